What follows belongs to an exercise in optimizing a design on an open flow for small area; a production flow would make more cautious choices.
RTL that was checked went through simulation tests only; none was proved equivalent to the original.
The runs stand in the order in which they began. Some may have run side by side, so a run need not build on the results above it, and the first need not be the original design.
The series may have gaps, and a smaller design here may also do less where the tests do not look.
For runs 2 to 7, only the layout was checked, not whether the RTL still works.
The flow treats the clock pin as an ideal source, which a real chip does not have.
No activity file was given, so power comes from the tool's default toggle rates.

<file path="design/flow/constraint.sdc">
create_clock -name core_clock -period 10.0 [get_ports {clk}]
set_input_delay 2.0000 -clock core_clock [delete_from_list [all_inputs] [get_ports {clk}]]
set_output_delay 2.0000 -clock core_clock [all_outputs]
set_load 0.01 [all_outputs]
</file>
<file path="design/flow/config.mk">
export PLATFORM = sky130hd
export DESIGN_NAME = alu_datamem_top
export DESIGN_NICKNAME = alu_datamem_top
export VERILOG_FILES = /design/flow/design.v
export SDC_FILE = /design/flow/constraint.sdc
export NUM_CORES = 4
export LEC_CHECK = 0
export CAP_MARGIN = 20
export CORE_MARGIN = 2
export CORE_UTILIZATION = 40
export SLEW_MARGIN = 20
</file>
<file path="design/flow/run.sh">
#!/bin/bash
# synth_recipe.tcl (not shown) runs the flow's synth.tcl, then flattens the netlist and writes it again
# the make line also repeats each setting of config.mk as NAME=value (left out here)
make -C /OpenROAD-flow-scripts/flow DESIGN_CONFIG=/design/flow/config.mk WORK_HOME=/design/flow/orfs CLKGATE_MAP_FILE= SYNTH_SCRIPT=/design/flow/synth_recipe.tcl finish
</file>
<file path="design/flow/design.v">
`timescale 1ns / 1ps
module TwoToOneMux(
input logic [15:0] a, b,
input logic sel_mux,
output logic [15:0] out
    );
    always_comb
        if (sel_mux)
            out = b;
        else
            out = a;
endmodule
`timescale 1ns / 1ps
module alu(
input logic signed [15:0] a,
input logic [15:0] b,
input logic [3:0] s,
output logic ovf, take_branch,
output logic [15:0] f
    );
    always_comb
        case(s)
            0 : begin
                   f = a + b;
                   take_branch = 0;
                   if ((a[15] & b[15] & ~f[15]) | (~a[15] & ~b[15] & f[15]))
                        ovf = 1;
                   else
                        ovf = 0;
                end
            1 : begin
                    f = ~b;
                    take_branch = 0;
                    ovf = 0;
                end
            2 : begin
                    f = a & b;
                    take_branch = 0;
                    ovf = 0;
                end
            3 : begin
                    f = a | b;
                    take_branch = 0;
                    ovf = 0;
                end
            4 : begin
                    f = a >>> b;
                    take_branch = 0;
                    ovf = 0;
                end
            5 : begin
                    f = a << b;
                    take_branch = 0;
                    ovf = 0;
                end
            6 : begin
                    f = 0;
                    if (a == 0)
                        take_branch = 1;
                    else
                        take_branch = 0;
                    ovf = 0;
                end
            7 : begin
                    f = 0;
                    if (a != 0)
                        take_branch = 1;
                    else
                        take_branch = 0;
                    ovf = 0;
                end
            default : begin
                        f = a ^ b;
                        take_branch = 0;
                        ovf = 0;
                    end
            endcase
endmodule
`timescale 1ns / 1ps
module regfile(
input logic rst, clk, wr_en,
input logic [2:0] rd0_addr, rd1_addr, wr_addr,
input logic [15:0] wr_data,
output logic [15:0] rd0_data, rd1_data);
    (* mem2reg *) reg [15:0] mem [0:7];
    always @ (posedge clk)
    begin
        if (rst)
            for (int i = 0; i < 8; i = i + 1)
                begin
                    mem[i] <= 0;
                end
       else if (wr_en)
        mem[wr_addr] <= wr_data;
    end
        assign rd0_data = mem[rd0_addr];
        assign rd1_data = mem[rd1_addr];
endmodule
`timescale 1ns / 1ps
module alu_datamem_top(input clk,	 
        input logic reset,
        input logic RegWrite,
        input logic [15:0] alu_input2_instr_src,
        input logic ALUSrc1, ALUSrc2,
        input logic [3:0] ALUOp,
        input logic MemToReg,
        input logic [2:0] regfile_ReadAddress1,	 
        input logic [2:0] regfile_ReadAddress2,	 
        input logic [2:0] regfile_WriteAddress,	 
        input logic [15:0] DataMemOut,
		output logic ovf_ctrl,
		output logic take_branch,
        output logic [15:0] alu_output,          
        output logic [15:0] regfile_WriteData,
        output logic [15:0] regfile_ReadData1,
        output logic [15:0] regfile_ReadData2,   
        output logic [15:0] alu_input1,
        output logic [15:0] alu_input2
    );
    logic alu_ovf_flag, alu_take_branch;
    logic [15:0] zero_register;
    assign zero_register = 16'd0;
	assign ovf_ctrl = alu_ovf_flag;
	assign take_branch = alu_take_branch;
    regfile reg1(.rst(reset),.clk(clk),.wr_en(RegWrite),.rd0_addr(regfile_ReadAddress1),
    .rd1_addr(regfile_ReadAddress2),.wr_addr(regfile_WriteAddress),
    .wr_data(regfile_WriteData),.rd0_data(regfile_ReadData1),.rd1_data(regfile_ReadData2)
    );
    TwoToOneMux mux1(.a(regfile_ReadData1),.b(zero_register),.sel_mux(ALUSrc1),.out(alu_input1));
    TwoToOneMux mux2(.a(regfile_ReadData2),.b(alu_input2_instr_src),.sel_mux(ALUSrc2),.out(alu_input2));
    alu sixteenbit_alu(
        .s(ALUOp),
        .a(alu_input1),
        .b(alu_input2),
        .f(alu_output),
        .ovf(alu_ovf_flag),
        .take_branch(alu_take_branch)
        );
    TwoToOneMux mux3(.a(alu_output),.b(DataMemOut),.sel_mux(MemToReg),.out(regfile_WriteData));
endmodule
</file>
==> results of run 1 <==
metal layers:
layer | vias up | global-route usage [%]
li1 | 5944 | -
met1 | 6406 | 46.3
met2 | 822 | 58.3
met3 | 157 | 5.36
met4 | 0 | 20.2
met5 | - | 0
worst max path at each step:
stage / from / to / slack [ns] / cells past startpoint
detailed placement: regfile_ReadAddress1[2] / regfile_WriteData[8] / 0.65 / 21
finish: regfile_ReadAddress1[2] / regfile_WriteData[6] / 0.45 / 21
global placement: regfile_ReadAddress1[2] / regfile_WriteData[0] / 0.61 / 15
CTS: regfile_ReadAddress1[2] / regfile_WriteData[8] / 0.64 / 21
global route: regfile_ReadAddress1[2] / regfile_WriteData[9] / 0.23 / 16
floorplan: regfile_ReadAddress2[2] / regfile_WriteData[14] / 1.94 / 20
cell usage after synthesis, types with 12 or more instances:
master	instances	share of area [%]
nand2_1	81	2.6
nor2_1	250	8.1
nand3b_1	24	1.6
inv_1	74	2.4
buf_4	14	0.91
a2111oi_0	26	2.0
mux2i_1	67	5.8
nand2b_1	23	1.2
o211ai_1	13	0.84
a221oi_1	27	2.0
o21ai_0	40	1.7
a31oi_1	17	0.92
o221ai_1	21	1.6
nor3b_1	14	0.91
mux2_2	18	1.8
a211oi_1	92	6.0
nor3_1	37	1.6
dfxtp_1	128	22
buf_2	32	1.4
ha_1	32	3.5
clkbuf_1	65	2.1
or3_1	12	0.65
nor2b_1	22	1.2
o2bb2ai_1	12	0.91
a21oi_1	72	3.1
o21a_1	12	0.78
nand3_1	25	1.1
o22ai_1	17	0.92
metrics by stage:
| stage | total power (uW) | setup slack, ns | area, um^2 |
|---|---|---|---|
| global route | 1810 | 0.227 | 14200 |
| CTS | 1740 | 0.636 | 14100 |
| finish | 1750 | 0.451 | 14200 |
| detailed placement | 1100 | 0.653 | 13500 |
| global placement | 1100 | 0.611 | 13500 |
| floorplan | 863 | 1.94 | 11600 |
final cells by class:
cell class / count / area (um^2) / area share (%)
timing repair buffer: 234 / 2130 / 15.1
inverter: 79 / 297 / 2.09
tap: 384 / 480 / 3.39
multi-input combinational: 1178 / 8080 / 57.0
sequential: 128 / 2560 / 18.1
clock buffer: 20 / 457 / 3.22
clock inverter: 12 / 158 / 1.11
power by group through the flow:
stage	combinational [uW]	sequential, uW	clock, uW
after global placement	546	553	0
final	562	543	650
after CTS	548	542	652
after detailed placement	546	553	0
after global routing	592	544	673
after floorplan	316	547	0
cell families (layout without fill, tap and decap cells):
family,after synthesis,in the layout,share of synthesized area (%)
AO/OA/AOI/OAI,495,495,33.2
adder cells (fa/ha/maj),33,33,3.64
multiplexers,94,94,9.25
flip-flops,128,128,22.2
AND/OR/NAND/NOR,545,545,22.7
XOR/XNOR,11,11,0.834
buffers and inverters,205,345,8.18
worst max-delay path, cell delays in order:
cell	delay (ns)
clkdlybuf4s50_1	0.94
or3_1	0.23
buf_4	0.19
nor2_1	0.08
a21oi_1	0.35
and2_1	0.49
ha_1	0.29
inv_1	0.06
fa_1	0.39
nor2b_1	0.12
o21a_1	0.13
o21ai_0	0.12
buf_4	0.17
nand2b_1	0.06
a21oi_1	0.08
xnor2_1	0.14
a21oi_1	0.43
o221ai_1	0.27
o21a_1	0.24
mux2_2	0.26
clkdlybuf4s50_1	0.49
==> flow_metrics.env, run 1 <==
export IMPL_status="no timing/DRC/antenna violations"
export IMPL_clock_sinks=128
export IMPL_pwr_share_comb_pct=32.0
export IMPL_m1WireLength_um=22000
export IMPL_rr_worst_depth=18
export IMPL_endpoint_kind="output port"
export IMPL_final_util_pct=49.6
export IMPL_final_cell_mix="nor2_1 (244), clkdlybuf4s50_1 (142), dfxtp_1 (128), a211oi_1 (92), buf_4 (85)"
export IMPL_ys_ff_latch=128
export IMPL_fmax_mhz=105
export IMPL_critPathRequiredTime_ns=8.00
export IMPL_hold_violations=0
export IMPL_holdPathStages=2
export IMPL_setup_viol=0
export IMPL_cp_max_fo=14
export IMPL_antenna_found_initial=0
export IMPL_place_hpwl_um=42300
export IMPL_top_layer_used="met4"
export IMPL_drt_iter0_drc=1459
export IMPL_mostFrequentLayoutCell="nor2_1"
export IMPL_clk_pin_slew_ns=0.06
export IMPL_hp_class="reg -> reg"
export IMPL_ff2ff_setup_slack_ns=5.19
export IMPL_r2r_start="reg1.mem[3][0]"
export IMPL_vias=13329
export IMPL_syn_to_final_growth_pct=22.6
export IMPL_grt_pass1_wl_um=82600
export IMPL_cts_root_buf="clkbuf_16"
export IMPL_antennaDiodeCount=0
export IMPL_hold_buffers=0
export IMPL_ys_types=95
export IMPL_first_global_vias=12587
export IMPL_fin_skew_ns=0.00979
export IMPL_holdPathEnd="reg1.mem[4][14]"
export IMPL_wl_per_cell_um=27.5
export IMPL_start_kind="input port"
export IMPL_gp_congestion=1.03
export IMPL_slew_viol_final=0
export IMPL_pwr_share_seq_pct=30.9
export IMPL_p_clk_share_pct=37.0
export IMPL_grt_usage_pct=36.2
export IMPL_cp_arrival_ns=7.55
export IMPL_power_switching_uw=609
export IMPL_ys_seq_area_share_pct=22.2
export IMPL_fp_row_count=62
export IMPL_routed_wl_um=56000
export IMPL_drtAntennaViolNets=0
export IMPL_wl_met2_um=25800
export IMPL_sw_frac_of_total_pct=34.7
export IMPL_power_internal_uw=1150
export IMPL_dp_cells=2002
export IMPL_fillers=2916
export IMPL_fin_crit_sh_pct=95.5
export IMPL_grt_setup_unrepaired="no"
export IMPL_p_leak_uw=0.00513
export IMPL_portBuffers=148
export IMPL_cts_buffers=17
export IMPL_cts_tree="done"
export IMPL_viasPerCell=6.55
export IMPL_drt_first_pass_iters=6
export IMPL_cts_setup_buffers=0
export IMPL_grt_overflow_total=0
export IMPL_nNetsFinal=1722
export IMPL_top_regs="reg1.mem x128"
export IMPL_yosysWarnings=3
export IMPL_layout_drive_gt1_share_pct=12.8
export IMPL_avgSynthCellArea_um2=7.64
export IMPL_min_from="reg1.mem[4][14]"
export IMPL_largest_register="reg1.mem"
export IMPL_die_x_um=174
export IMPL_die_y_um=174
export IMPL_worst_pin_slew_ns=1.05
export IMPL_pwr_density_cell_mw_per_mm2=124
export IMPL_syn_nets=1595
export IMPL_synthArstFlopShare_pct=0
export IMPL_netlist_instances=1511
export IMPL_insertion_delay_ns=0.43
export IMPL_layout_min_cycle_time_ns=9.55
export IMPL_regToRegEndpoint="reg1.mem[4][12]"
export IMPL_ir_worst_vdd_mv=0.119
export IMPL_timing_hold_ws_ns=0.504
export IMPL_worstSetupPathType="in -> out"
export IMPL_start_util_pct=40.5
export IMPL_grt_max_degree=105
export IMPL_wl_met3_um=4850
export IMPL_synth_edff_count=0
export IMPL_slew_headroom_pct=29.3
export IMPL_synth_flop_cell="dfxtp_1"
export IMPL_cts_max_level=4
export IMPL_tns_ns=0
export IMPL_drc_errors=0
export IMPL_io_pins=149
export IMPL_syn_area_mm2=0.0116
export IMPL_final_cells=2035
export IMPL_cts_resized=0
export IMPL_coreArea_mm2=0.0285
export IMPL_clockBufferDepth=2
export IMPL_largest_reg_flops=128
export IMPL_die_area_mm2=0.0303
export IMPL_maxCapViolCount=0
==> run 2, diff against run 1 <==
==> design/flow/design.v (replaced) <==
`timescale 1ns / 1ps
module TwoToOneMux(
input logic [15:0] a, b,
input logic sel_mux,
output logic [15:0] out
    );
    always_comb
        if (sel_mux)
            out = b;
        else
            out = a;
endmodule
module wb_bit(
input logic f, dmem, sel, rst,
output logic wd, wdz
    );
    assign wd  = sel ? dmem : f;
    assign wdz = wd & ~rst;
endmodule
module muxi(
input logic a, b, s,
output logic y
    );
    assign y = ~(s ? b : a);
endmodule
`timescale 1ns / 1ps
module alu_ctl(
input logic [3:0] s,
input logic big,                  
output logic add, sel_x, sel_g, sel_nb, sra, sll, op6, op7
    );
    assign add    = (s == 4'd0);
    assign sel_nb = (s == 4'd1);
    assign sel_g  = (s == 4'd2) | (s == 4'd3);
    assign sel_x  = (s == 4'd0) | (s == 4'd3) | s[3];
    assign sra    = (s == 4'd4);
    assign sll    = (s == 4'd5) & ~big;
    assign op6    = (s == 4'd6);
    assign op7    = (s == 4'd7);
endmodule
module sh_amt(
input logic [15:0] b,
output logic [3:0] amt,
output logic big
    );
    assign big = |b[15:4];
    assign amt = b[3:0] | {4{big}};
endmodule
module slice_p(
input logic a, b, cin, add, sel_x, sel_g, sel_nb, yrn, yln, sra, sll,
output logic f, coutn
    );
    logic p, g, x;
    assign p = a ^ b;
    assign g = a & b;
    assign coutn = ~((add & g) | (p & cin));
    assign x = p ^ cin;
    assign f = (x & sel_x) | (g & sel_g) | (~b & sel_nb) | (~yrn & sra) | (~yln & sll);
endmodule
module slice_n(
input logic a, b, cinn, add, sel_x, sel_g, sel_nb, yrn, yln, sra, sll,
output logic f, cout
    );
    logic p, g, x;
    assign p = a ^ b;
    assign g = a & b;
    assign cout = (add & g) | (p & ~cinn);
    assign x = p ^ ~cinn;
    assign f = (x & sel_x) | (g & sel_g) | (~b & sel_nb) | (~yrn & sra) | (~yln & sll);
endmodule
module slice_0(
input logic a, b, add, sel_x, sel_g, sel_nb, yrn, yln, sra, sll,
output logic f, coutn
    );
    logic p, g;
    assign p = a ^ b;
    assign g = a & b;
    assign coutn = ~(add & g);
    assign f = (p & sel_x) | (g & sel_g) | (~b & sel_nb) | (~yrn & sra) | (~yln & sll);
endmodule
module br_flag(
input logic [15:0] a,
input logic op6, op7,
output logic take_branch
    );
    logic z;
    assign z = ~|a;
    assign take_branch = (op6 & z) | (op7 & ~z);
endmodule
module ovf_flag(
input logic c15n, c16,
output logic ovf
    );
    assign ovf = ~c15n ^ c16;
endmodule
module rshift(
input logic [15:0] rn,
input logic [3:0] amt,
input logic fill,
output logic [15:0] yn
    );
    logic fill_n;
    assign fill_n = ~fill;
    logic [15:0] l0, l1, l2;
    genvar i;
    for (i = 0; i < 16; i = i + 1) begin : g
        muxi m0(.a(rn[i]), .b(i + 1 < 16 ? rn[i + 1] : fill_n), .s(amt[0]), .y(l0[i]));
        muxi m1(.a(l0[i]), .b(i + 2 < 16 ? l0[i + 2] : fill),   .s(amt[1]), .y(l1[i]));
        muxi m2(.a(l1[i]), .b(i + 4 < 16 ? l1[i + 4] : fill_n), .s(amt[2]), .y(l2[i]));
        muxi m3(.a(l2[i]), .b(i + 8 < 16 ? l2[i + 8] : fill),   .s(amt[3]), .y(yn[i]));
    end
endmodule
module alu(
input logic signed [15:0] a,
input logic [15:0] b,
input logic [3:0] s,
output logic ovf, take_branch,
output logic [15:0] f
    );
    logic add, sel_x, sel_g, sel_nb, sra, sll, op6, op7, big;
    logic [3:0] amt;
    logic [15:0] rn, yn;
    logic [16:0] c;    
    sh_amt  u_amt(.b(b), .amt(amt), .big(big));
    alu_ctl u_ctl(.s(s), .big(big), .add(add), .sel_x(sel_x), .sel_g(sel_g), .sel_nb(sel_nb),
                  .sra(sra), .sll(sll), .op6(op6), .op7(op7));
    genvar i;
    for (i = 0; i < 16; i = i + 1) begin : grev
        muxi r(.a(a[i]), .b(a[15 - i]), .s(s[0]), .y(rn[i]));
    end
    rshift u_sh(.rn(rn), .amt(amt), .fill(a[15] & sra), .yn(yn));
    assign c[0] = 1'b0;    
    slice_0 s0(.a(a[0]), .b(b[0]), .add(add), .sel_x(sel_x), .sel_g(sel_g), .sel_nb(sel_nb),
               .yrn(yn[0]), .yln(yn[15]), .sra(sra), .sll(sll), .f(f[0]), .coutn(c[1]));
    for (i = 1; i < 16; i = i + 1) begin : gs
        if (i % 2 == 1) begin : o
            slice_n sl(.a(a[i]), .b(b[i]), .cinn(c[i]), .add(add), .sel_x(sel_x), .sel_g(sel_g),
                       .sel_nb(sel_nb), .yrn(yn[i]), .yln(yn[15 - i]), .sra(sra), .sll(sll),
                       .f(f[i]), .cout(c[i + 1]));
        end else begin : e
            slice_p sl(.a(a[i]), .b(b[i]), .cin(c[i]), .add(add), .sel_x(sel_x), .sel_g(sel_g),
                       .sel_nb(sel_nb), .yrn(yn[i]), .yln(yn[15 - i]), .sra(sra), .sll(sll),
                       .f(f[i]), .coutn(c[i + 1]));
        end
    end
    ovf_flag u_ovf(.c15n(c[15]), .c16(c[16]), .ovf(ovf));
    br_flag  u_br(.a(a), .op6(op6), .op7(op7), .take_branch(take_branch));
endmodule
`timescale 1ns / 1ps
module rdec(
input logic [2:0] a,
output logic [7:0] s
    );
    always_comb
        for (int i = 0; i < 8; i = i + 1)
            s[i] = (a == i);
endmodule
module wdec(
input logic [2:0] a,
input logic en, rst,
output logic [7:0] s
    );
    always_comb
        for (int i = 0; i < 8; i = i + 1)
            s[i] = rst | (en & (a == i));
endmodule
module rmux8(
input logic [7:0] d,
input logic [7:0] s,
output logic y
    );
    assign y = |(d & s);
endmodule
module rport(
input logic [127:0] q,
input logic [2:0] addr,
output logic [15:0] data
    );
    logic [7:0] s;
    rdec dec(.a(addr), .s(s));
    genvar b;
    for (b = 0; b < 16; b = b + 1) begin : g
        rmux8 m(.d({q[112+b], q[96+b], q[80+b], q[64+b], q[48+b], q[32+b], q[16+b], q[b]}),
                .s(s), .y(data[b]));
    end
endmodule
`timescale 1ns / 1ps
module alu_datamem_top(input clk,	 
        input logic reset,
        input logic RegWrite,
        input logic [15:0] alu_input2_instr_src,
        input logic ALUSrc1, ALUSrc2,
        input logic [3:0] ALUOp,
        input logic MemToReg,
        input logic [2:0] regfile_ReadAddress1,	 
        input logic [2:0] regfile_ReadAddress2,	 
        input logic [2:0] regfile_WriteAddress,	 
        input logic [15:0] DataMemOut,
		output logic ovf_ctrl,
		output logic take_branch,
        output logic [15:0] alu_output,          
        output logic [15:0] regfile_WriteData,
        output logic [15:0] regfile_ReadData1,
        output logic [15:0] regfile_ReadData2,   
        output logic [15:0] alu_input1,
        output logic [15:0] alu_input2
    );
    (* mem2reg *) reg [15:0] mem [0:7];
    logic [7:0] we;
    logic [15:0] wdz;
    logic [127:0] q;
    wdec wdecode(.a(regfile_WriteAddress), .en(RegWrite), .rst(reset), .s(we));
    always @(posedge clk)
        for (int i = 0; i < 8; i = i + 1)
            if (we[i])
                mem[i] <= wdz;
    always_comb
        for (int i = 0; i < 8; i = i + 1)
            q[16 * i +: 16] = mem[i];
    rport rp1(.q(q), .addr(regfile_ReadAddress1), .data(regfile_ReadData1));
    rport rp2(.q(q), .addr(regfile_ReadAddress2), .data(regfile_ReadData2));
    assign alu_input1 = regfile_ReadData1 & {16{~ALUSrc1}};
    TwoToOneMux mux2(.a(regfile_ReadData2),.b(alu_input2_instr_src),.sel_mux(ALUSrc2),.out(alu_input2));
    alu sixteenbit_alu(
        .s(ALUOp),
        .a(alu_input1),
        .b(alu_input2),
        .f(alu_output),
        .ovf(ovf_ctrl),
        .take_branch(take_branch)
        );
    genvar i;
    for (i = 0; i < 16; i = i + 1) begin : gwb
        wb_bit w(.f(alu_output[i]), .dmem(DataMemOut[i]), .sel(MemToReg), .rst(reset),
                 .wd(regfile_WriteData[i]), .wdz(wdz[i]));
    end
endmodule
--- a/design/flow/config.mk
+++ b/design/flow/config.mk
@@ -10,2 +10,4 @@
 export CORE_UTILIZATION = 40
 export SLEW_MARGIN = 20
+export SYNTH_HIERARCHICAL = 1
+export SYNTH_MINIMUM_KEEP_SIZE = 0
==> run 2 against run 1 <==
Effect of this change: now fails the layout checks on setup timing; worst hold slack improved by 1.1 ns; power rose by 3.7%; die area down 29%; clock power shrank 5.4%; core utilization is 8.5 points higher; final cell count shrank 41%; first-iteration DRC count is 53% lower; register-to-register slack worse by 2.7 ns; combinational power down 7.5%; critical path depth increased by 26; wire length is 47% lower; final area fell by 17%; largest power group is now registers; highest routed layer unchanged.
==> flow_metrics.env, run 2 <==
export IMPL_mostFrequentLayoutCell="a22oi_1"
export IMPL_timing_hold_ws_ns=1.61
export IMPL_synth_edff_count=128
export IMPL_setup_viol=8
export IMPL_cp_max_fo=6
export IMPL_holdPathStages=8
export IMPL_avgSynthCellArea_um2=12.7
export IMPL_finalPower_uw=1820
export IMPL_synthArstFlopShare_pct=0
export IMPL_final_util_pct=58.1
export IMPL_pwr_density_cell_mw_per_mm2=155
export IMPL_wl_per_cell_um=24.6
export IMPL_drt_first_pass_iters=5
export IMPL_cp_common_cell="ha_2"
export IMPL_vias=7239
export IMPL_drt_iter0_drc=679
export IMPL_yosysTopAreaCellShare_pct=47.0
export IMPL_clockBufferDepth=2
export IMPL_die_x_um=147
export IMPL_netlist_instances=643
export IMPL_first_global_vias=7347
export IMPL_clock_sinks=128
export IMPL_violations="setup timing"
export IMPL_regToRegEndpoint="mem[2][15]"
export IMPL_routed_wl_um=29800
export IMPL_yosys_top_cells_count="a22oi_1 (144), edfxtp_1 (128), mux2i_1 (80)"
export IMPL_syn_to_final_growth_pct=43.2
export IMPL_ys_seq_area_share_pct=47.0
export IMPL_layout_min_cycle_time_ns=10.93
export IMPL_hp_class="reg -> reg"
export IMPL_largest_reg_flops=128
export IMPL_worst_pin_slew_ns=1.15
export IMPL_drc_errors=0
export IMPL_ys_ff_latch=128
export IMPL_die_area_mm2=0.0216
export IMPL_start_util_pct=40.6
export IMPL_cts_buffers=17
export IMPL_fmax_mhz=91.5
export IMPL_grt_setup_unrepaired="yes"
export IMPL_worstSetupPathType="in -> out"
export IMPL_status="complete, but fails checks"
export IMPL_yosysWarnings=10
export IMPL_synth_flop_cell="edfxtp_1"
export IMPL_syn_area_mm2=0.00819
export IMPL_hold_violations=0
export IMPL_place_hpwl_um=22400
export IMPL_grt_max_degree=25
export IMPL_portBuffers=148
export IMPL_gp_congestion=0.955
export IMPL_synth_area_leaders="edfxtp_1 (47%), a22oi_1 (13%), mux2i_1 (9.8%)"
export IMPL_critPathSlowestCell="mux2_4"
export IMPL_antenna_found_initial=0
export IMPL_cp_arrival_ns=8.93
export IMPL_yosysTopAreaCell="edfxtp_1"
export IMPL_cp_slowest_stage_delay_ns=0.32
export IMPL_grt_usage_pct=27.1
export IMPL_start_kind="input port"
export IMPL_p_leak_uw=0.00537
export IMPL_finalWorstSetupSlack_ns=-0.927
export IMPL_yosysMostFrequentCell="a22oi_1"
export IMPL_r2r_start="mem[2][1]"
export IMPL_ff2ff_setup_slack_ns=2.51
export IMPL_slew_headroom_pct=23.2
export IMPL_fin_skew_ns=0.0104
export IMPL_grt_pass1_wl_um=44300
export IMPL_ir_worst_vdd_mv=0.153
export IMPL_coreArea_mm2=0.0202
export IMPL_clk_pin_slew_ns=0.06
export IMPL_holdPathEnd="mem[4][1]"
export IMPL_rr_worst_depth=45
export IMPL_slew_viol_final=0
export IMPL_endpoint_kind="output port"
export IMPL_cts_max_level=4
export IMPL_antennaDiodeCount=0
export IMPL_largest_register="mem"
export IMPL_grt_overflow_total=0
export IMPL_maxCapViolCount=0
export IMPL_cts_root_buf="clkbuf_16"
export IMPL_final_cell_mix="a22oi_1 (140), clkdlybuf4s50_1 (129), edfxtp_1 (128), buf_4 (116), mux2i_1 (80)"
export IMPL_insertion_delay_ns=0.42
export IMPL_nNetsFinal=1008
export IMPL_startpoint="regfile_ReadAddress1[2]"
export IMPL_min_from="mem[7][1]"
export IMPL_fin_crit_sh_pct=109
export IMPL_critPathRequiredTime_ns=8.00
export IMPL_ys_types=39
export IMPL_die_y_um=147
export IMPL_layout_drive_gt1_share_pct=30.9
export IMPL_io_pins=149
export IMPL_cts_tree="done"
export IMPL_drtAntennaViolNets=0
export IMPL_top_regs="mem x128"
export IMPL_fp_row_count=52
export IMPL_syn_nets=725
export IMPL_viasPerCell=5.99
==> run 2: cell types whose count changed after synthesis, moves of 65 or more <==
cell / delta
a21oi_1: -65
a211oi_1: -92
dfxtp_1: -128
a22oi_1: +136
edfxtp_1: +128
nor2_1: -248
==> run 2: per-module statistics from Yosys (local to each module, per instance), a selection <==
module	cell area (um^2)	times used	cells inside
alu_datamem_top	3990	1	145
TwoToOneMux	249	1	18
alu_ctl	108	1	11
wdec	106	1	13
sh_amt	77.6	1	8
slice_n	68.8	8	10
rdec	65.1	2	8
slice_p	62.6	7	9
br_flag	48.8	1	6
slice_0	48.8	1	8
rmux8	36.3	32	5
wb_bit	28.8	16	2
muxi	10.0	80	1
ovf_flag	8.76	1	1
alu	6.26	1	1
rshift	3.75	1	1
==> run 2: worst max-delay path, delay by kind of cell <==
family / cells / cell delay [ns]
buffers and inverters: 10 / 0.74
and+or+nand+nor: 4 / 0.76
muxes: 1 / 0.32
AOI/OAI and AO/OA: 16 / 2.33
adders and majority gates: 16 / 2.73
==> run 2: area by class of cell <==
| cell class | count | area, um^2 |
|---|---|---|
| multi-input cells | 451 | 4320 |
| clock buffers | 17 | 425 |
| fillers | 1653 | 8450 |
| inverters | 59 | 221 |
| clock inverters | 14 | 168 |
| well taps | 270 | 338 |
| flip-flops and latches | 128 | 3840 |
| repair buffers | 269 | 2410 |
==> run 2: what timing repair did <==
item / 4_1_cts / 5_1_grt
buffers inserted: 11 / 5
cloned: 0 / 0
pin swaps: 19 / 17
hold buffers: 0 / 0
gates resized for setup: 90 / 14
setup endpoints to repair: 13 / 12
hold endpoints to repair: 0 / 0
==> run 2: metal layers <==
metal / part of all wire (%) / vias to the layer above / routed length (um) / GRT usage, %
li1: - / 3234 / - / -
met1: 42 / 3603 / 12400 / 35.2
met2: 49 / 350 / 14700 / 46.8
met3: 6.1 / 52 / 1810 / 3.76
met4: 2.8 / 0 / 840 / 8.80
met5: 0 / - / 0 / 0
==> run 2: cells by family (layout without fill, tap and decap cells) <==
kind of cell             Yosys count  after routing  synth area share [%]
multiplexers                     113            113                  15.5
buffers and inverters             64            359                  3.41
adder cells (fa/ha/maj)           31             31                  4.74
flip-flops                       128            128                  47.0
XOR/XNOR                           2              2                 0.214
AND/OR/NAND/NOR                  121            121                  11.8
AO/OA/AOI/OAI                    184            184                  17.4
==> run 2: worst max-delay path by stage <==
| stage | endpoint | slack, ns | cells past startpoint |
|---|---|---|---|
| floorplan | regfile_WriteData[15] | -0.58 | 46 |
| global placement | regfile_WriteData[15] | -1.93 | 48 |
| detailed placement | regfile_WriteData[15] | -1.95 | 49 |
| CTS | regfile_WriteData[15] | -0.91 | 48 |
| global route | regfile_WriteData[15] | -1.25 | 48 |
| finish | regfile_WriteData[15] | -0.93 | 47 |
==> run 2: metrics by stage <==
step | setup TNS [ns] | area [um^2] | worst slack, ns | cells
finish | -4.41 | 11700 | -0.927 | 1208
global route | -6.89 | 11700 | -1.25 | 1208
CTS | -4.11 | 11600 | -0.910 | 1204
detailed placement | -14.26 | 10900 | -1.95 | 1162
global placement | -13.43 | 10900 | -1.93 | 1162
floorplan | -1.14 | 8340 | -0.585 | 643
==> run 2: where the power goes <==
group          total [uW]  switching [uW]  internal [uW]
clock network         615             226            389
logic                 520             256            264
registers             684            28.4            655
==> run 3, diff against run 2 <==
--- a/design/flow/design.v
+++ b/design/flow/design.v
@@ -18,8 +18,42 @@
     assign wdz = wd & ~rst;
 endmodule
-module muxi(
-input logic a, b, s,
-output logic y
-    );
+module g_and2(input logic a, b, output logic y);
+    assign y = a & b;
+endmodule
+module g_nand2(input logic a, b, output logic y);
+    assign y = ~(a & b);
+endmodule
+module g_nand3(input logic a, b, c, output logic y);
+    assign y = ~(a & b & c);
+endmodule
+module g_xor2(input logic a, b, output logic y);
+    assign y = a ^ b;
+endmodule
+module g_xnor2(input logic a, b, output logic y);
+    assign y = ~(a ^ b);
+endmodule
+module g_ha(input logic a, b, output logic s, c);
+    assign s = a ^ b;
+    assign c = a & b;
+endmodule
+module g_a21oi(input logic a1, a2, b1, output logic y);
+    assign y = ~((a1 & a2) | b1);
+endmodule
+module g_o21ai(input logic a1, a2, b1, output logic y);
+    assign y = ~((a1 | a2) & b1);
+endmodule
+module g_a22oi(input logic a1, a2, b1, b2, output logic y);
+    assign y = ~((a1 & a2) | (b1 & b2));
+endmodule
+module g_a2bb2oi(input logic a1n, a2n, b1, b2, output logic y);
+    assign y = ~((~a1n & ~a2n) | (b1 & b2));
+endmodule
+module g_a222oi(input logic a1, a2, b1, b2, c1, c2, output logic y);
+    assign y = ~((a1 & a2) | (b1 & b2) | (c1 & c2));
+endmodule
+module g_mux2(input logic a, b, s, output logic y);
+    assign y = s ? b : a;
+endmodule
+module g_mux2i(input logic a, b, s, output logic y);
     assign y = ~(s ? b : a);
 endmodule
@@ -28,14 +62,14 @@
 input logic [3:0] s,
 input logic big,                  
-output logic add, sel_x, sel_g, sel_nb, sra, sll, op6, op7
-    );
-    assign add    = (s == 4'd0);
-    assign sel_nb = (s == 4'd1);
-    assign sel_g  = (s == 4'd2) | (s == 4'd3);
-    assign sel_x  = (s == 4'd0) | (s == 4'd3) | s[3];
-    assign sra    = (s == 4'd4);
-    assign sll    = (s == 4'd5) & ~big;
-    assign op6    = (s == 4'd6);
-    assign op7    = (s == 4'd7);
+output logic add, sel_x, sel_g, sel_nbn, sra, sll, op6, op7
+    );
+    assign add     = (s == 4'd0);
+    assign sel_nbn = (s != 4'd1);
+    assign sel_g   = (s == 4'd2) | (s == 4'd3);
+    assign sel_x   = (s == 4'd0) | (s == 4'd3) | s[3];
+    assign sra     = (s == 4'd4);
+    assign sll     = (s == 4'd5) & ~big;
+    assign op6     = (s == 4'd6);
+    assign op7     = (s == 4'd7);
 endmodule
 module sh_amt(
@@ -47,35 +81,47 @@
     assign amt = b[3:0] | {4{big}};
 endmodule
-module slice_p(
-input logic a, b, cin, add, sel_x, sel_g, sel_nb, yrn, yln, sra, sll,
+module out_sel(
+input logic x, sel_x, g, sel_g, yl, sll, b, sel_nbn, yr, sra,
+output logic f
+    );
+    logic n0, n1;
+    g_a222oi u0(.a1(x), .a2(sel_x), .b1(g), .b2(sel_g), .c1(yl), .c2(sll), .y(n0));
+    g_a2bb2oi u1(.a1n(b), .a2n(sel_nbn), .b1(yr), .b2(sra), .y(n1));
+    g_nand2 u2(.a(n0), .b(n1), .y(f));
+endmodule
+module slice_0(
+input logic a, b, add, sel_x, sel_g, sel_nbn, yr, yl, sra, sll,
 output logic f, coutn
     );
-    logic p, g, x;
-    assign p = a ^ b;
-    assign g = a & b;
-    assign coutn = ~((add & g) | (p & cin));
-    assign x = p ^ cin;
-    assign f = (x & sel_x) | (g & sel_g) | (~b & sel_nb) | (~yrn & sra) | (~yln & sll);
-endmodule
-module slice_n(
-input logic a, b, cinn, add, sel_x, sel_g, sel_nb, yrn, yln, sra, sll,
+    logic p, g;
+    g_ha    u_pg(.a(a), .b(b), .s(p), .c(g));
+    g_nand2 u_c(.a(g), .b(add), .y(coutn));
+    out_sel u_o(.x(p), .sel_x(sel_x), .g(g), .sel_g(sel_g), .yl(yl), .sll(sll),
+                .b(b), .sel_nbn(sel_nbn), .yr(yr), .sra(sra), .f(f));
+endmodule
+module slice_e(
+input logic a, b, cin, add, sel_x, sel_g, sel_nbn, yr, yl, sra, sll,
+output logic f, coutn
+    );
+    logic p, g, gk, x;
+    g_ha    u_pg(.a(a), .b(b), .s(p), .c(g));
+    g_and2  u_gk(.a(g), .b(add), .y(gk));
+    g_a21oi u_c(.a1(p), .a2(cin), .b1(gk), .y(coutn));
+    g_xor2  u_x(.a(p), .b(cin), .y(x));
+    out_sel u_o(.x(x), .sel_x(sel_x), .g(g), .sel_g(sel_g), .yl(yl), .sll(sll),
+                .b(b), .sel_nbn(sel_nbn), .yr(yr), .sra(sra), .f(f));
+endmodule
+module slice_o(
+input logic a, b, cinn, add, sel_x, sel_g, sel_nbn, yr, yl, sra, sll,
 output logic f, cout
     );
-    logic p, g, x;
-    assign p = a ^ b;
-    assign g = a & b;
-    assign cout = (add & g) | (p & ~cinn);
-    assign x = p ^ ~cinn;
-    assign f = (x & sel_x) | (g & sel_g) | (~b & sel_nb) | (~yrn & sra) | (~yln & sll);
-endmodule
-module slice_0(
-input logic a, b, add, sel_x, sel_g, sel_nb, yrn, yln, sra, sll,
-output logic f, coutn
-    );
-    logic p, g;
-    assign p = a ^ b;
-    assign g = a & b;
-    assign coutn = ~(add & g);
-    assign f = (p & sel_x) | (g & sel_g) | (~b & sel_nb) | (~yrn & sra) | (~yln & sll);
+    logic pn, g, gkn, x;
+    g_xnor2 u_p(.a(a), .b(b), .y(pn));
+    g_and2  u_g(.a(a), .b(b), .y(g));
+    g_nand2 u_gk(.a(g), .b(add), .y(gkn));
+    g_o21ai u_c(.a1(pn), .a2(cinn), .b1(gkn), .y(cout));
+    g_xor2  u_x(.a(pn), .b(cinn), .y(x));
+    out_sel u_o(.x(x), .sel_x(sel_x), .g(g), .sel_g(sel_g), .yl(yl), .sll(sll),
+                .b(b), .sel_nbn(sel_nbn), .yr(yr), .sra(sra), .f(f));
 endmodule
 module br_flag(
@@ -88,15 +134,9 @@
     assign take_branch = (op6 & z) | (op7 & ~z);
 endmodule
-module ovf_flag(
-input logic c15n, c16,
-output logic ovf
-    );
-    assign ovf = ~c15n ^ c16;
-endmodule
 module rshift(
-input logic [15:0] rn,
+input logic [15:0] r,
 input logic [3:0] amt,
 input logic fill,
-output logic [15:0] yn
+output logic [15:0] y
     );
     logic fill_n;
@@ -105,8 +145,8 @@
     genvar i;
     for (i = 0; i < 16; i = i + 1) begin : g
-        muxi m0(.a(rn[i]), .b(i + 1 < 16 ? rn[i + 1] : fill_n), .s(amt[0]), .y(l0[i]));
-        muxi m1(.a(l0[i]), .b(i + 2 < 16 ? l0[i + 2] : fill),   .s(amt[1]), .y(l1[i]));
-        muxi m2(.a(l1[i]), .b(i + 4 < 16 ? l1[i + 4] : fill_n), .s(amt[2]), .y(l2[i]));
-        muxi m3(.a(l2[i]), .b(i + 8 < 16 ? l2[i + 8] : fill),   .s(amt[3]), .y(yn[i]));
+        g_mux2i m0(.a(r[i]),  .b(i + 1 < 16 ? r[i + 1] : fill),    .s(amt[0]), .y(l0[i]));
+        g_mux2i m1(.a(l0[i]), .b(i + 2 < 16 ? l0[i + 2] : fill_n), .s(amt[1]), .y(l1[i]));
+        g_mux2i m2(.a(l1[i]), .b(i + 4 < 16 ? l1[i + 4] : fill),   .s(amt[2]), .y(l2[i]));
+        g_mux2i m3(.a(l2[i]), .b(i + 8 < 16 ? l2[i + 8] : fill_n), .s(amt[3]), .y(y[i]));
     end
 endmodule
@@ -118,32 +158,31 @@
 output logic [15:0] f
     );
-    logic add, sel_x, sel_g, sel_nb, sra, sll, op6, op7, big;
+    logic add, sel_x, sel_g, sel_nbn, sra, sll, op6, op7, big;
     logic [3:0] amt;
-    logic [15:0] rn, yn;
-    logic [16:0] c;    
+    logic [15:0] r, y;
+    logic [16:1] c;    
     sh_amt  u_amt(.b(b), .amt(amt), .big(big));
-    alu_ctl u_ctl(.s(s), .big(big), .add(add), .sel_x(sel_x), .sel_g(sel_g), .sel_nb(sel_nb),
+    alu_ctl u_ctl(.s(s), .big(big), .add(add), .sel_x(sel_x), .sel_g(sel_g), .sel_nbn(sel_nbn),
                   .sra(sra), .sll(sll), .op6(op6), .op7(op7));
     genvar i;
     for (i = 0; i < 16; i = i + 1) begin : grev
-        muxi r(.a(a[i]), .b(a[15 - i]), .s(s[0]), .y(rn[i]));
-    end
-    rshift u_sh(.rn(rn), .amt(amt), .fill(a[15] & sra), .yn(yn));
-    assign c[0] = 1'b0;    
-    slice_0 s0(.a(a[0]), .b(b[0]), .add(add), .sel_x(sel_x), .sel_g(sel_g), .sel_nb(sel_nb),
-               .yrn(yn[0]), .yln(yn[15]), .sra(sra), .sll(sll), .f(f[0]), .coutn(c[1]));
+        g_mux2 rv(.a(a[i]), .b(a[15 - i]), .s(s[0]), .y(r[i]));
+    end
+    rshift u_sh(.r(r), .amt(amt), .fill(a[15] & ~s[0]), .y(y));
+    slice_0 s0(.a(a[0]), .b(b[0]), .add(add), .sel_x(sel_x), .sel_g(sel_g), .sel_nbn(sel_nbn),
+               .yr(y[0]), .yl(y[15]), .sra(sra), .sll(sll), .f(f[0]), .coutn(c[1]));
     for (i = 1; i < 16; i = i + 1) begin : gs
         if (i % 2 == 1) begin : o
-            slice_n sl(.a(a[i]), .b(b[i]), .cinn(c[i]), .add(add), .sel_x(sel_x), .sel_g(sel_g),
-                       .sel_nb(sel_nb), .yrn(yn[i]), .yln(yn[15 - i]), .sra(sra), .sll(sll),
+            slice_o sl(.a(a[i]), .b(b[i]), .cinn(c[i]), .add(add), .sel_x(sel_x), .sel_g(sel_g),
+                       .sel_nbn(sel_nbn), .yr(y[i]), .yl(y[15 - i]), .sra(sra), .sll(sll),
                        .f(f[i]), .cout(c[i + 1]));
         end else begin : e
-            slice_p sl(.a(a[i]), .b(b[i]), .cin(c[i]), .add(add), .sel_x(sel_x), .sel_g(sel_g),
-                       .sel_nb(sel_nb), .yrn(yn[i]), .yln(yn[15 - i]), .sra(sra), .sll(sll),
+            slice_e sl(.a(a[i]), .b(b[i]), .cin(c[i]), .add(add), .sel_x(sel_x), .sel_g(sel_g),
+                       .sel_nbn(sel_nbn), .yr(y[i]), .yl(y[15 - i]), .sra(sra), .sll(sll),
                        .f(f[i]), .coutn(c[i + 1]));
         end
     end
-    ovf_flag u_ovf(.c15n(c[15]), .c16(c[16]), .ovf(ovf));
-    br_flag  u_br(.a(a), .op6(op6), .op7(op7), .take_branch(take_branch));
+    g_xnor2 u_ovf(.a(c[15]), .b(c[16]), .y(ovf));
+    br_flag u_br(.a(a), .op6(op6), .op7(op7), .take_branch(take_branch));
 endmodule
 `timescale 1ns / 1ps
@@ -170,5 +209,9 @@
 output logic y
     );
-    assign y = |(d & s);
+    logic n0, n1, n2;
+    g_a222oi u0(.a1(d[0]), .a2(s[0]), .b1(d[1]), .b2(s[1]), .c1(d[2]), .c2(s[2]), .y(n0));
+    g_a222oi u1(.a1(d[3]), .a2(s[3]), .b1(d[4]), .b2(s[4]), .c1(d[5]), .c2(s[5]), .y(n1));
+    g_a22oi  u2(.a1(d[6]), .a2(s[6]), .b1(d[7]), .b2(s[7]), .y(n2));
+    g_nand3  u3(.a(n0), .b(n1), .c(n2), .y(y));
 endmodule
 module rport(
==> design/flow/flow/run.sh (new file) <==
#!/bin/bash
# Standard ORFS flow, with two changes to how the layout is made:
#  - before floorplan, combinational cells are set to their smallest drive strength
#    (downsize.tcl); the flow's repair steps size up what timing and loads need;
#  - port buffers are the smallest buffer cell.
set -uo pipefail
F=$PWD/flow
bash standard.sh PRE_FLOORPLAN_TCL=$F/downsize.tcl \
  "BUFFER_PORTS_ARGS=-buffer_cell sky130_fd_sc_hd__buf_1" finish > make_finish.log 2>&1
==> design/flow/flow/downsize.tcl (new file) <==
# Before floorplan: put every combinational cell at the smallest drive strength of its
# function (the repair steps later size up whatever timing, slew or load needs).
set n 0
foreach inst [get_cells *] {
  set ref [get_property $inst ref_name]
  if { ![regexp {^(sky130_fd_sc_hd__[a-z0-9]+)_([0-9]+)$} $ref -> base drive] } { continue }
  set lc [get_lib_cells $ref]
  if { [get_property $lc is_sequential] } { continue }
  set best $ref
  set best_area [get_property $lc area]
  set best_drive $drive
  foreach cand [get_lib_cells ${base}_*] {
    set cname [get_property $cand name]
    if { ![regexp {^sky130_fd_sc_hd__[a-z0-9]+_([0-9]+)$} $cname -> cdrive] } { continue }
    if { [get_property $cand dont_use] } { continue }
    set a [get_property $cand area]
    if { $a < $best_area - 1e-6 || ($a < $best_area + 1e-6 && $cdrive > $best_drive && $a <= [get_property $lc area]) } {
      set best $cname
      set best_area $a
      set best_drive $cdrive
    }
  }
  if { $best ne $ref } {
    replace_cell $inst $best
    incr n
  }
}
puts "downsize: replaced $n cells"
==> design/flow/standard.sh (new file) <==
#!/bin/bash
# synth_recipe.tcl (not shown) runs the flow's synth.tcl, then flattens the netlist and writes it again
# the make line also repeats each setting of config.mk as NAME=value (left out here)
make -C /OpenROAD-flow-scripts/flow DESIGN_CONFIG=/design/flow/config.mk WORK_HOME=/design/flow/orfs CLKGATE_MAP_FILE= SYNTH_SCRIPT=/design/flow/synth_recipe.tcl "${@:-finish}"
--- a/design/flow/config.mk
+++ b/design/flow/config.mk
@@ -9,4 +9,5 @@
 export CORE_MARGIN = 2
 export CORE_UTILIZATION = 40
+export CTS_BUF_LIST = sky130_fd_sc_hd__clkbuf_4
 export SLEW_MARGIN = 20
 export SYNTH_HIERARCHICAL = 1
removed: design/flow/run.sh
==> run 3 against run 2 <==
Effect of this change: the flow now stops in 2_1_floorplan.
==> flow_metrics.env, run 3 <==
export IMPL_yosysWarnings=10
export IMPL_status="stopped before the end"
export IMPL_stop_error="Error: floorplan.tcl, 5 liberty_cell objects do not have a is_sequential property."
export IMPL_lastStage="2_1_floorplan"
==> run 4, diff against run 3 <==
==> design/flow/run.sh (new file) <==
#!/bin/bash
# synth_recipe.tcl (not shown) runs the flow's synth.tcl, then flattens the netlist and writes it again
# the make line also repeats each setting of config.mk as NAME=value (left out here)
make -C /OpenROAD-flow-scripts/flow DESIGN_CONFIG=/design/flow/config.mk WORK_HOME=/design/flow/orfs CLKGATE_MAP_FILE= SYNTH_SCRIPT=/design/flow/synth_recipe.tcl finish
removed: design/flow/flow/run.sh
removed: design/flow/flow/downsize.tcl
removed: design/flow/standard.sh
==> run 4 against run 3 <==
Effect of this change: the run now finishes clean.
==> flow_metrics.env, run 4 <==
export IMPL_status="no timing/DRC/antenna violations"
export IMPL_yosysTopAreaCell="edfxtp_1"
export IMPL_portBuffers=148
export IMPL_holdPathStages=8
export IMPL_ys_seq_area_share_pct=46.7
export IMPL_min_from="mem[4][2]"
export IMPL_synth_flop_cell="edfxtp_1"
export IMPL_grt_max_degree=24
export IMPL_drtAntennaViolNets=0
export IMPL_synth_area_leaders="edfxtp_1 (47%), a222oi_1 (9.7%), mux2i_1 (7.8%)"
export IMPL_start_kind="input port"
export IMPL_tns_ns=0
export IMPL_startpoint="regfile_ReadAddress2[2]"
export IMPL_regToRegEndpoint="mem[5][15]"
export IMPL_p_leak_uw=0.00433
export IMPL_wl_per_cell_um=27.1
export IMPL_hp_class="reg -> reg"
export IMPL_final_util_pct=53.4
export IMPL_syn_nets=636
export IMPL_ys_ff_latch=128
export IMPL_antenna_found_initial=1
export IMPL_hold_violations=0
export IMPL_nNetsFinal=849
export IMPL_drc_errors=0
export IMPL_worst_path_buf_inv=3
export IMPL_coreArea_mm2=0.0202
export IMPL_largest_register="mem"
export IMPL_drt_iter0_drc=1085
export IMPL_cp_slowest_stage_delay_ns=0.63
export IMPL_first_global_vias=6924
export IMPL_clk_pin_slew_ns=0.11
export IMPL_cp_max_fo=8
export IMPL_slew_headroom_pct=32.0
export IMPL_ir_worst_vdd_mv=0.118
export IMPL_grt_usage_pct=26.4
export IMPL_worstSetupPathType="in -> out"
export IMPL_netlist_instances=577
export IMPL_grt_setup_unrepaired="no"
export IMPL_critPathRequiredTime_ns=8.00
export IMPL_io_pins=149
export IMPL_syn_area_mm2=0.00824
export IMPL_routed_wl_um=29100
export IMPL_yosysTopAreaCellShare_pct=46.7
export IMPL_ys_types=41
export IMPL_drt_first_pass_iters=10
export IMPL_layout_min_cycle_time_ns=9.71
export IMPL_largest_reg_flops=128
export IMPL_fin_crit_sh_pct=97.1
export IMPL_clockBufferDepth=2
export IMPL_pwr_density_cell_mw_per_mm2=151
export IMPL_r2r_start="mem[0][2]"
export IMPL_insertion_delay_ns=0.53
export IMPL_place_hpwl_um=21500
export IMPL_die_y_um=148
export IMPL_slew_viol_final=0
export IMPL_yosysMostFrequentCell="edfxtp_1"
export IMPL_maxCapViolCount=0
export IMPL_yosys_top_cells_count="edfxtp_1 (128), a222oi_1 (80), mux2i_1 (64)"
export IMPL_cp_common_cell="a21oi_2"
export IMPL_die_x_um=148
export IMPL_cts_tree="done"
export IMPL_endpoint_kind="output port"
export IMPL_fp_row_count=52
export IMPL_critPathSlowestCell="clkdlybuf4s50_1"
export IMPL_crit_family="compound AO/OA/AOI/OAI gates"
export IMPL_synthArstFlopShare_pct=0
export IMPL_syn_to_final_growth_pct=31.3
export IMPL_synth_edff_count=128
export IMPL_grt_overflow_total=0
export IMPL_cp_arrival_ns=7.71
export IMPL_viasPerCell=6.35
export IMPL_ff2ff_setup_slack_ns=4.83
export IMPL_die_area_mm2=0.0218
export IMPL_layout_drive_gt1_share_pct=30.9
export IMPL_rr_worst_depth=22
export IMPL_yosysWarnings=10
export IMPL_fmax_mhz=103
export IMPL_final_cell_mix="clkdlybuf4s50_1 (146), edfxtp_1 (128), a222oi_1 (80), mux2i_1 (64), buf_4 (50)"
export IMPL_worst_pin_slew_ns=1.02
export IMPL_cts_max_level=4
export IMPL_start_util_pct=40.7
export IMPL_fin_skew_ns=0.0173
export IMPL_vias=6816
export IMPL_cts_root_buf="clkbuf_4"
export IMPL_grt_pass1_wl_um=43100
export IMPL_top_regs="mem x128"
export IMPL_avgSynthCellArea_um2=14.3
export IMPL_mostFrequentLayoutCell="clkdlybuf4s50_1"
export IMPL_holdPathEnd="mem[6][2]"
export IMPL_cts_buffers=17
export IMPL_setup_viol=0
export IMPL_gp_congestion=0.926
export IMPL_clock_sinks=128
run 4: final cells by class:
cell class	count	area [um^2]
Sequential cell	128	3840
Fill cell	1704	9420
Clock buffer	18	135
Clock inverter	14	238
Inverter	3	11.3
Tap cell	270	338
Multi-Input combinational cell	442	4400
Timing Repair Buffer	198	1850
Antenna cell	1	2.50
run 4: where the power goes:
| group | leakage, uW | internal, uW | switching [uW] |
|---|---|---|---|
| sequential | 0.00132 | 654 | 29.8 |
| combinational | 0.00283 | 244 | 258 |
| clock | 0.000185 | 251 | 192 |
run 4: tightest hold or removal path: cells and delay by family (launching register included):
kind	cells	cell delay (ns)
and+or+nand+nor	4	0.64
muxes	1	0.17
AOI/OAI and AO/OA	2	0.16
DFF	1	0.36
adders and majority gates	1	0.16
run 4: worst max path at each step:
stage | endpoint | depth (start not counted) | slack [ns]
3_5_place_dp | regfile_WriteData[15] | 26 | 0.10
4_1_cts | regfile_WriteData[15] | 26 | 0.1
3_3_place_gp | regfile_WriteData[15] | 26 | 0.11
6_report | regfile_WriteData[15] | 25 | 0.29
5_1_grt | regfile_WriteData[15] | 26 | 0.03
2_1_floorplan | regfile_WriteData[15] | 24 | 1.03
run 4: logic make-up (layout without fill, tap and decap cells):
kind of cell    count (synthesis)  after routing  share of synthesized area [%]
mux                           113            113                           16.4
compound gates                152            152                           19.8
other cells                     0              1                              0
simple gates                  144            144                           12.6
flops                         128            128                           46.7
fa+ha+maj                       8              8                           1.22
xor+xnor                       25             25                           2.66
buf+inv                         7            233                          0.699
run 4: Yosys stat by module (local to each module, per instance), excerpt:
module,cells inside,flip-flops and latches
g_a2bb2oi,1,0
g_xnor2,1,0
g_a21oi,1,0
alu_datamem_top,145,128
g_xor2,1,0
wb_bit,2,0
br_flag,6,0
TwoToOneMux,18,0
g_and2,1,0
g_nand2,1,0
g_ha,1,0
g_mux2i,1,0
g_nand3,1,0
run 4: per-layer routing:
metal  global-route usage, %  vias to the layer above  share of wire, %
li1                        -                     2968                 -
met5                       0                        -                 0
met1                    34.9                     3370                39
met2                    44.9                      425                50
met4                    8.56                        0               2.1
met3                    3.83                       53               9.0
run 4: per-stage QoR:
stage | setup slack (ns) | hold slack, ns | area [um^2] | instances | power [uW]
2_1_floorplan | 1.03 | 1.55 | 8240 | 577 | 937
3_3_place_gp | 0.113 | 1.53 | 10400 | 1041 | 1180
3_5_place_dp | 0.102 | 1.59 | 10400 | 1041 | 1190
4_1_cts | 0.0982 | 1.61 | 10800 | 1073 | 1630
5_1_grt | 0.0271 | 1.69 | 10800 | 1074 | 1690
6_report | 0.295 | 1.61 | 10800 | 1074 | 1630
run 4: repair_timing:
action | in CTS | in global routing
buffers inserted | 0 | 0
endpoints found under the setup margin | 0 | 4
hold buffers | 0 | 0
gates resized for setup | 0 | 5
==> run 5, diff against run 4 <==
==> design/flow/flow/run.sh (new file) <==
#!/bin/bash
# Standard ORFS flow, with two changes to how the layout is made:
#  - before floorplan, combinational cells are set to their smallest drive strength
#    (downsize.tcl); the flow's repair steps size up what timing and loads need;
#  - port buffers are the smallest buffer cell.
set -uo pipefail
F=$PWD/flow
bash standard.sh PRE_FLOORPLAN_TCL=$F/downsize.tcl \
  "BUFFER_PORTS_ARGS=-buffer_cell sky130_fd_sc_hd__buf_1" finish > make_finish.log 2>&1
==> design/flow/flow/downsize.tcl (new file) <==
# Before floorplan: put every combinational cell at the smallest drive strength of its
# function (the repair steps later size up whatever timing, slew or load needs).
set n 0
foreach inst [get_cells *] {
  set ref [get_property $inst ref_name]
  if { ![regexp {^(sky130_fd_sc_hd__[a-z0-9]+)_([0-9]+)$} $ref -> base drive] } { continue }
  if { [regexp {__(s?e?s?df|s?dl|conb|tap|fill|decap|diode)} $ref] } { continue }
  set lc [get_lib_cells $ref]
  set best $ref
  set best_area [get_property $lc area]
  set best_drive $drive
  foreach cand [get_lib_cells ${base}_*] {
    set cname [get_property $cand name]
    if { ![regexp {^sky130_fd_sc_hd__[a-z0-9]+_([0-9]+)$} $cname -> cdrive] } { continue }
    if { [get_property $cand dont_use] } { continue }
    set a [get_property $cand area]
    if { $a < $best_area - 1e-6 || ($a < $best_area + 1e-6 && $cdrive > $best_drive && $a <= [get_property $lc area]) } {
      set best $cname
      set best_area $a
      set best_drive $cdrive
    }
  }
  if { $best ne $ref } {
    replace_cell $inst $best
    incr n
  }
}
puts "downsize: replaced $n cells"
==> design/flow/standard.sh (new file) <==
#!/bin/bash
# synth_recipe.tcl (not shown) runs the flow's synth.tcl, then flattens the netlist and writes it again
# the make line also repeats each setting of config.mk as NAME=value (left out here)
make -C /OpenROAD-flow-scripts/flow DESIGN_CONFIG=/design/flow/config.mk WORK_HOME=/design/flow/orfs CLKGATE_MAP_FILE= SYNTH_SCRIPT=/design/flow/synth_recipe.tcl "${@:-finish}"
removed: design/flow/run.sh
==> run 5 against run 4 <==
Effect of this change: final area down 17%; via count down 1.6%; register-to-register slack worse by 0.61 ns; clock power down 13%; non-clock buffer count down 21; combinational power down 28%; synthesized cell count unchanged; final cell count down 5.3%; maximum frequency up 1.7%; wire length down 6.8%; sequential share of layout area up 7.2 points; largest cell class is now sequential cells; largest power group unchanged; highest routed layer unchanged.
==> flow_metrics.env, run 5 <==
export IMPL_grt_overflow_total=0
export IMPL_cp_arrival_ns=7.54
export IMPL_maxCapViolCount=0
export IMPL_fillers=1709
export IMPL_holdPathEnd="mem[6][0]"
export IMPL_critPathRequiredTime_ns=8.00
export IMPL_syn_nets=636
export IMPL_cp_slowest_stage_delay_ns=0.39
export IMPL_yosysWarnings=10
export IMPL_regToRegEndpoint="mem[7][15]"
export IMPL_pwr_density_cell_mw_per_mm2=159
export IMPL_start_kind="input port"
export IMPL_cts_max_level=4
export IMPL_portBuffers=148
export IMPL_layout_drive_gt1_share_pct=15.9
export IMPL_routed_wl_um=27100
export IMPL_cts_root_buf="clkbuf_4"
export IMPL_r2r_start="mem[0][0]"
export IMPL_final_cells=1017
export IMPL_holdPathStages=7
export IMPL_die_x_um=141
export IMPL_drc_errors=0
export IMPL_drt_first_pass_iters=10
export IMPL_largest_register="mem"
export IMPL_fin_skew_ns=0.0219
export IMPL_worstSetupPathType="in -> out"
export IMPL_cts_resized=0
export IMPL_dp_cells=984
export IMPL_drt_iter0_drc=1215
export IMPL_worst_pin_slew_ns=1.10
export IMPL_fp_row_count=50
export IMPL_slew_viol_final=0
export IMPL_die_y_um=141
export IMPL_cp_max_fo=8
export IMPL_mostFrequentLayoutCell="buf_1"
export IMPL_hold_buffers=0
export IMPL_clockBufferDepth=2
export IMPL_min_from="mem[7][0]"
export IMPL_top_regs="mem x128"
export IMPL_grt_pass1_wl_um=39700
export IMPL_cts_setup_buffers=0
export IMPL_wl_per_cell_um=26.7
export IMPL_io_pins=149
export IMPL_first_global_vias=6566
export IMPL_endpoint_kind="output port"
export IMPL_largest_reg_flops=128
export IMPL_rr_worst_depth=24
export IMPL_start_util_pct=40.6
export IMPL_clk_pin_slew_ns=0.12
export IMPL_status="no timing/DRC/antenna violations"
export IMPL_nNetsFinal=828
export IMPL_drtAntennaViolNets=0
export IMPL_grt_setup_unrepaired="no"
export IMPL_gp_congestion=1.00
export IMPL_cts_tree="done"
export IMPL_timing_hold_ws_ns=1.70
export IMPL_setup_viol=0
export IMPL_clock_sinks=128
export IMPL_hold_violations=0
export IMPL_fmax_mhz=105
export IMPL_layout_min_cycle_time_ns=9.54
export IMPL_coreArea_mm2=0.0186
export IMPL_tns_ns=0
export IMPL_fin_crit_sh_pct=95.4
export IMPL_viasPerCell=6.60
export IMPL_hp_class="reg -> reg"
export IMPL_place_hpwl_um=20100
export IMPL_die_area_mm2=0.0200
export IMPL_final_cell_mix="buf_1 (148), edfxtp_1 (128), a222oi_1 (80), mux2i_1 (64), mux2_2 (49)"
export IMPL_vias=6709
export IMPL_cts_buffers=17
export IMPL_p_leak_uw=0.00356
export IMPL_ff_latch_area_mm2=0.00384
export IMPL_slew_headroom_pct=26.7
export IMPL_netlist_instances=577
export IMPL_final_util_pct=48.2
export IMPL_grt_usage_pct=26.5
export IMPL_antenna_found_initial=1
export IMPL_insertion_delay_ns=0.53
export IMPL_multi_input_area_mm2=0.00374
export IMPL_ir_worst_vdd_mv=0.0940
export IMPL_grt_max_degree=25
export IMPL_critPathSlowestCell="a222oi_1"
export IMPL_ff2ff_setup_slack_ns=4.22
run 5: per-layer routing:
layer | wire [um] | track usage (%) | share of wire (%) | vias up
li1 | - | - | - | 2934
met1 | 10700 | 33.9 | 40 | 3330
met2 | 13400 | 45.5 | 50 | 401
met3 | 2230 | 4.69 | 8.2 | 44
met4 | 716 | 8.89 | 2.6 | 0
met5 | 0 | 0 | 0 | -
run 5: layout make-up:
| class | instances | share of cell area [%] |
|---|---|---|
| clock inverter | 15 | 2.13 |
| clock buffer | 17 | 1.42 |
| sequential | 128 | 42.8 |
| antenna | 1 | 0.0279 |
| tap | 234 | 3.26 |
| multi-input combinational | 442 | 41.7 |
| inverter | 3 | 0.125 |
| timing repair buffer | 177 | 8.61 |
run 5: power breakdown:
group | switching (uW) | internal [uW] | leakage (uW) | total, uW
clock | 189 | 197 | 0.000155 | 386
combinational | 237 | 125 | 0.00208 | 362
sequential | 26.4 | 654 | 0.00132 | 680
total | 452 | 976 | 0.00356 | 1430
run 5: how the worst max path moves through the flow:
stage,startpoint,cells past startpoint,endpoint,slack (ns)
after floorplan,regfile_ReadAddress1[2],24,regfile_WriteData[15],0.99
after global placement,regfile_ReadAddress2[2],25,regfile_WriteData[15],0.72
after detailed placement,regfile_ReadAddress1[1],26,regfile_WriteData[15],0.58
after CTS,regfile_ReadAddress1[1],26,regfile_WriteData[15],0.58
after global routing,regfile_ReadAddress1[0],27,regfile_WriteData[15],0.10
final,regfile_ReadAddress2[2],25,regfile_WriteData[15],0.46
run 5: per-stage QoR:
step                      setup slack [ns]  cell area (um^2)  total power, uW
final                                0.457              8980             1430
after global routing                 0.101              8980             1490
after CTS                            0.576              8980             1430
after detailed placement             0.577              8660             1050
after global placement               0.717              8660             1040
after floorplan                      0.990              7560              893
run 5: worst max-delay path, delay by kind of cell:
kind                      cells  cell delay (ns)
AOI/OAI and AO/OA            16             3.50
muxes                         2             0.65
and+or+nand+nor               3             0.62
buffers and inverters         2             0.41
xor gates and xnor gates      2             0.37
==> run 6, diff against run 5 <==
==> design/flow/flow/run.sh (replaced) <==
#!/bin/bash
# Standard ORFS flow, with these changes to how the layout is made:
#  - before floorplan, combinational cells are set to their smallest drive strength
#    (downsize.tcl); the flow's repair steps size up what timing and loads need;
#  - port buffers are the smallest buffer cell;
#  - clock tree synthesis without dummy balancing loads.
set -uo pipefail
F=$PWD/flow
bash standard.sh PRE_FLOORPLAN_TCL=$F/downsize.tcl \
  "BUFFER_PORTS_ARGS=-buffer_cell sky130_fd_sc_hd__buf_1" \
  "CTS_ARGS=-sink_clustering_enable -repair_clock_nets -buf_list sky130_fd_sc_hd__clkbuf_4 -dont_use_dummy_load" \
  finish > make_finish.log 2>&1
--- a/design/flow/config.mk
+++ b/design/flow/config.mk
@@ -8,6 +8,6 @@
 export CAP_MARGIN = 20
 export CORE_MARGIN = 2
-export CORE_UTILIZATION = 40
-export CTS_BUF_LIST = sky130_fd_sc_hd__clkbuf_4
+export CORE_UTILIZATION = 60
+export GPL_TIMING_DRIVEN = 0
 export SLEW_MARGIN = 20
 export SYNTH_HIERARCHICAL = 1
==> run 6 against run 5 <==
Effect of this change: still clean on timing, DRC and antenna; synthesized cell count did not move; worst setup slack got worse by 0.081 ns; combinational power rose by 2%; clock skew rose by 0.010 ns; sequential share of layout area rose by 0.31 points; flip-flop and latch count did not move; critical endpoint unchanged.
==> flow_metrics.env, run 6 <==
export IMPL_die_y_um=116
export IMPL_min_from="mem[4][8]"
export IMPL_cts_buffers=17
export IMPL_regToRegEndpoint="mem[7][15]"
export IMPL_clk_pin_slew_ns=0.09
export IMPL_cp_arrival_ns=7.62
export IMPL_portBuffers=147
export IMPL_largest_reg_flops=128
export IMPL_hp_class="reg -> reg"
export IMPL_worstSetupPathType="in -> out"
export IMPL_hold_violations=0
export IMPL_yosysWarnings=10
export IMPL_ff_latch_area_mm2=0.00384
export IMPL_timing_hold_ws_ns=1.64
export IMPL_status="no timing/DRC/antenna violations"
export IMPL_vias=6829
export IMPL_tns_ns=0
export IMPL_ir_worst_vdd_mv=0.147
export IMPL_start_kind="input port"
export IMPL_setup_viol=0
export IMPL_die_x_um=116
export IMPL_cts_tree="done"
export IMPL_pwr_density_cell_mw_per_mm2=143
export IMPL_first_global_vias=6499
export IMPL_fmax_mhz=104
export IMPL_cts_root_buf="clkbuf_4"
export IMPL_drt_iter0_drc=1252
export IMPL_place_hpwl_um=18100
export IMPL_grt_pass1_wl_um=37700
export IMPL_ff2ff_setup_slack_ns=4.18
export IMPL_critPathRequiredTime_ns=8.00
export IMPL_fillers=942
export IMPL_clockBufferDepth=2
export IMPL_antenna_found_initial=0
export IMPL_layout_min_cycle_time_ns=9.62
export IMPL_antennaDiodeCount=0
export IMPL_multi_input_area_mm2=0.00386
export IMPL_drt_first_pass_iters=10
export IMPL_fp_row_count=41
export IMPL_clock_sinks=128
export IMPL_coreArea_mm2=0.0125
export IMPL_routed_wl_um=26400
export IMPL_start_util_pct=60.7
export IMPL_slew_headroom_pct=24.4
export IMPL_gp_congestion=0.948
export IMPL_fin_crit_sh_pct=96.2
export IMPL_viasPerCell=7.20
export IMPL_netlist_instances=577
export IMPL_io_pins=149
export IMPL_worst_pin_slew_ns=1.13
export IMPL_insertion_delay_ns=0.53
export IMPL_grt_overflow_total=0
export IMPL_final_cell_mix="buf_1 (141), edfxtp_1 (128), a222oi_1 (80), mux2i_1 (64), mux2_2 (49)"
export IMPL_p_leak_uw=0.00356
export IMPL_grt_max_degree=25
export IMPL_syn_nets=636
export IMPL_die_area_mm2=0.0135
export IMPL_cp_max_fo=16
export IMPL_drtAntennaViolNets=0
export IMPL_grt_usage_pct=38.9
export IMPL_wl_per_cell_um=27.9
export IMPL_cts_max_level=4
export IMPL_layout_drive_gt1_share_pct=18.6
export IMPL_slew_viol_final=0
export IMPL_r2r_start="mem[0][1]"
export IMPL_fin_skew_ns=0.0321
export IMPL_maxCapViolCount=0
export IMPL_nNetsFinal=837
export IMPL_holdPathEnd="mem[4][8]"
export IMPL_mostFrequentLayoutCell="buf_1"
export IMPL_rr_worst_depth=23
export IMPL_top_regs="mem x128"
export IMPL_holdPathStages=7
export IMPL_drc_errors=0
export IMPL_endpoint_kind="output port"
export IMPL_largest_register="mem"
==> run 6: worst max-delay path by stage <==
stage	cells past startpoint	to	from
finish	26	regfile_WriteData[15]	regfile_ReadAddress2[0]
global placement	26	regfile_WriteData[15]	regfile_ReadAddress1[2]
floorplan	24	regfile_WriteData[15]	regfile_ReadAddress1[2]
CTS	26	regfile_WriteData[15]	regfile_ReadAddress2[1]
detailed placement	27	regfile_WriteData[15]	regfile_ReadAddress2[2]
global route	27	regfile_WriteData[15]	regfile_ReadAddress1[1]
==> run 6: what timing repair did <==
action	4_1_cts	5_1_grt
buffers inserted	5	13
endpoints found under the hold margin	0	0
endpoints found under the setup margin	6	4
resized for setup	25	10
pin swaps	0	2
hold buffers	0	0
==> run 6: metrics by stage <==
step                area, um^2  instances  setup slack [ns]  util, %  power, uW
finish                    8920        948             0.376     71.6       1270
global route              8920        948           -0.0127     71.6       1320
CTS                       8750        932           0.00835     70.2       1260
detailed placement        8500        910            -0.289     68.2       1040
global placement          8330        896             -1.61     66.8       1020
floorplan                 7560        577             0.990        -        893
==> run 6: critical path, stage by stage <==
cell      delay [ns]
clkbuf_2        0.19
and3b_4         0.55
a22oi_1         0.16
nand3_1         0.21
mux2_2          0.25
ha_1            0.18
nand2_1         0.09
o21ai_1         0.28
a21oi_1         0.16
o21ai_2         0.29
a21oi_1         0.15
o21ai_1         0.27
a21oi_1         0.14
o21ai_1         0.24
a21oi_1         0.13
o21ai_1         0.28
a21oi_2         0.12
o21ai_2         0.27
a21oi_2         0.12
o21ai_1         0.27
a21oi_2         0.12
xor2_1          0.18
a222oi_1        0.35
nand2_1         0.17
mux2_2          0.29
buf_1           0.13
==> run 6: report_power, final <==
group | total (uW) | internal [uW] | switching [uW] | leakage [uW]
sequential | 679 | 654 | 25.0 | 0.00132
clock | 225 | 77.5 | 148 | 0.0000782
combinational | 369 | 130 | 239 | 0.00217
==> run 6: per-layer routing <==
metal | GRT usage (%) | wire length, um | up-vias | share of wire (%)
met4 | 19.6 | 1060 | 0 | 4.0
met3 | 9.39 | 3290 | 86 | 12
li1 | - | - | 2923 | -
met5 | 0 | 0 | - | 0
met1 | 49.2 | 9280 | 3285 | 35
met2 | 63.0 | 12800 | 535 | 48
==> run 6: layout make-up <==
type                       count  area share [%]
buffer                         4           0.168
sequential                   128            43.1
inverter                       3           0.126
multi-input combinational    442            43.3
clock buffer                  17            1.43
tap                          172            2.41
timing repair buffer         182            9.52
==> run 7, diff against run 6 <==
--- a/design/flow/design.v
+++ b/design/flow/design.v
@@ -58,4 +58,16 @@
     assign y = ~(s ? b : a);
 endmodule
+module g_a21boi(input logic a1, a2, b1n, output logic y);
+    assign y = ~((a1 & a2) | ~b1n);
+endmodule
+module g_nor2b(input logic a, bn, output logic y);
+    assign y = ~(a | ~bn);
+endmodule
+module g_a221oi(input logic a1, a2, b1, b2, c1, output logic y);
+    assign y = ~((a1 & a2) | (b1 & b2) | c1);
+endmodule
+module g_a21o(input logic a1, a2, b1, output logic y);
+    assign y = (a1 & a2) | b1;
+endmodule
 `timescale 1ns / 1ps
 module alu_ctl(
@@ -73,11 +85,60 @@
     assign op7     = (s == 4'd7);
 endmodule
-module sh_amt(
+module sh_ctl(
 input logic [15:0] b,
-output logic [3:0] amt,
-output logic big
+input logic s0, a15,
+output logic big,
+output logic [3:0] ka,           
+output logic [3:0] kb,           
+output logic f1, f2, f3,         
+output logic amt3, amt3n, fc     
+    );
+    logic [3:0] amt;
+    logic fill;
+    assign big  = |b[15:4];
+    assign amt  = b[3:0] | {4{big}};
+    assign fill = a15 & ~s0;
+    assign ka = {s0 & amt[0], s0 & ~amt[0], ~s0 & amt[0], ~s0 & ~amt[0]};
+    assign kb = {amt[2] & amt[1], amt[2] & ~amt[1], ~amt[2] & amt[1], ~amt[2] & ~amt[1]};
+    assign f1 = ~fill & (amt[1] | amt[2]);
+    assign f2 = ~fill & amt[2];
+    assign f3 = ~fill & amt[2] & amt[1];
+    assign amt3  = amt[3];
+    assign amt3n = ~amt[3];
+    assign fc = fill & amt[3];
+endmodule
+module shifter(
+input logic [15:0] a,
+input logic [3:0] ka, kb,
+input logic f1, f2, f3, amt3, amt3n, fc, s0n,
+output logic [15:0] y
     );
-    assign big = |b[15:4];
-    assign amt = b[3:0] | {4{big}};
+    logic [15:0] lan, lb, n1, n2;
+    genvar i;
+    for (i = 0; i < 15; i = i + 1) begin : l1
+        g_a222oi u0(.a1(a[i]), .a2(ka[0]), .b1(a[i + 1]), .b2(ka[1]), .c1(a[15 - i]), .c2(ka[2]), .y(n1[i]));
+        g_a21boi u1(.a1(a[14 - i]), .a2(ka[3]), .b1n(n1[i]), .y(lan[i]));
+    end
+    g_a22oi l1_15(.a1(a[15]), .a2(s0n), .b1(a[0]), .b2(ka[2]), .y(lan[15]));
+    for (i = 0; i < 16; i = i + 1) begin : l2
+        if (i < 10) begin : a4
+            g_a222oi u0(.a1(lan[i]), .a2(kb[0]), .b1(lan[i + 2]), .b2(kb[1]), .c1(lan[i + 4]), .c2(kb[2]), .y(n2[i]));
+            g_a21boi u1(.a1(lan[i + 6]), .a2(kb[3]), .b1n(n2[i]), .y(lb[i]));
+        end else if (i < 12) begin : a3
+            g_a222oi u0(.a1(lan[i]), .a2(kb[0]), .b1(lan[i + 2]), .b2(kb[1]), .c1(lan[i + 4]), .c2(kb[2]), .y(n2[i]));
+            g_nor2b  u1(.a(f3), .bn(n2[i]), .y(lb[i]));
+        end else if (i < 14) begin : a2
+            g_a221oi u0(.a1(lan[i]), .a2(kb[0]), .b1(lan[i + 2]), .b2(kb[1]), .c1(f2), .y(lb[i]));
+        end else begin : a1
+            g_a21oi  u0(.a1(lan[i]), .a2(kb[0]), .b1(f1), .y(lb[i]));
+        end
+    end
+    for (i = 0; i < 16; i = i + 1) begin : l3
+        if (i < 8) begin : m
+            g_mux2 u(.a(lb[i]), .b(lb[i + 8]), .s(amt3), .y(y[i]));
+        end else begin : e
+            g_a21o u(.a1(lb[i]), .a2(amt3n), .b1(fc), .y(y[i]));
+        end
+    end
 endmodule
 module out_sel(
@@ -134,21 +195,4 @@
     assign take_branch = (op6 & z) | (op7 & ~z);
 endmodule
-module rshift(
-input logic [15:0] r,
-input logic [3:0] amt,
-input logic fill,
-output logic [15:0] y
-    );
-    logic fill_n;
-    assign fill_n = ~fill;
-    logic [15:0] l0, l1, l2;
-    genvar i;
-    for (i = 0; i < 16; i = i + 1) begin : g
-        g_mux2i m0(.a(r[i]),  .b(i + 1 < 16 ? r[i + 1] : fill),    .s(amt[0]), .y(l0[i]));
-        g_mux2i m1(.a(l0[i]), .b(i + 2 < 16 ? l0[i + 2] : fill_n), .s(amt[1]), .y(l1[i]));
-        g_mux2i m2(.a(l1[i]), .b(i + 4 < 16 ? l1[i + 4] : fill),   .s(amt[2]), .y(l2[i]));
-        g_mux2i m3(.a(l2[i]), .b(i + 8 < 16 ? l2[i + 8] : fill_n), .s(amt[3]), .y(y[i]));
-    end
-endmodule
 module alu(
 input logic signed [15:0] a,
@@ -159,15 +203,15 @@
     );
     logic add, sel_x, sel_g, sel_nbn, sra, sll, op6, op7, big;
-    logic [3:0] amt;
-    logic [15:0] r, y;
+    logic [3:0] ka, kb;
+    logic f1, f2, f3, amt3, amt3n, fc;
+    logic [15:0] y;
     logic [16:1] c;    
-    sh_amt  u_amt(.b(b), .amt(amt), .big(big));
+    sh_ctl  u_shc(.b(b), .s0(s[0]), .a15(a[15]), .big(big), .ka(ka), .kb(kb),
+                  .f1(f1), .f2(f2), .f3(f3), .amt3(amt3), .amt3n(amt3n), .fc(fc));
     alu_ctl u_ctl(.s(s), .big(big), .add(add), .sel_x(sel_x), .sel_g(sel_g), .sel_nbn(sel_nbn),
                   .sra(sra), .sll(sll), .op6(op6), .op7(op7));
+    shifter u_sh(.a(a), .ka(ka), .kb(kb), .f1(f1), .f2(f2), .f3(f3), .amt3(amt3), .amt3n(amt3n),
+                 .fc(fc), .s0n(~s[0]), .y(y));
     genvar i;
-    for (i = 0; i < 16; i = i + 1) begin : grev
-        g_mux2 rv(.a(a[i]), .b(a[15 - i]), .s(s[0]), .y(r[i]));
-    end
-    rshift u_sh(.r(r), .amt(amt), .fill(a[15] & ~s[0]), .y(y));
     slice_0 s0(.a(a[0]), .b(b[0]), .add(add), .sel_x(sel_x), .sel_g(sel_g), .sel_nbn(sel_nbn),
                .yr(y[0]), .yl(y[15]), .sra(sra), .sll(sll), .f(f[0]), .coutn(c[1]));
--- a/design/flow/config.mk
+++ b/design/flow/config.mk
@@ -8,5 +8,5 @@
 export CAP_MARGIN = 20
 export CORE_MARGIN = 2
-export CORE_UTILIZATION = 60
+export CORE_UTILIZATION = 55
 export GPL_TIMING_DRIVEN = 0
 export SLEW_MARGIN = 20
==> run 7 against run 6 <==
Effect of this change: via count increased by 5.0%; first-iteration DRC count grew 31%; synthesized cell count increased by 1.2%; critical endpoint is now regfile_WriteData[12]; wire length is 6.0% higher; sequential power barely moved.
==> flow_metrics.env, run 7 <==
export IMPL_status="no timing/DRC/antenna violations"
export IMPL_syn_nets=643
export IMPL_setup_viol=0
export IMPL_coreArea_mm2=0.0132
export IMPL_startpoint="ALUSrc2"
export IMPL_grt_usage_pct=37.5
export IMPL_critPathSlowestCell="buf_1"
export IMPL_start_util_pct=56.4
export IMPL_hp_class="reg -> reg"
export IMPL_antenna_found_initial=1
export IMPL_worst_pin_slew_ns=1.12
export IMPL_die_area_mm2=0.0145
export IMPL_finalWorstSetupSlack_ns=0.311
export IMPL_crit_family="simple AND/OR/NAND/NOR gates"
export IMPL_mostFrequentLayoutCell="buf_1"
export IMPL_place_ws_ns=-0.163
export IMPL_fp_row_count=42
export IMPL_portBuffers=147
export IMPL_fin_crit_sh_pct=96.9
export IMPL_cp_slowest_stage_delay_ns=0.84
export IMPL_layout_min_cycle_time_ns=9.69
export IMPL_gp_congestion=0.942
export IMPL_cts_max_level=4
export IMPL_viasPerCell=7.55
export IMPL_insertion_delay_ns=0.54
export IMPL_cp_common_cell="buf_1"
export IMPL_place_hpwl_um=18900
export IMPL_nNetsFinal=834
export IMPL_io_pins=149
export IMPL_hold_violations=0
export IMPL_first_global_vias=6605
export IMPL_pwr_density_cell_mw_per_mm2=145
export IMPL_die_y_um=121
export IMPL_clk_pin_slew_ns=0.10
export IMPL_grt_pass1_wl_um=39700
export IMPL_slew_viol_final=0
export IMPL_grt_setup_unrepaired="no"
export IMPL_drtAntennaViolNets=0
export IMPL_clock_sinks=128
export IMPL_routed_wl_um=28000
export IMPL_crit_path_cell_trace="buf_1 > buf_1 > mux2_2 > nor4_1 > nand3_1 > buf_1 > nor3_2 > a222oi_1 > a21boi_1 > a222oi_1 > nor2b_1 > mux2_2 > a222oi_1 > nand2_1 > mux2_2 > buf_1"
export IMPL_largest_register="mem"
export IMPL_ir_worst_vdd_mv=0.0987
export IMPL_cts_root_buf="clkbuf_4"
export IMPL_drc_errors=0
export IMPL_cts_buffers=17
export IMPL_fin_skew_ns=0.0441
export IMPL_maxCapViolCount=0
export IMPL_slew_headroom_pct=25.2
export IMPL_worstSetupPathType="in -> out"
export IMPL_drt_first_pass_iters=10
export IMPL_tns_ns=0
export IMPL_cp_max_fo=15
export IMPL_hold_buffers=0
export IMPL_min_from="mem[4][11]"
export IMPL_yosysWarnings=10
export IMPL_worst_path_buf_inv=4
export IMPL_endpoint_kind="output port"
export IMPL_clockBufferDepth=2
export IMPL_fmax_mhz=103
export IMPL_cts_tree="done"
export IMPL_p_leak_uw=0.00311
export IMPL_largest_reg_flops=128
export IMPL_cp_arrival_ns=7.69
export IMPL_final_cell_mix="buf_1 (143), edfxtp_1 (128), a222oi_1 (107), mux2_2 (41)"
export IMPL_layout_drive_gt1_share_pct=17.3
export IMPL_drt_iter0_drc=1641
export IMPL_vias=7173
export IMPL_netlist_instances=584
export IMPL_critPathRequiredTime_ns=8.00
export IMPL_r2r_start="mem[0][9]"
export IMPL_grt_max_degree=18
export IMPL_grt_overflow_total=0
export IMPL_start_kind="input port"
export IMPL_wl_per_cell_um=29.5
export IMPL_top_regs="mem x128"
export IMPL_die_x_um=121
## run 7: what timing repair did
item / in CTS / in global routing
setup endpoints to repair: 1 / 4
gates cloned: 0 / 0
gates resized for setup: 14 / 20
buffers inserted: 0 / 10
hold endpoints to repair: 0 / 0
pin swaps: 0 / 2
## run 7: worst min-delay path, delay by kind of cell (launching register included)
kind / cells / cell delay (ns)
muxes: 2 / 0.51
AOI/OAI and AO/OA: 2 / 0.24
DFF: 1 / 0.36
and+or+nand+nor: 3 / 0.40
## run 7: cell type report
cell class,count,area (um^2)
multi-input cells,448,3790
flip-flops and latches,128,3840
fillers,1054,4460
inverters,3,11.3
diodes,1,2.50
repair buffers,172,768
plain buffers,5,18.8
well taps,176,220
clock buffers,17,128
## run 7: metal layers
layer	track usage (%)	vias up	wire length, um
li1	-	3011	-
met1	48.3	3482	10200
met2	60.2	597	13300
met3	9.39	83	3500
met4	16.6	0	1090
met5	0	-	0
## run 7: final timing paths
kind,end,slack [ns],cells past startpoint
worst max-delay path,regfile_WriteData[12],0.31,16
worst min register to register,mem[3][11],1.71,7
worst min-delay path,mem[3][11],1.71,7
worst max register to register,mem[3][12],4.15,16
## run 7: report_power, final
part	internal [uW]	switching (uW)
Combinational	123	244
Clock	77.5	152
Sequential	654	24.8
## run 7: stage by stage
step	util (%)	std cells	cell area [um^2]	total power (uW)	hold WS (ns)
global route	66.3	950	8780	1320	1.79
CTS	65.2	939	8640	1260	1.70
global placement	62.2	907	8240	1020	1.64
finish	66.3	950	8780	1280	1.71
floorplan	-	584	7470	891	1.67
detailed placement	63.9	922	8470	1040	1.68
==> run 8, diff against run 7 <==
--- a/design/flow/design.v
+++ b/design/flow/design.v
@@ -70,9 +70,20 @@
     assign y = (a1 & a2) | b1;
 endmodule
+module g_a22o(input logic a1, a2, b1, b2, output logic y);
+    assign y = (a1 & a2) | (b1 & b2);
+endmodule
+module g_nand2b(input logic an, b, output logic y);
+    assign y = ~(~an & b);
+endmodule
+module g_o21bai(input logic a1, a2, b1n, output logic y);
+    assign y = ~((a1 | a2) & ~b1n);
+endmodule
 `timescale 1ns / 1ps
 module alu_ctl(
 input logic [3:0] s,
 input logic big,                  
-output logic add, sel_x, sel_g, sel_nbn, sra, sll, op6, op7
+input logic a15,
+output logic add, sel_x, sel_g, sel_nbn, sra, sll, op6, op7,
+output logic satn                 
     );
     assign add     = (s == 4'd0);
@@ -80,5 +91,6 @@
     assign sel_g   = (s == 4'd2) | (s == 4'd3);
     assign sel_x   = (s == 4'd0) | (s == 4'd3) | s[3];
-    assign sra     = (s == 4'd4);
+    assign sra     = (s == 4'd4) & ~big;
+    assign satn    = ~((s == 4'd4) & big & a15);
     assign sll     = (s == 4'd5) & ~big;
     assign op6     = (s == 4'd6);
@@ -97,5 +109,5 @@
     logic fill;
     assign big  = |b[15:4];
-    assign amt  = b[3:0] | {4{big}};
+    assign amt  = b[3:0];
     assign fill = a15 & ~s0;
     assign ka = {s0 & amt[0], s0 & ~amt[0], ~s0 & amt[0], ~s0 & ~amt[0]};
@@ -143,5 +155,5 @@
 endmodule
 module out_sel(
-input logic x, sel_x, g, sel_g, yl, sll, b, sel_nbn, yr, sra,
+input logic x, sel_x, g, sel_g, yl, sll, b, sel_nbn, yr, sra, satn,
 output logic f
     );
@@ -149,40 +161,73 @@
     g_a222oi u0(.a1(x), .a2(sel_x), .b1(g), .b2(sel_g), .c1(yl), .c2(sll), .y(n0));
     g_a2bb2oi u1(.a1n(b), .a2n(sel_nbn), .b1(yr), .b2(sra), .y(n1));
-    g_nand2 u2(.a(n0), .b(n1), .y(f));
+    g_nand3 u2(.a(n0), .b(n1), .c(satn), .y(f));
 endmodule
-module slice_0(
-input logic a, b, add, sel_x, sel_g, sel_nbn, yr, yl, sra, sll,
-output logic f, coutn
-    );
-    logic p, g;
-    g_ha    u_pg(.a(a), .b(b), .s(p), .c(g));
-    g_nand2 u_c(.a(g), .b(add), .y(coutn));
-    out_sel u_o(.x(p), .sel_x(sel_x), .g(g), .sel_g(sel_g), .yl(yl), .sll(sll),
-                .b(b), .sel_nbn(sel_nbn), .yr(yr), .sra(sra), .f(f));
-endmodule
-module slice_e(
-input logic a, b, cin, add, sel_x, sel_g, sel_nbn, yr, yl, sra, sll,
-output logic f, coutn
-    );
-    logic p, g, gk, x;
-    g_ha    u_pg(.a(a), .b(b), .s(p), .c(g));
-    g_and2  u_gk(.a(g), .b(add), .y(gk));
-    g_a21oi u_c(.a1(p), .a2(cin), .b1(gk), .y(coutn));
-    g_xor2  u_x(.a(p), .b(cin), .y(x));
-    out_sel u_o(.x(x), .sel_x(sel_x), .g(g), .sel_g(sel_g), .yl(yl), .sll(sll),
-                .b(b), .sel_nbn(sel_nbn), .yr(yr), .sra(sra), .f(f));
-endmodule
-module slice_o(
-input logic a, b, cinn, add, sel_x, sel_g, sel_nbn, yr, yl, sra, sll,
-output logic f, cout
-    );
-    logic pn, g, gkn, x;
-    g_xnor2 u_p(.a(a), .b(b), .y(pn));
-    g_and2  u_g(.a(a), .b(b), .y(g));
-    g_nand2 u_gk(.a(g), .b(add), .y(gkn));
-    g_o21ai u_c(.a1(pn), .a2(cinn), .b1(gkn), .y(cout));
-    g_xor2  u_x(.a(pn), .b(cinn), .y(x));
-    out_sel u_o(.x(x), .sel_x(sel_x), .g(g), .sel_g(sel_g), .yl(yl), .sll(sll),
-                .b(b), .sel_nbn(sel_nbn), .yr(yr), .sra(sra), .f(f));
+module pair_0(
+input logic [1:0] a, b,
+input logic add, sel_x, sel_g, sel_nbn, sra, sll, satn,
+input logic [1:0] yr, yl,
+output logic [1:0] f,
+output logic c2
+    );
+    logic [1:0] p, g, x;
+    logic gk0;
+    g_ha   u_pg0(.a(a[0]), .b(b[0]), .s(p[0]), .c(g[0]));
+    g_ha   u_pg1(.a(a[1]), .b(b[1]), .s(p[1]), .c(g[1]));
+    g_and2 u_gk0(.a(g[0]), .b(add), .y(gk0));
+    g_a22o u_c2(.a1(add), .a2(g[1]), .b1(p[1]), .b2(gk0), .y(c2));
+    assign x[0] = p[0];
+    g_xor2 u_x1(.a(p[1]), .b(gk0), .y(x[1]));
+    out_sel u_o0(.x(x[0]), .sel_x(sel_x), .g(g[0]), .sel_g(sel_g), .yl(yl[0]), .sll(sll),
+                 .b(b[0]), .sel_nbn(sel_nbn), .yr(yr[0]), .sra(sra), .satn(satn), .f(f[0]));
+    out_sel u_o1(.x(x[1]), .sel_x(sel_x), .g(g[1]), .sel_g(sel_g), .yl(yl[1]), .sll(sll),
+                 .b(b[1]), .sel_nbn(sel_nbn), .yr(yr[1]), .sra(sra), .satn(satn), .f(f[1]));
+endmodule
+module pair_e(
+input logic [1:0] a, b,
+input logic cin, add, sel_x, sel_g, sel_nbn, sra, sll, satn,
+input logic [1:0] yr, yl,
+output logic [1:0] f,
+output logic c1n, c2n
+    );
+    logic [1:0] p, g, x;
+    logic gk0, pp;
+    g_ha    u_pg0(.a(a[0]), .b(b[0]), .s(p[0]), .c(g[0]));
+    g_ha    u_pg1(.a(a[1]), .b(b[1]), .s(p[1]), .c(g[1]));
+    g_and2  u_gk0(.a(g[0]), .b(add), .y(gk0));
+    logic gg;
+    g_a22o  u_gg(.a1(add), .a2(g[1]), .b1(p[1]), .b2(gk0), .y(gg));
+    g_and2  u_pp(.a(p[0]), .b(p[1]), .y(pp));
+    g_a21oi u_c2(.a1(pp), .a2(cin), .b1(gg), .y(c2n));
+    g_a21oi u_c1(.a1(p[0]), .a2(cin), .b1(gk0), .y(c1n));
+    g_xor2  u_x0(.a(p[0]), .b(cin), .y(x[0]));
+    g_xnor2 u_x1(.a(p[1]), .b(c1n), .y(x[1]));
+    out_sel u_o0(.x(x[0]), .sel_x(sel_x), .g(g[0]), .sel_g(sel_g), .yl(yl[0]), .sll(sll),
+                 .b(b[0]), .sel_nbn(sel_nbn), .yr(yr[0]), .sra(sra), .satn(satn), .f(f[0]));
+    out_sel u_o1(.x(x[1]), .sel_x(sel_x), .g(g[1]), .sel_g(sel_g), .yl(yl[1]), .sll(sll),
+                 .b(b[1]), .sel_nbn(sel_nbn), .yr(yr[1]), .sra(sra), .satn(satn), .f(f[1]));
+endmodule
+module pair_o(
+input logic [1:0] a, b,
+input logic cinn, add, sel_x, sel_g, sel_nbn, sra, sll, satn,
+input logic [1:0] yr, yl,
+output logic [1:0] f,
+output logic c1, c2
+    );
+    logic pn0, g0, gk0, p1, g1, ppn, ggn;
+    logic [1:0] x;
+    g_xnor2  u_p0(.a(a[0]), .b(b[0]), .y(pn0));
+    g_and2   u_g0(.a(a[0]), .b(b[0]), .y(g0));
+    g_and2   u_gk0(.a(g0), .b(add), .y(gk0));
+    g_ha     u_pg1(.a(a[1]), .b(b[1]), .s(p1), .c(g1));
+    g_a22oi  u_gg(.a1(add), .a2(g1), .b1(p1), .b2(gk0), .y(ggn));
+    g_nand2b u_pp(.an(pn0), .b(p1), .y(ppn));
+    g_o21ai  u_c2(.a1(ppn), .a2(cinn), .b1(ggn), .y(c2));
+    g_o21bai u_c1(.a1(pn0), .a2(cinn), .b1n(gk0), .y(c1));
+    g_xor2   u_x0(.a(pn0), .b(cinn), .y(x[0]));
+    g_xor2   u_x1(.a(p1), .b(c1), .y(x[1]));
+    out_sel u_o0(.x(x[0]), .sel_x(sel_x), .g(g0), .sel_g(sel_g), .yl(yl[0]), .sll(sll),
+                 .b(b[0]), .sel_nbn(sel_nbn), .yr(yr[0]), .sra(sra), .satn(satn), .f(f[0]));
+    out_sel u_o1(.x(x[1]), .sel_x(sel_x), .g(g1), .sel_g(sel_g), .yl(yl[1]), .sll(sll),
+                 .b(b[1]), .sel_nbn(sel_nbn), .yr(yr[1]), .sra(sra), .satn(satn), .f(f[1]));
 endmodule
 module br_flag(
@@ -202,30 +247,32 @@
 output logic [15:0] f
     );
-    logic add, sel_x, sel_g, sel_nbn, sra, sll, op6, op7, big;
+    logic add, sel_x, sel_g, sel_nbn, sra, sll, op6, op7, big, satn;
     logic [3:0] ka, kb;
     logic f1, f2, f3, amt3, amt3n, fc;
     logic [15:0] y;
-    logic [16:1] c;    
     sh_ctl  u_shc(.b(b), .s0(s[0]), .a15(a[15]), .big(big), .ka(ka), .kb(kb),
                   .f1(f1), .f2(f2), .f3(f3), .amt3(amt3), .amt3n(amt3n), .fc(fc));
-    alu_ctl u_ctl(.s(s), .big(big), .add(add), .sel_x(sel_x), .sel_g(sel_g), .sel_nbn(sel_nbn),
+    alu_ctl u_ctl(.s(s), .big(big), .a15(a[15]), .satn(satn), .add(add), .sel_x(sel_x), .sel_g(sel_g), .sel_nbn(sel_nbn),
                   .sra(sra), .sll(sll), .op6(op6), .op7(op7));
     shifter u_sh(.a(a), .ka(ka), .kb(kb), .f1(f1), .f2(f2), .f3(f3), .amt3(amt3), .amt3n(amt3n),
                  .fc(fc), .s0n(~s[0]), .y(y));
     genvar i;
-    slice_0 s0(.a(a[0]), .b(b[0]), .add(add), .sel_x(sel_x), .sel_g(sel_g), .sel_nbn(sel_nbn),
-               .yr(y[0]), .yl(y[15]), .sra(sra), .sll(sll), .f(f[0]), .coutn(c[1]));
-    for (i = 1; i < 16; i = i + 1) begin : gs
-        if (i % 2 == 1) begin : o
-            slice_o sl(.a(a[i]), .b(b[i]), .cinn(c[i]), .add(add), .sel_x(sel_x), .sel_g(sel_g),
-                       .sel_nbn(sel_nbn), .yr(y[i]), .yl(y[15 - i]), .sra(sra), .sll(sll),
-                       .f(f[i]), .cout(c[i + 1]));
-        end else begin : e
-            slice_e sl(.a(a[i]), .b(b[i]), .cin(c[i]), .add(add), .sel_x(sel_x), .sel_g(sel_g),
-                       .sel_nbn(sel_nbn), .yr(y[i]), .yl(y[15 - i]), .sra(sra), .sll(sll),
-                       .f(f[i]), .coutn(c[i + 1]));
+    logic [16:1] c;
+    pair_0 p0(.a(a[1:0]), .b(b[1:0]), .add(add), .sel_x(sel_x), .sel_g(sel_g), .sel_nbn(sel_nbn),
+              .sra(sra), .sll(sll), .satn(satn), .yr(y[1:0]), .yl({y[14], y[15]}), .f(f[1:0]), .c2(c[2]));
+    for (i = 2; i < 16; i = i + 2) begin : gp
+        if (i % 4 == 2) begin : e
+            pair_e pr(.a(a[i + 1:i]), .b(b[i + 1:i]), .cin(c[i]), .add(add), .sel_x(sel_x),
+                      .sel_g(sel_g), .sel_nbn(sel_nbn), .sra(sra), .sll(sll), .satn(satn),
+                      .yr(y[i + 1:i]), .yl({y[14 - i], y[15 - i]}), .f(f[i + 1:i]),
+                      .c1n(c[i + 1]), .c2n(c[i + 2]));
+        end else begin : o
+            pair_o pr(.a(a[i + 1:i]), .b(b[i + 1:i]), .cinn(c[i]), .add(add), .sel_x(sel_x),
+                      .sel_g(sel_g), .sel_nbn(sel_nbn), .sra(sra), .sll(sll), .satn(satn),
+                      .yr(y[i + 1:i]), .yl({y[14 - i], y[15 - i]}), .f(f[i + 1:i]),
+                      .c1(c[i + 1]), .c2(c[i + 2]));
         end
     end
-    g_xnor2 u_ovf(.a(c[15]), .b(c[16]), .y(ovf));
+    g_xor2 u_ovf(.a(c[15]), .b(c[16]), .y(ovf));
     br_flag u_br(.a(a), .op6(op6), .op7(op7), .take_branch(take_branch));
 endmodule
==> design/flow/flow/run.sh (replaced) <==
#!/bin/bash
# Standard ORFS flow, with these changes to how the layout is made:
#  - before floorplan, combinational cells are set to their smallest drive strength
#    (downsize.tcl); the flow's repair steps size up what timing and loads need;
#  - port buffers are the smallest buffer cell;
#  - clock tree synthesis without dummy balancing loads, and clock buffers whose
#    flip-flop clock pins see a high slew are sized up (clkfix.tcl).
set -uo pipefail
F=$PWD/flow
bash standard.sh PRE_FLOORPLAN_TCL=$F/downsize.tcl POST_CTS_TCL=$F/clkfix.tcl \
  "BUFFER_PORTS_ARGS=-buffer_cell sky130_fd_sc_hd__buf_1" \
  "CTS_ARGS=-sink_clustering_enable -repair_clock_nets -buf_list sky130_fd_sc_hd__clkbuf_4 -dont_use_dummy_load" \
  finish > make_finish.log 2>&1
==> design/flow/flow/clkfix.tcl (new file) <==
estimate_parasitics -placement
set nfix 0
foreach inst [get_cells *] {
  set ref [get_property $inst ref_name]
  if { ![regexp {clkbuf_(\d+)$} $ref -> drv] } { continue }
  set opin [get_pins -of_objects $inst -filter "direction == output"]
  set worst 0
  foreach p [get_pins -of_objects [get_nets -of_objects $opin] -filter "direction == input"] {
    set s [get_property $p slew_max]
    if { $s > $worst } { set worst $s }
  }
  if { $worst > 0.10 } {
    set next [expr { $drv < 8 ? 8 : 16 }]
    if { $next != $drv } {
      replace_cell $inst sky130_fd_sc_hd__clkbuf_$next
      incr nfix
    }
  }
}
puts "clkfix: resized $nfix clock buffers"
if { $nfix > 0 } {
  detailed_placement
  check_placement -verbose
}
--- a/design/flow/config.mk
+++ b/design/flow/config.mk
@@ -8,6 +8,7 @@
 export CAP_MARGIN = 20
 export CORE_MARGIN = 2
-export CORE_UTILIZATION = 55
+export CORE_UTILIZATION = 50
 export GPL_TIMING_DRIVEN = 0
+export SETUP_SLACK_MARGIN = 0.1
 export SLEW_MARGIN = 20
 export SYNTH_HIERARCHICAL = 1
==> run 8 against run 7 <==
Effect of this change: still clean on timing, DRC and antenna; worst setup slack gained 0.10 ns; synthesized cell count grew 0.68%; sequential share of layout area grew 0.38 points; largest cell class unchanged.
==> flow_metrics.env, run 8 <==
export IMPL_die_x_um=127
export IMPL_worst_pin_slew_ns=1.16
export IMPL_first_global_vias=6836
export IMPL_dp_cells=934
export IMPL_hp_class="reg -> reg"
export IMPL_routed_wl_um=28400
export IMPL_tns_ns=0
export IMPL_final_cell_mix="buf_1 (150), edfxtp_1 (128), a222oi_1 (107), nand3_1 (49), mux2_2 (41)"
export IMPL_syn_nets=652
export IMPL_place_hpwl_um=19900
export IMPL_nNetsFinal=833
export IMPL_grt_setup_unrepaired="no"
export IMPL_vias=7133
export IMPL_mostFrequentLayoutCell="buf_1"
export IMPL_drt_first_pass_iters=11
export IMPL_start_kind="input port"
export IMPL_fin_crit_sh_pct=95.9
export IMPL_gp_congestion=0.913
export IMPL_grt_max_degree=18
export IMPL_grt_usage_pct=34.9
export IMPL_largest_reg_flops=128
export IMPL_hold_violations=0
export IMPL_drtAntennaViolNets=0
export IMPL_clock_sinks=128
export IMPL_yosysWarnings=10
export IMPL_wl_per_cell_um=29.8
export IMPL_finalWorstSetupSlack_ns=0.412
export IMPL_min_from="mem[7][9]"
export IMPL_drc_errors=0
export IMPL_clk_pin_slew_ns=0.09
export IMPL_antenna_found_initial=0
export IMPL_startpoint="regfile_ReadAddress2[2]"
export IMPL_fp_row_count=44
export IMPL_p_leak_uw=0.00307
export IMPL_coreArea_mm2=0.0146
export IMPL_layout_drive_gt1_share_pct=13.4
export IMPL_largest_register="mem"
export IMPL_finalPower_uw=1370
export IMPL_final_util_pct=59.4
export IMPL_cp_arrival_ns=7.59
export IMPL_fillers=1263
export IMPL_ir_worst_vdd_mv=0.0984
export IMPL_r2r_start="mem[0][0]"
export IMPL_top_regs="mem x128"
export IMPL_pwr_density_cell_mw_per_mm2=158
export IMPL_status="no timing/DRC/antenna violations"
export IMPL_grt_pass1_wl_um=41400
export IMPL_place_ws_ns=0.331
export IMPL_cts_tree="done"
export IMPL_drt_iter0_drc=1285
export IMPL_grt_overflow_total=0
export IMPL_portBuffers=146
export IMPL_cp_max_fo=16
export IMPL_antennaDiodeCount=0
export IMPL_die_y_um=127
export IMPL_insertion_delay_ns=0.42
export IMPL_critPathRequiredTime_ns=8.00
export IMPL_setup_viol=0
export IMPL_fmax_mhz=104
export IMPL_netlist_instances=588
export IMPL_layout_min_cycle_time_ns=9.59
export IMPL_worstSetupPathType="in -> out"
export IMPL_ff_latch_area_mm2=0.00384
export IMPL_slew_headroom_pct=22.5
export IMPL_maxCapViolCount=0
export IMPL_multi_input_area_mm2=0.00374
export IMPL_io_pins=149
export IMPL_final_cells=951
export IMPL_endpoint_kind="output port"
export IMPL_viasPerCell=7.50
export IMPL_fin_skew_ns=0.0357
export IMPL_die_area_mm2=0.0161
export IMPL_start_util_pct=51.6
export IMPL_slew_viol_final=0
[run 8: worst max-delay path, stage by stage]
cell	delay, ns
buf_1	0.25
and3b_1	0.58
a222oi_1	0.49
nand3_1	0.22
mux2_2	0.42
ha_1	0.23
and2_1	0.18
a22o_1	0.23
a21oi_1	0.34
o21ai_1	0.21
a21oi_1	0.30
o21ai_1	0.20
a21oi_1	0.33
o21ai_1	0.21
a21oi_1	0.28
xnor2_1	0.12
a222oi_1	0.35
nand3_1	0.16
mux2_2	0.34
buf_1	0.14
[run 8: through the flow]
| stage | hold WS [ns] | instance area, um^2 |
|---|---|---|
| after floorplan | 1.72 | 7550 |
| after global placement | 1.68 | 8330 |
| after detailed placement | 1.70 | 8520 |
| after global routing | 1.79 | 8700 |
| final | 1.71 | 8700 |
[run 8: worst paths after layout]
kind / to / slack [ns] / cells past startpoint
max reg2reg: mem[3][15] / 4.39 / 18
min: mem[6][9] / 1.71 / 7
max: regfile_WriteData[15] / 0.41 / 20
min reg2reg: mem[6][9] / 1.71 / 7
[run 8: power by group]
| part | internal (uW) | switching (uW) |
|---|---|---|
| combinational | 154 | 281 |
| sequential | 654 | 24.8 |
| clock | 100 | 158 |
[run 8: area by class of cell]
cell class,instances,share of cell area [%]
Tap cell,184,2.65
Inverter,4,0.173
Timing Repair Buffer,162,7.71
Clock buffer,17,1.83
Sequential cell,128,44.2
Buffer,7,0.532
Multi-Input combinational cell,449,42.9
[run 8: layer usage]
metal  global-route usage (%)  share of wire [%]
met5                        0                  0
met4                     14.1                3.7
met3                     7.72                 12
met2                     55.1                 46
met1                     47.0                 38
==> run 9, diff against run 8 <==
--- a/design/flow/config.mk
+++ b/design/flow/config.mk
@@ -6,10 +6,10 @@
 export NUM_CORES = 4
 export LEC_CHECK = 0
-export CAP_MARGIN = 20
+export CAP_MARGIN = 5
 export CORE_MARGIN = 2
 export CORE_UTILIZATION = 50
 export GPL_TIMING_DRIVEN = 0
 export SETUP_SLACK_MARGIN = 0.1
-export SLEW_MARGIN = 20
+export SLEW_MARGIN = 5
 export SYNTH_HIERARCHICAL = 1
 export SYNTH_MINIMUM_KEEP_SIZE = 0
==> run 9 against run 8 <==
Effect of this change: worst hold slack better by 0.012 ns; critical path depth down 1; worst setup slack worse by 0.10 ns; highest routed layer unchanged; clock-buffer cell count unchanged; synthesized cell count did not move; via count decreased by 0.56%; final area is 0.16% lower; combinational power is essentially flat; first-iteration DRC count rose by 7.7%; flip-flop and latch count unchanged; final cell count fell by 0.42%; still clean on timing, DRC and antenna.
==> flow_metrics.env, run 9 <==
export IMPL_die_x_um=127
export IMPL_nNetsFinal=829
export IMPL_critPathSlowestCell="nor3b_2"
export IMPL_met3_usage_pct=7.76
export IMPL_drtAntennaViolNets=0
export IMPL_fin_skew_ns=0.0346
export IMPL_drc_errors=0
export IMPL_finalPower_uw=1370
export IMPL_cp_max_fo=8
export IMPL_grt_pass1_wl_um=41900
export IMPL_cts_tree="done"
export IMPL_hp_class="reg -> reg"
export IMPL_vias=7093
export IMPL_insertion_delay_ns=0.42
export IMPL_holdPathStages=7
export IMPL_antenna_found_initial=0
export IMPL_setup_viol=0
export IMPL_fmax_mhz=103
export IMPL_layout_min_cycle_time_ns=9.69
export IMPL_antennaDiodeCount=0
export IMPL_die_y_um=127
export IMPL_final_cell_mix="buf_1 (151), edfxtp_1 (128), a222oi_1 (107), nand3_1 (49), mux2_2 (41)"
export IMPL_wl_per_cell_um=30.2
export IMPL_slew_headroom_pct=9.22
export IMPL_fp_row_count=44
export IMPL_cp_arrival_ns=7.69
export IMPL_p_clk_share_pct=18.9
export IMPL_place_hpwl_um=19900
export IMPL_p_leak_uw=0.00305
export IMPL_pwr_density_cell_mw_per_mm2=158
export IMPL_power_switching_uw=469
export IMPL_holdPathEnd="mem[7][9]"
export IMPL_ff2ff_setup_slack_ns=4.42
export IMPL_mostFrequentLayoutCell="buf_1"
export IMPL_pwr_share_comb_pct=31.7
export IMPL_finalWorstSetupSlack_ns=0.308
export IMPL_grt_max_degree=18
export IMPL_tns_ns=0
export IMPL_sw_frac_of_total_pct=34.2
export IMPL_ir_worst_vdd_mv=0.0980
export IMPL_use_met2_pct=55.0
export IMPL_die_area_mm2=0.0161
export IMPL_power_internal_uw=904
export IMPL_timing_hold_ws_ns=1.72
export IMPL_top_regs="mem x128"
export IMPL_ff_latch_area_mm2=0.00384
export IMPL_slew_viol_final=0
export IMPL_start_kind="input port"
export IMPL_viasPerCell=7.49
export IMPL_min_from="mem[7][9]"
export IMPL_clk_pin_slew_ns=0.09
export IMPL_yosysWarnings=10
export IMPL_cp_common_cell="a21oi_1"
export IMPL_rr_worst_depth=18
export IMPL_fin_crit_sh_pct=96.9
export IMPL_coreArea_mm2=0.0146
export IMPL_first_global_vias=6870
export IMPL_grt_busiest_layer="met2"
export IMPL_gp_congestion=0.913
export IMPL_multi_input_area_mm2=0.00374
export IMPL_hold_violations=0
export IMPL_grt_usage_pct=35.2
export IMPL_regToRegEndpoint="mem[2][15]"
export IMPL_routed_wl_um=28600
export IMPL_grt_overflow_total=0
export IMPL_cp_slowest_stage_delay_ns=0.74
export IMPL_critPathRequiredTime_ns=8.00
export IMPL_place_ws_ns=0.343
export IMPL_pwr_share_seq_pct=49.5
export IMPL_largest_reg_flops=128
export IMPL_netlist_instances=588
export IMPL_drt_iter0_drc=1384
export IMPL_start_util_pct=51.6
export IMPL_fillers=1227
export IMPL_use_met1_pct=47.4
export IMPL_worst_pin_slew_ns=1.36
export IMPL_crit_path_cell_trace="buf_1 > nor3b_2 > a222oi_1 > nand3_1 > nor2b_1 > ha_1 > a22o_1 > a21oi_1 > o21ai_1 > a21oi_1 > o21ai_1 > a21oi_1 > o21ai_1 > a21oi_1 > xnor2_1 > a222oi_1 > nand3_1 > mux2_2 > buf_1"
export IMPL_portBuffers=146
export IMPL_drt_first_pass_iters=9
export IMPL_r2r_start="mem[0][0]"
export IMPL_io_pins=149
export IMPL_largest_register="mem"
export IMPL_maxCapViolCount=0
export IMPL_worstSetupPathType="in -> out"
export IMPL_status="no timing/DRC/antenna violations"
export IMPL_endpoint_kind="output port"
export IMPL_clock_sinks=128
export IMPL_syn_nets=652
export IMPL_layout_drive_gt1_share_pct=12.7
export IMPL_grt_setup_unrepaired="no"
==> run 9: routing by layer <==
layer / wire (um) / part of all wire (%) / up-vias
li1: - / - / 3017
met5: 0 / 0 / -
met3: 3240 / 11 / 76
met2: 13200 / 46 / 530
met4: 1120 / 3.9 / 0
met1: 11000 / 38 / 3470
==> run 9: per-stage QoR <==
stage / instance area [um^2] / std cells / utilization (%)
floorplan: 7550 / 588 / -
global placement: 8330 / 918 / 56.9
detailed placement: 8500 / 930 / 58.1
global route: 8690 / 947 / 59.3
finish: 8690 / 947 / 59.3
==> run 9: critical path: cells and delay by family <==
family | cells | cell delay (ns)
compound gates | 10 | 2.62
simple gates | 4 | 1.76
buf+inv | 2 | 0.44
fa+ha+maj | 1 | 0.39
mux | 1 | 0.33
xor+xnor | 1 | 0.13
==> run 9: power by group through the flow <==
stage	Clock (uW)	Sequential, uW	Combinational, uW
floorplan	0	682	266
global placement	0	687	411
detailed placement	0	691	421
global route	284	685	459
finish	259	679	435
==> run 9: worst max path at each step <==
stage / from / endpoint / cells past startpoint
finish: regfile_ReadAddress1[1] / regfile_WriteData[15] / 19
global route: regfile_ReadAddress2[2] / regfile_WriteData[15] / 20
global placement: regfile_ReadAddress1[2] / regfile_WriteData[15] / 19
floorplan: regfile_ReadAddress1[2] / regfile_WriteData[15] / 17
detailed placement: regfile_ReadAddress1[0] / regfile_WriteData[15] / 19
==> run 9: layout make-up <==
cell class                 count  area share, %
sequential                   128           44.2
multi-input combinational    449           43.0
timing repair buffer         158           7.60
tap                          184           2.65
clock buffer                  17           1.76
buffer                         7          0.533
inverter                       4          0.173
==> run 10, diff against run 9 <==
--- a/design/flow/design.v
+++ b/design/flow/design.v
@@ -79,4 +79,13 @@
     assign y = ~((a1 | a2) & ~b1n);
 endmodule
+module g_inv(input logic a, output logic y);
+    assign y = ~a;
+endmodule
+module g_and3(input logic a, b, c, output logic y);
+    assign y = a & b & c;
+endmodule
+module g_or2(input logic a, b, output logic y);
+    assign y = a | b;
+endmodule
 `timescale 1ns / 1ps
 module alu_ctl(
@@ -87,13 +96,22 @@
 output logic satn                 
     );
-    assign add     = (s == 4'd0);
-    assign sel_nbn = (s != 4'd1);
-    assign sel_g   = (s == 4'd2) | (s == 4'd3);
-    assign sel_x   = (s == 4'd0) | (s == 4'd3) | s[3];
-    assign sra     = (s == 4'd4) & ~big;
-    assign satn    = ~((s == 4'd4) & big & a15);
-    assign sll     = (s == 4'd5) & ~big;
-    assign op6     = (s == 4'd6);
-    assign op7     = (s == 4'd7);
+    logic lo00, hi00, is4, is5, u_x, v_nb, w_nb, sat;
+    assign lo00 = ~s[1] & ~s[0];
+    assign hi00 = ~s[3] & ~s[2];
+    assign is4  = ~s[3] & s[2] & ~s[1] & ~s[0];
+    assign is5  = ~s[3] & s[2] & ~s[1] & s[0];
+    assign u_x  = ~s[2] & ~(s[1] ^ s[0]);
+    assign v_nb = s[3] | s[2];
+    assign w_nb = s[1] | ~s[0];
+    assign sat  = is4 & big;
+    assign op6  = (s == 4'd6);
+    assign op7  = (s == 4'd7);
+    g_and2  u_add(.a(hi00), .b(lo00), .y(add));
+    g_or2   u_nb(.a(v_nb), .b(w_nb), .y(sel_nbn));
+    g_and3  u_g(.a(~s[3]), .b(~s[2]), .c(s[1]), .y(sel_g));
+    g_or2   u_selx(.a(s[3]), .b(u_x), .y(sel_x));
+    g_and2  u_sra(.a(is4), .b(~big), .y(sra));
+    g_and2  u_sll(.a(is5), .b(~big), .y(sll));
+    g_nand2 u_sat(.a(sat), .b(a15), .y(satn));
 endmodule
 module sh_ctl(
@@ -282,7 +300,12 @@
 output logic [7:0] s
     );
-    always_comb
-        for (int i = 0; i < 8; i = i + 1)
-            s[i] = (a == i);
+    logic [2:0] an;
+    genvar i;
+    for (i = 0; i < 3; i = i + 1) begin : gi
+        g_inv u(.a(a[i]), .y(an[i]));
+    end
+    for (i = 0; i < 8; i = i + 1) begin : gs
+        g_and3 u(.a(i & 1 ? a[0] : an[0]), .b(i & 2 ? a[1] : an[1]), .c(i & 4 ? a[2] : an[2]), .y(s[i]));
+    end
 endmodule
 module wdec(
==> run 10 against run 9 <==
Effect of this change: sequential power barely moved; die area rose by 0.82%; still clean on timing, DRC and antenna; clock skew rose by 0.0044 ns.
==> flow_metrics.env, run 10 <==
export IMPL_status="no timing/DRC/antenna violations"
export IMPL_crit_family="compound AO/OA/AOI/OAI gates"
export IMPL_viasPerCell=7.51
export IMPL_worst_pin_slew_ns=1.25
export IMPL_cp_arrival_ns=7.58
export IMPL_drtAntennaViolNets=0
export IMPL_die_area_mm2=0.0162
export IMPL_ff2ff_setup_slack_ns=4.42
export IMPL_slew_headroom_pct=17.0
export IMPL_rr_worst_depth=18
export IMPL_routed_wl_um=28700
export IMPL_p_clk_share_pct=18.1
export IMPL_power_internal_uw=900
export IMPL_fp_row_count=45
export IMPL_clk_pin_slew_ns=0.07
export IMPL_cts_tree="done"
export IMPL_first_global_vias=6742
export IMPL_dp_cells=940
export IMPL_maxCapViolCount=0
export IMPL_slew_viol_final=0
export IMPL_antennaDiodeCount=0
export IMPL_start_kind="input port"
export IMPL_grt_usage_pct=35.0
export IMPL_tns_ns=0
export IMPL_sw_frac_of_total_pct=33.8
export IMPL_setup_viol=0
export IMPL_endpoint_kind="output port"
export IMPL_layout_min_cycle_time_ns=9.58
export IMPL_nNetsFinal=839
export IMPL_holdPathStages=7
export IMPL_worst_path_buf_inv=2
export IMPL_insertion_delay_ns=0.41
export IMPL_pwr_share_seq_pct=49.9
export IMPL_hp_class="reg -> reg"
export IMPL_crit_path_cell_trace="buf_1 > and3_1 > a222oi_1 > nand3_1 > nor2b_1 > ha_1 > a22o_1 > a21oi_1 > o21ai_1 > a21oi_1 > o21ai_1 > a21oi_2 > o21ai_1 > a21oi_1 > xnor2_1 > a222oi_1 > nand3_1 > mux2_2 > buf_1"
export IMPL_place_hpwl_um=19100
export IMPL_power_switching_uw=459
export IMPL_die_x_um=127
export IMPL_final_cell_mix="buf_1 (151), edfxtp_1 (128), a222oi_1 (107), nand3_1 (49), mux2_2 (41)"
export IMPL_netlist_instances=605
export IMPL_pwr_share_comb_pct=32.0
export IMPL_path_depth=19
export IMPL_antenna_found_initial=0
export IMPL_final_cells=957
export IMPL_syn_nets=673
export IMPL_clock_sinks=128
export IMPL_drt_first_pass_iters=9
export IMPL_mostFrequentLayoutCell="buf_1"
export IMPL_drc_errors=0
export IMPL_largest_register="mem"
export IMPL_fmax_mhz=104
export IMPL_drt_iter0_drc=1131
export IMPL_grt_overflow_total=0
export IMPL_grt_setup_unrepaired="no"
export IMPL_worstSetupPathType="in -> out"
export IMPL_critPathSlowestCell="and3_1"
export IMPL_critPathRequiredTime_ns=8.00
export IMPL_die_y_um=127
export IMPL_hold_violations=0
export IMPL_p_leak_uw=0.00308
export IMPL_cp_max_fo=16
export IMPL_wl_per_cell_um=30.0
export IMPL_top_regs="mem x128"
export IMPL_vias=7188
export IMPL_gp_congestion=0.932
export IMPL_coreArea_mm2=0.0150
export IMPL_finalPower_uw=1360
export IMPL_yosysWarnings=9
export IMPL_grt_max_degree=18
export IMPL_fin_skew_ns=0.0390
export IMPL_ir_worst_vdd_mv=0.100
export IMPL_portBuffers=147
export IMPL_pwr_density_cell_mw_per_mm2=159
export IMPL_start_util_pct=50.6
export IMPL_layout_drive_gt1_share_pct=10.9
export IMPL_fin_crit_sh_pct=95.8
export IMPL_io_pins=149
export IMPL_cp_slowest_stage_delay_ns=0.92
export IMPL_largest_reg_flops=128
export IMPL_grt_pass1_wl_um=42000
## run 10: changes by cell type in the layout (fill, tap and decap cells not counted), sizes merged, moves of 2 or more
cell,delta
and3,+16
buf,-12
or2,+2
and3b,-6
nor3b,-8
and2,+3
ha,+4
inv,+13
## run 10: tightest hold or removal path, stage by stage (launching register included)
cell	delay, ns
edfxtp_1	0.35
a22oi_1	0.07
nand3_1	0.11
mux2_2	0.24
a2bb2oi_1	0.17
nand3_1	0.15
mux2_2	0.30
nor2b_1	0.21
## run 10: metrics by stage
step                      utilization, %  setup WS, ns  hold slack (ns)  area [um^2]
after floorplan                        -          1.93             1.72         7610
after global placement              55.9         0.545             1.72         8400
after detailed placement            55.9         0.460             1.75         8400
after global routing                57.0         0.167             1.86         8570
final                               57.0         0.417             1.79         8570
## run 10: path summary, 6_finish.rpt
kind	from	endpoint
worst max-delay path	regfile_ReadAddress1[0]	regfile_WriteData[15]
worst min-delay path	mem[7][5]	mem[5][5]
worst max register to register	mem[0][0]	mem[7][15]
worst min register to register	mem[7][5]	mem[5][5]
## run 10: per-layer routing
| layer | vias to the layer above | wire [um] | global-route usage [%] |
|---|---|---|---|
| met5 | - | 0 | 0 |
| met3 | 70 | 3340 | 7.54 |
| met2 | 564 | 13200 | 53.7 |
| met4 | 0 | 880 | 13.4 |
| li1 | 3038 | - | - |
| met1 | 3516 | 11300 | 49.1 |
## run 10: power groups by stage
stage                     combinational [uW]  sequential [uW]  clock [uW]
final                                    435              679         246
after detailed placement                 421              690           0
after global routing                     461              685         272
after floorplan                          266              682           0
after global placement                   417              686           0
## run 10: area by class of cell
type / count / area, um^2
flip-flops and latches: 128 / 3840
clock buffers: 17 / 153
multi-input cells: 455 / 3690
well taps: 188 / 235
plain buffers: 5 / 28.8
fillers: 1302 / 6460
inverters: 17 / 63.8
repair buffers: 147 / 552
==> run 11, diff against run 10 <==
==> design/flow/flow/run.sh (replaced) <==
#!/bin/bash
# Standard ORFS flow, with these changes to how the layout is made:
#  - before floorplan, combinational cells are set to their smallest drive strength
#    (downsize.tcl); the flow's repair steps size up what timing and loads need;
#  - port buffers are the smallest buffer cell;
#  - clock tree synthesis without dummy balancing loads; then each clock buffer gets
#    the smallest size that keeps the clock-pin slew it drives low (clkfix.tcl).
set -uo pipefail
F=$PWD/flow
bash standard.sh PRE_FLOORPLAN_TCL=$F/downsize.tcl POST_CTS_TCL=$F/clkfix.tcl \
  "BUFFER_PORTS_ARGS=-buffer_cell sky130_fd_sc_hd__buf_1" \
  "CTS_ARGS=-sink_clustering_enable -repair_clock_nets -buf_list sky130_fd_sc_hd__clkbuf_2 -dont_use_dummy_load" \
  finish > make_finish.log 2>&1
==> design/flow/flow/clkfix.tcl (replaced) <==
set nfix 0
foreach inst [get_cells *] {
  set ref [get_property $inst ref_name]
  if { ![regexp {clkbuf_(\d+)$} $ref -> drv] } { continue }
  set opin [get_pins -of_objects $inst -filter "direction == output"]
  set sinks [get_pins -of_objects [get_nets -of_objects $opin] -filter "direction == input"]
  foreach size {2 4 8 16} {
    replace_cell $inst sky130_fd_sc_hd__clkbuf_$size
    estimate_parasitics -placement
    set worst 0
    foreach p $sinks {
      set s [get_property $p slew_max]
      if { $s > $worst } { set worst $s }
    }
    if { $worst <= 0.10 } { break }
  }
  if { $size != $drv } { incr nfix }
}
puts "clkfix: resized $nfix clock buffers"
if { $nfix > 0 } {
  detailed_placement
  check_placement -verbose
}
==> run 11 against run 10 <==
Effect of this change: still clean; critical path depth increased by 2; register-to-register slack about the same; first-iteration DRC count increased by 2.6%; global-route usage about the same; maximum frequency increased by 0.29%; combinational power about the same; non-clock buffer count unchanged; via count about the same; critical endpoint unchanged; largest cell class unchanged; highest routed layer unchanged.
==> flow_metrics.env, run 11 <==
export IMPL_status="no timing/DRC/antenna violations"
export IMPL_largest_reg_flops=128
export IMPL_place_ws_ns=0.460
export IMPL_syn_nets=673
export IMPL_tns_ns=0
export IMPL_antenna_found_initial=0
export IMPL_nNetsFinal=839
export IMPL_grt_usage_pct=35.1
export IMPL_coreArea_mm2=0.0150
export IMPL_grt_max_degree=18
export IMPL_routed_wl_um=28700
export IMPL_start_util_pct=50.6
export IMPL_cp_max_fo=16
export IMPL_fin_skew_ns=0.0435
export IMPL_drtAntennaViolNets=0
export IMPL_ir_worst_vdd_mv=0.101
export IMPL_slew_viol_final=0
export IMPL_final_util_pct=57.1
export IMPL_hp_class="reg -> reg"
export IMPL_endpoint_kind="output port"
export IMPL_grt_setup_unrepaired="no"
export IMPL_timing_hold_ws_ns=1.78
export IMPL_largest_register="mem"
export IMPL_clock_sinks=128
export IMPL_gp_congestion=0.932
export IMPL_fin_crit_sh_pct=95.6
export IMPL_layout_drive_gt1_share_pct=10.9
export IMPL_insertion_delay_ns=0.35
export IMPL_clk_pin_slew_ns=0.07
export IMPL_hold_violations=0
export IMPL_fp_row_count=45
export IMPL_worstSetupPathType="in -> out"
export IMPL_cts_tree="done"
export IMPL_critPathRequiredTime_ns=8.00
export IMPL_slew_headroom_pct=17.7
export IMPL_cp_arrival_ns=7.56
export IMPL_final_cell_mix="buf_1 (151), edfxtp_1 (128), a222oi_1 (107), nand3_1 (49), mux2_2 (41)"
export IMPL_mostFrequentLayoutCell="buf_1"
export IMPL_place_hpwl_um=19100
export IMPL_p_leak_uw=0.00309
export IMPL_first_global_vias=6753
export IMPL_viasPerCell=7.51
export IMPL_drc_errors=0
export IMPL_wl_per_cell_um=30.0
export IMPL_pwr_density_cell_mw_per_mm2=159
export IMPL_start_kind="input port"
export IMPL_die_x_um=127
export IMPL_drt_first_pass_iters=11
export IMPL_yosysWarnings=9
export IMPL_maxCapViolCount=0
export IMPL_io_pins=149
export IMPL_fmax_mhz=105
export IMPL_die_y_um=127
export IMPL_grt_overflow_total=0
export IMPL_netlist_instances=605
export IMPL_worst_pin_slew_ns=1.24
export IMPL_portBuffers=147
export IMPL_antennaDiodeCount=0
export IMPL_top_regs="mem x128"
export IMPL_grt_pass1_wl_um=41900
export IMPL_layout_min_cycle_time_ns=9.56
export IMPL_drt_iter0_drc=1160
export IMPL_die_area_mm2=0.0162
export IMPL_finalWorstSetupSlack_ns=0.445
export IMPL_vias=7183
export IMPL_setup_viol=0
run 11: cell types whose count changed in the layout (fill, tap and decap cells not counted):
cell / delta
clkbuf_4: -1
clkbuf_16: +1
clkbuf_8: -1
clkbuf_2: +1
run 11: where the power goes:
group | internal [uW] | switching (uW)
combinational | 150 | 284
sequential | 654 | 24.2
clock | 104 | 151
run 11: critical path, stage by stage:
cell and delay [ns]:
buf_1 0.19, inv_2 0.07, and3_1 0.49, a222oi_1 0.49, nand3_1 0.24, mux2_2 0.43, ha_1 0.22, and2_1 0.17
a22o_1 0.25, a21oi_1 0.31, o21ai_1 0.20, a21oi_1 0.35, o21ai_1 0.24, a21oi_2 0.30, o21ai_1 0.19, a21oi_1 0.26
xnor2_1 0.11, a222oi_1 0.37, nand3_1 0.18, mux2_2 0.35, buf_1 0.14
run 11: cell type report:
type                    count  area (um^2)
plain buffers               5         28.8
clock buffers              17          161
fillers                  1298         6460
inverters                  17         63.8
multi-input cells         455         3690
flip-flops and latches    128         3840
well taps                 188          235
repair buffers            147          552
run 11: path summary, 6_finish.rpt:
kind	start	end	slack, ns	cells after the start
setup / recovery	regfile_ReadAddress2[2]	regfile_WriteData[15]	0.44	21
hold / removal	mem[7][5]	mem[5][5]	1.78	7
setup reg to reg	mem[0][0]	mem[6][15]	4.43	18
hold reg to reg	mem[7][5]	mem[5][5]	1.78	7
run 11: per-layer routing:
metal | part of all wire [%] | vias up | global-route usage, %
li1 | - | 3035 | -
met1 | 39 | 3507 | 48.8
met2 | 46 | 570 | 54.1
met3 | 12 | 71 | 7.66
met4 | 3.1 | 0 | 13.1
met5 | 0 | - | 0
run 11: through the flow:
stage                     cells  total power [uW]  cell area (um^2)
after global routing        957              1430              8580
after detailed placement    940              1110              8400
after floorplan             605               948              7610
final                       957              1370              8580
after global placement      940              1100              8400
==> run 12, diff against run 11 <==
--- a/design/flow/design.v
+++ b/design/flow/design.v
@@ -93,12 +93,12 @@
 input logic big,                  
 input logic a15,
-output logic add, sel_x, sel_g, sel_nbn, sra, sll, op6, op7,
+output logic add, sel_x, sel_g, sel_nbn, shsel, op6, op7,
 output logic satn                 
     );
-    logic lo00, hi00, is4, is5, u_x, v_nb, w_nb, sat;
+    logic lo00, hi00, is4, is45, u_x, v_nb, w_nb, sat;
     assign lo00 = ~s[1] & ~s[0];
     assign hi00 = ~s[3] & ~s[2];
     assign is4  = ~s[3] & s[2] & ~s[1] & ~s[0];
-    assign is5  = ~s[3] & s[2] & ~s[1] & s[0];
+    assign is45 = ~s[3] & s[2] & ~s[1];
     assign u_x  = ~s[2] & ~(s[1] ^ s[0]);
     assign v_nb = s[3] | s[2];
@@ -111,6 +111,5 @@
     g_and3  u_g(.a(~s[3]), .b(~s[2]), .c(s[1]), .y(sel_g));
     g_or2   u_selx(.a(s[3]), .b(u_x), .y(sel_x));
-    g_and2  u_sra(.a(is4), .b(~big), .y(sra));
-    g_and2  u_sll(.a(is5), .b(~big), .y(sll));
+    g_and2  u_sh(.a(is45), .b(~big), .y(shsel));
     g_nand2 u_sat(.a(sat), .b(a15), .y(satn));
 endmodule
@@ -119,70 +118,67 @@
 input logic s0, a15,
 output logic big,
-output logic [3:0] ka,           
-output logic [3:0] kb,           
-output logic f1, f2, f3,         
-output logic amt3, amt3n, fc     
-    );
-    logic [3:0] amt;
-    logic fill;
-    assign big  = |b[15:4];
-    assign amt  = b[3:0];
-    assign fill = a15 & ~s0;
-    assign ka = {s0 & amt[0], s0 & ~amt[0], ~s0 & amt[0], ~s0 & ~amt[0]};
-    assign kb = {amt[2] & amt[1], amt[2] & ~amt[1], ~amt[2] & amt[1], ~amt[2] & ~amt[1]};
-    assign f1 = ~fill & (amt[1] | amt[2]);
-    assign f2 = ~fill & amt[2];
-    assign f3 = ~fill & amt[2] & amt[1];
-    assign amt3  = amt[3];
-    assign amt3n = ~amt[3];
-    assign fc = fill & amt[3];
+output logic [3:0] k0, kr, kl, fr
+    );
+    logic fill, fill_n, s0n;
+    assign big    = |b[15:4];
+    assign fill   = a15 & ~s0;
+    assign fill_n = ~fill;
+    assign s0n    = ~s0;
+    genvar k;
+    for (k = 0; k < 4; k = k + 1) begin : gk
+        g_inv  u0(.a(b[k]), .y(k0[k]));
+        g_and2 ur(.a(b[k]), .b(s0n), .y(kr[k]));
+        g_and2 ul(.a(b[k]), .b(s0), .y(kl[k]));
+        if (k % 2 == 0) begin : p
+            g_and2 uf(.a(kr[k]), .b(fill), .y(fr[k]));
+        end else begin : n
+            g_and2 uf(.a(kr[k]), .b(fill_n), .y(fr[k]));
+        end
+    end
 endmodule
-module shifter(
-input logic [15:0] a,
-input logic [3:0] ka, kb,
-input logic f1, f2, f3, amt3, amt3n, fc, s0n,
+module sh_level #(parameter int D = 1, parameter bit INV = 0) (
+input logic [15:0] x,
+input logic k0, kr, kl, fr,
 output logic [15:0] y
     );
-    logic [15:0] lan, lb, n1, n2;
     genvar i;
-    for (i = 0; i < 15; i = i + 1) begin : l1
-        g_a222oi u0(.a1(a[i]), .a2(ka[0]), .b1(a[i + 1]), .b2(ka[1]), .c1(a[15 - i]), .c2(ka[2]), .y(n1[i]));
-        g_a21boi u1(.a1(a[14 - i]), .a2(ka[3]), .b1n(n1[i]), .y(lan[i]));
-    end
-    g_a22oi l1_15(.a1(a[15]), .a2(s0n), .b1(a[0]), .b2(ka[2]), .y(lan[15]));
-    for (i = 0; i < 16; i = i + 1) begin : l2
-        if (i < 10) begin : a4
-            g_a222oi u0(.a1(lan[i]), .a2(kb[0]), .b1(lan[i + 2]), .b2(kb[1]), .c1(lan[i + 4]), .c2(kb[2]), .y(n2[i]));
-            g_a21boi u1(.a1(lan[i + 6]), .a2(kb[3]), .b1n(n2[i]), .y(lb[i]));
-        end else if (i < 12) begin : a3
-            g_a222oi u0(.a1(lan[i]), .a2(kb[0]), .b1(lan[i + 2]), .b2(kb[1]), .c1(lan[i + 4]), .c2(kb[2]), .y(n2[i]));
-            g_nor2b  u1(.a(f3), .bn(n2[i]), .y(lb[i]));
-        end else if (i < 14) begin : a2
-            g_a221oi u0(.a1(lan[i]), .a2(kb[0]), .b1(lan[i + 2]), .b2(kb[1]), .c1(f2), .y(lb[i]));
-        end else begin : a1
-            g_a21oi  u0(.a1(lan[i]), .a2(kb[0]), .b1(f1), .y(lb[i]));
-        end
-    end
-    for (i = 0; i < 16; i = i + 1) begin : l3
-        if (i < 8) begin : m
-            g_mux2 u(.a(lb[i]), .b(lb[i + 8]), .s(amt3), .y(y[i]));
-        end else begin : e
-            g_a21o u(.a1(lb[i]), .a2(amt3n), .b1(fc), .y(y[i]));
+    for (i = 0; i < 16; i = i + 1) begin : g
+        if (i + D < 16 && i - D >= 0) begin : mid
+            g_a222oi u(.a1(x[i]), .a2(k0), .b1(x[i + D]), .b2(kr), .c1(x[i - D]), .c2(kl), .y(y[i]));
+        end else if (i + D >= 16) begin : right
+            g_a221oi u(.a1(x[i]), .a2(k0), .b1(x[i - D]), .b2(kl), .c1(fr), .y(y[i]));
+        end else begin : left
+            if (INV) begin : n
+                g_a221oi u(.a1(x[i]), .a2(k0), .b1(x[i + D]), .b2(kr), .c1(kl), .y(y[i]));
+            end else begin : p
+                g_a22oi u(.a1(x[i]), .a2(k0), .b1(x[i + D]), .b2(kr), .y(y[i]));
+            end
         end
     end
 endmodule
+module shifter(
+input logic [15:0] a,
+input logic [3:0] k0, kr, kl, fr,
+output logic [15:0] y
+    );
+    logic [15:0] l0, l1, l2;
+    sh_level #(.D(1), .INV(0)) u0(.x(a),  .k0(k0[0]), .kr(kr[0]), .kl(kl[0]), .fr(fr[0]), .y(l0));
+    sh_level #(.D(2), .INV(1)) u1(.x(l0), .k0(k0[1]), .kr(kr[1]), .kl(kl[1]), .fr(fr[1]), .y(l1));
+    sh_level #(.D(4), .INV(0)) u2(.x(l1), .k0(k0[2]), .kr(kr[2]), .kl(kl[2]), .fr(fr[2]), .y(l2));
+    sh_level #(.D(8), .INV(1)) u3(.x(l2), .k0(k0[3]), .kr(kr[3]), .kl(kl[3]), .fr(fr[3]), .y(y));
+endmodule
 module out_sel(
-input logic x, sel_x, g, sel_g, yl, sll, b, sel_nbn, yr, sra, satn,
+input logic x, sel_x, g, sel_g, b, sel_nbn, y, shsel, satn,
 output logic f
     );
     logic n0, n1;
-    g_a222oi u0(.a1(x), .a2(sel_x), .b1(g), .b2(sel_g), .c1(yl), .c2(sll), .y(n0));
-    g_a2bb2oi u1(.a1n(b), .a2n(sel_nbn), .b1(yr), .b2(sra), .y(n1));
-    g_nand3 u2(.a(n0), .b(n1), .c(satn), .y(f));
+    g_a22oi   u0(.a1(x), .a2(sel_x), .b1(g), .b2(sel_g), .y(n0));
+    g_a2bb2oi u1(.a1n(b), .a2n(sel_nbn), .b1(y), .b2(shsel), .y(n1));
+    g_nand3   u2(.a(n0), .b(n1), .c(satn), .y(f));
 endmodule
 module pair_0(
 input logic [1:0] a, b,
-input logic add, sel_x, sel_g, sel_nbn, sra, sll, satn,
-input logic [1:0] yr, yl,
+input logic add, sel_x, sel_g, sel_nbn, shsel, satn,
+input logic [1:0] y,
 output logic [1:0] f,
 output logic c2
@@ -196,13 +192,13 @@
     assign x[0] = p[0];
     g_xor2 u_x1(.a(p[1]), .b(gk0), .y(x[1]));
-    out_sel u_o0(.x(x[0]), .sel_x(sel_x), .g(g[0]), .sel_g(sel_g), .yl(yl[0]), .sll(sll),
-                 .b(b[0]), .sel_nbn(sel_nbn), .yr(yr[0]), .sra(sra), .satn(satn), .f(f[0]));
-    out_sel u_o1(.x(x[1]), .sel_x(sel_x), .g(g[1]), .sel_g(sel_g), .yl(yl[1]), .sll(sll),
-                 .b(b[1]), .sel_nbn(sel_nbn), .yr(yr[1]), .sra(sra), .satn(satn), .f(f[1]));
+    out_sel u_o0(.x(x[0]), .sel_x(sel_x), .g(g[0]), .sel_g(sel_g), 
+                 .b(b[0]), .sel_nbn(sel_nbn), .y(y[0]), .shsel(shsel), .satn(satn), .f(f[0]));
+    out_sel u_o1(.x(x[1]), .sel_x(sel_x), .g(g[1]), .sel_g(sel_g), 
+                 .b(b[1]), .sel_nbn(sel_nbn), .y(y[1]), .shsel(shsel), .satn(satn), .f(f[1]));
 endmodule
 module pair_e(
 input logic [1:0] a, b,
-input logic cin, add, sel_x, sel_g, sel_nbn, sra, sll, satn,
-input logic [1:0] yr, yl,
+input logic cin, add, sel_x, sel_g, sel_nbn, shsel, satn,
+input logic [1:0] y,
 output logic [1:0] f,
 output logic c1n, c2n
@@ -220,13 +216,13 @@
     g_xor2  u_x0(.a(p[0]), .b(cin), .y(x[0]));
     g_xnor2 u_x1(.a(p[1]), .b(c1n), .y(x[1]));
-    out_sel u_o0(.x(x[0]), .sel_x(sel_x), .g(g[0]), .sel_g(sel_g), .yl(yl[0]), .sll(sll),
-                 .b(b[0]), .sel_nbn(sel_nbn), .yr(yr[0]), .sra(sra), .satn(satn), .f(f[0]));
-    out_sel u_o1(.x(x[1]), .sel_x(sel_x), .g(g[1]), .sel_g(sel_g), .yl(yl[1]), .sll(sll),
-                 .b(b[1]), .sel_nbn(sel_nbn), .yr(yr[1]), .sra(sra), .satn(satn), .f(f[1]));
+    out_sel u_o0(.x(x[0]), .sel_x(sel_x), .g(g[0]), .sel_g(sel_g), 
+                 .b(b[0]), .sel_nbn(sel_nbn), .y(y[0]), .shsel(shsel), .satn(satn), .f(f[0]));
+    out_sel u_o1(.x(x[1]), .sel_x(sel_x), .g(g[1]), .sel_g(sel_g), 
+                 .b(b[1]), .sel_nbn(sel_nbn), .y(y[1]), .shsel(shsel), .satn(satn), .f(f[1]));
 endmodule
 module pair_o(
 input logic [1:0] a, b,
-input logic cinn, add, sel_x, sel_g, sel_nbn, sra, sll, satn,
-input logic [1:0] yr, yl,
+input logic cinn, add, sel_x, sel_g, sel_nbn, shsel, satn,
+input logic [1:0] y,
 output logic [1:0] f,
 output logic c1, c2
@@ -244,8 +240,8 @@
     g_xor2   u_x0(.a(pn0), .b(cinn), .y(x[0]));
     g_xor2   u_x1(.a(p1), .b(c1), .y(x[1]));
-    out_sel u_o0(.x(x[0]), .sel_x(sel_x), .g(g0), .sel_g(sel_g), .yl(yl[0]), .sll(sll),
-                 .b(b[0]), .sel_nbn(sel_nbn), .yr(yr[0]), .sra(sra), .satn(satn), .f(f[0]));
-    out_sel u_o1(.x(x[1]), .sel_x(sel_x), .g(g1), .sel_g(sel_g), .yl(yl[1]), .sll(sll),
-                 .b(b[1]), .sel_nbn(sel_nbn), .yr(yr[1]), .sra(sra), .satn(satn), .f(f[1]));
+    out_sel u_o0(.x(x[0]), .sel_x(sel_x), .g(g0), .sel_g(sel_g), 
+                 .b(b[0]), .sel_nbn(sel_nbn), .y(y[0]), .shsel(shsel), .satn(satn), .f(f[0]));
+    out_sel u_o1(.x(x[1]), .sel_x(sel_x), .g(g1), .sel_g(sel_g), 
+                 .b(b[1]), .sel_nbn(sel_nbn), .y(y[1]), .shsel(shsel), .satn(satn), .f(f[1]));
 endmodule
 module br_flag(
@@ -265,28 +261,25 @@
 output logic [15:0] f
     );
-    logic add, sel_x, sel_g, sel_nbn, sra, sll, op6, op7, big, satn;
-    logic [3:0] ka, kb;
-    logic f1, f2, f3, amt3, amt3n, fc;
+    logic add, sel_x, sel_g, sel_nbn, shsel, op6, op7, big, satn;
+    logic [3:0] k0, kr, kl, fr;
     logic [15:0] y;
-    sh_ctl  u_shc(.b(b), .s0(s[0]), .a15(a[15]), .big(big), .ka(ka), .kb(kb),
-                  .f1(f1), .f2(f2), .f3(f3), .amt3(amt3), .amt3n(amt3n), .fc(fc));
-    alu_ctl u_ctl(.s(s), .big(big), .a15(a[15]), .satn(satn), .add(add), .sel_x(sel_x), .sel_g(sel_g), .sel_nbn(sel_nbn),
-                  .sra(sra), .sll(sll), .op6(op6), .op7(op7));
-    shifter u_sh(.a(a), .ka(ka), .kb(kb), .f1(f1), .f2(f2), .f3(f3), .amt3(amt3), .amt3n(amt3n),
-                 .fc(fc), .s0n(~s[0]), .y(y));
+    sh_ctl  u_shc(.b(b), .s0(s[0]), .a15(a[15]), .big(big), .k0(k0), .kr(kr), .kl(kl), .fr(fr));
+    alu_ctl u_ctl(.s(s), .big(big), .a15(a[15]), .satn(satn), .add(add), .sel_x(sel_x), .sel_g(sel_g),
+                  .sel_nbn(sel_nbn), .shsel(shsel), .op6(op6), .op7(op7));
+    shifter u_sh(.a(a), .k0(k0), .kr(kr), .kl(kl), .fr(fr), .y(y));
     genvar i;
     logic [16:1] c;
     pair_0 p0(.a(a[1:0]), .b(b[1:0]), .add(add), .sel_x(sel_x), .sel_g(sel_g), .sel_nbn(sel_nbn),
-              .sra(sra), .sll(sll), .satn(satn), .yr(y[1:0]), .yl({y[14], y[15]}), .f(f[1:0]), .c2(c[2]));
+              .shsel(shsel), .satn(satn), .y(y[1:0]), .f(f[1:0]), .c2(c[2]));
     for (i = 2; i < 16; i = i + 2) begin : gp
         if (i % 4 == 2) begin : e
             pair_e pr(.a(a[i + 1:i]), .b(b[i + 1:i]), .cin(c[i]), .add(add), .sel_x(sel_x),
-                      .sel_g(sel_g), .sel_nbn(sel_nbn), .sra(sra), .sll(sll), .satn(satn),
-                      .yr(y[i + 1:i]), .yl({y[14 - i], y[15 - i]}), .f(f[i + 1:i]),
+                      .sel_g(sel_g), .sel_nbn(sel_nbn), .shsel(shsel), .satn(satn),
+                      .y(y[i + 1:i]), .f(f[i + 1:i]),
                       .c1n(c[i + 1]), .c2n(c[i + 2]));
         end else begin : o
             pair_o pr(.a(a[i + 1:i]), .b(b[i + 1:i]), .cinn(c[i]), .add(add), .sel_x(sel_x),
-                      .sel_g(sel_g), .sel_nbn(sel_nbn), .sra(sra), .sll(sll), .satn(satn),
-                      .yr(y[i + 1:i]), .yl({y[14 - i], y[15 - i]}), .f(f[i + 1:i]),
+                      .sel_g(sel_g), .sel_nbn(sel_nbn), .shsel(shsel), .satn(satn),
+                      .y(y[i + 1:i]), .f(f[i + 1:i]),
                       .c1(c[i + 1]), .c2(c[i + 2]));
         end
==> design/flow/flow/run.sh (replaced) <==
#!/bin/bash
# Standard ORFS flow, with these changes to how the layout is made:
#  - before floorplan, combinational cells are set to their smallest drive strength
#    (downsize.tcl); the flow's repair steps size up what timing and loads need;
#  - port buffers are the smallest buffer cell;
#  - clock tree synthesis without dummy balancing loads, and clock buffers whose
#    flip-flop clock pins see a high slew are sized up (clkfix.tcl).
set -uo pipefail
F=$PWD/flow
bash standard.sh PRE_FLOORPLAN_TCL=$F/downsize.tcl POST_CTS_TCL=$F/clkfix.tcl \
  "BUFFER_PORTS_ARGS=-buffer_cell sky130_fd_sc_hd__buf_1" \
  "CTS_ARGS=-sink_clustering_enable -repair_clock_nets -buf_list sky130_fd_sc_hd__clkbuf_4 -dont_use_dummy_load" \
  finish > make_finish.log 2>&1
==> design/flow/flow/clkfix.tcl (replaced) <==
estimate_parasitics -placement
set nfix 0
foreach inst [get_cells *] {
  set ref [get_property $inst ref_name]
  if { ![regexp {clkbuf_(\d+)$} $ref -> drv] } { continue }
  set opin [get_pins -of_objects $inst -filter "direction == output"]
  set worst 0
  foreach p [get_pins -of_objects [get_nets -of_objects $opin] -filter "direction == input"] {
    set s [get_property $p slew_max]
    if { $s > $worst } { set worst $s }
  }
  if { $worst > 0.10 } {
    set next [expr { $drv < 8 ? 8 : 16 }]
    if { $next != $drv } {
      replace_cell $inst sky130_fd_sc_hd__clkbuf_$next
      incr nfix
    }
  }
}
puts "clkfix: resized $nfix clock buffers"
if { $nfix > 0 } {
  detailed_placement
  check_placement -verbose
}
==> run 12 against run 11 <==
Effect of this change: final cell count decreased by 1.5%; highest routed layer unchanged; synthesized cell count down 1.7%; maximum frequency is 0.23% higher; via count is 0.78% higher; still clean on timing, DRC and antenna; clock skew down 0.014 ns; critical path depth is 1 lower.
==> flow_metrics.env, run 12 <==
export IMPL_m1WireLength_um=10500
export IMPL_worst_pin_slew_ns=1.39
export IMPL_worst_path_buf_inv=3
export IMPL_cp_slowest_stage_delay_ns=0.82
export IMPL_slew_viol_final=0
export IMPL_tns_ns=0
export IMPL_ir_worst_vdd_mv=0.112
export IMPL_die_x_um=127
export IMPL_start_kind="input port"
export IMPL_drc_errors=0
export IMPL_cp_arrival_ns=7.53
export IMPL_fillers=1258
export IMPL_vias=7239
export IMPL_largest_reg_flops=128
export IMPL_setup_viol=0
export IMPL_crit_path_cell_trace="buf_1 > inv_2 > and3_1 > a222oi_1 > nand3_1 > nor2b_1 > ha_1 > a22o_1 > a21oi_1 > o21ai_1 > a21oi_1 > o21ai_1 > a21oi_1 > o21ai_1 > a21oi_1 > xnor2_1 > a22oi_1 > nand3_1 > mux2_2 > buf_1"
export IMPL_insertion_delay_ns=0.43
export IMPL_wl_per_cell_um=29.7
export IMPL_fin_crit_sh_pct=95.3
export IMPL_drt_first_pass_iters=8
export IMPL_portBuffers=147
export IMPL_fmax_mhz=105
export IMPL_wl_met2_um=12400
export IMPL_die_y_um=127
export IMPL_io_pins=149
export IMPL_top_layer_used="met4"
export IMPL_layout_min_cycle_time_ns=9.53
export IMPL_crit_family="compound AO/OA/AOI/OAI gates"
export IMPL_syn_nets=663
export IMPL_maxCapViolCount=0
export IMPL_grt_usage_pct=34.4
export IMPL_clk_pin_slew_ns=0.07
export IMPL_largest_register="mem"
export IMPL_top_regs="mem x128"
export IMPL_ff2ff_setup_slack_ns=4.66
export IMPL_antenna_found_initial=0
export IMPL_wl_met3_um=4270
export IMPL_p_leak_uw=0.00297
export IMPL_place_hpwl_um=18500
export IMPL_drt_iter0_drc=1117
export IMPL_timing_hold_ws_ns=1.72
export IMPL_critPathSlowestCell="and3_1"
export IMPL_die_area_mm2=0.0160
export IMPL_cp_max_fo=16
export IMPL_routed_wl_um=28000
export IMPL_fp_row_count=44
export IMPL_hp_class="reg -> reg"
export IMPL_grt_pass1_wl_um=40600
export IMPL_critPathRequiredTime_ns=8.00
export IMPL_pwr_density_cell_mw_per_mm2=160
export IMPL_clock_sinks=128
export IMPL_antennaDiodeCount=0
export IMPL_gp_congestion=0.917
export IMPL_status="no timing/DRC/antenna violations"
export IMPL_worstSetupPathType="in -> out"
export IMPL_first_global_vias=6929
export IMPL_cp_common_cell="a21oi_1"
export IMPL_yosysWarnings=9
export IMPL_cts_tree="done"
export IMPL_start_util_pct=51.6
export IMPL_slew_headroom_pct=7.10
export IMPL_nNetsFinal=829
export IMPL_drtAntennaViolNets=0
export IMPL_endpoint_kind="output port"
export IMPL_viasPerCell=7.68
export IMPL_coreArea_mm2=0.0146
export IMPL_grt_setup_unrepaired="no"
export IMPL_grt_overflow_total=0
export IMPL_final_cell_mix="buf_1 (149), edfxtp_1 (128), a222oi_1 (98), a22oi_1 (56), nand3_1 (49)"
export IMPL_netlist_instances=595
export IMPL_layout_drive_gt1_share_pct=10.5
export IMPL_hold_violations=0
export IMPL_grt_max_degree=18
export IMPL_fin_skew_ns=0.0296
export IMPL_mostFrequentLayoutCell="buf_1"
## run 12: cell type report
class	instances	area, um^2	share of cell area (%)
plain buffers	4	25.0	0.295
inverters	21	78.8	0.930
clock buffers	17	159	1.88
well taps	184	230	2.72
multi-input cells	442	3580	42.3
repair buffers	147	553	6.53
flip-flops and latches	128	3840	45.4
## run 12: final timing paths
check,start,to,cells after the start
hold reg to reg,mem[4][5],mem[5][5],7
setup / recovery,regfile_ReadAddress1[0],regfile_WriteData[15],20
hold / removal,mem[4][5],mem[5][5],7
setup reg to reg,mem[3][0],mem[6][15],18
## run 12: power breakdown
group / switching [uW] / internal, uW / total [uW]
logic: 272 / 141 / 414
registers: 24.9 / 655 / 679
clock network: 162 / 100 / 262
total: 459 / 896 / 1360
## run 12: worst register-to-register path: stages, from the launching register on
cell and delay [ns]:
edfxtp_1 0.40, a222oi_1 0.38, nand3_1 0.15, mux2_2 0.36, ha_1 0.24, and2_1 0.19
a22o_1 0.23, a21oi_1 0.43, o21ai_1 0.22, a21oi_1 0.30, o21ai_1 0.19, a21oi_1 0.33
o21ai_1 0.24, a21oi_1 0.28, xnor2_1 0.13, a22oi_1 0.19, nand3_1 0.12, mux2_2 0.37
nor2b_1 0.23
## run 12: through the flow
stage	std cells	setup slack (ns)	total power [uW]	util (%)	cell area, um^2
finish	943	0.467	1360	58.1	8470
global route	943	0.115	1410	58.1	8470
detailed placement	926	0.655	1090	56.9	8300
global placement	926	0.825	1080	56.9	8300
floorplan	595	2.10	942	-	7520
## run 12: layer usage
layer  global-route usage, %  vias to the layer above
met4                    12.6                        0
met1                    46.0                     3540
met2                    52.0                      594
met5                       0                        -
li1                        -                     3029
met3                    12.0                       76
==> run 13, diff against run 12 <==
--- a/design/flow/design.v
+++ b/design/flow/design.v
@@ -370,5 +370,8 @@
     rport rp1(.q(q), .addr(regfile_ReadAddress1), .data(regfile_ReadData1));
     rport rp2(.q(q), .addr(regfile_ReadAddress2), .data(regfile_ReadData2));
-    assign alu_input1 = regfile_ReadData1 & {16{~ALUSrc1}};
+    genvar i;
+    for (i = 0; i < 16; i = i + 1) begin : gin1
+        g_nor2b u(.a(ALUSrc1), .bn(regfile_ReadData1[i]), .y(alu_input1[i]));
+    end
     TwoToOneMux mux2(.a(regfile_ReadData2),.b(alu_input2_instr_src),.sel_mux(ALUSrc2),.out(alu_input2));
     alu sixteenbit_alu(
@@ -380,5 +383,4 @@
         .take_branch(take_branch)
         );
-    genvar i;
     for (i = 0; i < 16; i = i + 1) begin : gwb
         wb_bit w(.f(alu_output[i]), .dmem(DataMemOut[i]), .sel(MemToReg), .rst(reset),
==> run 13 against run 12 <==
Effect of this change: final area decreased by 0.13%; still clean; worst setup slack improved by 0.14 ns; via count fell by 2.2%; flip-flop and latch count is the same; maximum frequency grew 1.5%; critical endpoint unchanged; wire length decreased by 3.9%; die area fell by 0.14%; power decreased by 1.6%; register-to-register slack barely moved; clock-buffer cell count unchanged.
==> flow_metrics.env, run 13 <==
export IMPL_pwr_density_cell_mw_per_mm2=158
export IMPL_antennaDiodeCount=0
export IMPL_netlist_instances=594
export IMPL_fp_row_count=44
export IMPL_grt_setup_unrepaired="no"
export IMPL_wl_per_cell_um=28.5
export IMPL_slew_headroom_pct=6.18
export IMPL_status="no timing/DRC/antenna violations"
export IMPL_antenna_found_initial=0
export IMPL_clk_pin_slew_ns=0.08
export IMPL_fillers=1269
export IMPL_fin_area_mm2=0.00846
export IMPL_mostFrequentLayoutCell="buf_1"
export IMPL_fmax_mhz=106
export IMPL_crit_path_cell_trace="buf_1 > and3_1 > a22oi_1 > nand3_1 > nor2b_1 > ha_1 > a22o_1 > a21oi_1 > o21ai_1 > a21oi_1 > o21ai_1 > a21oi_1 > o21ai_1 > a21oi_1 > xnor2_1 > a22oi_1 > nand3_1 > mux2_2 > buf_1"
export IMPL_vias=7077
export IMPL_endpoint="regfile_WriteData[15]"
export IMPL_placed_cell_area_mm2=0.00829
export IMPL_grt_pass1_wl_um=39400
export IMPL_io_pins=149
export IMPL_hp_class="reg -> reg"
export IMPL_die_y_um=127
export IMPL_place_hpwl_um=18500
export IMPL_worst_path_buf_inv=2
export IMPL_start_util_pct=51.5
export IMPL_hold_violations=0
export IMPL_slew_viol_final=0
export IMPL_critPathRequiredTime_ns=8.00
export IMPL_ff2ff_setup_slack_ns=4.65
export IMPL_crit_family="compound AO/OA/AOI/OAI gates"
export IMPL_largest_reg_flops=128
export IMPL_worstSetupPathType="in -> out"
export IMPL_p_leak_uw=0.00295
export IMPL_insertion_delay_ns=0.41
export IMPL_timing_hold_ws_ns=1.73
export IMPL_drtAntennaViolNets=0
export IMPL_fin_crit_sh_pct=93.9
export IMPL_portBuffers=147
export IMPL_drt_first_pass_iters=12
export IMPL_viasPerCell=7.50
export IMPL_cts_tree="done"
export IMPL_path_depth=19
export IMPL_regToRegEndpoint="mem[1][15]"
export IMPL_top_regs="mem x128"
export IMPL_finalWorstSetupSlack_ns=0.609
export IMPL_start_kind="input port"
export IMPL_fin_skew_ns=0.0293
export IMPL_r2r_start="mem[0][0]"
export IMPL_die_area_mm2=0.0160
export IMPL_worst_pin_slew_ns=1.41
export IMPL_grt_overflow_total=0
export IMPL_drt_iter0_drc=1265
export IMPL_drc_errors=0
export IMPL_endpoint_kind="output port"
export IMPL_place_ws_ns=0.716
export IMPL_first_global_vias=6623
export IMPL_startpoint="regfile_ReadAddress1[2]"
export IMPL_final_cell_mix="buf_1 (149), edfxtp_1 (128), a222oi_1 (98), a22oi_1 (56), nand3_1 (49)"
export IMPL_clock_sinks=128
export IMPL_largest_register="mem"
export IMPL_die_x_um=127
export IMPL_gp_congestion=0.912
export IMPL_yosysWarnings=9
export IMPL_layout_min_cycle_time_ns=9.39
export IMPL_cp_max_fo=16
export IMPL_routed_wl_um=26900
export IMPL_layout_drive_gt1_share_pct=10.4
export IMPL_ir_worst_vdd_mv=0.0989
export IMPL_nNetsFinal=829
export IMPL_cp_common_cell="a21oi_1"
export IMPL_cp_arrival_ns=7.39
export IMPL_rr_worst_depth=18
export IMPL_grt_max_degree=18
export IMPL_coreArea_mm2=0.0146
export IMPL_tns_ns=0
export IMPL_maxCapViolCount=0
export IMPL_critPathSlowestCell="and3_1"
export IMPL_grt_usage_pct=32.9
export IMPL_syn_nets=662
export IMPL_setup_viol=0
export IMPL_cp_slowest_stage_delay_ns=0.87
export IMPL_finalPower_uw=1330
run 13: metal layers:
layer | GRT usage (%) | wire length, um | vias to the layer above | part of all wire, %
met5 | 0 | 0 | - | 0
met3 | 6.12 | 2930 | 66 | 11
li1 | - | - | 3034 | -
met1 | 46.0 | 10800 | 3456 | 40
met4 | 14.0 | 907 | 0 | 3.4
met2 | 50.6 | 12300 | 521 | 46
run 13: how the worst min path moves through the flow:
stage,from,to,slack (ns),depth (start not counted)
after floorplan,mem[4][10],mem[0][10],1.72,7
after global placement,mem[4][14],mem[6][14],1.67,7
after detailed placement,mem[4][14],mem[7][14],1.70,7
after global routing,mem[4][13],mem[6][13],1.81,7
final,mem[7][14],mem[7][14],1.73,7
run 13: power by group:
part,switching [uW],internal [uW]
Clock,149,91.7
Combinational,273,142
Sequential,24.3,654
Total,446,888
run 13: worst min-delay path: stages (launching register included):
cell and delay (ns):
edfxtp_1 0.35, a22oi_1 0.07, nand3_1 0.11, mux2_2 0.23, a2bb2oi_1 0.17, nand3_1 0.09
mux2_2 0.30, nor2b_1 0.21
run 13: layout make-up:
type	count	area [um^2]	share of cell area, %
multi-input combinational	442	3580	42.3
inverter	21	78.8	0.931
tap	184	230	2.72
timing repair buffer	148	567	6.70
clock buffer	17	146	1.73
buffer	3	21.3	0.251
sequential	128	3840	45.4
run 13: per-stage QoR:
step / std cells / utilization, %
detailed placement: 925 / 56.8
global route: 943 / 58.0
global placement: 925 / 56.8
finish: 943 / 58.0
floorplan: 594 / -
==> run 14, diff against run 13 <==
--- a/design/flow/design.v
+++ b/design/flow/design.v
@@ -370,8 +370,5 @@
     rport rp1(.q(q), .addr(regfile_ReadAddress1), .data(regfile_ReadData1));
     rport rp2(.q(q), .addr(regfile_ReadAddress2), .data(regfile_ReadData2));
-    genvar i;
-    for (i = 0; i < 16; i = i + 1) begin : gin1
-        g_nor2b u(.a(ALUSrc1), .bn(regfile_ReadData1[i]), .y(alu_input1[i]));
-    end
+    assign alu_input1 = regfile_ReadData1 & {16{~ALUSrc1}};
     TwoToOneMux mux2(.a(regfile_ReadData2),.b(alu_input2_instr_src),.sel_mux(ALUSrc2),.out(alu_input2));
     alu sixteenbit_alu(
@@ -383,4 +380,5 @@
         .take_branch(take_branch)
         );
+    genvar i;
     for (i = 0; i < 16; i = i + 1) begin : gwb
         wb_bit w(.f(alu_output[i]), .dmem(DataMemOut[i]), .sel(MemToReg), .rst(reset),
--- a/design/flow/config.mk
+++ b/design/flow/config.mk
@@ -8,5 +8,5 @@
 export CAP_MARGIN = 5
 export CORE_MARGIN = 2
-export CORE_UTILIZATION = 50
+export CORE_UTILIZATION = 60
 export GPL_TIMING_DRIVEN = 0
 export SETUP_SLACK_MARGIN = 0.1
==> run 14 against run 13 <==
Effect of this change: die area down 16%; highest routed layer unchanged; critical endpoint unchanged; still clean on timing, DRC and antenna; largest power group unchanged; flip-flop and latch count unchanged; core utilization up 12 points.
==> flow_metrics.env, run 14 <==
export IMPL_tns_ns=0
export IMPL_status="no timing/DRC/antenna violations"
export IMPL_worstSetupPathType="in -> out"
export IMPL_antennaDiodeCount=0
export IMPL_finalWorstSetupSlack_ns=0.691
export IMPL_worst_pin_slew_ns=1.37
export IMPL_insertion_delay_ns=0.42
export IMPL_place_ws_ns=0.909
export IMPL_finalPower_uw=1340
export IMPL_wl_per_cell_um=29.1
export IMPL_hp_class="reg -> reg"
export IMPL_endpoint_kind="output port"
export IMPL_place_hpwl_um=18000
export IMPL_critPathRequiredTime_ns=8.00
export IMPL_routed_wl_um=27000
export IMPL_first_global_vias=6577
export IMPL_hold_violations=0
export IMPL_grt_overflow_total=0
export IMPL_cp_max_fo=16
export IMPL_fillers=926
export IMPL_fin_area_mm2=0.00843
export IMPL_drt_iter0_drc=1800
export IMPL_viasPerCell=7.84
export IMPL_layout_drive_gt1_share_pct=10.3
export IMPL_grt_max_degree=18
export IMPL_syn_nets=663
export IMPL_die_y_um=116
export IMPL_slew_headroom_pct=8.83
export IMPL_io_pins=149
export IMPL_setup_viol=0
export IMPL_top_regs="mem x128"
export IMPL_clk_pin_slew_ns=0.09
export IMPL_start_util_pct=62.1
export IMPL_yosysWarnings=9
export IMPL_fp_row_count=40
export IMPL_fmax_mhz=107
export IMPL_start_kind="input port"
export IMPL_cp_arrival_ns=7.31
export IMPL_drt_first_pass_iters=19
export IMPL_portBuffers=147
export IMPL_grt_pass1_wl_um=39000
export IMPL_slew_viol_final=0
export IMPL_nNetsFinal=829
export IMPL_clock_sinks=128
export IMPL_p_leak_uw=0.00296
export IMPL_final_util_pct=69.6
export IMPL_placed_cell_area_mm2=0.00828
export IMPL_pwr_density_cell_mw_per_mm2=159
export IMPL_grt_usage_pct=40.4
export IMPL_multi_input_area_mm2=0.00358
export IMPL_layout_min_cycle_time_ns=9.31
export IMPL_gp_congestion=0.908
export IMPL_fin_crit_sh_pct=93.1
export IMPL_ff_latch_area_mm2=0.00384
export IMPL_largest_reg_flops=128
export IMPL_ir_worst_vdd_mv=0.123
export IMPL_cts_tree="done"
export IMPL_drc_errors=0
export IMPL_final_cell_mix="buf_1 (150), edfxtp_1 (128), a222oi_1 (98), a22oi_1 (56), nand3_1 (49)"
export IMPL_vias=7272
export IMPL_netlist_instances=595
export IMPL_die_area_mm2=0.0134
export IMPL_mostFrequentLayoutCell="buf_1"
export IMPL_largest_register="mem"
export IMPL_grt_setup_unrepaired="no"
export IMPL_antenna_found_initial=0
export IMPL_coreArea_mm2=0.0121
export IMPL_fin_skew_ns=0.0262
export IMPL_die_x_um=116
export IMPL_drtAntennaViolNets=0
export IMPL_maxCapViolCount=0
run 14: changes by cell type in the layout (fill, tap and decap cells not counted), sizes merged:
cell   before  now
and2b       0    6
nor2b      34   28
run 14: power by group:
part	leakage [uW]	switching, uW	internal [uW]
Combinational	0.00156	279	142
Sequential	0.00132	24.9	654
Clock	0.0000834	154	87.4
run 14: cell type report:
cell class	instances	area share, %
buffer	4	0.297
inverter	21	0.935
tap	168	2.49
multi-input combinational	442	42.5
timing repair buffer	147	6.54
sequential	128	45.6
clock buffer	17	1.66
run 14: critical path, cell delays in order:
cell and delay, ns:
buf_1 0.12, inv_2 0.08, and3_1 0.78, a222oi_1 0.24, nand3_1 0.18, nor2b_1 0.54, ha_1 0.37, a22o_1 0.21
a21oi_1 0.42, o21ai_1 0.23, a21oi_1 0.30, o21ai_1 0.18, a21oi_1 0.28, o21ai_1 0.19, a21oi_1 0.26, xnor2_1 0.11
a22oi_1 0.21, nand3_1 0.12, mux2_2 0.33, buf_1 0.14
run 14: per-stage QoR:
| step | instances | hold WS (ns) |
|---|---|---|
| floorplan | 595 | 1.72 |
| global placement | 910 | 1.68 |
| detailed placement | 910 | 1.70 |
| global route | 927 | 1.81 |
| finish | 927 | 1.73 |
run 14: per-layer routing:
layer	wire (um)	track usage (%)	share of wire (%)	vias up
met5	0	0	0	-
met4	1130	17.9	4.2	0
met3	4440	12.1	16	101
met2	11700	58.6	44	726
met1	9650	56.6	36	3414
li1	-	-	-	3031
run 14: path summary, 6_finish.rpt:
path                           startpoint                     to  slack, ns  cells after the start
setup / recovery  regfile_ReadAddress1[2]  regfile_WriteData[15]       0.69                     20
hold / removal                  mem[4][0]              mem[5][0]       1.73                      7
setup reg to reg                mem[0][1]             mem[2][15]       4.70                     17
hold reg to reg                 mem[4][0]              mem[5][0]       1.73                      7
==> run 15, diff against run 14 <==
--- a/design/flow/design.v
+++ b/design/flow/design.v
@@ -370,5 +370,8 @@
     rport rp1(.q(q), .addr(regfile_ReadAddress1), .data(regfile_ReadData1));
     rport rp2(.q(q), .addr(regfile_ReadAddress2), .data(regfile_ReadData2));
-    assign alu_input1 = regfile_ReadData1 & {16{~ALUSrc1}};
+    genvar i;
+    for (i = 0; i < 16; i = i + 1) begin : gin1
+        g_nor2b u(.a(ALUSrc1), .bn(regfile_ReadData1[i]), .y(alu_input1[i]));
+    end
     TwoToOneMux mux2(.a(regfile_ReadData2),.b(alu_input2_instr_src),.sel_mux(ALUSrc2),.out(alu_input2));
     alu sixteenbit_alu(
@@ -380,5 +383,4 @@
         .take_branch(take_branch)
         );
-    genvar i;
     for (i = 0; i < 16; i = i + 1) begin : gwb
         wb_bit w(.f(alu_output[i]), .dmem(DataMemOut[i]), .sel(MemToReg), .rst(reset),
--- a/design/flow/flow/clkfix.tcl
+++ b/design/flow/flow/clkfix.tcl
@@ -10,5 +10,5 @@
     if { $s > $worst } { set worst $s }
   }
-  if { $worst > 0.10 } {
+  if { $worst > 0.11 } {
     set next [expr { $drv < 8 ? 8 : 16 }]
     if { $next != $drv } {
==> run 15 against run 14 <==
Effect of this change: clock-buffer cell count did not move; sequential share of layout area rose by 0.095 points; die area fell by 0.15%; maximum frequency rose by 1.3%.
==> flow_metrics.env, run 15 <==
export IMPL_status="no timing/DRC/antenna violations"
export IMPL_cp_slowest_stage_delay_ns=0.81
export IMPL_drt_first_pass_iters=12
export IMPL_start_util_pct=62.0
export IMPL_endpoint_kind="output port"
export IMPL_startpoint="regfile_ReadAddress1[0]"
export IMPL_crit_family="compound AO/OA/AOI/OAI gates"
export IMPL_min_from="mem[4][11]"
export IMPL_finalPower_uw=1330
export IMPL_cp_common_cell="a21oi_1"
export IMPL_placed_cell_area_mm2=0.00827
export IMPL_clk_pin_slew_ns=0.11
export IMPL_insertion_delay_ns=0.41
export IMPL_layout_min_cycle_time_ns=9.19
export IMPL_antenna_found_initial=0
export IMPL_worst_path_buf_inv=3
export IMPL_vias=7239
export IMPL_final_util_pct=69.5
export IMPL_critPathSlowestCell="and3_1"
export IMPL_first_global_vias=6594
export IMPL_portBuffers=147
export IMPL_p_leak_uw=0.00294
export IMPL_largest_reg_flops=128
export IMPL_place_hpwl_um=17500
export IMPL_hp_class="reg -> reg"
export IMPL_fillers=912
export IMPL_fmax_mhz=109
export IMPL_power_internal_uw=879
export IMPL_die_x_um=116
export IMPL_pwr_share_comb_pct=31.5
export IMPL_netlist_instances=594
export IMPL_mostFrequentLayoutCell="buf_1"
export IMPL_die_area_mm2=0.0134
export IMPL_setup_viol=0
export IMPL_grt_setup_unrepaired="no"
export IMPL_routed_wl_um=26700
export IMPL_largest_register="mem"
export IMPL_grt_pass1_wl_um=38600
export IMPL_die_y_um=116
export IMPL_wl_per_cell_um=28.8
export IMPL_fin_skew_ns=0.0399
export IMPL_ir_worst_vdd_mv=0.110
export IMPL_maxCapViolCount=0
export IMPL_drt_iter0_drc=1437
export IMPL_grt_overflow_total=0
export IMPL_nNetsFinal=828
export IMPL_pwr_density_cell_mw_per_mm2=158
export IMPL_coreArea_mm2=0.0121
export IMPL_hold_violations=0
export IMPL_io_pins=149
export IMPL_drtAntennaViolNets=0
export IMPL_slew_viol_final=0
export IMPL_sw_frac_of_total_pct=33.7
export IMPL_place_ws_ns=0.985
export IMPL_grt_max_degree=18
export IMPL_top_regs="mem x128"
export IMPL_yosysWarnings=9
export IMPL_start_kind="input port"
export IMPL_pwr_share_seq_pct=51.2
export IMPL_fin_area_mm2=0.00842
export IMPL_critPathRequiredTime_ns=8.00
export IMPL_cp_arrival_ns=7.19
export IMPL_gp_congestion=1.04
export IMPL_finalWorstSetupSlack_ns=0.813
export IMPL_antennaDiodeCount=0
export IMPL_fin_crit_sh_pct=91.9
export IMPL_cts_tree="done"
export IMPL_layout_drive_gt1_share_pct=10.3
export IMPL_cp_max_fo=16
export IMPL_viasPerCell=7.82
export IMPL_syn_nets=662
export IMPL_ff2ff_setup_slack_ns=4.88
export IMPL_drc_errors=0
export IMPL_fp_row_count=40
export IMPL_power_switching_uw=448
export IMPL_worstSetupPathType="in -> out"
export IMPL_grt_usage_pct=39.8
export IMPL_worst_pin_slew_ns=1.36
export IMPL_tns_ns=0
export IMPL_final_cell_mix="buf_1 (149), edfxtp_1 (128), a222oi_1 (98), a22oi_1 (56), nand3_1 (49)"
export IMPL_p_clk_share_pct=17.3
export IMPL_r2r_start="mem[0][3]"
export IMPL_crit_path_cell_trace="buf_1 > inv_2 > and3_1 > a22oi_1 > nand3_1 > nor2b_1 > ha_1 > a22o_1 > a21oi_1 > o21ai_1 > a21oi_1 > o21ai_1 > a21oi_1 > o21ai_1 > a21oi_1 > xnor2_1 > a22oi_1 > nand3_1 > mux2_2 > buf_1"
export IMPL_clock_sinks=128
export IMPL_slew_headroom_pct=9.46
==> run 15: changes by cell type in the layout (fill, tap and decap cells not counted), sizes merged <==
cell / previous run / this run
buf: 150 / 149
and2b: 6 / 0
nor2b: 28 / 34
==> run 15: path summary, 6_finish.rpt <==
kind                           end  cells after the start
min reg2reg             mem[7][11]                      7
min                     mem[7][11]                      7
max reg2reg             mem[3][15]                     17
max          regfile_WriteData[15]                     20
==> run 15: final cells by class <==
cell class / instances / area (um^2) / area share, %
multi-input cells: 442 / 3580 / 42.5
plain buffers: 3 / 21.3 / 0.253
flip-flops and latches: 128 / 3840 / 45.7
inverters: 21 / 78.8 / 0.937
well taps: 168 / 210 / 2.50
repair buffers: 147 / 552 / 6.56
clock buffers: 17 / 134 / 1.59
==> run 15: power by group through the flow <==
stage / Combinational [uW] / Clock, uW / Sequential, uW
detailed placement: 402 / 0 / 690
global route: 444 / 253 / 684
finish: 418 / 230 / 679
floorplan: 260 / 0 / 682
global placement: 394 / 0 / 685
==> run 15: layer usage <==
layer / track usage, % / vias up / wire length (um)
li1: - / 3031 / -
met4: 14.5 / 0 / 933
met1: 57.5 / 3384 / 9740
met5: 0 / - / 0
met3: 12.9 / 81 / 4410
met2: 56.9 / 743 / 11600
==> run 15: through the flow <==
step	std cells	hold slack, ns
after floorplan	594	1.72
after global placement	909	1.69
after detailed placement	909	1.71
after global routing	926	1.81
final	926	1.75
==> run 15: worst reg2reg max path, cell delays in order, from the launching register on <==
cell	delay (ns)
edfxtp_1	0.40
a222oi_1	0.40
nand3_1	0.29
mux2_2	0.42
ha_1	0.34
a22o_1	0.21
a21oi_1	0.26
o21ai_1	0.25
a21oi_1	0.32
o21ai_1	0.19
a21oi_1	0.27
o21ai_1	0.20
a21oi_1	0.27
xnor2_1	0.11
a22oi_1	0.19
nand3_1	0.12
mux2_2	0.32
nor2b_1	0.21
==> run 16, diff against run 15 <==
--- a/design/flow/config.mk
+++ b/design/flow/config.mk
@@ -8,5 +8,5 @@
 export CAP_MARGIN = 5
 export CORE_MARGIN = 2
-export CORE_UTILIZATION = 60
+export CORE_UTILIZATION = 66
 export GPL_TIMING_DRIVEN = 0
 export SETUP_SLACK_MARGIN = 0.1
==> run 16 against run 15 <==
Effect of this change: via count about the same; final area is 0.34% lower; still clean; largest power group unchanged; flip-flop and latch count is the same; wire length fell by 4.6%; worst setup slack better by 0.0093 ns; clock skew is 0.0018 ns lower.
==> flow_metrics.env, run 16 <==
export IMPL_status="no timing/DRC/antenna violations"
export IMPL_antenna_found_initial=0
export IMPL_grt_max_degree=18
export IMPL_die_area_mm2=0.0122
export IMPL_cp_arrival_ns=7.18
export IMPL_fmax_mhz=109
export IMPL_first_global_vias=6685
export IMPL_grt_overflow_total=0
export IMPL_clock_sinks=128
export IMPL_crit_family="compound AO/OA/AOI/OAI gates"
export IMPL_die_x_um=111
export IMPL_worstSetupPathType="in -> out"
export IMPL_fin_skew_ns=0.0381
export IMPL_drt_first_pass_iters=17
export IMPL_drt_iter0_drc=1989
export IMPL_coreArea_mm2=0.0110
export IMPL_die_y_um=111
export IMPL_slew_viol_final=0
export IMPL_routed_wl_um=25400
export IMPL_cp_max_fo=16
export IMPL_io_pins=149
export IMPL_netlist_instances=594
export IMPL_top_regs="mem x128"
export IMPL_largest_reg_flops=128
export IMPL_cp_common_cell="a21oi_1"
export IMPL_final_cell_mix="buf_1 (149), edfxtp_1 (128), a222oi_1 (98), a22oi_1 (56), nand3_1 (49)"
export IMPL_slew_headroom_pct=20.0
export IMPL_wl_per_cell_um=28.3
export IMPL_endpoint_kind="output port"
export IMPL_syn_nets=662
export IMPL_crit_path_cell_trace="buf_1 > inv_2 > and3_1 > a222oi_1 > nand3_1 > nor2b_1 > ha_1 > and2_1 > a21oi_1 > o21ai_1 > a21oi_1 > o21ai_1 > a21oi_1 > o21ai_1 > a21oi_1 > xnor2_1 > a22oi_1 > nand3_1 > mux2_2 > buf_1"
export IMPL_start_kind="input port"
export IMPL_hold_violations=0
export IMPL_hp_class="reg -> reg"
export IMPL_dp_cells=881
export IMPL_clk_pin_slew_ns=0.10
export IMPL_antennaDiodeCount=0
export IMPL_largest_register="mem"
export IMPL_fp_row_count=38
export IMPL_worst_pin_slew_ns=1.20
export IMPL_tns_ns=0
export IMPL_start_util_pct=68.4
export IMPL_drc_errors=0
export IMPL_setup_viol=0
export IMPL_drtAntennaViolNets=0
export IMPL_final_cells=898
export IMPL_layout_drive_gt1_share_pct=10.3
export IMPL_gp_congestion=0.940
export IMPL_nNetsFinal=828
export IMPL_worst_path_buf_inv=3
export IMPL_maxCapViolCount=0
export IMPL_insertion_delay_ns=0.42
export IMPL_vias=7240
export IMPL_place_hpwl_um=16900
export IMPL_ir_worst_vdd_mv=0.116
export IMPL_grt_pass1_wl_um=37600
export IMPL_viasPerCell=8.06
export IMPL_critPathRequiredTime_ns=8.00
export IMPL_portBuffers=147
export IMPL_p_leak_uw=0.00294
export IMPL_ff2ff_setup_slack_ns=4.93
export IMPL_cts_tree="done"
export IMPL_pwr_density_cell_mw_per_mm2=159
export IMPL_grt_setup_unrepaired="no"
export IMPL_grt_usage_pct=40.1
export IMPL_critPathSlowestCell="and3_1"
export IMPL_fin_crit_sh_pct=91.8
export IMPL_yosysWarnings=9
export IMPL_layout_min_cycle_time_ns=9.18
export IMPL_mostFrequentLayoutCell="buf_1"
export IMPL_cp_slowest_stage_delay_ns=0.81
export IMPL_final_util_pct=76.4
run 16: cell count changes in the layout (fill, tap and decap cells not counted):
| cell | change |
|---|---|
| clkbuf_4 | -1 |
| clkbuf_8 | +1 |
run 16: path summary, 6_finish.rpt:
check,startpoint,endpoint,cells past startpoint
setup / recovery,regfile_ReadAddress1[2],regfile_WriteData[15],20
hold / removal,mem[4][15],mem[5][15],7
setup reg to reg,mem[0][0],mem[4][15],18
hold reg to reg,mem[4][15],mem[5][15],7
run 16: tightest hold or removal path, stage by stage (launching register included):
cell	delay (ns)
edfxtp_1	0.36
a222oi_1	0.08
nand3_1	0.10
mux2_2	0.22
a2bb2oi_1	0.19
nand3_1	0.11
mux2_2	0.29
nor2b_1	0.20
run 16: final cells by class:
class | count | area [um^2]
repair buffers | 147 | 552
fillers | 705 | 2600
clock buffers | 17 | 140
plain buffers | 3 | 21.3
flip-flops and latches | 128 | 3840
inverters | 21 | 78.8
well taps | 140 | 175
multi-input cells | 442 | 3580
run 16: layer usage:
layer,part of all wire (%),vias to the layer above,track usage [%]
li1,-,3017,-
met5,0,-,0
met2,43,760,57.4
met1,34,3336,53.3
met4,5.5,0,21.9
met3,17,127,15.0
run 16: through the flow:
stage | instance area (um^2) | setup slack (ns) | hold slack, ns | total power (uW)
3_5_place_dp | 8240 | 1.04 | 1.69 | 1090
2_1_floorplan | 7510 | 2.10 | 1.72 | 942
3_3_place_gp | 8240 | 1.23 | 1.65 | 1070
6_report | 8390 | 0.822 | 1.71 | 1340
5_1_grt | 8390 | 0.503 | 1.77 | 1380
run 16: power breakdown:
group          internal [uW]  switching, uW
registers                654           25.7
clock network           87.3            152
logic                    142            274
total                    883            452

==> re-timing with driven ports <==
In the flow no input, the clock included, has a driving cell. The finished layouts below were timed again as built, in two steps. Step 1 (the two cells are an assumption about what drives the block):
set clk [get_ports {clk}]
set_driving_cell -lib_cell sky130_fd_sc_hd__clkbuf_16 $clk
set_driving_cell -lib_cell sky130_fd_sc_hd__buf_2 [delete_from_list [all_inputs] $clk]
Step 2 also shifts input and output timing later by t, the mid clock arrival at the registers, as if the neighbouring blocks saw the same clock. Slacks: ideal ports / drivers / drivers and shift; pairs: ideal ports / drivers.
run	shift t [ns]	setup slack, ns	worst hold slack (ns)	latest minus earliest clock arrival (ns)	worst data-port slew with drivers (ns)
run 1	0.465	0.451 / 0.428 / 0.428	0.504 / 0.504 / 0.504	0.010 / 0.010	0.06
run 2	0.451	-0.927 / -0.962 / -0.962	1.607 / 1.607 / 1.607	0.010 / 0.010	0.07
run 4	0.561	0.295 / 0.270 / 0.270	1.613 / 1.613 / 1.613	0.017 / 0.018	0.05
run 5	0.551	0.457 / 0.422 / 0.422	1.699 / 1.699 / 1.699	0.022 / 0.022	0.04
run 6	0.543	0.376 / 0.352 / 0.352	1.639 / 1.639 / 1.639	0.032 / 0.032	0.04
run 7	0.552	0.311 / 0.286 / 0.286	1.708 / 1.708 / 1.708	0.045 / 0.044	0.03
run 8	0.440	0.412 / 0.386 / 0.386	1.712 / 1.712 / 1.712	0.036 / 0.036	0.03
run 9	0.445	0.308 / 0.279 / 0.279	1.724 / 1.724 / 1.724	0.035 / 0.035	0.03
run 10	0.426	0.417 / 0.392 / 0.392	1.791 / 1.791 / 1.791	0.039 / 0.039	0.04
run 11	0.374	0.445 / 0.419 / 0.419	1.782 / 1.782 / 1.782	0.044 / 0.043	0.04
run 12	0.449	0.467 / 0.446 / 0.446	1.718 / 1.718 / 1.718	0.029 / 0.030	0.04
run 13	0.430	0.609 / 0.588 / 0.588	1.733 / 1.733 / 1.733	0.030 / 0.029	0.04
run 14	0.447	0.691 / 0.666 / 0.666	1.734 / 1.734 / 1.734	0.026 / 0.026	0.04
run 15	0.424	0.813 / 0.787 / 0.787	1.750 / 1.750 / 1.750	0.040 / 0.040	0.04
run 16	0.429	0.822 / 0.801 / 0.801	1.714 / 1.714 / 1.714	0.038 / 0.038	0.04
